This design comes from an exercise in tuning for small area, a short achievable clock period and few clock cycles per item on the open sky130 flow, not from production work. Function was checked by simulation only, so behaviour that the tests miss may differ from the original. The runs stand in the order in which they began. Some may have run side by side, so a run need not build on the results above it, and the first need not be the original design. Some runs may be left out. An edit can pass the tests and still lose a function that they never use. Power and IR drop assume default switching activity.

===== flow/run.sh =====
#!/bin/bash
# synth_recipe.tcl (not shown) runs the flow's synth.tcl, then flattens the netlist and writes it again
# the make line also repeats each setting of config.mk as NAME=value (left out here)
make -C /OpenROAD-flow-scripts/flow DESIGN_CONFIG=/design/flow/config.mk WORK_HOME=/design/flow/orfs CLKGATE_MAP_FILE= SYNTH_SCRIPT=/design/flow/synth_recipe.tcl finish

===== flow/config.mk =====
export PLATFORM = sky130hd
export DESIGN_NAME = ssm
export DESIGN_NICKNAME = ssm
export VERILOG_FILES = /design/flow/design.v
export SDC_FILE = /design/flow/constraint.sdc
export NUM_CORES = 4
export LEC_CHECK = 0
export CAP_MARGIN = 20
export CORE_MARGIN = 2
export CORE_UTILIZATION = 40
export SLEW_MARGIN = 20

===== flow/constraint.sdc =====
create_clock -name core_clock -period 7.5 [get_ports {clk}]
set_input_delay 1.5000 -clock core_clock [delete_from_list [all_inputs] [get_ports {clk}]]
set_output_delay 1.5000 -clock core_clock [all_outputs]
set_load 0.01 [all_outputs]

===== flow/design.v =====
module sh_reg #(parameter LEN = 32)(clk, rst, clr, shl, shr, ld, d_in, d_out);
    input clk, rst, clr, shl, shr, ld;
    input [LEN-1:0] d_in;
    output reg[LEN-1:0] d_out;
    always @(posedge clk, posedge rst) begin
        if(rst)
            d_out <= {(LEN){1'b0}};
        else if (clr)
            d_out <= {(LEN){1'b0}};
        else if (ld)
            d_out <= d_in;
        else if (shl)
            d_out <= d_out << 1;
        else if (shr)
            d_out <= d_out >> 1;
    end
endmodule
module Counter #(
    parameter integer MAX = 32,  
    parameter integer WIDTH = $clog2(MAX)  
)
(
    input clk, cen, rst, clr,
    output at_max,
    output reg [WIDTH - 1 : 0] count
);
always @(posedge clk, posedge rst) begin
    if (rst) begin
        count <= 0;
    end 
    else if (clr) begin
        count <= 0;
    end 
    else if (cen) begin
        if (at_max) begin
            count <= 0;
        end else if(cen) begin
            count <= count + {{(WIDTH - 1){1'b0}}, 1'b1};
        end
    end
end
assign at_max = (count == (MAX - 1));
endmodule
module ssm_dp #(parameter LEN = 32) (clk, rst, a_in, b_in, n_in, ld_a, ld_b, ld_n, ld_p, clr_dp,
                                     clr_p, src_a, shl_a, shr_b, addr_src1_sel, addr_src2_sel, 
                                     p_src, cen,
                                     n_lt_sel, b_i, co, p_out);
    input clk, rst, ld_a, ld_b, ld_n, ld_p, clr_dp, clr_p, shl_a, shr_b, addr_src1_sel, addr_src2_sel, p_src, cen;
    input [1:0] src_a;
    input [LEN-1:0] a_in, b_in, n_in;
    output b_i, n_lt_sel, co;
    output [LEN-1:0] p_out;
    wire [LEN:0] selected_a, selected_p, adder_out, A, N, B, P;
    wire [LEN:0] selected_src1, selected_src2;
    wire [$clog2(LEN)-1:0] count;
    assign selected_a = (src_a == 2'd2) ? {1'b0, a_in} :
                        (src_a == 2'd1) ? adder_out :
                        A;
    assign selected_src1 = (addr_src1_sel) ? A : P;
    assign selected_src2 = (addr_src2_sel) ? (~{1'b0,N} + 1) : A;
    assign selected_p = (p_src) ? adder_out : P;
    assign adder_out = selected_src1 + selected_src2;
    assign n_lt_sel = (N <= selected_src1) ? 1'b1 : 1'b0;
    assign b_i = B[0];
    assign p_out = P[LEN-1:0];
    sh_reg #(LEN + 1) A_reg (clk, rst, clr_dp, shl_a, 1'b0, ld_a, selected_a, A),
                      B_reg (clk, rst, clr_dp, 1'b0 , shr_b, ld_b, {1'b0, b_in}, B),
                      N_reg (clk, rst, clr_dp, 1'b0 , 1'b0, ld_n, {1'b0, n_in}, N),
                      P_reg (clk, rst, clr_p, 1'b0 , 1'b0, ld_p, selected_p, P);
    Counter #(LEN) cntr (clk, cen, rst, clr_dp, co, count);
endmodule
module ssm_sm(clk, rst, start, co, b_i, n_lt_sel, ready, clr_dp, clr_p,ld_a, ld_b, ld_n, ld_p, 
              p_src, addr_src1_sel, addr_src2_sel, shr_b, shl_a, cen, src_a);
    input clk, rst, start, co, b_i, n_lt_sel;
    output reg ready, clr_dp, ld_a, ld_b, ld_n, ld_p, 
               p_src, addr_src1_sel, addr_src2_sel, shr_b, shl_a, cen, clr_p;
    output reg[1:0] src_a;
    localparam [2:0] S0_idle = 3'd0, S1_ld = 3'd1, S2_Add_c = 3'd2,
                     S3_sub_N = 3'd3, S4_sh_A = 3'd4, S5_Sub_A = 3'd5;
    reg [2:0] ns, ps;
    always @(posedge clk, posedge rst) begin
        if(rst)
            ps <= S0_idle;
        else
            ps <= ns;
    end
    always @(ps, start, co) begin
        case (ps)
            S0_idle:    ns <= (start) ? S1_ld : S0_idle;
            S1_ld  :    ns <= (start) ? S1_ld : S2_Add_c;
            S2_Add_c:   ns <= S3_sub_N;
            S3_sub_N:   ns <= S4_sh_A;
            S4_sh_A :   ns <= S5_Sub_A; 
            S5_Sub_A:   ns <= (co) ? S0_idle : S2_Add_c;
            default:    ns <= S0_idle;
        endcase
    end
    always @(ps, b_i, n_lt_sel) begin
        {ready, clr_dp, ld_a, ld_b, ld_n, ld_p, p_src, 
         addr_src1_sel, addr_src2_sel, shr_b, shl_a, cen, src_a, clr_p} = 15'd0;
        case (ps)
            S0_idle  :    {ready, clr_dp} = 2'b11;
            S1_ld    :    {ld_a, ld_b, ld_n, src_a, clr_p} = {3'b111,2'd2, 1'b1};
            S2_Add_c :    {ld_p, p_src, addr_src1_sel, addr_src2_sel} = {1'b1, b_i, 2'b00};
            S3_sub_N :    {ld_p, p_src, addr_src1_sel, addr_src2_sel} = {1'b1, n_lt_sel, 2'b01};
            S4_sh_A  :    shl_a = 1'b1;
            S5_Sub_A :    {ld_a, shr_b, addr_src1_sel, addr_src2_sel ,src_a, cen} = {4'b1111, (n_lt_sel) ? 2'd1 : 2'd0, 1'b1};
        endcase
    end
endmodule
module ssm #(parameter LEN = 128)(clk, rst, start, a_in, b_in, n_in, ready, p_out);
    input clk, rst, start;
    input [LEN-1:0] a_in, b_in, n_in;
    output ready;
    output[LEN-1:0] p_out;
    wire ready, clr_dp, ld_a, ld_b, ld_n, ld_p, 
         p_src, addr_src1_sel, addr_src2_sel, shr_b, shl_a, cen,
         co, b_i, n_lt_sel, clr_p;
    wire [1:0] src_a;
    ssm_dp #(LEN) dp (clk, rst, a_in, b_in, n_in, ld_a, ld_b, ld_n, ld_p, clr_dp,
                      clr_p, src_a, shl_a, shr_b, addr_src1_sel, addr_src2_sel, 
                      p_src, cen,
                      n_lt_sel, b_i, co, p_out);
    ssm_sm        sm (clk, rst, start, co, b_i, n_lt_sel, ready, clr_dp, clr_p, ld_a, ld_b, ld_n, ld_p, 
                      p_src, addr_src1_sel, addr_src2_sel, shr_b, shl_a, cen, src_a);
endmodule

==> impl_metrics.ini, run 1 <==
[route]
drtAntennaViolNets = 0
avgRoutedWirePerCell_um = 24.6
drc_errors = 0
via_per_inst = 5.87
vias = 41900
drtIter0Drc = 3966
routed_wl_um = 176000
first_pass_iters = 6

[clock_tree]
clock-sinks = 524
root_buffer = clkbuf_16
clockBufferDepth = 3
cts-buffers-inserted = 67
cts_setup_buffers = 0
clkSlewWorstSetupHoldPaths_ns = 0.06
h-tree-depth = 3
cts_tree = done
cts_resized = 0
holdBufCountCts = 0
clock_latency_ns = 0.67

[job]
maxCapViolCount = 0

[global_route]
grt-ovfl-total = 0
antenna_found_initial = 13
grt_pass1_wl_um = 262000
grt_pass1_vias = 40700
grt_max_degree = 156
grtUsageTotal = 0.322

[logic_synthesis]
ys_top_cells_by_area = dfrtp_1, nand2_1, ha_1
ys_ff_latch = 524
syn_area_um2 = 41300
syn_inst = 5428
synth_most_common_cell = nand2_1
synth_top_area_cell = dfrtp_1
synthArstFlopShare = 1.00
synth_commonest_cells = nand2_1, dfrtp_1, o21ai_0, a21oi_1, nor2_1
synth_edf_count = 0
syn_area_per_cell_um2 = 7.61
syn_nets = 6074
synth_top_area_frac = 0.317
synth.distinct_cells = 99
synth-main-ff-cell = dfrtp_1
synth_seq_area_share = 0.317
yosys_warnings = 3

[sta]
finalHoldViolCount = 0
tightest_slew_ns = 1.14
min_period_ns = 6.88
tns_ns = 0
fmax_ghz = 0.145
slew-limit-headroom = 0.237
fin_crit_sh = 0.917
maxSlewViolCount = 0
finalClockSkew_ns = 0.0235
rsz0062_at_grt = false
setup_violations = 0

[power_and_ir_drop]
combPwrFrac = 0.649
power_switching_mw = 11.2
p_seq_frac = 0.195
intPower_mw = 10.7
power_mw = 21.9
cellPowerDensity_nw_per_um2 = 440
p_clk_frac = 0.156
vdd_ir_drop_max_mv = 0.197
swShare = 0.513
cellLeakagePower_nw = 22.7

[min_path]
hp-class = flip-flop to flip-flop

[critical_path]
crit_type = flip-flop to flip-flop
worstPathRequired_ns = 8.08
crit_family = simple AND/OR/NAND/NOR gates
worstPathBufferInverterCount = 3
crit_arrival_ns = 7.46
worst-path-max-fanout = 8
start_kind = flip-flop
slowest_delay_ns = 0.53
cp-end-kind = flip-flop
slowest_stage = o311ai_1

[floorplanning]
start_util = 0.405
ioPinCount = 516
die_y_um = 325
dieArea_um2 = 106000
die_w_um = 325
core-area_um2 = 102000
core.rowCount = 117

[placement]
portBuffers = 515
hpwl_um = 135000
routabilityCongestion = 1.00

[cells_and_area]
num-nets-final = 6363
final_layout_size_suffix_gt1_frac = 0.0515
n_fill_cell = 10200
syn_to_final_growth_pct = 20.5

[status]
status = complete, no violations
-- final cells by class --
cell class / instances / area (µm²) / share of cell area
clock buffer: 99 / 1970 / 0.0395
timing repair buffer: 649 / 6460 / 0.130
inverter: 167 / 633 / 0.0127
antenna: 3 / 7.51 / 0.000151
sequential: 524 / 13100 / 0.263
clock inverter: 20 / 318 / 0.00638
tap: 1368 / 1710 / 0.0344
multi-input combinational: 4308 / 25600 / 0.514
-- worst min-delay path, stage by stage (launching register included) --
cell and delay [ns]:
dfrtp_1 0.34, nand2_1 0.04, o21ai_0 0.06
-- flip-flops by register name, indices dropped and copies added, names as in the netlist --
signal,flops
dp.A_reg.d_out,129
dp.B_reg.d_out,128
dp.N_reg.d_out,128
dp.P_reg.d_out,129
dp.cntr.count,7
sm.ps,3
-- power groups by stage --
| stage | clock network [mW] | logic, mW | registers (mW) |
|---|---|---|---|
| floorplan | 0 | 9.26 | 3.93 |
| global placement | 0 | 13.9 | 4.28 |
| detailed placement | 0 | 13.8 | 4.30 |
| CTS | 3.47 | 13.9 | 4.25 |
| global route | 3.58 | 15.3 | 4.34 |
| finish | 3.41 | 14.2 | 4.27 |
-- metrics by stage --
| step | utilization | area, µm² | hold slack (ns) | setup WS [ns] | instances |
|---|---|---|---|---|---|
| 3_5_place_dp | 0.465 | 47500 | 0.470 | 0.789 | 7016 |
| 6_report | 0.487 | 49800 | 0.476 | 0.623 | 7138 |
| 4_1_cts | 0.487 | 49800 | 0.483 | 0.758 | 7135 |
| 2_1_floorplan | - | 41300 | 0.450 | -1.12 | 5428 |
| 5_1_grt | 0.487 | 49800 | 0.503 | 0.181 | 7135 |
| 3_3_place_gp | 0.465 | 47500 | 0.460 | 0.794 | 7016 |
-- layer usage --
layer | global-route usage | part of all wire | up-vias
met1 | 0.437 | 0.43 | 20100
met2 | 0.498 | 0.44 | 1892
met5 | 0 | 0.00065 | -
met4 | 0.129 | 0.043 | 18
li1 | - | - | 19600
met3 | 0.0682 | 0.089 | 354
-- kinds of logic after synthesis --
group | after synthesis | synth area share
and+or+nand+nor | 2124 | 0.225
AOI/OAI and AO/OA | 1475 | 0.210
buffers and inverters | 596 | 0.0665
DFF | 524 | 0.317
adders and majority gates | 259 | 0.0786
xor gates and xnor gates | 226 | 0.0479
muxes | 224 | 0.0545
-- layout by cell type, fill, tap and decap left out, types with 86 or more instances in the layout --
cell type and n:
nand2_1 1230, dfrtp_1 522, clkdlybuf4s50_1 515, o21ai_0 473
a21oi_1 404, nor2_1 285, ha_1 258, mux2i_1 216
nand3_1 194, inv_1 164, o21ai_1 156, xor2_1 118
buf_4 110, xnor2_1 108, nand4_1 94, nor3_1 86
-- final timing paths --
check                                   startpoint                   to  slack [ns]  cells past startpoint
worst max-delay path             dp.N_reg.d_out[0]  dp.A_reg.d_out[127]        0.62                     26
worst min-delay path            dp.B_reg.d_out[25]   dp.B_reg.d_out[25]        0.48                      2
worst max register to register   dp.N_reg.d_out[0]  dp.A_reg.d_out[127]        0.62                     26
worst min register to register  dp.B_reg.d_out[25]   dp.B_reg.d_out[25]        0.48                      2
max in group asynchronous                      rst    dp.B_reg.d_out[1]        4.66                      4
min in group asynchronous                      rst   dp.N_reg.d_out[20]        1.31                      2
Testbench counts, summed over its fixed seeds: cycles 131,584, items 256.
==> run 2: changes to the inputs <==
==> flow/design.v (replaced) <==
module ssm #(parameter LEN = 128)(clk, rst, start, a_in, b_in, n_in, ready, p_out);
    input clk, rst, start;
    input [LEN-1:0] a_in, b_in, n_in;
    output reg ready;
    output [LEN-1:0] p_out;
    localparam W = LEN + 3;
    localparam [2:0] ST_IDLE = 3'd0, ST_LOOP = 3'd1, ST_E1 = 3'd2, ST_E2 = 3'd3, ST_E3 = 3'd4;
    reg [W-1:0] S, C;
    reg [2:0] st;
    reg [7:0] cnt;       
    reg bbit;            
    reg fb;              
    reg [1:0] nk;        
    reg fin;             
    reg neg1;            
    assign p_out = S[LEN-1:0];
    wire signed [6:0] est = S[W-1:W-7] + C[W-1:W-7];
    wire signed [6:0] t1 = 7'sd6 + {5'd0, nk};
    wire signed [6:0] t2 = 7'sd15 + {4'd0, nk, 1'b0} + {5'd0, nk};
    wire ge0 = est >= -7'sd2;
    wire ge1 = est >= t1;
    wire ge2 = est >= t2;
    wire q_m1 = ~fb & ~ge0;
    wire q_p1 = ~fb & ge1 & ~ge2;
    wire q_p2 = ~fb & ge2;
    wire qneg = q_p1 | q_p2;
    wire [W-1:0] n2 = {2'b00, n_in, 1'b0};
    wire [W-1:0] n4 = {1'b0, n_in, 2'b00};
    wire [W-1:0] qt = (({W{q_m1 | q_p1}} & n2) | ({W{q_p2}} & n4)) ^ {W{qneg}};
    wire [W-1:0] x1 = {S[W-2:0], 1'b0};
    wire [W-1:0] x2 = {C[W-2:0], 1'b0};
    wire [W-1:0] x3 = {3'b000, a_in & {LEN{bbit}}};
    wire [W-1:0] s1 = x1 ^ x2 ^ x3;
    wire [W-1:0] c1 = (x1 & x2) | (x1 & x3) | (x2 & x3);
    wire [W-1:0] c1s = {c1[W-2:0], 1'b0};
    wire [W-1:0] csa_s = s1 ^ c1s ^ qt;
    wire [W-1:0] c2 = (s1 & c1s) | (s1 & qt) | (c1s & qt);
    wire [W-1:0] csa_c = {c2[W-2:0], qneg};
    wire cin = (st == ST_E2 && !neg1) || st == ST_E3;
    wire [W-1:0] X = S + C + {{(W-1){1'b0}}, cin};
    wire xneg = X[W-1];
    wire [W-1:0] n1 = {3'b000, n_in};
    wire lastbit = cnt[7];
    wire e2_done = neg1 | xneg;
    wire leave = (st == ST_E2 && e2_done) || st == ST_E3;
    wire to_idle = leave && (!fb || fin);
    always @(posedge clk or posedge rst) begin
        if (rst)
            S <= {W{1'b0}};
        else case (st)
            ST_IDLE: if (start) S <= {W{1'b0}};
            ST_LOOP: S <= csa_s;
            ST_E1:   S <= X;
            ST_E2:   if (e2_done ? neg1 : 1'b1) S <= X;
            ST_E3:   if (!xneg) S <= X;
            default: S <= S;
        endcase
    end
    always @(posedge clk) begin
        case (st)
            ST_LOOP: C <= csa_c;
            ST_E1:   C <= xneg ? n1 : ~n1;
            ST_E2:   C <= e2_done ? {W{1'b0}} : ~n1;
            default: C <= {W{1'b0}};
        endcase
    end
    always @(posedge clk or posedge rst) begin
        if (rst) begin
            st <= ST_IDLE;
            ready <= 1'b1;
            cnt <= 8'd0;
            bbit <= 1'b0;
            fb <= 1'b0;
            nk <= 2'd0;
            fin <= 1'b0;
            neg1 <= 1'b0;
        end else begin
            case (st)
                ST_IDLE: if (start) begin
                    st <= ST_LOOP;
                    ready <= 1'b0;
                    cnt <= 8'd126;
                    bbit <= b_in[LEN-1];
                    fb <= ~n_in[LEN-1];
                    nk <= n_in[LEN-2:LEN-3];
                    fin <= 1'b0;
                end
                ST_LOOP: begin
                    if (!lastbit) begin
                        bbit <= b_in[cnt[6:0]];
                        cnt <= cnt - 8'd1;
                    end else
                        fin <= 1'b1;
                    if (fb || lastbit) st <= ST_E1;
                end
                ST_E1: begin
                    neg1 <= xneg;
                    st <= ST_E2;
                end
                ST_E2: if (e2_done) begin
                    st <= to_idle ? ST_IDLE : ST_LOOP;
                    ready <= to_idle;
                end else
                    st <= ST_E3;
                ST_E3: begin
                    st <= to_idle ? ST_IDLE : ST_LOOP;
                    ready <= to_idle;
                end
                default: st <= ST_IDLE;
            endcase
        end
    end
endmodule
==> impl_metrics.ini, run 2 <==
[critical_path]
crit_type = flip-flop to flip-flop
crit_family = compound AO/OA/AOI/OAI gates
crit_arrival_ns = 6.41
slowest_stage = buf_4
rr_endpoint = C[76]
reg2regPathDepth = 18
rr_startpoint = st[2]
path_cells = nor2_1 -> nand2_1 -> o21ai_0 -> inv_1 -> fa_1 -> fa_1 -> nor2b_1 -> o31a_1 -> o21ai_1 -> a21oi_1 -> o21a_1 -> o21ai_1 -> a221oi_2 -> a21oi_1 -> xor2_1 -> a2111o_2 -> buf_4 -> o221ai_1
worst-path-max-fanout = 84
cp-end-kind = flip-flop
slowest_delay_ns = 0.82
path_depth = 18
start_kind = flip-flop
worstPathBufferInverterCount = 2
r2r_slack_ns = 1.47
worstPathRequired_ns = 7.88

[sta]
holdWs_ns = 0.490
tightest_slew_ns = 1.15
finalHoldViolCount = 0
fmax_ghz = 0.166
postLayoutSetupSlackWorst_ns = 1.47
fin_crit_sh = 0.805
setup_violations = 0
slew-limit-headroom = 0.230
rsz0062_at_grt = false
min_period_ns = 6.03
maxSlewViolCount = 0
tns_ns = 0
finalClockSkew_ns = 0.0312

[route]
drtAntennaViolNets = 0
via_per_inst = 5.66
first_pass_iters = 5
drtIter0Drc = 2298
vias = 28800
avgRoutedWirePerCell_um = 22.5
routed_wl_um = 114000
drc_errors = 0

[cells_and_area]
area.sequential_um2 = 6360
top_regs = C x131, S x131, cnt x8
final_cell_mix = nand2_1, clkdlybuf4s50_1, o21ai_0
final_layout_size_suffix_gt1_frac = 0.0416
multi_input_area_um2 = 21900
num-nets-final = 4808
n_fill_cell = 7501
syn_to_final_growth_pct = 19.4
layout_commonest_cell = nand2_1
utilization = 0.483

[floorplanning]
die_w_um = 284
core.rowCount = 102
die_y_um = 284
core-area_um2 = 77500
ioPinCount = 516
start_util = 0.405
dieArea_um2 = 80600

[clock_tree]
cts_setup_buffers = 0
cts-buffers-inserted = 37
root_buffer = clkbuf_16
h-tree-depth = 2
cts_resized = 0
clkSlewWorstSetupHoldPaths_ns = 0.06
holdBufCountCts = 0
clockBufferDepth = 3
cts_tree = done
clock_latency_ns = 0.57
clock-sinks = 280

[logic_synthesis]
ys_ff_latch = 280
ys_top_cells_by_area = fa_1, dfrtp_1, dfxtp_1
synth.distinct_cells = 84
syn_area_um2 = 31400
synthArstFlopShare = 0.532
synth_edf_count = 0
syn_inst = 3813
synth_commonest_cells = nand2_1, o21ai_0, inv_1, fa_1, o221ai_1
synth_seq_area_share = 0.203
synth_top_area_cell = fa_1
synth-main-ff-cell = dfrtp_1
synth_most_common_cell = nand2_1
synth_top_area_frac = 0.166
syn_area_per_cell_um2 = 8.22
yosys_warnings = 1
syn_nets = 4604

[global_route]
grt_pass1_vias = 28600
use_met1 = 0.378
grt-ovfl-total = 0
grt-busiest-layer = met2
grt_max_degree = 150
grt_pass1_wl_um = 176000
grtUsageTotal = 0.279
antenna_found_initial = 15
grt_use_met2 = 0.456
gr-usage-met3 = 0.0514

[status]
status = complete, no violations

[min_path]
min_to = fin
min_from = fin
hp-class = flip-flop to flip-flop
hold_depth = 2

[placement]
portBuffers = 515
routabilityCongestion = 0.962
pre_cts_ws_ns = 1.51
hpwl_um = 88000

[job]
maxCapViolCount = 0
[run 2: logic make-up after synthesis]
logic type,count (synthesis),synth area share
buf+inv,699,0.102
fa+ha+maj,404,0.223
compound gates,1194,0.250
mux,50,0.0328
flops,280,0.203
xor+xnor,136,0.0380
simple gates,1050,0.152
[run 2: area by class of cell]
class	instances	share of cell area
flip-flops and latches	280	0.170
clock buffers	56	0.0290
repair buffers	544	0.145
inverters	320	0.0322
clock inverters	9	0.00414
well taps	1040	0.0348
multi-input cells	2834	0.585
diodes	8	0.000535
[run 2: how the worst max path moves through the flow]
stage	endpoint	startpoint	slack, ns
3_3_place_gp	C[59]	st[2]	1.73
3_5_place_dp	C[76]	st[2]	1.51
4_1_cts	C[116]	st[2]	1.48
2_1_floorplan	S[0]	rst	1.99
5_1_grt	C[45]	st[2]	1.0
6_report	C[76]	st[2]	1.47
[run 2: per-stage QoR]
stage | area [µm²] | cells
after global routing | 37400 | 5088
final | 37400 | 5091
after floorplan | 31400 | 3813
after CTS | 37400 | 5083
after detailed placement | 36200 | 5018
after global placement | 36200 | 5018
[run 2: worst min-delay path: cells and delay by family, from the launching register on]
kind               cells  cell delay (ns)
and+or+nand+nor        1             0.05
DFF                    1             0.34
AOI/OAI and AO/OA      1             0.06
[run 2: layer usage]
layer,vias up,part of all wire
li1,13600,-
met1,14000,0.43
met2,998,0.47
met3,158,0.072
met4,12,0.027
met5,-,0.00066
Testbench counts for the RTL of run 2, summed over its fixed seeds: cycles 33,620, items 256.
Power of run 2 is not shown: the default activity estimate is doubtful for this run.
==> run 3: changes to the inputs <==
==> flow/design.v (replaced) <==
module bk_add #(parameter W = 64) (
    input  [W-1:0] a, b,
    input          ci,
    output [W-1:0] s,
    output         co
);
    localparam N = W + 1;                  
    localparam L = $clog2(N);
    wire [N*(L+1)-1:0] gu, pu, gd;
    assign gu[N-1:0] = {a & b, ci};
    assign pu[N-1:0] = {a ^ b, 1'b0};
    genvar l, i;
    generate for (l = 0; l < L; l = l + 1) begin : up
        for (i = 0; i < N; i = i + 1) begin : b_
            if ((i % (2 << l)) == (2 << l) - 1) begin : c
                assign gu[(l+1)*N+i] = gu[l*N+i] | (pu[l*N+i] & gu[l*N+i-(1<<l)]);
                assign pu[(l+1)*N+i] = pu[l*N+i] & pu[l*N+i-(1<<l)];
            end else begin : n
                assign gu[(l+1)*N+i] = gu[l*N+i];
                assign pu[(l+1)*N+i] = pu[l*N+i];
            end
        end
    end endgenerate
    assign gd[L*N +: N] = gu[L*N +: N];
    generate for (l = L - 1; l >= 0; l = l - 1) begin : dn
        for (i = 0; i < N; i = i + 1) begin : b_
            if (l >= 1 && i >= (3 << (l - 1)) - 1 && ((i + 1 - (3 << (l - 1))) % (2 << (l - 1))) == 0) begin : c
                assign gd[l*N+i] = gd[(l+1)*N+i] | (pu[l*N+i] & gd[(l+1)*N+i-(1<<(l-1))]);
            end else begin : n
                assign gd[l*N+i] = gd[(l+1)*N+i];
            end
        end
    end endgenerate
    assign s = pu[N-1:1] ^ gd[N-2:0];
    assign co = gd[N-1];
endmodule
module ssm #(parameter LEN = 128)(clk, rst, start, a_in, b_in, n_in, ready, p_out);
    input clk, rst, start;
    input [LEN-1:0] a_in, b_in, n_in;
    output reg ready;
    output [LEN-1:0] p_out;
    localparam W = LEN + 3;
    localparam WL = 66;            
    localparam WH = W - WL;
    localparam [1:0] ST_IDLE = 2'd0, ST_LOOP = 2'd1, ST_CONV = 2'd2, ST_LOADC = 2'd3;
    reg [W-1:0] S, C;
    reg [1:0] st;
    reg [7:0] cnt;       
    reg bbit;            
    reg tl;              
    reg ph;              
    reg fb;              
    reg [1:0] nk;        
    reg [1:0] fstep;     
    reg [1:0] lq;        
    reg cinr;            
    assign p_out = S[LEN:1];
    wire signed [6:0] est = S[W-1:W-7] + C[W-1:W-7];
    wire signed [6:0] t1 = 7'sd6 + {5'd0, nk};
    wire signed [6:0] t2 = 7'sd15 + {4'd0, nk, 1'b0} + {5'd0, nk};
    wire ge0 = est >= -7'sd2;
    wire ge1 = est >= t1;
    wire ge2 = est >= t2;
    wire [1:0] eq = fb ? 2'd0 : ~ge0 ? 2'd1 : ~ge1 ? 2'd0 : ~ge2 ? 2'd2 : 2'd3;
    wire [1:0] qs = (st == ST_LOOP) ? eq : lq;
    wire q_n2 = (qs == 2'd1) | (qs == 2'd2);
    wire q_n4 = (qs == 2'd3);
    wire qneg = qs[1];
    wire [W-1:0] n2 = {2'b00, n_in, 1'b0};
    wire [W-1:0] n4 = {1'b0, n_in, 2'b00};
    wire [W-1:0] qt = (({W{q_n2}} & n2) | ({W{q_n4}} & n4)) ^ {W{qneg}};
    wire [W-1:0] x1 = {S[W-2:0], 1'b0};
    wire [W-1:0] x2 = {C[W-2:0], 1'b0};
    wire [W-1:0] x3 = {3'b000, a_in & {LEN{bbit}}};
    wire [W-1:0] s1 = x1 ^ x2 ^ x3;
    wire [W-1:0] c1 = (x1 & x2) | (x1 & x3) | (x2 & x3);
    wire [W-1:0] c1s = {c1[W-2:0], 1'b0};
    wire [W-1:0] csa_s = s1 ^ c1s ^ qt;
    wire [W-1:0] c2 = (s1 & c1s) | (s1 & qt) | (c1s & qt);
    wire [W-1:0] csa_c = {c2[W-2:0], qneg};
    wire [WL-1:0] slo;
    wire [WH-1:0] shi;
    wire co, co_hi;
    bk_add #(WL) add_lo (.a(S[WL-1:0]), .b(C[WL-1:0]), .ci(cinr), .s(slo), .co(co));
    bk_add #(WH) add_hi (.a(S[W-1:WL]), .b(C[W-1:WL]), .ci(1'b0), .s(shi), .co(co_hi));
    wire xneg = shi[WH-1];
    wire conv_done = ~co;
    reg dn, nx;
    reg [1:0] lq_n, fstep_n;
    always @(*) begin
        dn = 1'b0; nx = 1'b0; lq_n = 2'd1; fstep_n = 2'd2;
        if (!fb) begin
            if (fstep == 2'd0 && xneg) begin lq_n = 2'd1; fstep_n = 2'd2; end
            else dn = 1'b1;
        end else if (!ph) begin
            case (fstep)
                2'd0: begin lq_n = 2'd3; fstep_n = 2'd1; end
                2'd1: if (xneg) begin lq_n = 2'd1; fstep_n = 2'd2; end else nx = 1'b1;
                2'd2: if (xneg) begin lq_n = 2'd1; fstep_n = 2'd3; end else nx = 1'b1;
                default: nx = 1'b1;
            endcase
        end else begin
            case (fstep)
                2'd0: begin lq_n = 2'd2; fstep_n = 2'd1; end
                2'd1: if (xneg) begin lq_n = 2'd1; fstep_n = 2'd2; end else dn = 1'b1;
                default: dn = 1'b1;
            endcase
        end
    end
    always @(posedge clk or posedge rst) begin
        if (rst)
            S <= {W{1'b0}};
        else case (st)
            ST_IDLE: if (start) S <= {W{1'b0}};
            ST_LOOP: S <= csa_s;
            ST_CONV: S <= {shi, slo};
            default: S <= S;
        endcase
    end
    always @(posedge clk) begin
        case (st)
            ST_LOOP:  C <= csa_c;
            ST_CONV:  C <= {{(WH-1){1'b0}}, co, {WL{1'b0}}};
            ST_LOADC: C <= qt;
            default:  C <= {W{1'b0}};
        endcase
    end
    always @(posedge clk or posedge rst) begin
        if (rst) begin
            st <= ST_IDLE;
            ready <= 1'b1;
            cnt <= 8'd0;
            bbit <= 1'b0;
            tl <= 1'b0;
            ph <= 1'b0;
            fb <= 1'b0;
            nk <= 2'd0;
            fstep <= 2'd0;
            lq <= 2'd0;
            cinr <= 1'b0;
        end else begin
            case (st)
                ST_IDLE: if (start) begin
                    st <= ST_LOOP;
                    ready <= 1'b0;
                    cnt <= 8'd126;
                    bbit <= b_in[LEN-1];
                    tl <= 1'b0;
                    ph <= 1'b0;
                    fb <= ~n_in[LEN-1];
                    nk <= n_in[LEN-2:LEN-3];
                    fstep <= 2'd0;
                end
                ST_LOOP: begin
                    if (tl) begin
                        ph <= 1'b1;
                        st <= ST_CONV;
                    end else begin
                        if (cnt[7]) begin
                            bbit <= 1'b0;
                            tl <= 1'b1;
                        end else begin
                            bbit <= b_in[cnt[6:0]];
                            cnt <= cnt - 8'd1;
                        end
                        if (fb) st <= ST_CONV;
                    end
                    fstep <= 2'd0;
                end
                ST_CONV: begin
                    cinr <= 1'b0;
                    if (conv_done) begin
                        if (dn) begin
                            st <= ST_IDLE;
                            ready <= 1'b1;
                        end else if (nx)
                            st <= ST_LOOP;
                        else begin
                            st <= ST_LOADC;
                            lq <= lq_n;
                            fstep <= fstep_n;
                        end
                    end
                end
                ST_LOADC: begin
                    cinr <= lq[1];
                    st <= ST_CONV;
                end
            endcase
        end
    end
endmodule
==> impl_metrics.ini, run 3 <==
[status]
status = complete, no violations

[logic_synthesis]
syn_area_per_cell_um2 = 9.64
synth_edf_count = 0
synthAdderAreaFrac = 0.291
syn_inst = 2905
synth-main-ff-cell = dfrtp_1
synth_top_family_by_area = adder cells
synthMuxAreaShare = 0.0364
synth_compound_gate_area_share = 0.172
synthSimpleGateAreaFrac = 0.100
ys_top_cells_by_area = fa_1, dfrtp_1, dfxtp_1
synth_xor_area_frac = 0.0738
syn_area_um2 = 28000
synth_most_common_cell = fa_1
syn_nets = 3767
synth_commonest_cells = fa_1, inv_1, nand2_1, ha_1, o21ai_0
synth_top_area_frac = 0.212
synth.distinct_cells = 69
synth_top_area_cell = fa_1
ys_ff_latch = 284
synth_seq_area_share = 0.230
synthArstFlopShare = 0.539
yosys_warnings = 1

[clock_tree]
cts_tree = done
clkSlewWorstSetupHoldPaths_ns = 0.06
cts_setup_buffers = 0
cts-buffers-inserted = 38
holdBufCountCts = 0
clock_latency_ns = 0.57
clock-sinks = 284
clockBufferDepth = 3
cts_resized = 0
h-tree-depth = 2
root_buffer = clkbuf_16

[critical_path]
worstPathRequired_ns = 7.97
crit_type = flip-flop to flip-flop
r2r_slack_ns = 1.57
crit_arrival_ns = 6.41
worst-path-max-fanout = 4
cp-end-kind = flip-flop
start_kind = flip-flop

[cells_and_area]
top_regs = C x131, S x131, cnt x8
area.sequential_um2 = 6460
n_fill_cell = 6370
utilization = 0.492
num-nets-final = 4056
multi_input_area_um2 = 18900
final_layout_size_suffix_gt1_frac = 0.0503
final_cell_mix = clkdlybuf4s50_1, fa_1, inv_1
syn_to_final_growth_pct = 22.3
layout_commonest_cell = clkdlybuf4s50_1

[global_route]
grt_use_met2 = 0.457
antenna_found_initial = 15
grtUsageTotal = 0.265
use_met1 = 0.331
gr-usage-met3 = 0.0421
grt_pass1_wl_um = 146000
grt-ovfl-total = 0
grt-busiest-layer = met2
grt_pass1_vias = 25100
grt_max_degree = 130

[power_and_ir_drop]
swShare = 0.497
p_seq_frac = 0.153
vdd_ir_drop_max_mv = 0.615
power_switching_mw = 7.43
combPwrFrac = 0.718
p_clk_frac = 0.128
cellLeakagePower_nw = 15.0
power_mw = 15.0
cellPowerDensity_nw_per_um2 = 437
intPower_mw = 7.53

[route]
drc_errors = 0
first_pass_iters = 6
routed_wl_um = 95300
via_per_inst = 5.55
vias = 23200
drtAntennaViolNets = 0
avgRoutedWirePerCell_um = 22.8
drtIter0Drc = 1912

[floorplanning]
core.rowCount = 97
dieArea_um2 = 72200
ioPinCount = 516
start_util = 0.402
die_w_um = 269
core-area_um2 = 69700
die_y_um = 269

[min_path]
hp-class = flip-flop to flip-flop

[sta]
maxSlewViolCount = 0
fmax_ghz = 0.169
rsz0062_at_grt = false
slew-limit-headroom = 0.0752
tightest_slew_ns = 1.39
finalHoldViolCount = 0
fin_crit_sh = 0.791
holdWs_ns = 0.486
tns_ns = 0
finalClockSkew_ns = 0.0273
min_period_ns = 5.93
setup_violations = 0
postLayoutSetupSlackWorst_ns = 1.57

[job]
maxCapViolCount = 0

[placement]
pre_cts_ws_ns = 1.69
hpwl_um = 69600
routabilityCongestion = 0.923
portBuffers = 515
==> run 3: cells by family after synthesis <==
kind of cell	after synthesis
XOR/XNOR	231
AND/OR/NAND/NOR	591
buffers and inverters	551
AO/OA/AOI/OAI	724
multiplexers	49
adder cells (fa/ha/maj)	475
flip-flops	284
==> run 3: power by group through the flow <==
stage,clock network (mW),logic [mW],registers (mW)
2_1_floorplan,0,8.07,2.16
3_3_place_gp,0,10.4,2.31
3_5_place_dp,0,10.7,2.33
4_1_cts,1.96,10.7,2.30
5_1_grt,2.01,11.9,2.36
6_report,1.92,10.8,2.30
==> run 3: final timing paths <==
check / startpoint / endpoint / cells past startpoint
worst max-delay path: S[2] / st[1] / 16
worst min-delay path: lq[0] / lq[0] / 1
worst max register to register: S[2] / st[1] / 16
worst min register to register: lq[0] / lq[0] / 1
max in group asynchronous: rst / S[89] / 3
min in group asynchronous: rst / S[18] / 2
==> run 3: routing by layer <==
layer  vias up  wire, µm
met5         -        13
met3       187      6520
li1      10400         -
met4         2      3730
met2       931     46900
met1     11600     38200
==> run 3: final cells by class <==
type,instances,share of cell area
diodes,10,0.000731
clock buffers,53,0.0315
clock inverters,16,0.00555
inverters,263,0.0290
multi-input cells,2070,0.553
flip-flops and latches,284,0.189
well taps,940,0.0343
repair buffers,537,0.157
==> run 3: per-stage QoR <==
step	area, µm²	std cells
2_1_floorplan	28000	2905
5_1_grt	34300	4173
4_1_cts	34200	4162
3_3_place_gp	32900	4092
3_5_place_dp	32900	4093
6_report	34300	4173
==> run 3: critical path: stages (launching register included) <==
cell	delay [ns]
dfrtp_1	0.44
ha_1	0.35
o21ai_0	0.17
a21oi_1	0.06
o21a_1	0.18
o311ai_0	0.79
a211oi_1	0.29
o21ai_0	0.36
a21oi_1	0.12
nor3_1	0.69
o31ai_1	0.29
o31ai_1	0.37
fa_1	0.41
nor2_1	0.16
a2111oi_0	0.76
o311ai_0	0.26
o21ai_0	0.13
Testbench counts for the RTL of run 3, summed over its fixed seeds: cycles 33,799, items 256.
==> run 4: changes to the inputs <==
--- a/flow/config.mk
+++ b/flow/config.mk
@@ -7,2 +7,3 @@
 export LEC_CHECK = 0
+export ABC_CLOCK_PERIOD_IN_PS = 3000
 export CAP_MARGIN = 20
@@ -10,2 +11,3 @@
 export CORE_UTILIZATION = 40
+export SETUP_SLACK_MARGIN = 4.3
 export SLEW_MARGIN = 20
==> impl_metrics.ini, run 4 <==
[cells_and_area]
layout_commonest_cell = clkdlybuf4s50_1
final_cells = 4413
n_fill_cell = 5900
multi_input_area_um2 = 22100
top_regs = C x131, S x131, cnt x8
final_cell_mix = clkdlybuf4s50_1, inv_1, nand2_1
area.sequential_um2 = 6530
num-nets-final = 4300
final_layout_size_suffix_gt1_frac = 0.287
syn_to_final_growth_pct = 42.6

[global_route]
grt_max_degree = 136
grt-ovfl-total = 0
antenna_found_initial = 12
grt_pass1_vias = 27200
grt_pass1_wl_um = 161000
grtUsageTotal = 0.296

[logic_synthesis]
synth_most_common_cell = fa_1
syn_area_per_cell_um2 = 9.64
synthArstFlopShare = 0.539
synth_top_area_frac = 0.212
synth_commonest_cells = fa_1, inv_1, nand2_1, ha_1, o21ai_0
ys_top_cells_by_area = fa_1, dfrtp_1, dfxtp_1
synth_edf_count = 0
synth-main-ff-cell = dfrtp_1
ys_ff_latch = 284
synth_top_area_cell = fa_1
syn_inst = 2905
syn_nets = 3767
syn_area_um2 = 28000
yosys_warnings = 1
synth.distinct_cells = 69
synth_seq_area_share = 0.230

[placement]
routabilityCongestion = 0.868
hpwl_um = 69200
pre_cts_ws_ns = 1.87
placed_cells = 4095
portBuffers = 515

[clock_tree]
clock_latency_ns = 0.56
clkSlewWorstSetupHoldPaths_ns = 0.06
cts_tree = done
clockBufferDepth = 3
h-tree-depth = 2
clock-sinks = 284
root_buffer = clkbuf_16
cts-buffers-inserted = 39

[job]
maxCapViolCount = 0

[critical_path]
slowest_stage = dfrtp_2
worst-path-max-fanout = 3
worstPathRequired_ns = 7.93
reg2regPathDepth = 19
crit_arrival_ns = 5.07
rr_startpoint = S[87]
crit_type = flip-flop to flip-flop
cp-end-kind = flip-flop
path_cells = ha_4 -> nand4_1 -> nor3_2 -> o211ai_1 -> a21boi_2 -> a211oi_4 -> o311a_1 -> o21ai_2 -> and3_4 -> a31oi_4 -> o221a_4 -> fa_2 -> xor2_2 -> o21ai_1 -> nand2_1 -> a31o_2 -> inv_2 -> nand2_4 -> mux2_2
start_kind = flip-flop
startpoint = S[87]
slowest_delay_ns = 0.44

[sta]
setup_violations = 0
min_period_ns = 4.64
maxSlewViolCount = 0
fin_crit_sh = 0.618
slew-limit-headroom = 0.100
fmax_ghz = 0.216
tightest_slew_ns = 1.35
tns_ns = 0
finalHoldViolCount = 0
rsz0062_at_grt = true
postLayoutSetupSlackWorst_ns = 2.86
finalClockSkew_ns = 0.0273

[route]
avgRoutedWirePerCell_um = 24.7
vias = 24800
first_pass_iters = 5
drtIter0Drc = 1757
drc_errors = 0
drtAntennaViolNets = 0
via_per_inst = 5.63
routed_wl_um = 109000

[floorplanning]
start_util = 0.402
core-area_um2 = 69700
dieArea_um2 = 72200
ioPinCount = 516
die_w_um = 269
die_y_um = 269
core.rowCount = 97

[min_path]
hold_depth = 1
hp-class = flip-flop to flip-flop
min_from = cinr

[status]
status = complete, no violations
run 4: metal layers:
metal | routed length (µm) | part of all wire | vias up | global-route usage
li1 | - | - | 11000 | -
met1 | 42900 | 0.39 | 12600 | 0.362
met2 | 54000 | 0.50 | 1012 | 0.502
met3 | 6890 | 0.063 | 243 | 0.0508
met4 | 5100 | 0.047 | 8 | 0.152
met5 | 36 | 0.00033 | - | 0
run 4: final timing paths:
path,to,slack [ns]
worst max-delay path,lq[1],2.86
worst min-delay path,cinr,0.50
worst max register to register,lq[1],2.86
worst min register to register,cinr,0.50
max in group asynchronous,bbit,4.80
min in group asynchronous,S[116],1.33
run 4: cell families after synthesis:
| group | share of synthesized area |
|---|---|
| compound gates | 0.172 |
| simple gates | 0.100 |
| buf+inv | 0.0957 |
| fa+ha+maj | 0.291 |
| flops | 0.230 |
| xor+xnor | 0.0738 |
| mux | 0.0364 |
run 4: what timing repair did:
action | CTS | global route
pin swaps | 401 | 167
hold endpoints to repair | 0 | 0
resized for setup | 732 | 185
endpoints found under the setup margin | 292 | 299
buffers inserted | 168 | 56
cloned | 16 | 2
hold buffers | 0 | 0
run 4: final cells by class:
| cell class | instances | area share |
|---|---|---|
| Multi-Input combinational cell | 2070 | 0.553 |
| Timing Repair Buffer | 780 | 0.199 |
| Sequential cell | 284 | 0.163 |
| Tap cell | 940 | 0.0294 |
| Clock buffer | 63 | 0.0284 |
| Inverter | 263 | 0.0250 |
| Clock inverter | 7 | 0.00160 |
| Antenna cell | 6 | 0.000376 |
run 4: through the flow:
stage	util	hold WS, ns	instance area [µm²]
after floorplan	-	0.454	28700
after global placement	0.479	0.483	33400
after detailed placement	0.479	0.485	33400
after CTS	0.554	0.498	38600
after global routing	0.574	0.515	40000
final	0.574	0.500	40000
run 4: critical path: cells and delay by family (launching register included):
family	cells	cell delay (ns)
DFF	1	0.44
xor gates and xnor gates	1	0.18
and+or+nand+nor	5	0.80
AOI/OAI and AO/OA	9	2.06
buffers and inverters	1	0.08
adders and majority gates	2	0.66
muxes	1	0.27
Power of run 4 is not shown: the default activity estimate is doubtful for this run.
==> run 5: changes to the inputs <==
--- a/flow/design.v
+++ b/flow/design.v
@@ -52,3 +52,2 @@
     reg fb;              
-    reg [1:0] nk;        
     reg [1:0] fstep;     
@@ -56,17 +55,28 @@
     reg cinr;            
+    reg [6:0] nt1, nt2;  
+    function cmp_neg(input [6:0] x, input [6:0] y, input [6:0] z);
+        reg [6:0] hs, hc, t;
+        begin
+            hs = x ^ y ^ z;
+            hc = (x & y) | (x & z) | (y & z);
+            t = hs + {hc[5:0], 1'b0};
+            cmp_neg = t[6];
+        end
+    endfunction
     assign p_out = S[LEN:1];
-    wire signed [6:0] est = S[W-1:W-7] + C[W-1:W-7];
-    wire signed [6:0] t1 = 7'sd6 + {5'd0, nk};
-    wire signed [6:0] t2 = 7'sd15 + {4'd0, nk, 1'b0} + {5'd0, nk};
-    wire ge0 = est >= -7'sd2;
-    wire ge1 = est >= t1;
-    wire ge2 = est >= t2;
-    wire [1:0] eq = fb ? 2'd0 : ~ge0 ? 2'd1 : ~ge1 ? 2'd0 : ~ge2 ? 2'd2 : 2'd3;
-    wire [1:0] qs = (st == ST_LOOP) ? eq : lq;
-    wire q_n2 = (qs == 2'd1) | (qs == 2'd2);
-    wire q_n4 = (qs == 2'd3);
-    wire qneg = qs[1];
+    wire [6:0] st_ = S[W-1:W-7], ct_ = C[W-1:W-7];
+    wire lt0 = cmp_neg(st_, ct_, 7'd2);
+    wire lt1 = cmp_neg(st_, ct_, nt1);
+    wire lt2 = cmp_neg(st_, ct_, nt2);
+    wire in_loop = (st == ST_LOOP);
+    wire e_p2 = ~fb & lt0;
+    wire e_m2 = ~fb & ~lt1 & lt2;
+    wire e_m4 = ~fb & ~lt2;
+    wire sel_p2 = in_loop ? e_p2 : (lq == 2'd1);
+    wire sel_m2 = in_loop ? e_m2 : (lq == 2'd2);
+    wire sel_m4 = in_loop ? e_m4 : (lq == 2'd3);
+    wire qneg = sel_m2 | sel_m4;
     wire [W-1:0] n2 = {2'b00, n_in, 1'b0};
     wire [W-1:0] n4 = {1'b0, n_in, 2'b00};
-    wire [W-1:0] qt = (({W{q_n2}} & n2) | ({W{q_n4}} & n4)) ^ {W{qneg}};
+    wire [W-1:0] qt = ({W{sel_p2}} & n2) | ({W{sel_m2}} & ~n2) | ({W{sel_m4}} & ~n4);
     wire [W-1:0] x1 = {S[W-2:0], 1'b0};
@@ -136,3 +146,4 @@
             fb <= 1'b0;
-            nk <= 2'd0;
+            nt1 <= 7'd0;
+            nt2 <= 7'd0;
             fstep <= 2'd0;
@@ -150,3 +161,4 @@
                     fb <= ~n_in[LEN-1];
-                    nk <= n_in[LEN-2:LEN-3];
+                    nt1 <= 7'd0 - (7'd6 + {5'd0, n_in[LEN-2:LEN-3]});
+                    nt2 <= 7'd0 - (7'd15 + {4'd0, n_in[LEN-2:LEN-3], 1'b0} + {5'd0, n_in[LEN-2:LEN-3]});
                     fstep <= 2'd0;
--- a/flow/config.mk
+++ b/flow/config.mk
@@ -7,3 +7,2 @@
 export LEC_CHECK = 0
-export ABC_CLOCK_PERIOD_IN_PS = 3000
 export CAP_MARGIN = 20
@@ -11,3 +10,3 @@
 export CORE_UTILIZATION = 40
-export SETUP_SLACK_MARGIN = 4.3
+export SETUP_SLACK_MARGIN = 4.5
 export SLEW_MARGIN = 20
==> impl_metrics.ini, run 5 <==
[sta]
min_period_ns = 4.35
tightest_slew_ns = 1.35
finalClockSkew_ns = 0.0294
tns_ns = 0
maxSlewViolCount = 0
setup_violations = 0
fmax_ghz = 0.230
holdWs_ns = 0.503
finalHoldViolCount = 0
rsz0062_at_grt = true
fin_crit_sh = 0.580
slew-limit-headroom = 0.0995

[critical_path]
worstPathRequired_ns = 7.91
start_kind = flip-flop
crit_type = flip-flop to flip-flop
crit_arrival_ns = 4.76
slowest_delay_ns = 0.48
worst-path-max-fanout = 4
rr_endpoint = S[17]
reg2regPathDepth = 17
rr_startpoint = S[126]
cp-end-kind = flip-flop
r2r_slack_ns = 3.15
path_cells = fa_1 -> ha_1 -> nand2_1 -> a21oi_2 -> o21ai_2 -> a21oi_2 -> or3b_4 -> mux2_4 -> o32a_2 -> buf_12 -> buf_16 -> buf_12 -> o221a_4 -> fa_1 -> o22ai_1 -> nand3_1 -> o21ai_1
slowest_stage = o32a_2

[floorplanning]
start_util = 0.404
die_w_um = 270
dieArea_um2 = 72800
ioPinCount = 516
core.rowCount = 97
core-area_um2 = 70000
die_y_um = 270

[logic_synthesis]
ys_top_cells_by_area = fa_1, dfrtp_1, dfxtp_1
syn_area_per_cell_um2 = 9.59
synthArstFlopShare = 0.551
syn_inst = 2949
synth_most_common_cell = nand2_1
syn_area_um2 = 28300
synth-main-ff-cell = dfrtp_1
synth_seq_area_share = 0.235
syn_nets = 3823
synth_commonest_cells = nand2_1, inv_1, fa_1, o21ai_0, dfrtp_1
synth_top_area_frac = 0.234
yosys_warnings = 1
ys_ff_latch = 292
synth_top_area_cell = fa_1
synth.distinct_cells = 68
synth_edf_count = 0

[power_and_ir_drop]
cellLeakagePower_nw = 16.0
vdd_ir_drop_max_mv = 0.320
power_mw = 15.0
cellPowerDensity_nw_per_um2 = 400

[route]
drtIter0Drc = 1628
routed_wl_um = 103000
drtAntennaViolNets = 0
vias = 24400
drc_errors = 0
via_per_inst = 5.61
first_pass_iters = 7
avgRoutedWirePerCell_um = 23.7

[min_path]
hp-class = flip-flop to flip-flop
min_from = nt1[3]
hold_depth = 2
min_to = nt1[3]

[clock_tree]
h-tree-depth = 2
cts_tree = done
clock_latency_ns = 0.57
clockBufferDepth = 3
clock-sinks = 292
cts-buffers-inserted = 39
holdBufCountCts = 0
root_buffer = clkbuf_16
clkSlewWorstSetupHoldPaths_ns = 0.06

[global_route]
grt_pass1_vias = 26600
antenna_found_initial = 8
grtUsageTotal = 0.278
grt_max_degree = 96
grt_pass1_wl_um = 157000
grt-ovfl-total = 0

[placement]
hpwl_um = 66800
portBuffers = 515
routabilityCongestion = 0.851
dpl_cell_area_um2 = 33900

[cells_and_area]
top_regs = C x131, S x131, cnt x8
num-nets-final = 4244
layout_commonest_cell = nand2_1
design_area_um2 = 37600
utilization = 0.536
final_cell_mix = nand2_1, inv_1, fa_1
final_layout_size_suffix_gt1_frac = 0.249
n_fill_cell = 6175
syn_to_final_growth_pct = 32.9

[job]
maxCapViolCount = 0

[status]
status = complete, no violations
[run 5: logic make-up (layout without fill, tap and decap cells)]
group / Yosys count / in the layout / share of synthesized area
fa+ha+maj: 487 / 487 / 0.303
compound gates: 737 / 738 / 0.188
other cells: 0 / 4 / 0
buf+inv: 640 / 1087 / 0.105
simple gates: 675 / 677 / 0.111
xor+xnor: 68 / 68 / 0.0211
flops: 292 / 292 / 0.235
mux: 50 / 50 / 0.0366
[run 5: layer usage]
| layer | part of all wire | GRT usage | wire (µm) | up-vias |
|---|---|---|---|---|
| met5 | 0.00058 | 0 | 60 | - |
| met3 | 0.066 | 0.0463 | 6810 | 214 |
| li1 | - | - | - | 10900 |
| met2 | 0.49 | 0.474 | 50500 | 962 |
| met4 | 0.034 | 0.103 | 3530 | 8 |
| met1 | 0.41 | 0.354 | 42100 | 12300 |
[run 5: power by group]
group / switching (mW) / total, mW / leakage [nW] / internal (mW)
Combinational: 5.77 / 10.7 / 12.3 / 4.88
Sequential: 0.542 / 2.53 / 3.05 / 1.99
Clock: 0.779 / 1.85 / 0.577 / 1.07
Total: 7.09 / 15.0 / 16.0 / 7.94
[run 5: worst max-delay path by stage]
stage / startpoint / endpoint / slack [ns] / cells after the start
floorplan: S[126] / S[69] / 3.62 / 16
CTS: S[67] / lq[1] / 3.13 / 17
finish: S[126] / S[17] / 3.15 / 17
global route: S[126] / S[3] / 3.04 / 17
global placement: st[1] / S[25] / 2.75 / 13
detailed placement: st[1] / S[21] / 2.64 / 13
[run 5: per-stage QoR]
| step | setup WS [ns] | std cells |
|---|---|---|
| finish | 3.15 | 4343 |
| CTS | 3.13 | 4305 |
| detailed placement | 2.64 | 4132 |
| floorplan | 3.62 | 2949 |
| global route | 3.04 | 4342 |
| global placement | 2.75 | 4132 |
[run 5: what timing repair did]
item                       CTS  global route
pin swaps                  120            88
cloned                      20             3
setup endpoints to repair  398           276
gates resized for setup    646           324
buffers inserted            83            31
[run 5: critical path, delay by kind of cell (launching register included)]
kind                     cells  cell delay (ns)
AO/OA/AOI/OAI                7             1.11
adder cells (fa/ha/maj)      3             1.24
buffers and inverters        3             0.45
flip-flops                   1             0.44
multiplexers                 1             0.32
AND/OR/NAND/NOR              3             0.60
[run 5: final cells by class]
class	instances	area [µm²]	share of cell area
diodes	4	10.0	0.000267
clock buffers	66	1150	0.0306
clock inverters	4	51.3	0.00137
inverters	347	1310	0.0349
multi-input cells	2020	20800	0.554
flip-flops and latches	292	6780	0.181
well taps	940	1180	0.0313
repair buffers	670	6260	0.167
Testbench counts for the RTL of run 5, summed over its fixed seeds: cycles 33,799, items 256.
==> run 6: changes to the inputs <==
==> flow/design.v (replaced) <==
module bk_add #(parameter W = 64) (
    input  [W-1:0] a, b,
    input          ci,
    output [W-1:0] s,
    output         co
);
    localparam N = W + 1;                  
    localparam L = $clog2(N);
    wire [N*(L+1)-1:0] gu, pu, gd;
    assign gu[N-1:0] = {a & b, ci};
    assign pu[N-1:0] = {a ^ b, 1'b0};
    genvar l, i;
    generate for (l = 0; l < L; l = l + 1) begin : up
        for (i = 0; i < N; i = i + 1) begin : b_
            if ((i % (2 << l)) == (2 << l) - 1) begin : c
                assign gu[(l+1)*N+i] = gu[l*N+i] | (pu[l*N+i] & gu[l*N+i-(1<<l)]);
                assign pu[(l+1)*N+i] = pu[l*N+i] & pu[l*N+i-(1<<l)];
            end else begin : n
                assign gu[(l+1)*N+i] = gu[l*N+i];
                assign pu[(l+1)*N+i] = pu[l*N+i];
            end
        end
    end endgenerate
    assign gd[L*N +: N] = gu[L*N +: N];
    generate for (l = L - 1; l >= 0; l = l - 1) begin : dn
        for (i = 0; i < N; i = i + 1) begin : b_
            if (l >= 1 && i >= (3 << (l - 1)) - 1 && ((i + 1 - (3 << (l - 1))) % (2 << (l - 1))) == 0) begin : c
                assign gd[l*N+i] = gd[(l+1)*N+i] | (pu[l*N+i] & gd[(l+1)*N+i-(1<<(l-1))]);
            end else begin : n
                assign gd[l*N+i] = gd[(l+1)*N+i];
            end
        end
    end endgenerate
    assign s = pu[N-1:1] ^ gd[N-2:0];
    assign co = gd[N-1];
endmodule
module ssm #(parameter LEN = 128)(clk, rst, start, a_in, b_in, n_in, ready, p_out);
    input clk, rst, start;
    input [LEN-1:0] a_in, b_in, n_in;
    output reg ready;
    output [LEN-1:0] p_out;
    localparam W = LEN + 3;
    localparam NB = 4;             
    localparam WB = 33;            
    localparam [2:0] ST_IDLE = 3'd0, ST_LOOP = 3'd1, ST_CONV = 3'd2, ST_FIN = 3'd3;
    reg [W-1:0] S, C;
    reg [2:0] st;
    reg [7:0] cnt;       
    reg bbit;            
    reg [4:0] ab;        
    reg first;           
    reg tl;              
    reg ph;              
    reg fb;              
    reg [7:0] nt1, nt2;  
    reg [4:0] atop;      
    reg [6:0] ntop;      
    reg qp2, qm2, qm4;   
    reg [1:0] fstep;     
    reg cinr;            
    assign p_out = S[LEN:1];
    function cmp_neg8(input [7:0] x, input [7:0] y, input [7:0] z);
        reg [7:0] hs, hc, u, v, g, p, g1, p1, g2, p2;
        begin
            hs = x ^ y ^ z;
            hc = (x & y) | (x & z) | (y & z);
            u = hs;
            v = {hc[6:0], 1'b0};
            g = u & v;
            p = u ^ v;
            g1 = g | (p & {g[6:0], 1'b0});
            p1 = p & {p[6:0], 1'b0};
            g2 = g1 | (p1 & {g1[5:0], 2'b00});
            p2 = p1 & {p1[5:0], 2'b00};
            cmp_neg8 = p[7] ^ (g2[6] | (p2[6] & g2[2]));
        end
    endfunction
    wire in_loop = (st == ST_LOOP);
    wire in_fin = (st == ST_FIN);
    wire xneg = S[W-1];
    reg dn, nx, ld, d_p2, d_m2, d_m4;
    reg [1:0] fstep_n;
    always @(*) begin
        dn = 1'b0; nx = 1'b0; ld = 1'b0; d_p2 = 1'b0; d_m2 = 1'b0; d_m4 = 1'b0; fstep_n = 2'd2;
        if (!fb) begin
            if (fstep == 2'd0 && xneg) begin ld = 1'b1; d_p2 = 1'b1; fstep_n = 2'd2; end
            else dn = 1'b1;
        end else if (!ph) begin
            case (fstep)
                2'd0: begin ld = 1'b1; d_m4 = 1'b1; fstep_n = 2'd1; end
                2'd1: if (xneg) begin ld = 1'b1; d_p2 = 1'b1; fstep_n = 2'd2; end else nx = 1'b1;
                2'd2: if (xneg) begin ld = 1'b1; d_p2 = 1'b1; fstep_n = 2'd3; end else nx = 1'b1;
                default: nx = 1'b1;
            endcase
        end else begin
            case (fstep)
                2'd0: begin ld = 1'b1; d_m2 = 1'b1; fstep_n = 2'd1; end
                2'd1: if (xneg) begin ld = 1'b1; d_p2 = 1'b1; fstep_n = 2'd2; end else dn = 1'b1;
                default: dn = 1'b1;
            endcase
        end
    end
    wire sel_p2 = (in_loop & qp2) | (in_fin & d_p2);
    wire sel_m2 = (in_loop & qm2) | (in_fin & d_m2);
    wire sel_m4 = (in_loop & qm4) | (in_fin & d_m4);
    wire qneg = sel_m2 | sel_m4;
    wire [W-1:0] n2 = {2'b00, n_in, 1'b0};
    wire [W-1:0] n4 = {1'b0, n_in, 2'b00};
    wire [W-1:0] qt = ({W{sel_p2}} & n2) | ({W{sel_m2}} & ~n2) | ({W{sel_m4}} & ~n4);
    wire [W-1:0] x1 = {S[W-2:0], first};
    wire [W-1:0] x2 = {C[W-2:0], first};
    wire [W-1:0] x3 = {3'b000, a_in & {LEN{bbit}}};
    wire [W-1:0] s1 = x1 ^ x2 ^ x3;
    wire [W-1:0] c1 = (x1 & x2) | (x1 & x3) | (x2 & x3);
    wire [W-1:0] c1s = {c1[W-2:0], 1'b0};
    wire [W-1:0] csa_s = s1 ^ c1s ^ qt;
    wire [W-1:0] c2 = (s1 & c1s) | (s1 & qt) | (c1s & qt);
    wire [W-1:0] csa_c = {c2[W-2:0], qneg};
    wire [7:0] ex1 = S[W-2:W-9];
    wire [7:0] ex2 = C[W-2:W-9];
    wire [7:0] ex3 = {3'b000, ab};
    wire [7:0] en2 = {2'b00, ntop[6:1]};
    wire [7:0] en4 = {1'b0, ntop};
    wire [7:0] ext = ({8{qp2}} & en2) | ({8{qm2}} & ~en2) | ({8{qm4}} & ~en4);
    wire [7:0] es1 = ex1 ^ ex2 ^ ex3;
    wire [7:0] ec1 = {((ex1 & ex2) | (ex1 & ex3) | (ex2 & ex3)), 1'b0} ;
    wire [7:0] es2 = es1 ^ ec1 ^ ext;
    wire [7:0] ec2 = {((es1 & ec1) | (es1 & ext) | (ec1 & ext)), 1'b0};
    wire g0 = ~cmp_neg8(es2, ec2, 8'd6);
    wire g1 = ~cmp_neg8(es2, ec2, nt1);
    wire g2 = ~cmp_neg8(es2, ec2, nt2);
    wire [W-1:0] sum;
    wire [NB-1:0] bco;
    genvar gb;
    generate for (gb = 0; gb < NB; gb = gb + 1) begin : blk
        localparam LO = gb * WB;
        localparam WD = (gb == NB - 1) ? W - LO : WB;
        bk_add #(WD) add (.a(S[LO+WD-1:LO]), .b(C[LO+WD-1:LO]), .ci(gb == 0 ? cinr : 1'b0),
                          .s(sum[LO+WD-1:LO]), .co(bco[gb]));
    end endgenerate
    reg [W-1:0] cc;      
    integer ib;
    always @(*) begin
        cc = {W{1'b0}};
        for (ib = 0; ib < NB - 1; ib = ib + 1)
            cc[(ib + 1) * WB] = bco[ib];
    end
    wire conv_done = ~|bco[NB-2:0];
    always @(posedge clk or posedge rst) begin
        if (rst)
            S <= {W{1'b0}};
        else case (st)
            ST_LOOP: S <= csa_s;
            ST_CONV: S <= sum;
            default: S <= S;
        endcase
    end
    always @(posedge clk) begin
        case (st)
            ST_IDLE: C <= ~S;
            ST_LOOP: C <= csa_c;
            ST_CONV: C <= cc;
            default: C <= qt;
        endcase
    end
    always @(posedge clk or posedge rst) begin
        if (rst) begin
            st <= ST_IDLE;
            ready <= 1'b1;
            cnt <= 8'd0;
            bbit <= 1'b0;
            ab <= 5'd0;
            first <= 1'b0;
            tl <= 1'b0;
            ph <= 1'b0;
            fb <= 1'b0;
            nt1 <= 8'd0;
            nt2 <= 8'd0;
            atop <= 5'd0;
            ntop <= 7'd0;
            qp2 <= 1'b0;
            qm2 <= 1'b0;
            qm4 <= 1'b0;
            fstep <= 2'd0;
            cinr <= 1'b0;
        end else begin
            case (st)
                ST_IDLE: if (start) begin
                    st <= ST_LOOP;
                    ready <= 1'b0;
                    cnt <= 8'd126;
                    bbit <= b_in[LEN-1];
                    ab <= a_in[LEN-1:LEN-5] & {5{b_in[LEN-1]}};
                    first <= 1'b1;
                    tl <= 1'b0;
                    ph <= 1'b0;
                    fb <= ~n_in[LEN-1];
                    nt1 <= 8'd0 - (8'd12 + {5'd0, n_in[LEN-2:LEN-4]});
                    nt2 <= 8'd0 - (8'd27 + {4'd0, n_in[LEN-2:LEN-4], 1'b0} + {5'd0, n_in[LEN-2:LEN-4]});
                    atop <= a_in[LEN-1:LEN-5];
                    ntop <= n_in[LEN-1:LEN-7];
                    qp2 <= 1'b0;
                    qm2 <= 1'b0;
                    qm4 <= 1'b0;
                    fstep <= 2'd0;
                end
                ST_LOOP: begin
                    first <= 1'b0;
                    qp2 <= ~fb & ~g0;
                    qm2 <= ~fb & g1 & ~g2;
                    qm4 <= ~fb & g2;
                    if (tl) begin
                        ph <= 1'b1;
                        st <= ST_CONV;
                    end else begin
                        if (cnt[7]) begin
                            bbit <= 1'b0;
                            ab <= 5'd0;
                            tl <= 1'b1;
                        end else begin
                            bbit <= b_in[cnt[6:0]];
                            ab <= atop & {5{b_in[cnt[6:0]]}};
                            cnt <= cnt - 8'd1;
                        end
                        if (fb) st <= ST_CONV;
                    end
                    fstep <= 2'd0;
                end
                ST_CONV: begin
                    cinr <= 1'b0;
                    if (conv_done) st <= ST_FIN;
                end
                ST_FIN: begin
                    qp2 <= 1'b0;
                    qm2 <= 1'b0;
                    qm4 <= 1'b0;
                    if (dn) begin
                        st <= ST_IDLE;
                        ready <= 1'b1;
                    end else if (nx)
                        st <= ST_LOOP;
                    else begin
                        st <= ST_CONV;
                        cinr <= qneg;
                        fstep <= fstep_n;
                    end
                end
                default: st <= ST_IDLE;
            endcase
        end
    end
endmodule
==> impl_metrics.ini, run 6 <==
[logic_synthesis]
syn_area_per_cell_um2 = 9.78
synth_most_common_cell = fa_1
synth.distinct_cells = 72
synth_edf_count = 0
ys_top_cells_by_area = fa_1, dfrtp_1, dfxtp_1
syn_inst = 3084
synth_commonest_cells = fa_1, nand2_1, nor2_1, dfrtp_1, o21ai_0
synthArstFlopShare = 0.579
synth_top_area_cell = fa_1
yosys_warnings = 1
ys_ff_latch = 311
synth-main-ff-cell = dfrtp_1
syn_nets = 3981
synth_top_area_frac = 0.227
synth_seq_area_share = 0.236
syn_area_um2 = 30200

[critical_path]
rr_endpoint = qm2
slowest_stage = fa_1
path_cells = fa_1 -> inv_2 -> fa_1 -> inv_2 -> fa_1 -> ha_1 -> a41o_1 -> a21oi_2 -> nor2b_1 -> o211ai_1 -> nand3_1 -> nor2_1 -> a21oi_1 -> o31ai_1
crit_top_cell = fa_1
crit_arrival_ns = 3.96
worst-path-max-fanout = 3
crit_type = flip-flop to flip-flop
rr_startpoint = S[124]
start_kind = flip-flop
slowest_delay_ns = 0.52
r2r_slack_ns = 4.03
worstPathRequired_ns = 7.99
cp-end-kind = flip-flop
reg2regPathDepth = 14
startpoint = S[124]

[global_route]
antenna_found_initial = 9
grt_pass1_wl_um = 168000
grtUsageTotal = 0.285
grt_pass1_vias = 26600
grt_max_degree = 117
grt-ovfl-total = 0

[clock_tree]
h-tree-depth = 2
root_buffer = clkbuf_16
cts_tree = done
clock_latency_ns = 0.59
clockBufferDepth = 3
cts-buffers-inserted = 43
clkSlewWorstSetupHoldPaths_ns = 0.06
clock-sinks = 311

[cells_and_area]
area.sequential_um2 = 7290
syn_to_final_growth_pct = 32.7
multi_input_area_um2 = 22200
n_fill_cell = 6686
final_cell_mix = fa_1, nand2_1, clkdlybuf4s50_1
layout_commonest_cell = fa_1
top_regs = C x131, S x131, cnt x8
utilization = 0.536
num-nets-final = 4431
final_layout_size_suffix_gt1_frac = 0.208

[route]
met3WireLength_um = 7850
drtAntennaViolNets = 0
met2_length_um = 54600
wl_met1_um = 49200
first_pass_iters = 5
highest_layer = met5
avgRoutedWirePerCell_um = 25.5
via_per_inst = 5.71
routed_wl_um = 116000
drtIter0Drc = 1760
vias = 25900
drc_errors = 0

[floorplanning]
core.rowCount = 100
die_y_um = 279
start_util = 0.404
core-area_um2 = 74600
ioPinCount = 516
die_w_um = 279
dieArea_um2 = 77600

[sta]
fin_crit_sh = 0.463
rsz0062_at_grt = true
slew-limit-headroom = 0.273
fmax_ghz = 0.288
min_period_ns = 3.47
finalHoldViolCount = 0
tightest_slew_ns = 1.09
maxSlewViolCount = 0
setup_violations = 0
tns_ns = 0
holdWs_ns = 0.476
finalClockSkew_ns = 0.0152

[placement]
hpwl_um = 73500
routabilityCongestion = 0.861
portBuffers = 515

[min_path]
min_to = nt2[3]
min_from = nt2[3]
hp-class = flip-flop to flip-flop
hold_depth = 2

[job]
maxCapViolCount = 0

[status]
status = complete, no violations
[run 6: routing by layer]
| metal | GRT usage | up-vias |
|---|---|---|
| met5 | 0 | - |
| met4 | 0.0959 | 6 |
| met3 | 0.0480 | 236 |
| met2 | 0.461 | 1064 |
| met1 | 0.387 | 13000 |
| li1 | - | 11700 |
[run 6: worst max-delay path by stage]
stage            end  slack (ns)
2_1_floorplan   S[0]        3.69
3_3_place_gp   ab[4]        3.48
3_5_place_dp   S[76]        3.46
4_1_cts          qm2        3.98
5_1_grt          qm2        3.87
6_report         qm2        4.03
[run 6: worst max-delay path, delay by kind of cell, from the launching register on]
family	cells	cell delay, ns
fa+ha+maj	4	1.77
compound gates	5	0.80
flops	1	0.43
simple gates	3	0.26
buf+inv	2	0.12
[run 6: repair_timing]
item | CTS | global route
endpoints found under the hold margin | 0 | 0
setup endpoints to repair | 402 | 228
cloned | 9 | 10
hold buffers | 0 | 0
buffers inserted | 115 | 45
resized for setup | 607 | 278
pin swaps | 106 | 140
[run 6: kinds of logic after synthesis]
family / Yosys count / synth area share
muxes: 143 / 0.0687
AOI/OAI and AO/OA: 815 / 0.187
xor gates and xnor gates: 74 / 0.0215
buffers and inverters: 481 / 0.0785
DFF: 311 / 0.236
and+or+nand+nor: 750 / 0.111
adders and majority gates: 510 / 0.297
[run 6: through the flow]
step / worst slack (ns) / instance area, µm² / instances
after floorplan: 3.69 / 30100 / 3084
after global placement: 3.48 / 35000 / 4279
after detailed placement: 3.46 / 35000 / 4279
after CTS: 3.98 / 38500 / 4482
after global routing: 3.87 / 40000 / 4541
final: 4.03 / 40000 / 4542
[run 6: layout make-up]
cell class,instances,area share
flip-flops and latches,311,0.182
inverters,165,0.0158
repair buffers,720,0.180
clock inverters,4,0.000500
clock buffers,75,0.0357
diodes,5,0.000313
well taps,969,0.0303
multi-input cells,2293,0.555
Testbench counts for the RTL of run 6, summed over its fixed seeds: cycles 34,168, items 256.
Power of run 6 is not shown: the default activity estimate is doubtful for this run.
==> run 7: changes to the inputs <==
==> flow/flow/run.sh (new file) <==
#!/bin/bash
# The standard layout (standard.sh, standard synthesis included), with the
# ports buffered by the smallest buffer cell instead of the one buffer_ports picks.
set -euo pipefail
export BUFFER_PORTS_ARGS="-buffer_cell sky130_fd_sc_hd__buf_1"
bash standard.sh finish > standard_flow.log 2>&1
==> flow/standard.sh (new file) <==
#!/bin/bash
# synth_recipe.tcl (not shown) runs the flow's synth.tcl, then flattens the netlist and writes it again
# the make line also repeats each setting of config.mk as NAME=value (left out here)
make -C /OpenROAD-flow-scripts/flow DESIGN_CONFIG=/design/flow/config.mk WORK_HOME=/design/flow/orfs CLKGATE_MAP_FILE= SYNTH_SCRIPT=/design/flow/synth_recipe.tcl "${@:-finish}"
removed: flow/run.sh
==> impl_metrics.ini, run 7 <==
[status]
status = complete, no violations

[placement]
portBuffers = 515
pre_cts_ws_ns = 3.34
routabilityCongestion = 0.877
hpwl_um = 73200

[route]
first_pass_iters = 7
via_per_inst = 5.78
drtAntennaViolNets = 0
routed_wl_um = 114000
avgRoutedWirePerCell_um = 25.0
drtIter0Drc = 1999
drc_errors = 0
vias = 26200

[floorplanning]
start_util = 0.404
core.rowCount = 100
core-area_um2 = 74600
die_y_um = 279
ioPinCount = 516
dieArea_um2 = 77600
die_w_um = 279

[global_route]
grtUsageTotal = 0.275
grt_pass1_vias = 26300
grt-ovfl-total = 0
grt_pass1_wl_um = 163000
antenna_found_initial = 17
grt_max_degree = 127

[cells_and_area]
layout_commonest_cell = buf_1
n_fill_cell = 6901
top_regs = C x131, S x131, cnt x8
syn_to_final_growth_pct = 23.2
final_layout_size_suffix_gt1_frac = 0.195
final_cell_mix = buf_1, fa_1, nand2_1
num-nets-final = 4428

[clock_tree]
cts-buffers-inserted = 42
clkSlewWorstSetupHoldPaths_ns = 0.06
holdBufCountCts = 0
clock-sinks = 311
h-tree-depth = 2
root_buffer = clkbuf_16
clock_latency_ns = 0.58
clockBufferDepth = 3
cts_tree = done

[sta]
min_period_ns = 3.51
finalHoldViolCount = 0
fmax_ghz = 0.285
tns_ns = 0
slew-limit-headroom = 0.235
finalClockSkew_ns = 0.0214
postLayoutSetupSlackWorst_ns = 3.99
setup_violations = 0
maxSlewViolCount = 0
rsz0062_at_grt = true
fin_crit_sh = 0.468
tightest_slew_ns = 1.15

[logic_synthesis]
yosys_warnings = 1
syn_area_um2 = 30200
synth_most_common_cell = fa_1
ys_ff_latch = 311
synth.distinct_cells = 72
synth_edf_count = 0
syn_nets = 3981
ys_top_cells_by_area = fa_1, dfrtp_1, dfxtp_1
synth_top_area_frac = 0.227
synth-main-ff-cell = dfrtp_1
synth_top_area_cell = fa_1
syn_inst = 3084
synth_seq_area_share = 0.236
syn_area_per_cell_um2 = 9.78
synthArstFlopShare = 0.579
synth_commonest_cells = fa_1, nand2_1, nor2_1, dfrtp_1, o21ai_0

[min_path]
min_from = ready
hp-class = flip-flop to flip-flop

[critical_path]
path_cells = fa_1 -> inv_2 -> fa_1 -> inv_2 -> fa_1 -> ha_1 -> a41o_1 -> a21oi_2 -> nor2b_1 -> o211ai_1 -> nand3_1 -> nor2_1 -> a21oi_1 -> o31ai_1
slowest_stage = fa_1
worst-path-max-fanout = 4
slowest_delay_ns = 0.55
crit_top_cell = fa_1
crit_arrival_ns = 3.99
startpoint = C[124]
worstPathRequired_ns = 7.98
start_kind = flip-flop
cp-end-kind = flip-flop
rr_startpoint = C[124]
crit_type = flip-flop to flip-flop

[job]
maxCapViolCount = 0
-- run 7: cell counts after synthesis --
Identical to the previous run, type by type.
-- run 7: cell families after synthesis --
| family | after synthesis | share of synthesized area |
|---|---|---|
| simple gates | 750 | 0.111 |
| buf+inv | 481 | 0.0785 |
| flops | 311 | 0.236 |
| compound gates | 815 | 0.187 |
| mux | 143 | 0.0687 |
| fa+ha+maj | 510 | 0.297 |
| xor+xnor | 74 | 0.0215 |
-- run 7: metal layers --
metal  part of all wire  up-vias  GRT usage
met4              0.041       20     0.0958
li1                   -    11700          -
met2               0.46     1089      0.439
met5             0.0011        -          0
met1               0.42    13200      0.374
met3              0.078      275     0.0514
-- run 7: final timing paths --
kind / end / slack, ns / cells past startpoint
hold / removal: ready / 0.48 / 2
min in group asynchronous: S[6] / 0.85 / 2
hold reg to reg: ready / 0.48 / 2
setup / recovery: qm2 / 3.99 / 14
max in group asynchronous: S[72] / 5.42 / 3
setup reg to reg: qm2 / 3.99 / 14
-- run 7: what timing repair did --
item,in CTS,in global routing
pin swaps,104,154
gates resized for setup,249,268
setup endpoints to repair,268,186
hold endpoints to repair,0,0
buffers inserted,74,83
gates cloned,7,12
-- run 7: area by class of cell --
cell class | instances | area [µm²] | share of cell area
clock inverter | 9 | 98.8 | 0.00266
antenna | 6 | 15.0 | 0.000404
timing repair buffer | 716 | 4190 | 0.113
sequential | 311 | 7220 | 0.194
clock buffer | 67 | 1250 | 0.0335
multi-input combinational | 2295 | 22500 | 0.606
inverter | 165 | 643 | 0.0173
tap | 969 | 1210 | 0.0326
-- run 7: critical path, delay by kind of cell, from the launching register on --
kind,cells,cell delay [ns]
AOI/OAI and AO/OA,5,0.83
buffers and inverters,2,0.12
and+or+nand+nor,3,0.28
DFF,1,0.37
adders and majority gates,4,1.83
-- run 7: metrics by stage --
stage / hold WS [ns] / cells / area [µm²] / util
2_1_floorplan: 0.450 / 3084 / 30100 / -
3_3_place_gp: 0.459 / 4280 / 31800 / 0.427
3_5_place_dp: 0.469 / 4280 / 31800 / 0.427
4_1_cts: 0.477 / 4437 / 34900 / 0.469
5_1_grt: 0.515 / 4537 / 37200 / 0.498
6_report: 0.476 / 4538 / 37200 / 0.498
Power of run 7 is not shown: the default activity estimate is doubtful for this run.
==> run 8: changes to the inputs <==
--- a/flow/design.v
+++ b/flow/design.v
@@ -36,2 +36,29 @@
 endmodule
+module sk_add #(parameter W = 64) (
+    input  [W-1:0] a, b,
+    input          ci,
+    output [W-1:0] s,
+    output         co
+);
+    localparam N = W + 1;                  
+    localparam L = $clog2(N);
+    wire [N*(L+1)-1:0] g, p;
+    assign g[N-1:0] = {a & b, ci};
+    assign p[N-1:0] = {a ^ b, 1'b0};
+    genvar l, i;
+    generate for (l = 0; l < L; l = l + 1) begin : lv
+        for (i = 0; i < N; i = i + 1) begin : b_
+            if ((i >> l) % 2 == 1) begin : c
+                localparam J = ((i >> l) << l) - 1;
+                assign g[(l+1)*N+i] = g[l*N+i] | (p[l*N+i] & g[l*N+J]);
+                assign p[(l+1)*N+i] = p[l*N+i] & p[l*N+J];
+            end else begin : n
+                assign g[(l+1)*N+i] = g[l*N+i];
+                assign p[(l+1)*N+i] = p[l*N+i];
+            end
+        end
+    end endgenerate
+    assign s = p[N-1:1] ^ g[L*N +: N-1];
+    assign co = g[L*N+N-1];
+endmodule
 module ssm #(parameter LEN = 128)(clk, rst, start, a_in, b_in, n_in, ready, p_out);
@@ -49,3 +76,4 @@
     reg bbit;            
-    reg [4:0] ab;        
+    reg bnx;             
+    reg [7:0] w0, w1, w2;  
     reg first;           
@@ -120,3 +148,2 @@
     wire [7:0] ex2 = C[W-2:W-9];
-    wire [7:0] ex3 = {3'b000, ab};
     wire [7:0] en2 = {2'b00, ntop[6:1]};
@@ -124,9 +151,13 @@
     wire [7:0] ext = ({8{qp2}} & en2) | ({8{qm2}} & ~en2) | ({8{qm4}} & ~en4);
-    wire [7:0] es1 = ex1 ^ ex2 ^ ex3;
-    wire [7:0] ec1 = {((ex1 & ex2) | (ex1 & ex3) | (ex2 & ex3)), 1'b0} ;
-    wire [7:0] es2 = es1 ^ ec1 ^ ext;
-    wire [7:0] ec2 = {((es1 & ec1) | (es1 & ext) | (ec1 & ext)), 1'b0};
-    wire g0 = ~cmp_neg8(es2, ec2, 8'd6);
-    wire g1 = ~cmp_neg8(es2, ec2, nt1);
-    wire g2 = ~cmp_neg8(es2, ec2, nt2);
+    wire [7:0] es1 = ex1 ^ ex2 ^ ext;
+    wire [7:0] ec1 = {((ex1 & ex2) | (ex1 & ext) | (ex2 & ext)), 1'b0};
+    wire g0 = ~cmp_neg8(es1, ec1, w0);
+    wire g1 = ~cmp_neg8(es1, ec1, w1);
+    wire g2 = ~cmp_neg8(es1, ec1, w2);
+    wire [7:0] at8 = {3'b000, atop};
+    wire [7:0] wa0 = at8 + 8'd6, wa1 = at8 + nt1, wa2 = at8 + nt2;
+    wire [2:0] kin = n_in[LEN-2:LEN-4];
+    wire [7:0] nt1_in = 8'd0 - (8'd12 + {5'd0, kin});
+    wire [7:0] nt2_in = 8'd0 - (8'd27 + {4'd0, kin, 1'b0} + {5'd0, kin});
+    wire [7:0] at_in = b_in[LEN-1] ? {3'b000, a_in[LEN-1:LEN-5]} : 8'd0;
     wire [W-1:0] sum;
@@ -137,3 +168,3 @@
         localparam WD = (gb == NB - 1) ? W - LO : WB;
-        bk_add #(WD) add (.a(S[LO+WD-1:LO]), .b(C[LO+WD-1:LO]), .ci(gb == 0 ? cinr : 1'b0),
+        sk_add #(WD) add (.a(S[LO+WD-1:LO]), .b(C[LO+WD-1:LO]), .ci(gb == 0 ? cinr : 1'b0),
                           .s(sum[LO+WD-1:LO]), .co(bco[gb]));
@@ -169,18 +200,2 @@
             ready <= 1'b1;
-            cnt <= 8'd0;
-            bbit <= 1'b0;
-            ab <= 5'd0;
-            first <= 1'b0;
-            tl <= 1'b0;
-            ph <= 1'b0;
-            fb <= 1'b0;
-            nt1 <= 8'd0;
-            nt2 <= 8'd0;
-            atop <= 5'd0;
-            ntop <= 7'd0;
-            qp2 <= 1'b0;
-            qm2 <= 1'b0;
-            qm4 <= 1'b0;
-            fstep <= 2'd0;
-            cinr <= 1'b0;
         end else begin
@@ -190,48 +205,6 @@
                     ready <= 1'b0;
-                    cnt <= 8'd126;
-                    bbit <= b_in[LEN-1];
-                    ab <= a_in[LEN-1:LEN-5] & {5{b_in[LEN-1]}};
-                    first <= 1'b1;
-                    tl <= 1'b0;
-                    ph <= 1'b0;
-                    fb <= ~n_in[LEN-1];
-                    nt1 <= 8'd0 - (8'd12 + {5'd0, n_in[LEN-2:LEN-4]});
-                    nt2 <= 8'd0 - (8'd27 + {4'd0, n_in[LEN-2:LEN-4], 1'b0} + {5'd0, n_in[LEN-2:LEN-4]});
-                    atop <= a_in[LEN-1:LEN-5];
-                    ntop <= n_in[LEN-1:LEN-7];
-                    qp2 <= 1'b0;
-                    qm2 <= 1'b0;
-                    qm4 <= 1'b0;
-                    fstep <= 2'd0;
-                end
-                ST_LOOP: begin
-                    first <= 1'b0;
-                    qp2 <= ~fb & ~g0;
-                    qm2 <= ~fb & g1 & ~g2;
-                    qm4 <= ~fb & g2;
-                    if (tl) begin
-                        ph <= 1'b1;
-                        st <= ST_CONV;
-                    end else begin
-                        if (cnt[7]) begin
-                            bbit <= 1'b0;
-                            ab <= 5'd0;
-                            tl <= 1'b1;
-                        end else begin
-                            bbit <= b_in[cnt[6:0]];
-                            ab <= atop & {5{b_in[cnt[6:0]]}};
-                            cnt <= cnt - 8'd1;
-                        end
-                        if (fb) st <= ST_CONV;
-                    end
-                    fstep <= 2'd0;
-                end
-                ST_CONV: begin
-                    cinr <= 1'b0;
-                    if (conv_done) st <= ST_FIN;
-                end
+                end
+                ST_LOOP: if (tl || fb) st <= ST_CONV;
+                ST_CONV: if (conv_done) st <= ST_FIN;
                 ST_FIN: begin
-                    qp2 <= 1'b0;
-                    qm2 <= 1'b0;
-                    qm4 <= 1'b0;
                     if (dn) begin
@@ -241,7 +214,4 @@
                         st <= ST_LOOP;
-                    else begin
+                    else
                         st <= ST_CONV;
-                        cinr <= qneg;
-                        fstep <= fstep_n;
-                    end
                 end
@@ -251,2 +221,56 @@
     end
+    always @(posedge clk) begin
+        case (st)
+            ST_IDLE: if (start) begin
+                cnt <= 8'd125;
+                bbit <= b_in[LEN-1];
+                bnx <= b_in[LEN-2];
+                w0 <= at_in + 8'd6;
+                w1 <= at_in + nt1_in;
+                w2 <= at_in + nt2_in;
+                first <= 1'b1;
+                tl <= 1'b0;
+                ph <= 1'b0;
+                fb <= ~n_in[LEN-1];
+                nt1 <= nt1_in;
+                nt2 <= nt2_in;
+                atop <= a_in[LEN-1:LEN-5];
+                ntop <= n_in[LEN-1:LEN-7];
+                qp2 <= 1'b0;
+                qm2 <= 1'b0;
+                qm4 <= 1'b0;
+                fstep <= 2'd0;
+                cinr <= 1'b0;
+            end
+            ST_LOOP: begin
+                first <= 1'b0;
+                qp2 <= ~fb & ~g0;
+                qm2 <= ~fb & g1 & ~g2;
+                qm4 <= ~fb & g2;
+                if (tl)
+                    ph <= 1'b1;
+                else begin
+                    bbit <= bnx;
+                    bnx <= cnt[7] ? 1'b0 : b_in[cnt[6:0]];
+                    w0 <= bnx ? wa0 : 8'd6;
+                    w1 <= bnx ? wa1 : nt1;
+                    w2 <= bnx ? wa2 : nt2;
+                    cnt <= cnt - 8'd1;
+                    if (cnt == 8'hfe) tl <= 1'b1;
+                end
+                fstep <= 2'd0;
+            end
+            ST_CONV: cinr <= 1'b0;
+            ST_FIN: begin
+                qp2 <= 1'b0;
+                qm2 <= 1'b0;
+                qm4 <= 1'b0;
+                if (!dn && !nx) begin
+                    cinr <= qneg;
+                    fstep <= fstep_n;
+                end
+            end
+            default: ;
+        endcase
+    end
 endmodule
==> impl_metrics.ini, run 8 <==
[placement]
hpwl_um = 75900
portBuffers = 515
routabilityCongestion = 0.864
placed_cells = 4492
dpl_cell_area_um2 = 33000

[logic_synthesis]
synth_commonest_cells = fa_1, nand2_1, a21oi_1, nor2_1, o21ai_0
synth_xor_area_frac = 0.0344
ys_top_cells_by_area = fa_1, dfrtp_1, dfxtp_1
synthArstFlopShare = 0.409
synth_top_family_by_area = adder cells
synthSimpleGateAreaFrac = 0.120
synth_most_common_cell = fa_1
synthMuxAreaShare = 0.0565
yosys_warnings = 1
ys_ff_latch = 328
syn_nets = 4101
synthAdderAreaFrac = 0.271
synth_edf_count = 63
synth_top_area_frac = 0.197
synth-main-ff-cell = dfrtp_1
synth.distinct_cells = 75
syn_inst = 3224
synth_compound_gate_area_share = 0.192
syn_area_per_cell_um2 = 9.62
synth_top_area_cell = fa_1
synth_seq_area_share = 0.254
syn_area_um2 = 31000

[route]
first_pass_iters = 8
via_per_inst = 5.77
avgRoutedWirePerCell_um = 24.9
vias = 27300
routed_wl_um = 118000
drtIter0Drc = 2285
drc_errors = 0
drtAntennaViolNets = 0

[global_route]
grt_pass1_vias = 27000
grtUsageTotal = 0.282
grt_max_degree = 135
antenna_found_initial = 22
grt-ovfl-total = 0
grt_pass1_wl_um = 169000

[critical_path]
worstPathRequired_ns = 7.84
crit_type = flip-flop to flip-flop
cp-end-kind = flip-flop
worst-path-max-fanout = 5
start_kind = flip-flop
crit_arrival_ns = 3.78

[floorplanning]
ioPinCount = 516
die_y_um = 283
dieArea_um2 = 79800
die_w_um = 283
start_util = 0.402
core-area_um2 = 77100
core.rowCount = 102

[cells_and_area]
n_fill_cell = 7281
area.sequential_um2 = 7930
utilization = 0.493
multi_input_area_um2 = 22900
final_cell_mix = buf_1, nand2_1, fa_1
top_regs = C x131, S x131
final_layout_size_suffix_gt1_frac = 0.165
final_cells = 4724
num-nets-final = 4510
layout_commonest_cell = buf_1
design_area_um2 = 38000
syn_to_final_growth_pct = 22.5

[status]
status = complete, no violations

[clock_tree]
cts_tree = done
root_buffer = clkbuf_16
clock_latency_ns = 0.61
holdBufCountCts = 0
clkSlewWorstSetupHoldPaths_ns = 0.06
cts-buffers-inserted = 43
clockBufferDepth = 3
h-tree-depth = 2
clock-sinks = 328

[sta]
min_period_ns = 3.44
fin_crit_sh = 0.459
tns_ns = 0
rsz0062_at_grt = true
finalClockSkew_ns = 0.0240
setup_violations = 0
slew-limit-headroom = 0.219
finalHoldViolCount = 0
fmax_ghz = 0.291
maxSlewViolCount = 0
tightest_slew_ns = 1.17

[min_path]
hp-class = flip-flop to flip-flop

[job]
maxCapViolCount = 0
==> run 8: changes by cell type after synthesis, sizes merged, moves of 36 or more <==
cell    change
a211oi     -36
fa         -37
a21oi      +79
xor2       +45
dfrtp      -46
edfxtp     +63
==> run 8: area by class of cell <==
cell class	instances	area share
multi-input cells	2441	0.602
clock buffers	58	0.0311
inverters	147	0.0149
diodes	16	0.00105
repair buffers	672	0.102
flip-flops and latches	328	0.209
clock inverters	22	0.00589
well taps	1040	0.0342
==> run 8: cell families after synthesis <==
| family | after synthesis |
|---|---|
| AO/OA/AOI/OAI | 886 |
| AND/OR/NAND/NOR | 815 |
| adder cells (fa/ha/maj) | 490 |
| buffers and inverters | 462 |
| flip-flops | 328 |
| XOR/XNOR | 122 |
| multiplexers | 121 |
==> run 8: worst paths after layout <==
path                       startpoint  endpoint  slack (ns)  cells after the start
max                               qm2       qm4        4.06                     16
min                             ready     ready        0.54                      2
max reg2reg                       qm2       qm4        4.06                     16
min reg2reg                     ready     ready        0.54                      2
max in group asynchronous         rst     S[80]        5.54                      3
min in group asynchronous         rst     S[48]        1.17                      3
==> run 8: critical path: stages (launching register included) <==
cell and delay [ns]:
edfxtp_1 0.44, buf_4 0.18, buf_4 0.15, a22o_1 0.21, a21oi_2 0.12, fa_2 0.20, inv_1 0.10, fa_1 0.40
ha_1 0.30, a41o_1 0.21, a21oi_2 0.17, nor2b_1 0.06, o21ai_1 0.11, nand2b_1 0.09, a21oi_2 0.19, xnor2_2 0.10
nor2b_1 0.14
==> run 8: metrics by stage <==
step | setup slack, ns | hold WS [ns]
finish | 4.06 | 0.535
global route | 3.86 | 0.540
CTS | 4.06 | 0.532
detailed placement | 2.88 | 0.519
global placement | 2.88 | 0.521
floorplan | 3.89 | 0.514
==> run 8: layer usage <==
metal / global-route usage / share of wire / up-vias
met1: 0.378 / 0.41 / 13500
met4: 0.108 / 0.037 / 8
met2: 0.453 / 0.47 / 1252
met5: 0 / 0.00042 / -
li1: - / - / 12200
met3: 0.0506 / 0.086 / 241
==> run 8: what timing repair did <==
action | in CTS | in global routing
gates cloned | 12 | 14
gates resized for setup | 211 | 198
buffers inserted | 68 | 42
setup endpoints to repair | 328 | 228
pin swaps | 56 | 62
Testbench counts for the RTL of run 8, summed over its fixed seeds: cycles 34,168, items 256.
Power of run 8 is not shown: the default activity estimate is doubtful for this run.
==> run 9: changes to the inputs <==
--- a/flow/config.mk
+++ b/flow/config.mk
@@ -9,3 +9,3 @@
 export CORE_MARGIN = 2
-export CORE_UTILIZATION = 40
+export CORE_UTILIZATION = 60
 export SETUP_SLACK_MARGIN = 4.5
==> impl_metrics.ini, run 9 <==
[status]
status = complete, no violations

[route]
drtIter0Drc = 2509
first_pass_iters = 6
avgRoutedWirePerCell_um = 26.2
vias = 28000
drc_errors = 0
routed_wl_um = 114000
drtAntennaViolNets = 0
via_per_inst = 6.44

[sta]
maxSlewViolCount = 0
fin_crit_sh = 0.453
tightest_slew_ns = 1.08
finalHoldViolCount = 0
setup_violations = 0
fmax_ghz = 0.294
finalClockSkew_ns = 0.0208
tns_ns = 0
slew-limit-headroom = 0.283
rsz0062_at_grt = true
min_period_ns = 3.40

[critical_path]
worst-path-max-fanout = 4
r2r_slack_ns = 4.10
reg2regPathDepth = 15
crit_type = flip-flop to flip-flop
startpoint = qm4
rr_startpoint = qm4
crit_arrival_ns = 3.73
start_kind = flip-flop
rr_endpoint = qm2
cp-end-kind = flip-flop
worstPathRequired_ns = 7.83

[job]
maxCapViolCount = 0

[logic_synthesis]
syn_area_um2 = 31000
synth_commonest_cells = fa_1, nand2_1, a21oi_1, nor2_1, o21ai_0
synthArstFlopShare = 0.409
yosys_warnings = 1
ys_ff_latch = 328
synth-main-ff-cell = dfrtp_1
synth_edf_count = 63
syn_inst = 3224
synth_seq_area_share = 0.254
syn_area_per_cell_um2 = 9.62
ys_top_cells_by_area = fa_1, dfrtp_1, dfxtp_1
synth_most_common_cell = fa_1
syn_nets = 4101
synth_top_area_cell = fa_1
synth.distinct_cells = 75
synth_top_area_frac = 0.197

[global_route]
grt_pass1_vias = 28200
grtUsageTotal = 0.405
grt_pass1_wl_um = 165000
antenna_found_initial = 18
grt-ovfl-total = 0
grt_max_degree = 135

[clock_tree]
clock-sinks = 328
clockBufferDepth = 3
cts-buffers-inserted = 42
clkSlewWorstSetupHoldPaths_ns = 0.05
root_buffer = clkbuf_16
h-tree-depth = 2
cts_tree = done
clock_latency_ns = 0.59
holdBufCountCts = 0

[floorplanning]
die_y_um = 231
dieArea_um2 = 53500
core.rowCount = 83
ioPinCount = 516
core-area_um2 = 51200
start_util = 0.606
die_w_um = 231

[cells_and_area]
final_layout_size_suffix_gt1_frac = 0.159
num-nets-final = 4492
top_regs = C x131, S x131
syn_to_final_growth_pct = 20.1
final_cell_mix = buf_1, nand2_1, fa_1
utilization = 0.728
layout_commonest_cell = buf_1

[min_path]
min_from = ready
min_to = ready
hp-class = flip-flop to flip-flop
hold_depth = 2

[placement]
hpwl_um = 73500
routabilityCongestion = 1.01
portBuffers = 515
-- run 9: per-layer routing --
metal  vias up  wire length (µm)  track usage
met5         -                51            0
met4        10              7810        0.221
met3       398             10900       0.0840
met2      1628             53100        0.654
met1     13800             42200        0.511
li1      12200                 -            -
-- run 9: worst max path at each step --
| stage | end | slack, ns | depth (start not counted) |
|---|---|---|---|
| global route | qm4 | 3.94 | 14 |
| floorplan | w2[6] | 3.89 | 10 |
| finish | qm2 | 4.10 | 15 |
| CTS | qm4 | 4.12 | 14 |
| detailed placement | S[93] | 3.10 | 9 |
| global placement | S[98] | 3.23 | 9 |
-- run 9: worst max-delay path: stages (launching register included) --
cell and delay, ns:
edfxtp_1 0.47, a22o_1 0.19, a21oi_2 0.04, fa_1 0.56, inv_2 0.06, buf_4 0.13, fa_1 0.53, ha_1 0.22
a41o_1 0.20, a21oi_2 0.11, nor2b_1 0.05, o21ai_1 0.14, nand2b_1 0.09, a21oi_2 0.13, xnor2_1 0.13, nor3_1 0.07
-- run 9: area by class of cell --
| cell class | count | area, µm² |
|---|---|---|
| fillers | 3848 | 13900 |
| multi-input cells | 2438 | 22800 |
| clock buffers | 66 | 1290 |
| well taps | 680 | 851 |
| inverters | 147 | 568 |
| diodes | 18 | 45.0 |
| clock inverters | 12 | 105 |
| repair buffers | 658 | 3680 |
| flip-flops and latches | 328 | 7910 |
-- run 9: what timing repair did --
item / in CTS / in global routing
setup endpoints to repair: 336 / 272
setup buffers: 59 / 43
gates resized for setup: 204 / 201
gates cloned: 10 / 12
pin swaps: 54 / 87
-- run 9: through the flow --
stage	hold slack [ns]	std cells	cell area, µm²	setup slack, ns
final	0.531	4347	37300	4.10
after global routing	0.597	4341	37300	3.94
after CTS	0.532	4274	35600	4.12
after detailed placement	0.529	4127	32500	3.10
after global placement	0.529	4127	32500	3.23
after floorplan	0.514	3224	31200	3.89
-- run 9: logic make-up after synthesis --
logic type,Yosys count,share of synthesized area
AO/OA/AOI/OAI,886,0.192
AND/OR/NAND/NOR,815,0.120
adder cells (fa/ha/maj),490,0.271
buffers and inverters,462,0.0719
flip-flops,328,0.254
XOR/XNOR,122,0.0344
multiplexers,121,0.0565
Power of run 9 is not shown: the default activity estimate is doubtful for this run.
==> run 10: changes to the inputs <==
--- a/flow/design.v
+++ b/flow/design.v
@@ -69,4 +69,4 @@
     localparam W = LEN + 3;
-    localparam NB = 4;             
-    localparam WB = 33;            
+    localparam NB = 5;             
+    localparam WB = 27;            
     localparam [2:0] ST_IDLE = 3'd0, ST_LOOP = 3'd1, ST_CONV = 3'd2, ST_FIN = 3'd3;
@@ -77,2 +77,6 @@
     reg bnx;             
+    reg [7:0] es;        
+    reg [7:0] ahi;       
+    reg [7:0] rab;       
+    reg [8:0] nhi;       
     reg [7:0] w0, w1, w2;  
@@ -146,4 +150,2 @@
     wire [W-1:0] csa_c = {c2[W-2:0], qneg};
-    wire [7:0] ex1 = S[W-2:W-9];
-    wire [7:0] ex2 = C[W-2:W-9];
     wire [7:0] en2 = {2'b00, ntop[6:1]};
@@ -151,4 +153,4 @@
     wire [7:0] ext = ({8{qp2}} & en2) | ({8{qm2}} & ~en2) | ({8{qm4}} & ~en4);
-    wire [7:0] es1 = ex1 ^ ex2 ^ ext;
-    wire [7:0] ec1 = {((ex1 & ex2) | (ex1 & ext) | (ex2 & ext)), 1'b0};
+    wire [7:0] es1 = es;
+    wire [7:0] ec1 = ext;
     wire g0 = ~cmp_neg8(es1, ec1, w0);
@@ -161,3 +163,15 @@
     wire [7:0] nt2_in = 8'd0 - (8'd27 + {4'd0, kin, 1'b0} + {5'd0, kin});
-    wire [7:0] at_in = b_in[LEN-1] ? {3'b000, a_in[LEN-1:LEN-5]} : 8'd0;
+    wire [9:0] rx1 = S[W-3:W-12];                           
+    wire [9:0] rx2 = C[W-3:W-12];
+    wire [9:0] rx3 = {2'b00, rab};                          
+    wire [9:0] rs1 = rx1 ^ rx2 ^ rx3;
+    wire [9:0] rc1 = (rx1 & rx2) | (rx1 & rx3) | (rx2 & rx3);
+    wire [8:0] rn2 = {1'b0, nhi[8:1]};                      
+    wire [8:0] rn4 = nhi;                                   
+    wire [8:0] rqt = ({9{qp2}} & rn2) | ({9{qm2}} & ~rn2) | ({9{qm4}} & ~rn4);
+    wire [8:0] ra = rs1[9:1];                               
+    wire [8:0] rb = rc1[8:0];                               
+    wire [8:0] rs2 = ra ^ rb ^ rqt;
+    wire [8:0] rc2 = (ra & rb) | (ra & rqt) | (rb & rqt);
+    wire [7:0] es_nx = rs2[8:1] + rc2[7:0];                
     wire [W-1:0] sum;
@@ -227,5 +241,2 @@
                 bnx <= b_in[LEN-2];
-                w0 <= at_in + 8'd6;
-                w1 <= at_in + nt1_in;
-                w2 <= at_in + nt2_in;
                 first <= 1'b1;
@@ -234,2 +245,5 @@
                 fb <= ~n_in[LEN-1];
+                w0 <= 8'd6;
+                w1 <= nt1_in;
+                w2 <= nt2_in;
                 nt1 <= nt1_in;
@@ -237,2 +251,5 @@
                 atop <= a_in[LEN-1:LEN-5];
+                ahi <= a_in[LEN-1:LEN-8];
+                rab <= a_in[LEN-1:LEN-8] & {8{b_in[LEN-1]}};
+                nhi <= n_in[LEN-1:LEN-9];
                 ntop <= n_in[LEN-1:LEN-7];
@@ -243,2 +260,3 @@
                 cinr <= 1'b0;
+                es <= 8'hff;
             end
@@ -246,5 +264,6 @@
                 first <= 1'b0;
-                qp2 <= ~fb & ~g0;
-                qm2 <= ~fb & g1 & ~g2;
-                qm4 <= ~fb & g2;
+                es <= es_nx;
+                qp2 <= ~fb & ~first & ~g0;
+                qm2 <= ~fb & ~first & g1 & ~g2;
+                qm4 <= ~fb & ~first & g2;
                 if (tl)
@@ -253,2 +272,3 @@
                     bbit <= bnx;
+                    rab <= ahi & {8{bnx}};
                     bnx <= cnt[7] ? 1'b0 : b_in[cnt[6:0]];
==> impl_metrics.ini, run 10 <==
[logic_synthesis]
syn_area_per_cell_um2 = 9.76
synth_xor_area_frac = 0.0310
synth_edf_count = 84
yosys_warnings = 1
syn_inst = 3266
synth-main-ff-cell = dfrtp_1
syn_area_um2 = 31900
synthSimpleGateAreaFrac = 0.116
ys_ff_latch = 349
synth_commonest_cells = nand2_1, fa_1, o21ai_0, a21oi_1, nor2_1
syn_nets = 4145
synth.distinct_cells = 74
synth_most_common_cell = nand2_1
synthMuxAreaShare = 0.0518
synth_top_area_frac = 0.197
synthArstFlopShare = 0.384
synth_top_family_by_area = adder cells
synth_top_area_cell = fa_1
synth_seq_area_share = 0.267
ys_top_cells_by_area = fa_1, dfrtp_1, dfxtp_1
synthAdderAreaFrac = 0.267
synth_compound_gate_area_share = 0.194

[cells_and_area]
design_area_um2 = 36700
top_regs = C x131, S x131, nhi x9
layout_commonest_cell = buf_1
final_layout_size_suffix_gt1_frac = 0.108
syn_to_final_growth_pct = 15.1
n_fill_cell = 4119
final_cell_mix = buf_1, nand2_1, fa_1
num-nets-final = 4497

[sta]
tns_ns = 0
rsz0062_at_grt = true
finalClockSkew_ns = 0.0195
min_period_ns = 3.09
slew-limit-headroom = 0.302
fmax_ghz = 0.324
maxSlewViolCount = 0
finalHoldViolCount = 0
fin_crit_sh = 0.411
setup_violations = 0
tightest_slew_ns = 1.05

[critical_path]
crit_type = flip-flop to flip-flop
worstPathRequired_ns = 7.83
worst-path-max-fanout = 4
reg2regPathDepth = 14
start_kind = flip-flop
cp-end-kind = flip-flop
crit_arrival_ns = 3.41
slowest_delay_ns = 0.49
path_cells = buf_6 -> buf_6 -> buf_4 -> mux2i_2 -> o21ai_2 -> inv_2 -> fa_1 -> inv_1 -> ha_1 -> o21ai_1 -> nand2b_1 -> a21oi_2 -> mux2_2 -> o21ba_2
slowest_stage = edfxtp_1
crit_top_cell = buf_6

[min_path]
hp-class = flip-flop to flip-flop
hold_depth = 1

[placement]
portBuffers = 515
hpwl_um = 71600
dpl_cell_area_um2 = 33400
routabilityCongestion = 0.954

[clock_tree]
cts_tree = done
root_buffer = clkbuf_16
h-tree-depth = 2
clock-sinks = 349
clock_latency_ns = 0.59
holdBufCountCts = 0
clkSlewWorstSetupHoldPaths_ns = 0.06
cts-buffers-inserted = 44
clockBufferDepth = 3

[route]
drtAntennaViolNets = 0
first_pass_iters = 5
avgRoutedWirePerCell_um = 25.1
drtIter0Drc = 2363
via_per_inst = 6.41
vias = 27900
routed_wl_um = 109000
drc_errors = 0

[global_route]
grt_pass1_vias = 28100
grtUsageTotal = 0.383
grt_pass1_wl_um = 161000
grt-ovfl-total = 0
antenna_found_initial = 23
grt_max_degree = 133

[floorplanning]
core.rowCount = 84
die_y_um = 235
ioPinCount = 516
dieArea_um2 = 55000
start_util = 0.607
core-area_um2 = 52600
die_w_um = 235

[job]
maxCapViolCount = 0

[status]
status = complete, no violations
[run 10: cell families after synthesis]
| group | Yosys count |
|---|---|
| compound gates | 912 |
| xor+xnor | 113 |
| fa+ha+maj | 493 |
| buf+inv | 490 |
| flops | 349 |
| mux | 112 |
| simple gates | 797 |
[run 10: layout make-up]
cell class,count,area [µm²],share of cell area
Multi-Input combinational cell,2430,21900,0.598
Sequential cell,349,8510,0.232
Timing Repair Buffer,617,3200,0.0872
Clock buffer,61,1280,0.0348
Tap cell,688,861,0.0235
Inverter,176,672,0.0183
Clock inverter,19,211,0.00576
Antenna cell,12,30.0,0.000818
[run 10: timing repair]
item / CTS / global route
endpoints found under the setup margin: 328 / 204
pin swaps: 24 / 48
resized for setup: 101 / 125
cloned: 8 / 4
setup buffers: 43 / 22
[run 10: worst max-delay path: cells and delay by family, from the launching register on]
kind / cells / cell delay, ns
adder cells (fa/ha/maj): 2 / 0.61
multiplexers: 2 / 0.54
flip-flops: 1 / 0.49
AND/OR/NAND/NOR: 1 / 0.09
AO/OA/AOI/OAI: 4 / 0.54
buffers and inverters: 5 / 0.57
[run 10: metrics by stage]
step / std cells / utilization / hold WS [ns] / worst slack (ns)
floorplan: 3266 / - / 0.479 / 4.18
global placement: 4183 / 0.635 / 0.512 / 3.49
detailed placement: 4183 / 0.635 / 0.526 / 3.40
CTS: 4314 / 0.682 / 0.540 / 4.35
global route: 4348 / 0.698 / 0.562 / 4.31
finish: 4352 / 0.698 / 0.536 / 4.41
[run 10: final timing paths]
check / start / end / slack (ns)
max reg2reg: qp2 / qm4 / 4.41
min in group asynchronous: rst / S[6] / 0.80
max in group asynchronous: rst / S[121] / 5.51
min: ahi[2] / rab[2] / 0.54
max: qp2 / qm4 / 4.41
min reg2reg: ahi[2] / rab[2] / 0.54
[run 10: per-layer routing]
layer,GRT usage,vias to the layer above,share of wire
met1,0.488,13800,0.38
li1,-,12300,-
met5,0,-,0.0015
met2,0.627,1426,0.47
met4,0.171,26,0.050
met3,0.0833,365,0.094
Testbench counts for the RTL of run 10, summed over its fixed seeds: cycles 34,177, items 256.
Power of run 10 is not shown: the default activity estimate is doubtful for this run.
==> run 11: changes to the inputs <==
--- a/flow/design.v
+++ b/flow/design.v
@@ -221,3 +221,9 @@
                 ST_LOOP: if (tl || fb) st <= ST_CONV;
-                ST_CONV: if (conv_done) st <= ST_FIN;
+                ST_CONV: if (conv_done) begin
+                    if (!fb && (fstep != 2'd0 || !sum[W-1])) begin
+                        st <= ST_IDLE;
+                        ready <= 1'b1;
+                    end else
+                        st <= ST_FIN;
+                end
                 ST_FIN: begin
==> impl_metrics.ini, run 11 <==
[status]
status = complete, no violations

[clock_tree]
clkSlewWorstSetupHoldPaths_ns = 0.06
clock_latency_ns = 0.59
cts-buffers-inserted = 44
h-tree-depth = 2
root_buffer = clkbuf_16
clockBufferDepth = 3
clock-sinks = 349
cts_tree = done

[floorplanning]
ioPinCount = 516
core.rowCount = 84
die_y_um = 234
dieArea_um2 = 54800
core-area_um2 = 52400
die_w_um = 234
start_util = 0.605

[placement]
pre_cts_ws_ns = 3.33
routabilityCongestion = 0.909
portBuffers = 515
hpwl_um = 67300

[cells_and_area]
final_layout_size_suffix_gt1_frac = 0.137
top_regs = C x131, S x131, nhi x9
num-nets-final = 4488
final_cell_mix = buf_1, nand2_1, fa_1
n_fill_cell = 4032
syn_to_final_growth_pct = 17.0
layout_commonest_cell = buf_1

[logic_synthesis]
synth.distinct_cells = 82
syn_nets = 4120
syn_area_per_cell_um2 = 9.79
synth_most_common_cell = nand2_1
synth_seq_area_share = 0.268
ys_ff_latch = 349
synth_top_area_cell = fa_1
syn_area_um2 = 31800
synth_commonest_cells = nand2_1, fa_1, a21oi_1, nor2_1, o21ai_0
synth_top_area_frac = 0.197
synth-main-ff-cell = dfrtp_1
syn_inst = 3242
ys_top_cells_by_area = fa_1, dfrtp_1, dfxtp_1
synth_edf_count = 84
yosys_warnings = 1
synthArstFlopShare = 0.384

[sta]
tns_ns = 0
tightest_slew_ns = 1.21
min_period_ns = 3.13
fmax_ghz = 0.319
slew-limit-headroom = 0.196
maxSlewViolCount = 0
fin_crit_sh = 0.418
rsz0062_at_grt = true
finalClockSkew_ns = 0.0223
setup_violations = 0
finalHoldViolCount = 0
postLayoutSetupSlackWorst_ns = 4.37

[critical_path]
cp-endpoint = qm2
rr_startpoint = qm2
slowest_stage = edfxtp_1
path_cells = mux2i_1 -> o21a_2 -> fa_1 -> inv_1 -> ha_1 -> a31o_2 -> a21o_1 -> a21o_1 -> a21o_1 -> a21oi_2 -> xor2_1 -> nor3_1
start_kind = flip-flop
slowest_delay_ns = 0.51
cp-end-kind = flip-flop
r2r_slack_ns = 4.37
worst-path-max-fanout = 6
rr_endpoint = qm2
crit_type = flip-flop to flip-flop
crit_arrival_ns = 3.45
crit_top_cell = a21o_1
reg2regPathDepth = 12
worstPathRequired_ns = 7.82
startpoint = qm2

[global_route]
grtUsageTotal = 0.369
grt_pass1_wl_um = 155000
grt-ovfl-total = 0
antenna_found_initial = 17
grt_pass1_vias = 27900
grt_max_degree = 118

[route]
drtAntennaViolNets = 0
highest_layer = met5
wl_met1_um = 40400
met3WireLength_um = 9630
routed_wl_um = 106000
via_per_inst = 6.26
drtIter0Drc = 1940
drc_errors = 0
first_pass_iters = 5
met2_length_um = 49400
avgRoutedWirePerCell_um = 24.3
vias = 27200

[job]
maxCapViolCount = 0

[min_path]
hp-class = flip-flop to flip-flop
==> run 11: cell types whose count changed in the layout (fill, tap and decap cells not counted), moves of 27 or more <==
| cell | previous run | this run |
|---|---|---|
| o221ai_2 | 41 | 87 |
| dfrtp_1 | 125 | 98 |
| o221ai_1 | 87 | 40 |
| dfrtp_2 | 8 | 35 |
| a21oi_1 | 185 | 212 |
==> run 11: per-stage QoR <==
step	instance area [µm²]	hold WS, ns	instances	utilization
after global placement	33200	0.521	4157	0.633
after global routing	37100	0.558	4344	0.708
after CTS	36000	0.545	4283	0.687
final	37100	0.541	4346	0.708
after floorplan	31800	0.509	3242	-
after detailed placement	33200	0.528	4157	0.633
==> run 11: worst min-delay path by stage <==
stage          startpoint  endpoint  slack [ns]  cells past startpoint
2_1_floorplan      S[129]    S[129]        0.51                      2
3_3_place_gp       ahi[1]    rab[1]        0.52                      1
3_5_place_dp       ahi[1]    rab[1]        0.53                      1
4_1_cts            ahi[2]    rab[2]        0.55                      1
5_1_grt            ahi[2]    rab[2]        0.56                      1
6_report           ahi[0]    rab[0]        0.54                      1
==> run 11: what timing repair did <==
action,4_1_cts,5_1_grt
pin swaps,46,59
gates cloned,8,9
gates resized for setup,184,120
setup buffers,39,39
hold buffers,0,0
endpoints found under the setup margin,284,241
==> run 11: cells by family (layout without fill, tap and decap cells) <==
kind of cell,Yosys count,after routing,share of synthesized area
muxes,124,124,0.0545
xor gates and xnor gates,126,126,0.0348
DFF,349,349,0.268
AOI/OAI and AO/OA,882,882,0.191
other,0,15,0
and+or+nand+nor,772,772,0.110
adders and majority gates,495,495,0.269
buffers and inverters,494,895,0.0737
==> run 11: per-layer routing <==
metal / vias up / global-route usage
met1: 13400 / 0.453
met4: 8 / 0.185
met2: 1283 / 0.612
met5: - / 0
met3: 360 / 0.0861
li1: 12100 / -
==> run 11: layout make-up <==
type / instances / area, µm² / share of cell area
multi-input cells: 2399 / 22300 / 0.599
flip-flops and latches: 349 / 8550 / 0.230
repair buffers: 636 / 3360 / 0.0904
clock buffers: 68 / 1290 / 0.0348
well taps: 688 / 861 / 0.0232
inverters: 180 / 686 / 0.0185
clock inverters: 11 / 101 / 0.00273
diodes: 15 / 37.5 / 0.00101
==> run 11: worst max-delay path: cells and delay by family, from the launching register on <==
family                   cells  cell delay, ns
AO/OA/AOI/OAI                6            1.18
adder cells (fa/ha/maj)      2            0.65
flip-flops                   1            0.51
XOR/XNOR                     1            0.23
multiplexers                 1            0.18
AND/OR/NAND/NOR              1            0.08
buffers and inverters        1            0.07
Testbench counts for the RTL of run 11, summed over its fixed seeds: cycles 33,921, items 256.
Power of run 11 is not shown: the default activity estimate is doubtful for this run.
==> run 12: changes to the inputs <==
--- a/flow/design.v
+++ b/flow/design.v
@@ -78,3 +78,2 @@
     reg [7:0] es;        
-    reg [7:0] ahi;       
     reg [7:0] rab;       
@@ -86,4 +85,2 @@
     reg fb;              
-    reg [7:0] nt1, nt2;  
-    reg [4:0] atop;      
     reg [6:0] ntop;      
@@ -158,4 +155,2 @@
     wire g2 = ~cmp_neg8(es1, ec1, w2);
-    wire [7:0] at8 = {3'b000, atop};
-    wire [7:0] wa0 = at8 + 8'd6, wa1 = at8 + nt1, wa2 = at8 + nt2;
     wire [2:0] kin = n_in[LEN-2:LEN-4];
@@ -163,2 +158,5 @@
     wire [7:0] nt2_in = 8'd0 - (8'd27 + {4'd0, kin, 1'b0} + {5'd0, kin});
+    wire [7:0] nt1 = nt1_in, nt2 = nt2_in;
+    wire [7:0] at8 = {3'b000, a_in[LEN-1:LEN-5]};
+    wire [7:0] wa0 = at8 + 8'd6, wa1 = at8 + nt1, wa2 = at8 + nt2;
     wire [9:0] rx1 = S[W-3:W-12];                           
@@ -254,6 +252,2 @@
                 w2 <= nt2_in;
-                nt1 <= nt1_in;
-                nt2 <= nt2_in;
-                atop <= a_in[LEN-1:LEN-5];
-                ahi <= a_in[LEN-1:LEN-8];
                 rab <= a_in[LEN-1:LEN-8] & {8{b_in[LEN-1]}};
@@ -278,3 +272,3 @@
                     bbit <= bnx;
-                    rab <= ahi & {8{bnx}};
+                    rab <= a_in[LEN-1:LEN-8] & {8{bnx}};
                     bnx <= cnt[7] ? 1'b0 : b_in[cnt[6:0]];
==> impl_metrics.ini, run 12 <==
[logic_synthesis]
synth_top_area_frac = 0.200
synth_most_common_cell = a21oi_1
synthArstFlopShare = 0.405
syn_inst = 3292
synth_commonest_cells = a21oi_1, fa_1, inv_1, nand2_1, nor2_1
ys_top_cells_by_area = fa_1, dfrtp_1, dfxtp_1
synth_top_area_cell = fa_1
yosys_warnings = 1
ys_ff_latch = 331
synth-main-ff-cell = dfrtp_1
syn_nets = 4171
synth_edf_count = 66
synth_seq_area_share = 0.254
syn_area_per_cell_um2 = 9.50
syn_area_um2 = 31300
synth.distinct_cells = 82

[placement]
portBuffers = 515
hpwl_um = 72400
routabilityCongestion = 0.930

[critical_path]
crit_arrival_ns = 3.58
slowest_stage = fa_2
start_kind = input port
worstPathBufferInverterCount = 4
crit_family = adder cells
crit_type = input port to flip-flop
worstPathRequired_ns = 7.91
cp-end-kind = flip-flop
slowest_delay_ns = 0.42
crit_top_cell = buf_6
path_cells = buf_8 -> clkinvlp_4 -> buf_6 -> ha_4 -> fa_2 -> xnor2_2 -> ha_1 -> buf_6 -> o21ai_1 -> nand2b_1 -> and2_4 -> o31ai_2
worst-path-max-fanout = 4

[cells_and_area]
final_layout_size_suffix_gt1_frac = 0.137
syn_to_final_growth_pct = 18.2
final_cell_mix = buf_1, fa_1, a21oi_1
n_fill_cell = 4011
top_regs = C x131, S x131, nhi x9
num-nets-final = 4557
layout_commonest_cell = buf_1

[min_path]
hp-class = flip-flop to flip-flop

[status]
status = complete, no violations

[global_route]
grt_pass1_vias = 28600
grt-ovfl-total = 0
grt_max_degree = 135
grt_pass1_wl_um = 165000
antenna_found_initial = 23
grtUsageTotal = 0.403

[route]
routed_wl_um = 115000
vias = 28200
first_pass_iters = 6
avgRoutedWirePerCell_um = 26.1
drtAntennaViolNets = 0
via_per_inst = 6.38
drtIter0Drc = 2464
drc_errors = 0

[sta]
maxSlewViolCount = 0
min_period_ns = 3.17
tns_ns = 0
tightest_slew_ns = 0.986
setup_violations = 0
finalClockSkew_ns = 0.0131
finalHoldViolCount = 0
slew-limit-headroom = 0.343
rsz0062_at_grt = true
fin_crit_sh = 0.422
fmax_ghz = 0.316

[floorplanning]
core-area_um2 = 51400
die_y_um = 232
die_w_um = 232
dieArea_um2 = 54000
start_util = 0.608
core.rowCount = 83
ioPinCount = 516

[clock_tree]
root_buffer = clkbuf_16
holdBufCountCts = 0
h-tree-depth = 2
cts_tree = done
cts-buffers-inserted = 43
clockBufferDepth = 3
clkSlewWorstSetupHoldPaths_ns = 0.06
clock_latency_ns = 0.59
clock-sinks = 331

[job]
maxCapViolCount = 0
## run 12: tightest hold or removal path: stages (launching register included)
cell,delay [ns]
dfrtp_1,0.39
nor2_1,0.09
a21oi_1,0.05
## run 12: worst paths after layout
kind                           start      to  slack, ns  depth (start not counted)
max                        n_in[125]   w2[4]       4.33                         12
min                           S[129]  S[129]       0.57                          2
max reg2reg                      qm2     qp2       4.36                         14
min reg2reg                   S[129]  S[129]       0.57                          2
max in group asynchronous        rst   S[37]       5.54                          3
min in group asynchronous        rst   S[64]       1.13                          3
## run 12: cell type report
cell class                 count  area [µm²]  area share
clock buffer                  65        1280      0.0347
antenna                       20        50.0     0.00135
clock inverter                14         200     0.00542
inverter                     277        1060      0.0288
tap                          680         851      0.0230
sequential                   331        8000       0.217
multi-input combinational   2383       22100       0.597
timing repair buffer         642        3440      0.0930
## run 12: per-layer routing
metal	vias up	part of all wire	global-route usage
li1	12200	-	-
met1	13800	0.35	0.480
met2	1648	0.46	0.654
met3	480	0.11	0.0941
met4	14	0.077	0.264
met5	-	0.00072	0
## run 12: cells by family (layout without fill, tap and decap cells)
kind of cell	after synthesis	count (layout)	share of synthesized area
multiplexers	107	107	0.0514
buffers and inverters	587	998	0.0860
other	0	20	0
XOR/XNOR	126	126	0.0353
AND/OR/NAND/NOR	716	723	0.106
AO/OA/AOI/OAI	929	931	0.194
adder cells (fa/ha/maj)	496	496	0.273
flip-flops	331	331	0.254
## run 12: through the flow
stage | hold WS [ns] | setup slack [ns] | instances | util | cell area [µm²]
floorplan | 0.509 | 3.93 | 3292 | - | 31400
global route | 0.592 | 4.28 | 4405 | 0.719 | 36900
finish | 0.569 | 4.33 | 4412 | 0.719 | 37000
CTS | 0.572 | 4.35 | 4357 | 0.696 | 35800
global placement | 0.540 | 3.22 | 4199 | 0.638 | 32800
detailed placement | 0.566 | 3.14 | 4199 | 0.638 | 32800
## run 12: what timing repair did
item,CTS,global route
pin swaps,64,40
setup buffers,70,23
setup endpoints to repair,338,280
cloned,9,12
gates resized for setup,158,134
Testbench counts for the RTL of run 12, summed over its fixed seeds: cycles 33,921, items 256.
Power of run 12 is not shown: the default activity estimate is doubtful for this run.
==> run 13: changes to the inputs <==
--- a/flow/config.mk
+++ b/flow/config.mk
@@ -10,2 +10,3 @@
 export CORE_UTILIZATION = 60
+export CTS_BUF_LIST = sky130_fd_sc_hd__clkbuf_4 sky130_fd_sc_hd__clkbuf_8
 export SETUP_SLACK_MARGIN = 4.5
==> impl_metrics.ini, run 13 <==
[logic_synthesis]
syn_area_per_cell_um2 = 9.50
syn_area_um2 = 31300
synth_commonest_cells = a21oi_1, fa_1, inv_1, nand2_1, nor2_1
synthArstFlopShare = 0.405
ys_ff_latch = 331
yosys_warnings = 1
synth.distinct_cells = 82
synth-main-ff-cell = dfrtp_1
ys_top_cells_by_area = fa_1, dfrtp_1, dfxtp_1
synth_most_common_cell = a21oi_1
synth_top_area_frac = 0.200
syn_inst = 3292
synth_seq_area_share = 0.254
synth_top_area_cell = fa_1
syn_nets = 4171
synth_edf_count = 66

[route]
drc_errors = 0
drtAntennaViolNets = 0
vias = 28500
avgRoutedWirePerCell_um = 26.1
drtIter0Drc = 2451
routed_wl_um = 116000
first_pass_iters = 5
via_per_inst = 6.38

[sta]
holdWs_ns = 0.569
fmax_ghz = 0.305
slew-limit-headroom = 0.332
rsz0062_at_grt = true
tns_ns = 0
min_period_ns = 3.28
finalHoldViolCount = 0
tightest_slew_ns = 1.00
maxSlewViolCount = 0
fin_crit_sh = 0.437
finalClockSkew_ns = 0.0295
setup_violations = 0

[critical_path]
crit_type = flip-flop to flip-flop
startpoint = S[122]
crit_arrival_ns = 3.67
start_kind = flip-flop
worstPathRequired_ns = 7.89
worstPathBufferInverterCount = 2
path_cells = fa_1 -> inv_1 -> fa_1 -> inv_1 -> ha_1 -> a21o_1 -> a21oi_2 -> o21bai_1 -> a21oi_2 -> o21bai_1 -> a21oi_1 -> xnor2_1 -> nand2_1
slowest_delay_ns = 0.51
cp-end-kind = flip-flop
crit_family = adder cells
rr_startpoint = S[122]
slowest_stage = fa_1
worst-path-max-fanout = 2

[cells_and_area]
final_layout_size_suffix_gt1_frac = 0.150
layout_commonest_cell = buf_1
multi_input_area_um2 = 22100
n_fill_cell = 3980
syn_to_final_growth_pct = 18.4
top_regs = C x131, S x131, nhi x9
final_cell_mix = buf_1, fa_1, a21oi_1
area.sequential_um2 = 8000
num-nets-final = 4586
final_cells = 4460

[floorplanning]
dieArea_um2 = 54000
ioPinCount = 516
die_y_um = 232
core-area_um2 = 51400
start_util = 0.608
die_w_um = 232
core.rowCount = 83

[global_route]
antenna_found_initial = 23
grtUsageTotal = 0.409
grt_pass1_wl_um = 166000
grt-ovfl-total = 0
grt_max_degree = 135
grt_pass1_vias = 29000

[clock_tree]
clock-sinks = 331
holdBufCountCts = 0
clkSlewWorstSetupHoldPaths_ns = 0.06
root_buffer = clkbuf_8
cts-buffers-inserted = 67
clock_latency_ns = 0.65
clockBufferDepth = 3
cts_tree = done
h-tree-depth = 3

[min_path]
min_from = S[129]
hp-class = flip-flop to flip-flop

[placement]
placed_cells = 4199
hpwl_um = 72400
routabilityCongestion = 0.930
portBuffers = 515

[job]
maxCapViolCount = 0

[status]
status = complete, no violations
-- run 13: repair_timing --
action                                  in CTS  in global routing
endpoints found under the setup margin     338                279
cloned                                      10                 13
setup buffers                               73                 23
gates resized for setup                    168                126
pin swaps                                   60                 49
-- run 13: area by class of cell --
cell class | instances | area share
antenna | 21 | 0.00142
clock buffer | 112 | 0.0367
clock inverter | 9 | 0.00115
inverter | 277 | 0.0288
multi-input combinational | 2384 | 0.597
sequential | 331 | 0.216
tap | 680 | 0.0230
timing repair buffer | 646 | 0.0955
-- run 13: through the flow --
step,setup WS (ns),area (µm²),util
6_report,4.22,37000,0.720
5_1_grt,4.15,37000,0.720
4_1_cts,4.33,35900,0.698
3_5_place_dp,3.14,32800,0.638
3_3_place_gp,3.22,32800,0.638
2_1_floorplan,3.93,31400,-
-- run 13: cells by family (layout without fill, tap and decap cells) --
kind of cell | Yosys count | in the layout | synth area share
DFF | 331 | 331 | 0.254
other | 0 | 21 | 0
and+or+nand+nor | 716 | 724 | 0.106
buffers and inverters | 587 | 1044 | 0.0860
muxes | 107 | 107 | 0.0514
AOI/OAI and AO/OA | 929 | 931 | 0.194
adders and majority gates | 496 | 496 | 0.273
xor gates and xnor gates | 126 | 126 | 0.0353
-- run 13: worst reg2reg max path: cells and delay by family (launching register included) --
family	cells	cell delay, ns
flip-flops	1	0.42
buffers and inverters	2	0.10
AO/OA/AOI/OAI	6	1.00
adder cells (fa/ha/maj)	3	1.30
XOR/XNOR	1	0.13
AND/OR/NAND/NOR	1	0.06
-- run 13: layer usage --
| metal | vias to the layer above | part of all wire | track usage |
|---|---|---|---|
| met5 | - | 0.00069 | 0 |
| met4 | 12 | 0.080 | 0.298 |
| met3 | 523 | 0.11 | 0.106 |
| met2 | 1712 | 0.46 | 0.653 |
| met1 | 13900 | 0.35 | 0.476 |
| li1 | 12300 | - | - |
-- run 13: final timing paths --
| path | endpoint | slack [ns] | depth (start not counted) |
|---|---|---|---|
| worst max-delay path | es[7] | 4.22 | 13 |
| worst min-delay path | S[129] | 0.57 | 2 |
| worst max register to register | es[7] | 4.22 | 13 |
| worst min register to register | S[129] | 0.57 | 2 |
| max in group asynchronous | S[37] | 5.60 | 3 |
| min in group asynchronous | S[68] | 1.04 | 3 |
Power of run 13 is not shown: the default activity estimate is doubtful for this run.
==> run 14: changes to the inputs <==
--- a/flow/design.v
+++ b/flow/design.v
@@ -78,2 +78,3 @@
     reg [7:0] es;        
+    reg [7:0] nt1, nt2;  
     reg [7:0] rab;       
@@ -158,3 +159,2 @@
     wire [7:0] nt2_in = 8'd0 - (8'd27 + {4'd0, kin, 1'b0} + {5'd0, kin});
-    wire [7:0] nt1 = nt1_in, nt2 = nt2_in;
     wire [7:0] at8 = {3'b000, a_in[LEN-1:LEN-5]};
@@ -252,2 +252,4 @@
                 w2 <= nt2_in;
+                nt1 <= nt1_in;
+                nt2 <= nt2_in;
                 rab <= a_in[LEN-1:LEN-8] & {8{b_in[LEN-1]}};
--- a/flow/config.mk
+++ b/flow/config.mk
@@ -10,3 +10,2 @@
 export CORE_UTILIZATION = 60
-export CTS_BUF_LIST = sky130_fd_sc_hd__clkbuf_4 sky130_fd_sc_hd__clkbuf_8
 export SETUP_SLACK_MARGIN = 4.5
==> impl_metrics.ini, run 14 <==
[sta]
maxSlewViolCount = 0
finalClockSkew_ns = 0.0191
min_period_ns = 3.31
slew-limit-headroom = 0.320
tns_ns = 0
rsz0062_at_grt = true
postLayoutSetupSlackWorst_ns = 4.19
fmax_ghz = 0.302
finalHoldViolCount = 0
fin_crit_sh = 0.442
tightest_slew_ns = 1.02
setup_violations = 0
holdWs_ns = 0.483

[floorplanning]
core.rowCount = 84
ioPinCount = 516
die_y_um = 233
start_util = 0.603
dieArea_um2 = 54500
die_w_um = 233
core-area_um2 = 52300

[clock_tree]
clock-sinks = 341
cts-buffers-inserted = 43
cts_tree = done
clock_latency_ns = 0.60
root_buffer = clkbuf_16
clkSlewWorstSetupHoldPaths_ns = 0.06
h-tree-depth = 2
clockBufferDepth = 3

[placement]
routabilityCongestion = 0.985
portBuffers = 515
hpwl_um = 67900
pre_cts_ws_ns = 3.42
placed_cells = 4144

[global_route]
grt_pass1_wl_um = 156000
grt-ovfl-total = 0
grt_pass1_vias = 27700
grtUsageTotal = 0.375
grt_max_degree = 135
antenna_found_initial = 29

[cells_and_area]
final_layout_size_suffix_gt1_frac = 0.147
num-nets-final = 4506
layout_commonest_cell = buf_1
final_cell_mix = buf_1, nand2_1, fa_1
final_cells = 4372
syn_to_final_growth_pct = 18.4
n_fill_cell = 4064
top_regs = C x131, S x131

[critical_path]
path_cells = ha_2 -> a21o_1 -> a21o_1 -> a21oi_2 -> o211ai_1 -> a41oi_2 -> buf_6 -> o21ai_4 -> a2111oi_4 -> nand3_4 -> a211oi_4 -> mux2i_1
crit_type = flip-flop to flip-flop
start_kind = flip-flop
crit_arrival_ns = 3.81
startpoint = S[74]
rr_startpoint = S[74]
slowest_delay_ns = 0.46
cp-end-kind = flip-flop
crit_top_cell = a21o_1
worstPathRequired_ns = 8.00
worst-path-max-fanout = 5
slowest_stage = a2111oi_4

[logic_synthesis]
synth_commonest_cells = nand2_1, fa_1, a21oi_1, nor2_1, ha_1
synth_edf_count = 76
synth_seq_area_share = 0.262
synth_most_common_cell = nand2_1
ys_top_cells_by_area = fa_1, dfrtp_1, dfxtp_1
synth-main-ff-cell = dfrtp_1
synth_top_area_cell = fa_1
syn_area_per_cell_um2 = 9.77
syn_inst = 3233
syn_area_um2 = 31600
synthArstFlopShare = 0.393
yosys_warnings = 1
synth.distinct_cells = 84
syn_nets = 4111
ys_ff_latch = 341
synth_top_area_frac = 0.198

[route]
drtIter0Drc = 2172
vias = 27700
via_per_inst = 6.33
routed_wl_um = 111000
avgRoutedWirePerCell_um = 25.4
first_pass_iters = 6
drc_errors = 0
drtAntennaViolNets = 0

[min_path]
min_from = ready
hp-class = flip-flop to flip-flop

[job]
maxCapViolCount = 0

[status]
status = complete, no violations
-- run 14: changes by cell type after synthesis, sizes merged, moves of 37 or more --
cell	previous run	this run
a21oi	333	230
a2bb2oi	34	114
inv	277	180
nand2	237	316
o21a	59	22
o22ai	58	2
-- run 14: kinds of logic (layout without fill, tap and decap cells) --
| kind of cell | after synthesis | in the layout | synth area share |
|---|---|---|---|
| adder cells (fa/ha/maj) | 495 | 495 | 0.270 |
| buffers and inverters | 494 | 923 | 0.0740 |
| multiplexers | 143 | 143 | 0.0624 |
| flip-flops | 341 | 341 | 0.262 |
| AO/OA/AOI/OAI | 847 | 847 | 0.183 |
| XOR/XNOR | 128 | 128 | 0.0355 |
| other | 0 | 22 | 0 |
| AND/OR/NAND/NOR | 785 | 785 | 0.113 |
-- run 14: area by class of cell --
cell class,count,area (µm²),share of cell area
Sequential cell,341,8310,0.222
Inverter,180,697,0.0186
Antenna cell,22,55.1,0.00147
Clock buffer,60,1210,0.0324
Clock inverter,19,190,0.00509
Tap cell,688,861,0.0230
Multi-Input combinational cell,2398,22300,0.598
Timing Repair Buffer,664,3710,0.0993
-- run 14: worst paths after layout --
path / to / slack, ns / cells after the start
setup / recovery: st[1] / 4.19 / 12
hold / removal: ready / 0.48 / 2
setup reg to reg: st[1] / 4.19 / 12
hold reg to reg: ready / 0.48 / 2
max in group asynchronous: S[58] / 5.55 / 3
min in group asynchronous: S[13] / 1.03 / 3
-- run 14: metrics by stage --
step / utilization / instance area [µm²]
finish: 0.714 / 37400
floorplan: - / 31600
global placement: 0.631 / 33000
CTS: 0.677 / 35500
detailed placement: 0.631 / 33000
global route: 0.714 / 37400
-- run 14: critical path: cells and delay by family, from the launching register on --
| kind | cells | cell delay [ns] |
|---|---|---|
| simple gates | 1 | 0.18 |
| flops | 1 | 0.44 |
| buf+inv | 1 | 0.16 |
| fa+ha+maj | 1 | 0.34 |
| mux | 1 | 0.27 |
| compound gates | 8 | 1.81 |
-- run 14: repair_timing --
item | CTS | global route
hold buffers | 0 | 0
pin swaps | 57 | 111
cloned | 5 | 20
endpoints found under the setup margin | 341 | 256
setup buffers | 57 | 45
gates resized for setup | 98 | 231
-- run 14: layer usage --
metal | vias up | share of wire | track usage
li1 | 12100 | - | -
met1 | 13600 | 0.37 | 0.463
met2 | 1402 | 0.46 | 0.607
met3 | 485 | 0.095 | 0.0940
met4 | 22 | 0.070 | 0.198
met5 | - | 0.0014 | 0
Testbench counts for the RTL of run 14, summed over its fixed seeds: cycles 33,921, items 256.
Power of run 14 is not shown: the default activity estimate is doubtful for this run.
==> run 15: changes to the inputs <==
--- a/flow/design.v
+++ b/flow/design.v
@@ -219,9 +219,3 @@
                 ST_LOOP: if (tl || fb) st <= ST_CONV;
-                ST_CONV: if (conv_done) begin
-                    if (!fb && (fstep != 2'd0 || !sum[W-1])) begin
-                        st <= ST_IDLE;
-                        ready <= 1'b1;
-                    end else
-                        st <= ST_FIN;
-                end
+                ST_CONV: if (conv_done) st <= ST_FIN;
                 ST_FIN: begin
==> impl_metrics.ini, run 15 <==
[logic_synthesis]
synth_commonest_cells = nand2_1, fa_1, a21oi_1, nor2_1, ha_1
synth_seq_area_share = 0.264
synth_top_area_cell = fa_1
synth_edf_count = 76
synth-main-ff-cell = dfrtp_1
yosys_warnings = 1
syn_nets = 4071
synth_most_common_cell = nand2_1
syn_area_per_cell_um2 = 9.80
syn_inst = 3192
ys_ff_latch = 341
synthArstFlopShare = 0.393
synth.distinct_cells = 66
synth_top_area_frac = 0.200
ys_top_cells_by_area = fa_1, dfrtp_1, dfxtp_1
syn_area_um2 = 31300

[min_path]
min_to = S[129]
hp-class = flip-flop to flip-flop
hold_depth = 2
min_from = S[129]

[critical_path]
slowest_delay_ns = 0.53
start_kind = flip-flop
cp-end-kind = flip-flop
slowest_stage = fa_2
crit_type = flip-flop to flip-flop
r2r_slack_ns = 4.31
rr_startpoint = fstep[0]
crit_arrival_ns = 3.68
rr_endpoint = S[117]
worst-path-max-fanout = 6
reg2regPathDepth = 15
worstPathRequired_ns = 7.99
worstPathBufferInverterCount = 5
crit_family = compound AO/OA/AOI/OAI gates
path_cells = inv_2 -> ha_4 -> mux2i_1 -> nor2b_1 -> o21bai_4 -> a32o_4 -> buf_6 -> buf_12 -> buf_16 -> buf_12 -> nand2_4 -> o221ai_4 -> fa_2 -> mux2i_1 -> a21oi_1

[floorplanning]
dieArea_um2 = 54000
start_util = 0.608
core.rowCount = 83
die_w_um = 232
ioPinCount = 516
die_y_um = 232
core-area_um2 = 51400

[sta]
min_period_ns = 3.19
holdWs_ns = 0.577
tns_ns = 0
finalClockSkew_ns = 0.0252
slew-limit-headroom = 0.171
finalHoldViolCount = 0
fmax_ghz = 0.314
maxSlewViolCount = 0
setup_violations = 0
tightest_slew_ns = 1.24
rsz0062_at_grt = true
fin_crit_sh = 0.425
postLayoutSetupSlackWorst_ns = 4.31

[clock_tree]
clock_latency_ns = 0.59
cts-buffers-inserted = 42
clkSlewWorstSetupHoldPaths_ns = 0.06
clockBufferDepth = 3
root_buffer = clkbuf_16
cts_tree = done
h-tree-depth = 2
clock-sinks = 341
holdBufCountCts = 0

[job]
maxCapViolCount = 0

[global_route]
grt_pass1_vias = 28300
grt_max_degree = 135
grtUsageTotal = 0.395
gr-usage-met3 = 0.101
grt-ovfl-total = 0
antenna_found_initial = 25
grt_pass1_wl_um = 162000
grt-busiest-layer = met2
use_met1 = 0.490
grt_use_met2 = 0.623

[cells_and_area]
area.sequential_um2 = 8270
top_regs = C x131, S x131
multi_input_area_um2 = 22900
syn_to_final_growth_pct = 22.2
num-nets-final = 4494
n_fill_cell = 3734
final_layout_size_suffix_gt1_frac = 0.176
layout_commonest_cell = buf_1
final_cell_mix = buf_1, fa_1, nand2_1

[route]
via_per_inst = 6.35
avgRoutedWirePerCell_um = 25.4
routed_wl_um = 110000
vias = 27600
drtAntennaViolNets = 0
drc_errors = 0
drtIter0Drc = 2247
first_pass_iters = 5

[placement]
hpwl_um = 67200
portBuffers = 515
pre_cts_ws_ns = 2.86
routabilityCongestion = 0.919

[status]
status = complete, no violations
-- run 15: cell types whose count changed in the layout (fill, tap and decap cells not counted), moves of 27 or more --
cell	previous run	this run
o21ai_1	10	158
o21ai_0	163	35
nand2_1	307	265
nand2_4	5	37
fa_1	300	269
fa_2	13	44
o221ai_4	5	32
-- run 15: cell type report --
class | instances | share of cell area
clock buffer | 68 | 0.0349
multi-input combinational | 2369 | 0.600
tap | 680 | 0.0223
clock inverter | 10 | 0.00259
inverter | 173 | 0.0172
timing repair buffer | 688 | 0.106
antenna | 15 | 0.000982
sequential | 341 | 0.217
-- run 15: metrics by stage --
stage	util	cell area [µm²]	cells
after detailed placement	0.636	32700	4097
after global placement	0.636	32700	4097
after floorplan	-	31300	3192
after global routing	0.743	38200	4343
final	0.743	38200	4344
after CTS	0.701	36000	4263
-- run 15: what timing repair did --
action | in CTS | in global routing
gates cloned | 20 | 9
setup endpoints to repair | 331 | 265
gates resized for setup | 188 | 308
setup buffers | 68 | 57
pin swaps | 63 | 162
-- run 15: cell families (layout without fill, tap and decap cells) --
| group | count (synthesis) | count (layout) | synth area share |
|---|---|---|---|
| and+or+nand+nor | 758 | 759 | 0.109 |
| DFF | 341 | 341 | 0.264 |
| muxes | 128 | 128 | 0.0578 |
| buffers and inverters | 485 | 939 | 0.0741 |
| xor gates and xnor gates | 129 | 129 | 0.0361 |
| adders and majority gates | 496 | 496 | 0.273 |
| AOI/OAI and AO/OA | 855 | 857 | 0.185 |
| other | 0 | 15 | 0 |
-- run 15: worst max-delay path by stage --
stage,startpoint,endpoint,slack (ns),cells past startpoint
finish,fstep[0],S[117],4.31,15
global route,S[122],es[7],4.18,14
CTS,S[122],es[7],4.31,14
detailed placement,st[1],S[58],2.86,11
global placement,st[1],S[120],3.04,11
floorplan,b_in[127],bnx,4.18,5
-- run 15: worst min-delay path, stage by stage (launching register included) --
cell	delay [ns]
dfrtp_1	0.40
nor2_1	0.09
a21oi_1	0.04
-- run 15: layer usage --
layer | wire length (µm) | vias to the layer above
met5 | 156 | -
met4 | 7380 | 22
met3 | 10900 | 446
met2 | 51100 | 1471
met1 | 41000 | 13600
li1 | - | 12100
Testbench counts for the RTL of run 15, summed over its fixed seeds: cycles 34,177, items 256.
Power of run 15 is not shown: the default activity estimate is doubtful for this run.
==> run 16: changes to the inputs <==
--- a/flow/design.v
+++ b/flow/design.v
@@ -78,3 +78,3 @@
     reg [7:0] es;        
-    reg [7:0] nt1, nt2;  
+    reg [7:0] ahi;       
     reg [7:0] rab;       
@@ -86,2 +86,4 @@
     reg fb;              
+    reg [7:0] nt1, nt2;  
+    reg [4:0] atop;      
     reg [6:0] ntop;      
@@ -156,2 +158,4 @@
     wire g2 = ~cmp_neg8(es1, ec1, w2);
+    wire [7:0] at8 = {3'b000, atop};
+    wire [7:0] wa0 = at8 + 8'd6, wa1 = at8 + nt1, wa2 = at8 + nt2;
     wire [2:0] kin = n_in[LEN-2:LEN-4];
@@ -159,4 +163,2 @@
     wire [7:0] nt2_in = 8'd0 - (8'd27 + {4'd0, kin, 1'b0} + {5'd0, kin});
-    wire [7:0] at8 = {3'b000, a_in[LEN-1:LEN-5]};
-    wire [7:0] wa0 = at8 + 8'd6, wa1 = at8 + nt1, wa2 = at8 + nt2;
     wire [9:0] rx1 = S[W-3:W-12];                           
@@ -248,2 +250,4 @@
                 nt2 <= nt2_in;
+                atop <= a_in[LEN-1:LEN-5];
+                ahi <= a_in[LEN-1:LEN-8];
                 rab <= a_in[LEN-1:LEN-8] & {8{b_in[LEN-1]}};
@@ -268,3 +272,3 @@
                     bbit <= bnx;
-                    rab <= a_in[LEN-1:LEN-8] & {8{bnx}};
+                    rab <= ahi & {8{bnx}};
                     bnx <= cnt[7] ? 1'b0 : b_in[cnt[6:0]];
--- a/flow/config.mk
+++ b/flow/config.mk
@@ -10,3 +10,3 @@
 export CORE_UTILIZATION = 60
-export SETUP_SLACK_MARGIN = 4.5
+export SETUP_SLACK_MARGIN = 4.4
 export SLEW_MARGIN = 20
==> impl_metrics.ini, run 16 <==
[route]
drtIter0Drc = 2077
drtAntennaViolNets = 0
first_pass_iters = 7
avgRoutedWirePerCell_um = 24.7
vias = 27600
via_per_inst = 6.37
routed_wl_um = 107000
drc_errors = 0

[sta]
fin_crit_sh = 0.424
rsz0062_at_grt = true
slew-limit-headroom = 0.312
fmax_ghz = 0.315
tightest_slew_ns = 1.03
finalClockSkew_ns = 0.0154
min_period_ns = 3.18
finalHoldViolCount = 0
tns_ns = 0
setup_violations = 0
maxSlewViolCount = 0

[floorplanning]
core-area_um2 = 52600
ioPinCount = 516
die_y_um = 235
die_w_um = 235
start_util = 0.607
dieArea_um2 = 55000
core.rowCount = 84

[critical_path]
rr_startpoint = S[121]
cp-end-kind = flip-flop
r2r_slack_ns = 4.32
rr_endpoint = es[6]
worstPathRequired_ns = 7.82
crit_type = flip-flop to flip-flop
reg2regPathDepth = 14
crit_arrival_ns = 3.50
start_kind = flip-flop
worst-path-max-fanout = 2

[clock_tree]
clock-sinks = 349
cts_tree = done
cts-buffers-inserted = 44
root_buffer = clkbuf_16
clkSlewWorstSetupHoldPaths_ns = 0.06
clockBufferDepth = 3
holdBufCountCts = 0
clock_latency_ns = 0.58
h-tree-depth = 2

[logic_synthesis]
ys_ff_latch = 349
synth_top_area_cell = fa_1
synth-main-ff-cell = dfrtp_1
syn_area_um2 = 31900
yosys_warnings = 1
syn_inst = 3266
synthArstFlopShare = 0.384
syn_nets = 4145
synth_most_common_cell = nand2_1
synth_commonest_cells = nand2_1, fa_1, o21ai_0, a21oi_1, nor2_1
synth.distinct_cells = 74
synth_top_area_frac = 0.197
syn_area_per_cell_um2 = 9.76
synth_edf_count = 84
ys_top_cells_by_area = fa_1, dfrtp_1, dfxtp_1
synth_seq_area_share = 0.267

[cells_and_area]
num-nets-final = 4477
top_regs = C x131, S x131, nhi x9
utilization = 0.687
syn_to_final_growth_pct = 13.2
layout_commonest_cell = buf_1
final_cell_mix = buf_1, nand2_1, fa_1
final_layout_size_suffix_gt1_frac = 0.0887
final_cells = 4335

[status]
status = complete, no violations

[global_route]
grt_max_degree = 135
grt-ovfl-total = 0
grt_pass1_wl_um = 158000
grt_pass1_vias = 27700
antenna_found_initial = 29
grtUsageTotal = 0.380

[min_path]
hold_depth = 2
min_to = S[129]
hp-class = flip-flop to flip-flop
min_from = S[129]

[placement]
portBuffers = 515
routabilityCongestion = 0.914
placed_cells = 4179
hpwl_um = 69700

[job]
maxCapViolCount = 0
[run 16: through the flow]
step	area, µm²	hold WS (ns)	setup WS (ns)
finish	36100	0.534	4.32
global placement	33300	0.503	3.73
global route	36100	0.557	4.23
CTS	35400	0.534	4.36
floorplan	31900	0.479	4.18
detailed placement	33300	0.516	3.62
[run 16: timing repair]
| item | in CTS | in global routing |
|---|---|---|
| endpoints found under the setup margin | 277 | 250 |
| buffers inserted | 27 | 22 |
| gates cloned | 8 | 4 |
| pin swaps | 18 | 33 |
| resized for setup | 35 | 94 |
[run 16: worst max path at each step]
stage	from	slack, ns	end
final	S[121]	4.32	es[6]
after global routing	S[122]	4.23	es[7]
after CTS	fstep[0]	4.36	S[109]
after detailed placement	st[0]	3.62	S[95]
after global placement	st[1]	3.73	S[95]
after floorplan	b_in[127]	4.18	bnx
[run 16: worst max-delay path: stages (launching register included)]
cell and delay (ns):
dfrtp_2 0.42, fa_1 0.52, inv_1 0.06, fa_1 0.46, inv_2 0.07, ha_2 0.18
inv_1 0.07, fa_2 0.38, nor2b_1 0.14, o21ai_0 0.09, nand2b_1 0.10, a21o_1 0.13
a21oi_2 0.06, xor2_1 0.17, nand2_1 0.08
[run 16: final cells by class]
type	instances	area, µm²
tap	688	861
inverter	176	677
sequential	349	8500
clock buffer	67	1350
fill	4165	16500
antenna	16	40.0
timing repair buffer	598	2940
multi-input combinational	2429	21600
clock inverter	12	82.6
[run 16: kinds of logic after synthesis]
kind of cell               count (synthesis)  share of synthesized area
muxes                                    112                     0.0518
adders and majority gates                493                      0.267
buffers and inverters                    490                     0.0731
and+or+nand+nor                          797                      0.116
xor gates and xnor gates                 113                     0.0310
DFF                                      349                      0.267
AOI/OAI and AO/OA                        912                      0.194
[run 16: metal layers]
metal	vias to the layer above	track usage	wire length (µm)
met5	-	0	163
li1	12200	-	-
met3	318	0.0895	10800
met4	28	0.171	4850
met2	1483	0.620	50500
met1	13600	0.482	40700
Testbench counts for the RTL of run 16, summed over its fixed seeds: cycles 34,177, items 256.
Power of run 16 is not shown: the default activity estimate is doubtful for this run.
==> run 17: changes to the inputs <==
--- a/flow/config.mk
+++ b/flow/config.mk
@@ -9,4 +9,4 @@
 export CORE_MARGIN = 2
-export CORE_UTILIZATION = 60
-export SETUP_SLACK_MARGIN = 4.4
+export CORE_UTILIZATION = 50
+export SETUP_SLACK_MARGIN = 4.5
 export SLEW_MARGIN = 20
==> impl_metrics.ini, run 17 <==
[logic_synthesis]
synth.distinct_cells = 74
synth_seq_area_share = 0.267
synthArstFlopShare = 0.384
synth_commonest_cells = nand2_1, fa_1, o21ai_0, a21oi_1, nor2_1
syn_nets = 4145
syn_inst = 3266
ys_ff_latch = 349
syn_area_per_cell_um2 = 9.76
synth-main-ff-cell = dfrtp_1
synth_top_area_cell = fa_1
yosys_warnings = 1
synth_edf_count = 84
ys_top_cells_by_area = fa_1, dfrtp_1, dfxtp_1
synth_most_common_cell = nand2_1
syn_area_um2 = 31900
synth_top_area_frac = 0.197

[critical_path]
rr_startpoint = S[122]
cp-end-kind = flip-flop
rr_endpoint = es[7]
worstPathRequired_ns = 7.82
start_kind = flip-flop
crit_arrival_ns = 3.44
r2r_slack_ns = 4.38
worst-path-max-fanout = 2
reg2regPathDepth = 13
crit_type = flip-flop to flip-flop

[sta]
postLayoutSetupSlackWorst_ns = 4.38
fmax_ghz = 0.320
fin_crit_sh = 0.416
finalHoldViolCount = 0
min_period_ns = 3.12
rsz0062_at_grt = true
setup_violations = 0
slew-limit-headroom = 0.257
maxSlewViolCount = 0
finalClockSkew_ns = 0.0166
tns_ns = 0
tightest_slew_ns = 1.12

[global_route]
grt_pass1_wl_um = 167000
grt_pass1_vias = 28300
grt_max_degree = 117
antenna_found_initial = 23
grt-ovfl-total = 0
grtUsageTotal = 0.329

[clock_tree]
cts-buffers-inserted = 44
clock-sinks = 349
clkSlewWorstSetupHoldPaths_ns = 0.06
root_buffer = clkbuf_16
h-tree-depth = 2
clock_latency_ns = 0.59
clockBufferDepth = 3
cts_tree = done

[route]
routed_wl_um = 113000
avgRoutedWirePerCell_um = 25.0
drtAntennaViolNets = 0
first_pass_iters = 6
drc_errors = 0
vias = 27400
via_per_inst = 6.08
drtIter0Drc = 2067

[floorplanning]
die_y_um = 257
core-area_um2 = 63100
start_util = 0.505
die_w_um = 257
core.rowCount = 92
ioPinCount = 516
dieArea_um2 = 65800

[cells_and_area]
final_layout_size_suffix_gt1_frac = 0.0997
final_cell_mix = buf_1, nand2_1, fa_1
layout_commonest_cell = buf_1
n_fill_cell = 5666
utilization = 0.582
top_regs = C x131, S x131, nhi x9
num-nets-final = 4498
syn_to_final_growth_pct = 15.2
design_area_um2 = 36700

[min_path]
min_to = rab[2]
hold_depth = 1
hp-class = flip-flop to flip-flop
min_from = ahi[2]

[placement]
pre_cts_ws_ns = 2.85
routabilityCongestion = 0.913
dpl_cell_area_um2 = 33500
portBuffers = 515
hpwl_um = 72800

[job]
maxCapViolCount = 0

[status]
status = complete, no violations
run 17: cell count changes in the layout (fill, tap and decap cells not counted), sizes merged:
cell,change
clkbuf,+7
bufbuf,-1
clkinvlp,+2
diode,-4
clkdlybuf4s15,+1
buf,+18
clkinv,-6
a32o,+1
inv,-1
run 17: logic make-up (layout without fill, tap and decap cells):
logic type | Yosys count | in the layout | share of synthesized area
AO/OA/AOI/OAI | 912 | 915 | 0.194
XOR/XNOR | 113 | 113 | 0.0310
adder cells (fa/ha/maj) | 493 | 493 | 0.267
buffers and inverters | 490 | 873 | 0.0731
flip-flops | 349 | 349 | 0.267
multiplexers | 112 | 112 | 0.0518
other | 0 | 12 | 0
AND/OR/NAND/NOR | 797 | 797 | 0.116
run 17: cell type report:
class,instances,area [µm²],share of cell area
antenna,12,30.0,0.000818
clock buffer,73,1340,0.0365
clock inverter,6,53.8,0.00146
inverter,176,676,0.0184
multi-input combinational,2430,21800,0.594
sequential,349,8510,0.232
tap,846,1060,0.0288
timing repair buffer,617,3240,0.0881
timing repair inverter,1,5.00,0.000136
run 17: routing by layer:
layer,global-route usage,wire (µm),share of wire,vias to the layer above
li1,-,-,-,12300
met1,0.420,44800,0.40,13600
met2,0.540,53100,0.47,1190
met3,0.0729,9530,0.085,291
met4,0.138,5050,0.045,28
met5,0,183,0.0016,-
run 17: worst max path at each step:
stage,cells past startpoint,from,end
after floorplan,5,b_in[127],bnx
after global placement,9,st[1],S[95]
after detailed placement,9,st[1],S[95]
after CTS,13,rab[3],es[7]
after global routing,16,qm2,es[6]
final,13,S[122],es[7]
run 17: timing repair:
| item | 4_1_cts | 5_1_grt |
|---|---|---|
| gates resized for setup | 93 | 96 |
| setup endpoints to repair | 342 | 273 |
| setup buffers | 43 | 26 |
| hold buffers | 0 | 0 |
| pin swaps | 22 | 39 |
| gates cloned | 8 | 6 |
run 17: stage by stage:
stage | hold slack [ns] | cells
2_1_floorplan | 0.479 | 3266
3_3_place_gp | 0.514 | 4336
3_5_place_dp | 0.527 | 4336
4_1_cts | 0.545 | 4466
5_1_grt | 0.567 | 4505
6_report | 0.543 | 4510
run 17: critical path, cell delays in order, from the launching register on:
cell and delay [ns]:
dfrtp_2 0.43, fa_1 0.53, inv_2 0.04, fa_1 0.49, inv_1 0.05, ha_1 0.28
a21o_1 0.17, a21oi_2 0.15, o21bai_1 0.11, a21oi_2 0.17, o21bai_1 0.09, a21oi_2 0.14
xnor2_1 0.12, nand2_1 0.08
Power of run 17 is not shown: the default activity estimate is doubtful for this run.
==> run 18: changes to the inputs <==
--- a/flow/design.v
+++ b/flow/design.v
@@ -241,3 +241,2 @@
                 bnx <= b_in[LEN-2];
-                first <= 1'b1;
                 tl <= 1'b0;
@@ -245,5 +244,2 @@
                 fb <= ~n_in[LEN-1];
-                w0 <= 8'd6;
-                w1 <= nt1_in;
-                w2 <= nt2_in;
                 nt1 <= nt1_in;
@@ -252,18 +248,8 @@
                 ahi <= a_in[LEN-1:LEN-8];
-                rab <= a_in[LEN-1:LEN-8] & {8{b_in[LEN-1]}};
                 nhi <= n_in[LEN-1:LEN-9];
                 ntop <= n_in[LEN-1:LEN-7];
-                qp2 <= 1'b0;
-                qm2 <= 1'b0;
-                qm4 <= 1'b0;
                 fstep <= 2'd0;
                 cinr <= 1'b0;
-                es <= 8'hff;
             end
             ST_LOOP: begin
-                first <= 1'b0;
-                es <= es_nx;
-                qp2 <= ~fb & ~first & ~g0;
-                qm2 <= ~fb & ~first & g1 & ~g2;
-                qm4 <= ~fb & ~first & g2;
                 if (tl)
@@ -272,7 +258,3 @@
                     bbit <= bnx;
-                    rab <= ahi & {8{bnx}};
                     bnx <= cnt[7] ? 1'b0 : b_in[cnt[6:0]];
-                    w0 <= bnx ? wa0 : 8'd6;
-                    w1 <= bnx ? wa1 : nt1;
-                    w2 <= bnx ? wa2 : nt2;
                     cnt <= cnt - 8'd1;
@@ -284,5 +266,2 @@
             ST_FIN: begin
-                qp2 <= 1'b0;
-                qm2 <= 1'b0;
-                qm4 <= 1'b0;
                 if (!dn && !nx) begin
@@ -295,2 +274,13 @@
     end
+    always @(posedge clk) begin
+        first <= (st == ST_IDLE);
+        es <= es_nx;
+        qp2 <= in_loop & ~fb & ~first & ~g0;
+        qm2 <= in_loop & ~fb & ~first & g1 & ~g2;
+        qm4 <= in_loop & ~fb & ~first & g2;
+        w0 <= bnx ? wa0 : 8'd6;
+        w1 <= bnx ? wa1 : nt1;
+        w2 <= bnx ? wa2 : nt2;
+        rab <= (st == ST_IDLE) ? (a_in[LEN-1:LEN-8] & {8{b_in[LEN-1]}}) : (ahi & {8{bnx}});
+    end
 endmodule
--- a/flow/config.mk
+++ b/flow/config.mk
@@ -9,3 +9,3 @@
 export CORE_MARGIN = 2
-export CORE_UTILIZATION = 50
+export CORE_UTILIZATION = 60
 export SETUP_SLACK_MARGIN = 4.5
==> impl_metrics.ini, run 18 <==
[critical_path]
crit_arrival_ns = 3.29
crit_top_cell = mux4_2
worst-path-max-fanout = 1
startpoint = b_in[18]
slowest_stage = mux4_2
rr_startpoint = fstep[0]
path_cells = clkbuf_2 -> mux4_2 -> mux4_2 -> mux4_2 -> mux2i_1 -> o31ai_1
crit_family = multiplexers
crit_type = input port to flip-flop
slowest_delay_ns = 0.50
start_kind = input port
worstPathRequired_ns = 7.81
worstPathBufferInverterCount = 1
cp-end-kind = flip-flop

[global_route]
grt_pass1_vias = 27500
grt-ovfl-total = 0
grt_pass1_wl_um = 159000
grtUsageTotal = 0.384
antenna_found_initial = 11
grt_max_degree = 195

[sta]
tns_ns = 0
slew-limit-headroom = 0.200
rsz0062_at_grt = true
fmax_ghz = 0.335
setup_violations = 0
min_period_ns = 2.98
fin_crit_sh = 0.397
tightest_slew_ns = 1.20
finalHoldViolCount = 0
finalClockSkew_ns = 0.0200
maxSlewViolCount = 0

[clock_tree]
clkSlewWorstSetupHoldPaths_ns = 0.06
clockBufferDepth = 3
holdBufCountCts = 0
cts_tree = done
clock_latency_ns = 0.59
h-tree-depth = 2
cts-buffers-inserted = 42
root_buffer = clkbuf_16
clock-sinks = 349

[logic_synthesis]
synthArstFlopShare = 0.384
ys_top_cells_by_area = fa_1, dfxtp_1, dfrtp_1
synth.distinct_cells = 73
synth_compound_gate_area_share = 0.186
synth_xor_area_frac = 0.0377
yosys_warnings = 1
syn_area_per_cell_um2 = 9.52
synth_most_common_cell = a21oi_1
syn_nets = 4178
synthMuxAreaShare = 0.0605
synth_edf_count = 42
syn_inst = 3299
synthAdderAreaFrac = 0.272
synth_top_area_cell = fa_1
synth_seq_area_share = 0.257
syn_area_um2 = 31400
synth_top_family_by_area = adder cells
synth-main-ff-cell = dfxtp_1
synth_commonest_cells = a21oi_1, fa_1, inv_1, nor2_1, nand2_1
ys_ff_latch = 349
synth_top_area_frac = 0.200
synthSimpleGateAreaFrac = 0.0979

[route]
drc_errors = 0
vias = 27600
routed_wl_um = 108000
avgRoutedWirePerCell_um = 24.9
first_pass_iters = 6
via_per_inst = 6.32
drtIter0Drc = 2403
drtAntennaViolNets = 0

[cells_and_area]
final_cells = 4363
final_layout_size_suffix_gt1_frac = 0.125
top_regs = C x131, S x131, nhi x9
area.sequential_um2 = 8120
layout_commonest_cell = buf_1
final_cell_mix = buf_1, fa_1, a21oi_1
num-nets-final = 4522
n_fill_cell = 3947
design_area_um2 = 36500
multi_input_area_um2 = 21700
syn_to_final_growth_pct = 16.4

[placement]
routabilityCongestion = 0.964
dpl_cell_area_um2 = 32800
hpwl_um = 68000
placed_cells = 4199
portBuffers = 515

[job]
maxCapViolCount = 0

[min_path]
hp-class = flip-flop to flip-flop
min_from = ahi[2]

[floorplanning]
core-area_um2 = 51500
die_y_um = 233
ioPinCount = 516
dieArea_um2 = 54200
start_util = 0.610
die_w_um = 233
core.rowCount = 83

[status]
status = complete, no violations
-- run 18: changes by cell type after synthesis, moves of 15 or more --
cell       before  now
a21o_1         61   44
a21oi_1       199  341
a22oi_1        27    1
a2bb2oi_1     103   23
dfxtp_1       131  173
edfxtp_1       84   42
inv_1         175  289
nand2_1       320  200
nor2_1        196  231
o211ai_1       28   13
o21a_1         10   64
o21ai_0       209  138
o22ai_1         6   62
xnor2_1        60   78
-- run 18: final timing paths --
path                            endpoint  slack [ns]  cells past startpoint
worst max-delay path                 bnx        4.52                      6
worst min-delay path              rab[2]        0.47                      1
worst max register to register     S[30]        4.54                     13
worst min register to register    rab[2]        0.47                      1
max in group asynchronous          S[60]        5.53                      3
min in group asynchronous          S[19]        1.10                      3
-- run 18: repair_timing --
action,CTS,global route
cloned,11,9
gates resized for setup,129,182
pin swaps,28,62
setup buffers,28,32
setup endpoints to repair,285,197
-- run 18: routing by layer --
metal,vias up,global-route usage,part of all wire
met4,6,0.173,0.046
met5,-,0,0.00044
met3,306,0.0869,0.11
met1,13600,0.518,0.39
li1,12100,-,-
met2,1582,0.592,0.46
-- run 18: metrics by stage --
stage          worst slack, ns  hold slack, ns  utilization
4_1_cts                   4.41           0.467        0.685
2_1_floorplan             4.05           0.432            -
5_1_grt                   4.42           0.496        0.709
6_report                  4.52           0.468        0.710
3_5_place_dp              2.90           0.457        0.637
3_3_place_gp              3.00           0.443        0.637
-- run 18: final cells by class --
| class | count | share of cell area |
|---|---|---|
| Multi-Input combinational cell | 2348 | 0.594 |
| Sequential cell | 349 | 0.222 |
| Timing Repair Buffer | 611 | 0.0907 |
| Clock buffer | 56 | 0.0324 |
| Inverter | 291 | 0.0303 |
| Tap cell | 680 | 0.0233 |
| Clock inverter | 21 | 0.00661 |
| Antenna cell | 7 | 0.000479 |
-- run 18: kinds of logic after synthesis --
logic type	count (synthesis)
buffers and inverters	604
DFF	349
adders and majority gates	496
muxes	135
and+or+nand+nor	667
AOI/OAI and AO/OA	913
xor gates and xnor gates	135
Testbench counts for the RTL of run 18, summed over its fixed seeds: cycles 34,177, items 256.
Power of run 18 is not shown: the default activity estimate is doubtful for this run.
==> run 19: changes to the inputs <==
--- a/flow/config.mk
+++ b/flow/config.mk
@@ -9,3 +9,3 @@
 export CORE_MARGIN = 2
-export CORE_UTILIZATION = 60
+export CORE_UTILIZATION = 50
 export SETUP_SLACK_MARGIN = 4.5
==> impl_metrics.ini, run 19 <==
[logic_synthesis]
synth_seq_area_share = 0.257
synth_top_area_cell = fa_1
synth.distinct_cells = 73
ys_top_cells_by_area = fa_1, dfxtp_1, dfrtp_1
syn_inst = 3299
synth_edf_count = 42
synth_commonest_cells = a21oi_1, fa_1, inv_1, nor2_1, nand2_1
syn_area_um2 = 31400
ys_ff_latch = 349
syn_nets = 4178
synth_top_area_frac = 0.200
synth-main-ff-cell = dfxtp_1
synthArstFlopShare = 0.384
syn_area_per_cell_um2 = 9.52
yosys_warnings = 1
synth_most_common_cell = a21oi_1

[clock_tree]
h-tree-depth = 2
clockBufferDepth = 3
holdBufCountCts = 0
clkSlewWorstSetupHoldPaths_ns = 0.06
cts_tree = done
cts-buffers-inserted = 45
root_buffer = clkbuf_16
clock-sinks = 349
clock_latency_ns = 0.60

[route]
drtAntennaViolNets = 0
drtIter0Drc = 2005
via_per_inst = 5.95
avgRoutedWirePerCell_um = 25.3
first_pass_iters = 6
vias = 26900
drc_errors = 0
routed_wl_um = 115000

[critical_path]
slowest_delay_ns = 0.71
rr_endpoint = st[0]
start_kind = flip-flop
startpoint = st[1]
cp-endpoint = st[0]
reg2regPathDepth = 8
path_cells = inv_2 -> ha_4 -> buf_4 -> inv_2 -> buf_6 -> nor3_1 -> a2111oi_0 -> a311oi_2
slowest_stage = a2111oi_0
crit_top_cell = inv_2
r2r_slack_ns = 4.46
crit_type = flip-flop to flip-flop
worst-path-max-fanout = 51
worstPathRequired_ns = 7.94
rr_startpoint = st[1]
cp-end-kind = flip-flop
crit_arrival_ns = 3.48

[sta]
finalHoldViolCount = 0
finalClockSkew_ns = 0.0220
maxSlewViolCount = 0
tightest_slew_ns = 1.13
setup_violations = 0
rsz0062_at_grt = true
fmax_ghz = 0.329
tns_ns = 0
min_period_ns = 3.04
slew-limit-headroom = 0.246
fin_crit_sh = 0.405

[cells_and_area]
num-nets-final = 4517
syn_to_final_growth_pct = 16.1
final_layout_size_suffix_gt1_frac = 0.106
final_cell_mix = buf_1, fa_1, a21oi_1
n_fill_cell = 5564
area.sequential_um2 = 8110
top_regs = C x131, S x131, nhi x9
layout_commonest_cell = buf_1
multi_input_area_um2 = 21400

[placement]
routabilityCongestion = 0.958
hpwl_um = 75100
portBuffers = 515

[floorplanning]
die_w_um = 255
start_util = 0.507
dieArea_um2 = 64800
core-area_um2 = 61900
die_y_um = 255
ioPinCount = 516
core.rowCount = 91

[global_route]
antenna_found_initial = 23
grt_pass1_vias = 27300
grtUsageTotal = 0.340
grt-ovfl-total = 0
grt_pass1_wl_um = 167000
grt_max_degree = 135

[min_path]
min_from = ahi[2]
hp-class = flip-flop to flip-flop

[job]
maxCapViolCount = 0

[status]
status = complete, no violations
run 19: cell count changes in the layout (fill, tap and decap cells not counted), moves of 6 or more:
cell	previous run	this run
o221ai_1	78	110
o221ai_2	52	22
clkbuf_1	7	23
buf_4	54	44
diode_2	7	17
clkinv_2	11	3
o21ai_0	116	124
o21ai_1	18	10
a21oi_2	43	36
fa_1	302	309
fa_2	11	4
a21oi_1	293	299
dfrtp_1	112	118
dfrtp_2	21	15
run 19: worst max-delay path, delay by kind of cell, from the launching register on:
kind / cells / cell delay [ns]
buffers and inverters: 4 / 1.20
DFF: 1 / 0.43
and+or+nand+nor: 1 / 0.18
adders and majority gates: 1 / 0.20
AOI/OAI and AO/OA: 2 / 0.82
run 19: cell type report:
| class | instances | share of cell area |
|---|---|---|
| Clock buffer | 77 | 0.0366 |
| Sequential cell | 349 | 0.222 |
| Timing Repair Buffer | 604 | 0.0918 |
| Tap cell | 837 | 0.0287 |
| Antenna cell | 17 | 0.00117 |
| Multi-Input combinational cell | 2347 | 0.588 |
| Clock inverter | 6 | 0.00144 |
| Inverter | 291 | 0.0303 |
run 19: logic make-up (layout without fill, tap and decap cells):
group / Yosys count / after routing / synth area share
muxes: 135 / 135 / 0.0605
AOI/OAI and AO/OA: 913 / 914 / 0.186
adders and majority gates: 496 / 496 / 0.272
other: 0 / 17 / 0
DFF: 349 / 349 / 0.257
and+or+nand+nor: 667 / 667 / 0.0979
buffers and inverters: 604 / 978 / 0.0882
xor gates and xnor gates: 135 / 135 / 0.0377
run 19: per-stage QoR:
stage / utilization / cell area (µm²) / hold WS, ns / std cells / setup slack, ns
after floorplan: - / 31400 / 0.432 / 3299 / 4.05
after global placement: 0.533 / 33000 / 0.447 / 4360 / 2.84
after detailed placement: 0.533 / 33000 / 0.459 / 4360 / 2.73
after CTS: 0.571 / 35400 / 0.469 / 4472 / 4.48
after global routing: 0.589 / 36500 / 0.483 / 4527 / 4.41
final: 0.589 / 36500 / 0.461 / 4528 / 4.46
run 19: worst min-delay path by stage:
stage	to	slack (ns)	cells past startpoint
floorplan	rab[0]	0.43	1
global placement	rab[2]	0.45	1
detailed placement	rab[0]	0.46	1
CTS	rab[2]	0.47	1
global route	rab[2]	0.48	1
finish	rab[2]	0.46	1
run 19: metal layers:
layer | track usage | wire length, µm
met1 | 0.467 | 47400
met2 | 0.534 | 52700
met3 | 0.0666 | 10200
met4 | 0.127 | 4180
met5 | 0 | 69
run 19: timing repair:
action	CTS	global route
buffers inserted	19	29
pin swaps	9	44
gates cloned	10	10
setup endpoints to repair	286	191
gates resized for setup	127	127
Power of run 19 is not shown: the default activity estimate is doubtful for this run.
==> run 20: changes to the inputs <==
--- a/flow/config.mk
+++ b/flow/config.mk
@@ -9,4 +9,4 @@
 export CORE_MARGIN = 2
-export CORE_UTILIZATION = 50
-export SETUP_SLACK_MARGIN = 4.5
+export CORE_UTILIZATION = 60
+export SETUP_SLACK_MARGIN = 4.6
 export SLEW_MARGIN = 20
==> impl_metrics.ini, run 20 <==
[job]
maxCapViolCount = 0

[logic_synthesis]
synth-main-ff-cell = dfxtp_1
synth_top_family_by_area = adder cells
syn_inst = 3299
synth_top_area_cell = fa_1
synth_compound_gate_area_share = 0.186
synthAdderAreaFrac = 0.272
ys_ff_latch = 349
synth.distinct_cells = 73
synthSimpleGateAreaFrac = 0.0979
syn_area_per_cell_um2 = 9.52
synth_edf_count = 42
synth_most_common_cell = a21oi_1
synthMuxAreaShare = 0.0605
ys_top_cells_by_area = fa_1, dfxtp_1, dfrtp_1
synth_seq_area_share = 0.257
synthArstFlopShare = 0.384
synth_xor_area_frac = 0.0377
syn_nets = 4178
yosys_warnings = 1
synth_commonest_cells = a21oi_1, fa_1, inv_1, nor2_1, nand2_1
synth_top_area_frac = 0.200
syn_area_um2 = 31400

[sta]
maxSlewViolCount = 0
tightest_slew_ns = 1.23
min_period_ns = 3.16
finalHoldViolCount = 0
fin_crit_sh = 0.421
finalClockSkew_ns = 0.0305
rsz0062_at_grt = true
slew-limit-headroom = 0.180
setup_violations = 0
tns_ns = 0
fmax_ghz = 0.317

[cells_and_area]
final_layout_size_suffix_gt1_frac = 0.184
syn_to_final_growth_pct = 22.8
utilization = 0.748
num-nets-final = 4600
layout_commonest_cell = buf_1
final_cell_mix = buf_1, inv_1, fa_1
top_regs = C x131, S x131, nhi x9
n_fill_cell = 3739
area.sequential_um2 = 8140
multi_input_area_um2 = 23000

[global_route]
grt_pass1_vias = 27600
grtUsageTotal = 0.386
grt_pass1_wl_um = 159000
antenna_found_initial = 9
grt_max_degree = 135
grt-ovfl-total = 0

[route]
vias = 28000
via_per_inst = 6.31
routed_wl_um = 112000
first_pass_iters = 5
drc_errors = 0
avgRoutedWirePerCell_um = 25.2
drtAntennaViolNets = 0
drtIter0Drc = 2526

[placement]
hpwl_um = 68000
portBuffers = 515
routabilityCongestion = 0.969

[critical_path]
start_kind = flip-flop
crit_arrival_ns = 3.64
worstPathRequired_ns = 7.99
crit_type = flip-flop to flip-flop
reg2regPathDepth = 14
cp-end-kind = flip-flop
worst-path-max-fanout = 7

[clock_tree]
clock-sinks = 349
h-tree-depth = 2
clockBufferDepth = 3
holdBufCountCts = 0
cts-buffers-inserted = 44
cts_tree = done
clock_latency_ns = 0.60
clkSlewWorstSetupHoldPaths_ns = 0.06
root_buffer = clkbuf_16

[floorplanning]
core-area_um2 = 51500
die_y_um = 233
dieArea_um2 = 54200
die_w_um = 233
core.rowCount = 83
ioPinCount = 516
start_util = 0.610

[min_path]
hold_depth = 1
hp-class = flip-flop to flip-flop

[status]
status = complete, no violations
[run 20: routing by layer]
layer,GRT usage,up-vias,part of all wire
met5,0,-,0.00016
met4,0.166,4,0.057
met3,0.0798,384,0.10
met2,0.601,1634,0.45
met1,0.525,13800,0.38
li1,-,12200,-
[run 20: final timing paths]
check	start	endpoint	slack, ns
hold reg to reg	ahi[1]	rab[1]	0.46
setup / recovery	fstep[0]	S[92]	4.34
min in group asynchronous	rst	S[18]	0.98
setup reg to reg	fstep[0]	S[92]	4.34
hold / removal	ahi[1]	rab[1]	0.46
max in group asynchronous	rst	S[89]	5.38
[run 20: layout make-up]
class	instances	area share
flip-flops and latches	349	0.211
clock inverters	11	0.00224
inverters	291	0.0287
multi-input cells	2349	0.596
diodes	8	0.000519
clock buffers	70	0.0353
well taps	680	0.0221
repair buffers	686	0.103
[run 20: metrics by stage]
step	setup WS (ns)	area, µm²	hold WS (ns)	cells
6_report	4.34	38500	0.462	4444
5_1_grt	4.26	38500	0.486	4440
4_1_cts	4.47	36000	0.464	4358
3_5_place_dp	3.53	32800	0.449	4202
3_3_place_gp	3.58	32800	0.449	4202
2_1_floorplan	4.05	31400	0.432	3299
[run 20: kinds of logic after synthesis]
family                     count (synthesis)
adders and majority gates                496
DFF                                      349
and+or+nand+nor                          667
AOI/OAI and AO/OA                        913
buffers and inverters                    604
xor gates and xnor gates                 135
muxes                                    135
[run 20: what timing repair did]
item                                    CTS  global route
endpoints found under the setup margin  283           243
gates cloned                             13            12
pin swaps                                41           158
gates resized for setup                 213           350
buffers inserted                         62            66
[run 20: critical path, cell delays in order (launching register included)]
cell and delay [ns]:
edfxtp_1 0.42, inv_2 0.15, ha_4 0.24, mux2_4 0.30, mux2i_4 0.23, o31ai_4 0.14, buf_8 0.18, buf_12 0.13
buf_16 0.15, buf_4 0.15, nand2_4 0.05, o221ai_2 0.10, fa_2 0.54, mux2i_1 0.08, a21oi_1 0.17
Power of run 20 is not shown: the default activity estimate is doubtful for this run.
==> run 21: changes to the inputs <==
--- a/flow/config.mk
+++ b/flow/config.mk
@@ -9,4 +9,4 @@
 export CORE_MARGIN = 2
-export CORE_UTILIZATION = 60
-export SETUP_SLACK_MARGIN = 4.6
+export CORE_UTILIZATION = 55
+export SETUP_SLACK_MARGIN = 4.5
 export SLEW_MARGIN = 20
==> impl_metrics.ini, run 21 <==
[critical_path]
slowest_stage = mux4_2
start_kind = input port
worstPathRequired_ns = 7.80
path_cells = buf_1 -> mux4_2 -> mux4_2 -> mux4_2 -> mux2i_1 -> o31ai_1
worst-path-max-fanout = 1
crit_top_cell = mux4_2
cp-end-kind = flip-flop
slowest_delay_ns = 0.50
crit_type = input port to flip-flop
crit_arrival_ns = 3.35
worstPathBufferInverterCount = 1
crit_family = multiplexers

[logic_synthesis]
synthArstFlopShare = 0.384
ys_ff_latch = 349
ys_top_cells_by_area = fa_1, dfxtp_1, dfrtp_1
synth-main-ff-cell = dfxtp_1
synth_top_area_frac = 0.200
synth_seq_area_share = 0.257
synth.distinct_cells = 73
yosys_warnings = 1
syn_area_um2 = 31400
syn_inst = 3299
syn_area_per_cell_um2 = 9.52
synth_commonest_cells = a21oi_1, fa_1, inv_1, nor2_1, nand2_1
syn_nets = 4178
synth_most_common_cell = a21oi_1
synth_edf_count = 42
synth_top_area_cell = fa_1

[clock_tree]
clkSlewWorstSetupHoldPaths_ns = 0.07
cts-buffers-inserted = 43
clockBufferDepth = 3
h-tree-depth = 2
root_buffer = clkbuf_16
clock_latency_ns = 0.60
clock-sinks = 349
cts_tree = done

[route]
drtIter0Drc = 2086
vias = 27200
avgRoutedWirePerCell_um = 25.1
via_per_inst = 6.11
first_pass_iters = 5
drc_errors = 0
routed_wl_um = 112000
drtAntennaViolNets = 0

[sta]
min_period_ns = 3.05
fin_crit_sh = 0.406
tightest_slew_ns = 0.966
finalHoldViolCount = 0
fmax_ghz = 0.328
maxSlewViolCount = 0
setup_violations = 0
rsz0062_at_grt = true
finalClockSkew_ns = 0.0286
tns_ns = 0
slew-limit-headroom = 0.356

[placement]
routabilityCongestion = 0.957
portBuffers = 515
hpwl_um = 70500

[global_route]
grt_pass1_wl_um = 162000
antenna_found_initial = 15
grt_pass1_vias = 27400
grtUsageTotal = 0.356
grt-ovfl-total = 0
grt_max_degree = 131

[floorplanning]
core-area_um2 = 56400
ioPinCount = 516
start_util = 0.557
die_w_um = 243
core.rowCount = 87
dieArea_um2 = 59000
die_y_um = 243

[job]
maxCapViolCount = 0

[cells_and_area]
layout_commonest_cell = buf_1
top_regs = C x131, S x131, nhi x9
num-nets-final = 4525
syn_to_final_growth_pct = 16.4
final_cell_mix = buf_1, fa_1, a21oi_1
final_layout_size_suffix_gt1_frac = 0.109

[status]
status = complete, no violations

[min_path]
hp-class = flip-flop to flip-flop
## run 21: cell counts after synthesis
No cell type changed its count.
## run 21: worst paths after layout
kind	start	endpoint	slack [ns]	depth (start not counted)
setup / recovery	b_in[29]	bnx	4.45	6
hold / removal	ahi[0]	rab[0]	0.46	1
setup reg to reg	st[1]	st[0]	4.54	8
hold reg to reg	ahi[0]	rab[0]	0.46	1
max in group asynchronous	rst	S[83]	5.48	3
min in group asynchronous	rst	S[16]	0.80	2
## run 21: repair_timing
action / in CTS / in global routing
setup buffers: 21 / 34
hold buffers: 0 / 0
gates resized for setup: 105 / 135
gates cloned: 10 / 13
pin swaps: 17 / 49
endpoints found under the setup margin: 285 / 237
## run 21: cells by family (layout without fill, tap and decap cells)
group / Yosys count / in the layout / share of synthesized area
other cells: 0 / 16 / 0
xor+xnor: 135 / 135 / 0.0377
flops: 349 / 349 / 0.257
mux: 135 / 135 / 0.0605
simple gates: 667 / 667 / 0.0979
fa+ha+maj: 496 / 496 / 0.272
compound gates: 913 / 913 / 0.186
buf+inv: 604 / 986 / 0.0882
## run 21: layout make-up
| class | count | area, µm² |
|---|---|---|
| Timing Repair Buffer | 615 | 3430 |
| Tap cell | 756 | 946 |
| Multi-Input combinational cell | 2346 | 21400 |
| Clock inverter | 9 | 110 |
| Fill cell | 4716 | 19800 |
| Inverter | 291 | 1110 |
| Sequential cell | 349 | 8120 |
| Clock buffer | 71 | 1400 |
| Antenna cell | 16 | 40.0 |
## run 21: stage by stage
stage	worst slack, ns	hold WS [ns]	util	cells	instance area, µm²
final	4.45	0.461	0.648	4453	36500
after global routing	4.41	0.484	0.648	4447	36500
after CTS	4.44	0.465	0.625	4389	35300
after detailed placement	3.01	0.449	0.583	4278	32900
after global placement	3.13	0.447	0.583	4278	32900
after floorplan	4.05	0.432	-	3299	31400
## run 21: per-layer routing
metal  vias up  part of all wire  GRT usage
met2      1297              0.46      0.565
met5         -           0.00018          0
met1     13600              0.41      0.482
met3       261             0.090     0.0682
met4         4             0.043      0.142
li1      12100                 -          -
Power of run 21 is not shown: the default activity estimate is doubtful for this run.

afterwards: timing with drivers on the ports:
The results above use ideal ports. As a check the final layouts listed here were re-extracted and re-timed, cells and wires unchanged. Step 1 assumes that a clkbuf_16 drives the clock port and a buf_2 every other input. Step 2 times the ports against the registers' clock, not the clock port: input delays grow and output delays shrink by t, the midpoint of the rising clock arrivals with the driver on. Slacks: no drivers / after step 1 / after step 2; pairs: no drivers / after step 1.
| run | t, ns | setup WS [ns] | clock arrival spread, ns |
|---|---|---|---|
| run 1 | 0.736 | 0.623 / 0.623 / 0.623 | 0.023 / 0.024 |
| run 2 | 0.623 | 1.465 / 1.465 / 1.465 | 0.031 / 0.031 |
| run 3 | 0.615 | 1.568 / 1.568 / 1.568 | 0.028 / 0.027 |
| run 4 | 0.610 | 2.862 / 2.862 / 2.862 | 0.027 / 0.028 |
| run 5 | 0.627 | 3.153 / 3.153 / 2.918 | 0.030 / 0.030 |
| run 6 | 0.629 | 4.030 / 4.030 / 3.848 | 0.018 / 0.018 |
| run 7 | 0.621 | 3.988 / 3.988 / 3.925 | 0.023 / 0.023 |
| run 8 | 0.653 | 4.060 / 4.060 / 3.620 | 0.027 / 0.026 |
| run 9 | 0.645 | 4.100 / 4.100 / 3.614 | 0.023 / 0.023 |
| run 10 | 0.643 | 4.415 / 4.415 / 3.875 | 0.021 / 0.021 |
| run 11 | 0.639 | 4.367 / 4.367 / 4.041 | 0.024 / 0.024 |
| run 12 | 0.641 | 4.334 / 4.340 / 3.700 | 0.013 / 0.013 |
| run 13 | 0.697 | 4.219 / 4.219 / 3.689 | 0.033 / 0.033 |
| run 14 | 0.649 | 4.188 / 4.188 / 3.908 | 0.019 / 0.019 |
| run 15 | 0.649 | 4.315 / 4.315 / 3.879 | 0.029 / 0.029 |
| run 16 | 0.638 | 4.323 / 4.323 / 3.855 | 0.016 / 0.016 |
| run 17 | 0.651 | 4.377 / 4.377 / 3.907 | 0.020 / 0.020 |
| run 18 | 0.651 | 4.519 / 4.505 / 3.891 | 0.023 / 0.023 |
| run 19 | 0.661 | 4.460 / 4.460 / 3.818 | 0.025 / 0.025 |
| run 20 | 0.653 | 4.344 / 4.344 / 3.842 | 0.031 / 0.031 |
| run 21 | 0.646 | 4.452 / 4.479 / 3.833 | 0.029 / 0.028 |
After both steps setup and hold are still met in every run listed. The setup slack of run 19, which loses most, moves by 0.000 ns with the drivers and by -0.642 ns with both steps.
